Source: an optimization exercise on an open RTL-to-GDS flow (aim: small area). Production flows keep margins and buffers that such runs may drop. In this exercise RTL edits were held to simulation tests only and were not proved equivalent to the original. Order is by start time. A run may have started before the one above it ended, and the first run may already hold edits. The series may have gaps, and a smaller design here may also do less where the tests do not look. No activity file was given, so power comes from the tool's default toggle rates.

===== run.sh =====
#!/bin/bash
# synth_recipe.tcl (not shown) runs the flow's synth.tcl, then flattens the netlist and writes it again
# the make line also repeats each setting of config.mk as NAME=value (left out here)
make -C /OpenROAD-flow-scripts/flow DESIGN_CONFIG=/design/flow/config.mk WORK_HOME=/design/flow/orfs CLKGATE_MAP_FILE= SYNTH_SCRIPT=/design/flow/synth_recipe.tcl finish

===== config.mk =====
export PLATFORM = sky130hd
export DESIGN_NAME = gm
export DESIGN_NICKNAME = gm
export VERILOG_FILES = /design/flow/design.v
export SDC_FILE = /design/flow/constraint.sdc
export NUM_CORES = 4
export LEC_CHECK = 0
export CAP_MARGIN = 20
export CORE_MARGIN = 2
export CORE_UTILIZATION = 40
export SLEW_MARGIN = 20

===== constraint.sdc =====
create_clock -name core_clock -period 25.0 [get_ports {clk_1mhz}]
set_input_delay 5.0000 -clock core_clock [delete_from_list [all_inputs] [get_ports {clk_1mhz}]]
set_output_delay 5.0000 -clock core_clock [all_outputs]
set_load 0.01 [all_outputs]

===== design.v =====
module rand_gen #(
    parameter [8:0] SEED = 9'd0  
)(
    input wire clk_1mhz, input wire rst,
    output reg [8:0] rand_num
);
reg [15:0] lfsr;
always @(posedge clk_1mhz or posedge rst) begin
    if (rst) begin
        lfsr <= {7'd0, SEED};
        rand_num <= 9'd0;
    end else begin
        lfsr <= {lfsr[14:0], lfsr[15] ^ lfsr[13] ^ lfsr[12] ^ lfsr[10]};
        rand_num <= lfsr[8:0];  
    end
end
endmodule
module key_button_input(
    input wire clk_1mhz, input wire rst,
    input wire[10:0] key_button_in,
    output reg button_pressed,
    output reg[3:0] button_value
);
always @(posedge clk_1mhz or posedge rst) begin
    if (rst) begin
        button_pressed <= 1'b0;
        button_value <= 4'd0;
    end else begin
        case (key_button_in)
            11'b000_0000_0001: begin button_pressed <= 1'b1; button_value <= 4'd1; end
            11'b000_0000_0010: begin button_pressed <= 1'b1; button_value <= 4'd2; end
            11'b000_0000_0100: begin button_pressed <= 1'b1; button_value <= 4'd3; end
            11'b000_0000_1000: begin button_pressed <= 1'b1; button_value <= 4'd4; end
            11'b000_0001_0000: begin button_pressed <= 1'b1; button_value <= 4'd5; end
            11'b000_0010_0000: begin button_pressed <= 1'b1; button_value <= 4'd6; end
            11'b000_0100_0000: begin button_pressed <= 1'b1; button_value <= 4'd7; end
            11'b000_1000_0000: begin button_pressed <= 1'b1; button_value <= 4'd8; end
            11'b001_0000_0000: begin button_pressed <= 1'b1; button_value <= 4'd9; end
            11'b010_0000_0000: begin button_pressed <= 1'b1; button_value <= 4'd10; end
            11'b100_0000_0000: begin button_pressed <= 1'b1; button_value <= 4'd11; end
            default: begin button_pressed <= 1'b0; button_value <= 4'd0; end
        endcase
    end
end
endmodule
module leds_output(
    input wire [3:0] mole_pos1,  
    input wire [3:0] mole_pos2,  
    output reg [7:0] leds  
);
always @(*) begin
    leds = 8'b00000000;
    leds = (mole_pos1 != 4'b0000) ? (leds | (8'b1 << (mole_pos1 - 1))) : leds;
    leds = (mole_pos2 != 4'b0000) ? (leds | (8'b1 << (mole_pos2 - 1))) : leds;
end
endmodule
module peizo_output (
    input wire clk_1MHz, input wire rst,
    input wire [3:0] mode,
    output reg piezo_out
);
wire [11:0] freq;
reg  [11:0] cnt;
assign freq = (mode == 4'b0001) ? 12'd19 :  
              (mode == 4'b0010) ? 12'd17 :  
              (mode == 4'b0011) ? 12'd15 :  
              (mode == 4'b0100) ? 12'd14 :  
              (mode == 4'b0101) ? 12'd13 :  
              (mode == 4'b0110) ? 12'd11 :  
              (mode == 4'b0111) ? 12'd10 :  
              (mode == 4'b1000) ? 12'd9  :  
                                    12'd0;   
always @(posedge clk_1MHz or posedge rst) begin
    if (rst) begin
        cnt <= 12'd0;
        piezo_out <= 1'b0;
    end 
    else if (freq > 0) begin
        cnt <= cnt + 12'd1;
        if (cnt >= freq) begin 
            piezo_out <= ~piezo_out;
            cnt <= 12'd0;
        end
    end 
    else begin
        cnt <= 12'd0;
        piezo_out <= 1'b0;
    end
end
endmodule
module seg_output(
    input  wire       clk_1mhz,
    input  wire       rst,
    input  wire [1:0] lives,      
    output reg  [7:0] seg_out    
);
    wire [3:0] lives_ext = {2'b00, lives};
    function [7:0] encode_7seg(input [3:0] digit);
        begin
            case (digit)
                4'd0: encode_7seg = 8'b00111111;
                4'd1: encode_7seg = 8'b00000110;
                4'd2: encode_7seg = 8'b01011011;
                4'd3: encode_7seg = 8'b01001111;
                4'd4: encode_7seg = 8'b01100110;
                4'd5: encode_7seg = 8'b01101101;
                4'd6: encode_7seg = 8'b01111101;
                4'd7: encode_7seg = 8'b00000111;
                4'd8: encode_7seg = 8'b01111111;
                4'd9: encode_7seg = 8'b01101111;
                default: encode_7seg = 8'b00000000;  
            endcase
        end
    endfunction
    always @(posedge clk_1mhz or posedge rst) begin
        if (rst) begin
            seg_out <= 8'b00000000;  
        end else begin
            seg_out <= encode_7seg(lives_ext[3:0]);  
        end
    end
endmodule
module seg_arr_output(
    input  wire       clk_1mhz,
    input  wire       rst,
    input  wire [6:0] base_score, 
    input  wire [9:0] score,      
    output reg  [7:0] seg_out,    
    output reg  [7:0] array_out   
);
    localparam integer REFRESH_DIV = 10;  
    localparam COMMON_ANODE = 1;            
    reg [9:0] refresh_cnt;  
    reg [2:0] scan_idx;     
    always @(posedge clk_1mhz or posedge rst) begin
        if (rst) begin
            refresh_cnt <= 10'd0;
            scan_idx    <= 3'd0;
        end else if (refresh_cnt == REFRESH_DIV - 1) begin
            refresh_cnt <= 10'd0;
            scan_idx    <= scan_idx + 3'd1;
        end else begin
            refresh_cnt <= refresh_cnt + 10'd1;
        end
    end
    wire [13:0] score_clamped = (score > 14'd9999) ? 14'd9999 : score;
    wire [3:0] thousands = score_clamped / 14'd1000;
    wire [3:0] hundreds  = (score_clamped / 14'd100) % 10;
    wire [3:0] tens      = (score_clamped / 14'd10) % 10;
    wire [3:0] ones      = score_clamped % 14'd10;
    wire blank_thousands = (thousands == 4'd0);
    wire blank_hundreds  = blank_thousands && (hundreds == 4'd0);
    wire blank_tens      = blank_hundreds && (tens == 4'd0);
    wire [3:0] bs_tens = (base_score / 7'd10) % 10;
    wire [3:0] bs_ones = base_score % 7'd10;
    wire bs_blank_tens = (bs_tens == 4'd0);
    reg [3:0] digit_val;
    reg       digit_blank;
    always @(*) begin
        digit_blank = 1'b0;
        case (scan_idx)
            3'd7: begin digit_val = 4'h0;    digit_blank = 1'b1; end
            3'd6: begin digit_val = 4'h0;    digit_blank = 1'b1; end
            3'd5: begin digit_val = bs_tens; digit_blank = bs_blank_tens; end
            3'd4: begin digit_val = bs_ones; digit_blank = 1'b0; end 
            3'd3: begin digit_val = thousands; digit_blank = blank_thousands; end  
            3'd2: begin digit_val = hundreds;  digit_blank = blank_hundreds;  end  
            3'd1: begin digit_val = tens;      digit_blank = blank_tens;      end  
            3'd0: digit_val = ones;                                            
            default: begin digit_val = 4'h0; digit_blank = 1'b1; end
        endcase
    end
    function [7:0] encode_digit;
        input [3:0] d;
        begin
            case (d)
                4'd0: encode_digit = 8'b11111100;  
                4'd1: encode_digit = 8'b01100000;  
                4'd2: encode_digit = 8'b11011010;  
                4'd3: encode_digit = 8'b11110010;  
                4'd4: encode_digit = 8'b01100110;  
                4'd5: encode_digit = 8'b10110110;  
                4'd6: encode_digit = 8'b10111110;  
                4'd7: encode_digit = 8'b11100000;  
                4'd8: encode_digit = 8'b11111110;  
                4'd9: encode_digit = 8'b11110110;  
                default: encode_digit = 8'b00000000;  
            endcase
        end
    endfunction
    wire [7:0] seg_raw = encode_digit(digit_val);
    always @(*) begin
        seg_out = digit_blank ? 8'b00000000 : seg_raw;
        if (COMMON_ANODE) begin
            array_out = ~(8'b0000_0001 << scan_idx);  
        end else begin
            array_out = (8'b0000_0001 << scan_idx);   
        end
    end
endmodule
module servo_output (
    input  wire       clk_1mhz,
    input  wire       rst,
    input  wire       enable,       
    input  wire [6:0] timer,        
    output reg        servo_out
);
    localparam integer FRAME_CYCLES       = 200;     
    localparam integer MIN_PULSE_CYCLES   = 7;       
    localparam integer MAX_PULSE_CYCLES   = 23;      
    localparam integer CENTER_PULSE_CYCLES= (MIN_PULSE_CYCLES + MAX_PULSE_CYCLES)/2;  
    localparam integer TIMER_MAX          = 60;      
    reg [14:0] frame_cnt;  
    wire frame_last = (frame_cnt == FRAME_CYCLES - 1);
    always @(posedge clk_1mhz or posedge rst) begin
        if (rst) begin
            frame_cnt <= 15'd0;
        end else if (frame_last) begin
            frame_cnt <= 15'd0;
        end else begin
            frame_cnt <= frame_cnt + 15'd1;
        end
    end
    wire [6:0] timer_clamped = (timer > TIMER_MAX[6:0]) ? TIMER_MAX[6:0] : timer;
    localparam integer RANGE = (MAX_PULSE_CYCLES - MIN_PULSE_CYCLES);  
    wire [21:0] scaled = RANGE * timer_clamped;  
    wire [12:0] mapped_pulse = MIN_PULSE_CYCLES + (scaled / TIMER_MAX);  
    reg [12:0] active_pulse;
    always @(*) begin
        if (!enable) begin
            active_pulse = CENTER_PULSE_CYCLES;
        end else begin
            active_pulse = mapped_pulse;
        end
    end
    always @(posedge clk_1mhz or posedge rst) begin
        if (rst) begin
            servo_out <= 1'b0;  
        end else begin
            servo_out <= (frame_cnt < active_pulse);
        end
    end
endmodule
module rgb_led_output (
    input  wire        clk,
    input  wire        rst,
    input  wire [2:0]  state,
    input  wire        timer_running,
    input  wire [6:0]  timer,
    output reg [3:0]  led_red,
    output reg [3:0]  led_green,
    output reg [3:0]  led_blue
);
    always @(posedge clk or posedge rst) begin
        if (rst) begin
            led_red   <= 4'b0000;
            led_green <= 4'b0000;
            led_blue  <= 4'b0000;
        end else begin
            case (state)
                3'b001: begin 
                    if (timer_running) begin
                        if (timer > 7'd0) begin  
                            led_red   <= 4'b1111;
                            led_green <= 4'b1111;
                            led_blue  <= 4'b0000;
                        end else begin  
                            led_red   <= 4'b0000;
                            led_green <= 4'b1111;
                            led_blue  <= 4'b0000;
                        end
                    end else begin
                        led_red   <= 4'b0000;
                        led_green <= 4'b0000;
                        led_blue  <= 4'b0000;
                    end
                end
                3'b011: begin  
                    led_red   <= 4'b1111;
                    led_green <= 4'b0000;
                    led_blue  <= 4'b0000;
                end
                3'b101: begin  
                    led_red   <= 4'b0000;
                    led_green <= 4'b1111;
                    led_blue  <= 4'b0000;
                end
                default: begin  
                    led_red   <= 4'b0000;
                    led_green <= 4'b0000;
                    led_blue  <= 4'b0000;
                end
            endcase
        end
    end
endmodule
module text_lcd_output (
    input  wire        clk_1mhz,
    input  wire        rst,
    input  wire [2:0]  gsm_state,
    input  wire [1:0]  gsm_stage,
    input  wire [9:0]  gsm_high_score,
    input  wire        gsm_high_score_updated,
    output reg         lcd_rs,
    output reg         lcd_rw,
    output wire        lcd_en,
    output reg [7:0]   lcd_data
);
reg [3:0] state;
parameter delay = 4'd0, 
    function_set = 4'd1, 
    entry_mode = 4'd2,
    disp_onoff = 4'd3,
    line1 = 4'd4,
    line2 = 4'd5,
    delay_t = 4'd6,
    clear_disp = 4'd7,
    idle = 4'd8;
reg update_req;
reg [2:0] prev_gsm_state;
reg prev_high_score_updated;
wire [9:0] high_score_clamped = (gsm_high_score > 10'd999) ? 10'd999 : gsm_high_score;
wire [3:0] hs_hundreds = (high_score_clamped / 10'd100) % 10;
wire [3:0] hs_tens     = (high_score_clamped / 10'd10) % 10;
wire [3:0] hs_ones     = high_score_clamped % 10;
always @(posedge clk_1mhz or posedge rst) begin
    if (rst) begin
        update_req <= 1'b1;
        prev_gsm_state <= 3'b000;
    end
    else begin
        if (gsm_state != prev_gsm_state) begin
            update_req <= 1'b1;
            prev_gsm_state <= gsm_state;
        end
        if (gsm_high_score_updated != prev_high_score_updated) begin
            update_req <= 1'b1;
            prev_high_score_updated <= gsm_high_score_updated;
        end
        else if (state == clear_disp) update_req <= 1'b0;
    end
end
reg clk_100hz;
reg [19:0] cnt_100hz, cnt;
wire lcd_tick = (cnt_100hz >= 20'd49) && !clk_100hz;
wire [19:0] cnt_inc = cnt + 20'd1;
always @(posedge clk_1mhz or posedge rst) begin
    if (rst) begin
        cnt_100hz <= 20'd0;
        clk_100hz <= 1'b0;
    end else begin
        if (cnt_100hz < 20'd49) begin
            cnt_100hz <= cnt_100hz + 20'd1;
        end else begin
            cnt_100hz <= 20'd0;
            clk_100hz <= ~clk_100hz;
        end
    end
end
always @(posedge clk_1mhz or posedge rst) begin
    if (rst) begin
        state <= delay;
        cnt <= 20'd0;
    end
    else if (lcd_tick) begin
        cnt <= cnt_inc;
        case (state)
            delay:          begin if (cnt_inc >= 70) begin state <= function_set; cnt <= 20'd0; end end
            function_set:   begin if (cnt_inc >= 30) begin state <= disp_onoff; cnt <= 20'd0; end end
            disp_onoff:     begin if (cnt_inc >= 30) begin state <= entry_mode; cnt <= 20'd0; end end
            entry_mode:     begin if (cnt_inc >= 30) begin state <= idle; cnt <= 20'd0; end end
            idle:           begin if (update_req) begin state <= clear_disp; cnt <= 20'd0; end end
            line1:          begin if (cnt_inc >= 20) begin state <= line2; cnt <= 20'd0; end end
            line2:          begin if (cnt_inc >= 20) begin state <= idle; cnt <= 20'd0; end end
            delay_t:        begin if (cnt_inc >= 2) begin state <= clear_disp; cnt <= 20'd0; end end
            clear_disp:     begin if (cnt_inc >= 2) begin state <= line1; cnt <= 20'd0; end end
            default:        begin state <= delay; cnt <= 20'd0; end
        endcase
    end
end
always @(posedge clk_1mhz or posedge rst) begin
    if (rst) begin
        lcd_rs   <= 1'b1;
        lcd_rw   <= 1'b1;
        lcd_data <= 8'b00000000;
    end
    else if (lcd_tick) begin
        case (state)
            function_set: begin
                lcd_rs   <= 1'b0; lcd_rw   <= 1'b0; lcd_data <= 8'b00111100;
            end
            disp_onoff: begin 
                lcd_rs   <= 1'b0; lcd_rw   <= 1'b0; lcd_data <= 8'b00001100;
            end
            entry_mode: begin
                lcd_rs   <= 1'b0; lcd_rw   <= 1'b0; lcd_data <= 8'b00000110;
            end
            line1: begin
                lcd_rw <= 1'b0;
                if (gsm_state == 3'b001) begin
                    case (cnt)
                        0: begin
                            lcd_rs   <= 1'b0; lcd_data <= 8'b10000000;  
                        end
                        1: begin
                            lcd_rs   <= 1'b1; lcd_data <= 8'b01010010;  
                        end
                        2: begin
                            lcd_rs   <= 1'b1; lcd_data <= 8'b01000101;  
                        end
                        3: begin
                            lcd_rs   <= 1'b1; lcd_data <= 8'b01000001;  
                        end
                        4: begin
                            lcd_rs   <= 1'b1; lcd_data <= 8'b01000100;  
                        end
                        5: begin
                            lcd_rs   <= 1'b1; lcd_data <= 8'b01011001;  
                        end
                        default : begin
                            lcd_rs <= 1'b1; lcd_data <= 8'b00100000;  
                        end
                    endcase
                end
                else if (gsm_state == 3'b010) begin
                    case (cnt)
                        0: begin
                            lcd_rs   <= 1'b0; lcd_data <= 8'b10000000;  
                        end
                        1: begin
                            lcd_rs   <= 1'b1; lcd_data <= 8'b01010000;  
                        end
                        2: begin
                            lcd_rs   <= 1'b1; lcd_data <= 8'b01001100;  
                        end
                        3: begin
                            lcd_rs   <= 1'b1; lcd_data <= 8'b01000001;  
                        end
                        4: begin
                            lcd_rs   <= 1'b1; lcd_data <= 8'b01011001;  
                        end
                        5: begin
                            lcd_rs   <= 1'b1; lcd_data <= 8'b01001001;  
                        end
                        6: begin
                            lcd_rs   <= 1'b1; lcd_data <= 8'b01001110;  
                        end
                        7: begin
                            lcd_rs   <= 1'b1; lcd_data <= 8'b01000111;  
                        end
                        default : begin
                            lcd_rs <= 1'b1; lcd_data <= 8'b00100000;  
                        end
                    endcase
                end
                else if (gsm_state == 3'b011) begin
                    case (cnt)
                        0: begin
                            lcd_rs   <= 1'b0; lcd_data <= 8'b10000000;  
                        end
                        1: begin
                            lcd_rs   <= 1'b1; lcd_data <= 8'b01000111;  
                        end
                        2: begin
                            lcd_rs   <= 1'b1; lcd_data <= 8'b01000001;  
                        end
                        3: begin
                            lcd_rs   <= 1'b1; lcd_data <= 8'b01001101;  
                        end
                        4: begin
                            lcd_rs   <= 1'b1; lcd_data <= 8'b01000101;  
                        end
                        5: begin
                            lcd_rs   <= 1'b1; lcd_data <= 8'b00100000;  
                        end
                        6: begin
                            lcd_rs   <= 1'b1; lcd_data <= 8'b01001111;  
                        end
                        7: begin
                            lcd_rs   <= 1'b1; lcd_data <= 8'b01010110;  
                        end
                        8: begin
                            lcd_rs   <= 1'b1; lcd_data <= 8'b01000101;  
                        end
                        9: begin
                            lcd_rs   <= 1'b1; lcd_data <= 8'b01010010;  
                        end
                        default : begin
                            lcd_rs <= 1'b1; lcd_data <= 8'b00100000;  
                        end
                    endcase
                end
                else if (gsm_state == 3'b100) begin
                    case (cnt)
                        0: begin
                            lcd_rs   <= 1'b0; lcd_data <= 8'b10000000;  
                        end
                        1: begin
                            lcd_rs   <= 1'b1; lcd_data <= 8'b01010011;  
                        end
                        2: begin
                            lcd_rs   <= 1'b1; lcd_data <= 8'b01010100;  
                        end
                        3: begin
                            lcd_rs   <= 1'b1; lcd_data <= 8'b01000001;  
                        end
                        4: begin
                            lcd_rs   <= 1'b1; lcd_data <= 8'b01000111;  
                        end
                        5: begin
                            lcd_rs   <= 1'b1; lcd_data <= 8'b01000101;  
                        end
                        6: begin
                            lcd_rs   <= 1'b1; lcd_data <= 8'b00100000;  
                        end
                        7: begin
                            lcd_rs   <= 1'b1; lcd_data <= 8'b01000011;  
                        end
                        8: begin
                            lcd_rs   <= 1'b1; lcd_data <= 8'b01001100;  
                        end
                        9: begin
                            lcd_rs   <= 1'b1; lcd_data <= 8'b01000101;  
                        end
                        10: begin
                            lcd_rs   <= 1'b1; lcd_data <= 8'b01000001;  
                        end
                        default : begin
                            lcd_rs <= 1'b1; lcd_data <= 8'b00100000;  
                        end
                    endcase
                end
                else if (gsm_state == 3'b101) begin
                    case (cnt)
                        0: begin
                            lcd_rs   <= 1'b0; lcd_data <= 8'b10000000;  
                        end
                        1: begin
                            lcd_rs   <= 1'b1; lcd_data <= 8'b01000111;  
                        end
                        2: begin
                            lcd_rs   <= 1'b1; lcd_data <= 8'b01000001;  
                        end
                        3: begin
                            lcd_rs   <= 1'b1; lcd_data <= 8'b01001101;  
                        end
                        4: begin
                            lcd_rs   <= 1'b1; lcd_data <= 8'b01000101;  
                        end
                        5: begin
                            lcd_rs   <= 1'b1; lcd_data <= 8'b00100000;  
                        end
                        6: begin
                            lcd_rs   <= 1'b1; lcd_data <= 8'b01000011;  
                        end
                        7: begin
                            lcd_rs   <= 1'b1; lcd_data <= 8'b01001100;  
                        end
                        8: begin
                            lcd_rs   <= 1'b1; lcd_data <= 8'b01000101;  
                        end
                        9: begin
                            lcd_rs   <= 1'b1; lcd_data <= 8'b01000001;  
                        end
                        10: begin
                            lcd_rs   <= 1'b1; lcd_data <= 8'b01010010;  
                        end
                        default : begin
                            lcd_rs <= 1'b1; lcd_data <= 8'b00100000;  
                        end
                    endcase
                end
                else begin
                    case (cnt)
                        0: begin
                            lcd_rs   <= 1'b0; lcd_data <= 8'b10000000;  
                        end
                        default : begin
                            lcd_rs <= 1'b1; lcd_data <= 8'b00100000;  
                        end
                    endcase
                end 
            end
            line2: begin
                if (gsm_state == 3'b001 || gsm_state == 3'b010) begin
                    case(cnt)
                        0: begin
                            lcd_rs   <= 1'b0; lcd_data <= 8'b11000000;  
                        end
                        1: begin
                            lcd_rs   <= 1'b1; lcd_data <= 8'b01010011;  
                        end
                        2: begin
                            lcd_rs   <= 1'b1; lcd_data <= 8'b01010100;  
                        end
                        3: begin
                            lcd_rs   <= 1'b1; lcd_data <= 8'b01000001;  
                        end
                        4: begin
                            lcd_rs   <= 1'b1; lcd_data <= 8'b01000111;  
                        end
                        5: begin
                            lcd_rs   <= 1'b1; lcd_data <= 8'b01000101;  
                        end
                        6: begin
                            lcd_rs   <= 1'b1; lcd_data <= 8'b00111010;  
                        end
                        7: begin
                            lcd_rs   <= 1'b1; lcd_data <= 8'b00100000;  
                        end
                        8: begin
                            lcd_rs   <= 1'b1; lcd_data <= {6'b001100, gsm_stage};  
                        end
                        default : begin
                            lcd_rs <= 1'b1; lcd_data <= 8'b00100000;  
                        end
                    endcase
                end
                else if (gsm_state == 3'b011 || gsm_state == 3'b101) begin
                    case (cnt)
                        0: begin
                            lcd_rs   <= 1'b0;
                            lcd_data <= 8'b11000000;  
                        end
                        1: begin
                            lcd_rs   <= 1'b1;
                            lcd_data <= 8'b01000010;  
                        end
                        2: begin
                            lcd_rs   <= 1'b1;
                            lcd_data <= 8'b01000101;  
                        end
                        3: begin
                            lcd_rs   <= 1'b1;
                            lcd_data <= 8'b01010011;  
                        end
                        4: begin
                            lcd_rs   <= 1'b1;
                            lcd_data <= 8'b01010100;  
                        end
                        5: begin
                            lcd_rs   <= 1'b1;
                            lcd_data <= 8'b00111010;  
                        end
                        6: begin
                            lcd_rs   <= 1'b1;
                            lcd_data <= 8'b00100000;  
                        end
                        8: begin
                            lcd_rs   <= 1'b1;
                            if (hs_hundreds != 4'd0) begin
                                lcd_data <= {4'b0011, hs_hundreds};  
                            end else begin
                                lcd_data <= 8'b00100000;  
                            end
                        end
                        9: begin
                            lcd_rs   <= 1'b1;
                            if (hs_hundreds != 4'd0 || hs_tens != 4'd0) begin
                                lcd_data <= {4'b0011, hs_tens};      
                            end else begin
                                lcd_data <= 8'b00100000;  
                            end
                        end
                        10: begin
                            lcd_rs   <= 1'b1;
                            lcd_data <= {4'b0011, hs_ones};      
                        end
                        11: begin
                            lcd_rs   <= 1'b1;
                            if (gsm_high_score_updated) begin
                                lcd_data <= 8'b00101010;  
                            end else begin
                                lcd_data <= 8'b00100000;  
                            end
                        end
                        default : begin
                            lcd_rs <= 1'b1;
                            lcd_data <= 8'b00100000;  
                        end
                    endcase
                end
                else begin
                    case (cnt)
                        0: begin
                            lcd_rs   <= 1'b0;
                            lcd_data <= 8'b11000000;  
                        end
                        default : begin
                            lcd_rs <= 1'b1;
                            lcd_data <= 8'b00100000;  
                        end
                    endcase
                end
            end
            delay_t: begin
                lcd_rs   <= 1'b0;
                lcd_rw   <= 1'b0;
                lcd_data <= 8'b00000010;             
            end
            clear_disp: begin
                lcd_rs   <= 1'b0;
                lcd_rw   <= 1'b0;
                lcd_data <= 8'b00000001;  
            end
            default: begin
                lcd_rs   <= 1'b1;
                lcd_rw   <= 1'b1;
                lcd_data <= 8'b00000000;
            end
        endcase
    end
end
assign lcd_en = (state == idle) ? 1'b0 : clk_100hz;
endmodule
module gsm(
    input wire clk_1mhz, input wire rst,
    input wire [3:0] flag,  
    input wire trig,  
    output reg done,  
    output reg sec_posedge,  
    output reg timer_running,  
    output reg [6:0] timer,  
    output reg [2:0] state,  
    output reg [1:0] stage,  
    output reg [1:0] lives,  
    output reg [9:0] score,  
    output reg [6:0] base_score,  
    output reg [9:0] high_score,  
    output reg high_score_updated  
);
localparam integer BASE_DURATION = 10'd10;  
localparam integer BASE_SCORE = 7'd30; 
localparam integer PLAY_DURATION = 7'd60; 
localparam integer READY_DURATION = 7'd4; 
reg [1:0] sync_trig;
reg [9:0] clk_cnt, mille_cnt;
always @(posedge clk_1mhz) begin
    if (rst || state == 3'b000) begin
        done <= 1'b0;
        sec_posedge <= 1'b0;
        timer_running <= 1'b0;
        timer <= READY_DURATION;
        state <= 3'b001;  
        stage <= 2'd1;  
        lives <= 2'd3;  
        base_score <= BASE_SCORE;  
        score <= 10'd0;  
        high_score <= 10'd0;  
        high_score_updated <= 1'b0;  
        sync_trig <= 2'b00;
        clk_cnt <= 10'd0;
        mille_cnt <= 10'd0;
    end
    else begin
        done <= 1'b0;
        sec_posedge <= 1'b0;
        sync_trig <= {sync_trig[0], trig};
        if (sync_trig[0] & ~sync_trig[1]) begin
            case (flag)
                4'b0001: begin 
                    score <= score + 10'd1; 
                    if (base_score > 0) begin
                        base_score <= base_score - 7'd1;
                    end
                end  
                4'b0010: begin if (lives > 0) lives <= lives - 2'd1; end  
                4'b0100: begin timer_running <= 1'b0; end  
                4'b0101: begin timer_running <= 1'b1; end  
                4'b1000: begin   
                    state <= 3'b001; 
                    timer <= READY_DURATION;
                    timer_running <= 1'b0; 
                    lives <= 2'd3;  
                    base_score <= BASE_SCORE;  
                    high_score_updated <= 1'b0;
                end
                4'b1010: begin 
                    state <= 3'b010;  
                    timer <= PLAY_DURATION;
                    timer_running <= 1'b1;
                    high_score_updated <= 1'b0;
                end
                4'b1100: begin
                    state <= 3'b100;
                    stage <= stage + 2'd1;
                    timer_running <= 1'b0;
                    high_score_updated <= 1'b0;
                end
                4'b1101: begin 
                    state <= 3'b011;
                    timer_running <= 1'b0;
                    if (score > high_score) begin
                        high_score <= score;  
                        high_score_updated <= 1'b1;
                    end
                end
                4'b1110: begin 
                    state <= 3'b101;
                    timer_running <= 1'b0;
                    if (score > high_score) begin
                        high_score <= score;  
                        high_score_updated <= 1'b1;
                    end
                end
                4'b1111: begin 
                    state <= 3'b001;  
                    timer <= READY_DURATION;
                    timer_running <= 1'b0;
                    stage <= 2'd1;  
                    lives <= 2'd3;  
                    score <= 10'd0;  
                    base_score <= BASE_SCORE;  
                    high_score_updated <= 1'b0;
                end
            endcase
            done <= 1'b1;
        end
        if (timer_running) begin
            if (clk_cnt < BASE_DURATION - 1) begin
                clk_cnt <= clk_cnt + 10'd1;
            end else begin
                clk_cnt <= 10'd0;
                if (mille_cnt < 10'd999) begin
                    mille_cnt <= mille_cnt + 10'd1;
                end else begin
                    mille_cnt <= 10'd0;
                    if (timer > 0) begin
                        timer <= timer - 7'd1;
                        sec_posedge <= 1'b1;
                    end else begin
                        timer_running <= 1'b0; 
                    end
                end
            end
        end else begin
            clk_cnt <= 10'd0;
            mille_cnt <= 10'd0;
        end
    end
end
endmodule
module igm #(
    parameter [8:0] SEED = 9'd0  
)(
    input wire clk_1mhz,
    input wire rst,
    input wire enable,
    input wire [1:0] gsm_stage,
    output reg [3:0] mole_pos  
);
localparam integer BASE_DURATION = 10'd10;  
wire [9:0] mole_dur;
wire [8:0] inter_limit;
assign mole_dur = (gsm_stage == 2'b01) ? 10'd1000 :  
                  (gsm_stage == 2'b10) ? 10'd750  :  
                  (gsm_stage == 2'b11) ? 10'd500  :  
                                         10'd1000;  
assign inter_limit = (gsm_stage == 2'b01) ? 9'd500 :  
                     (gsm_stage == 2'b10) ? 9'd250 :  
                     (gsm_stage == 2'b11) ? 9'd200 :  
                                            9'd500;  
reg [9:0] clk_cnt, mille_cnt;
wire [8:0] rand_val;  
reg [1:0] mole_state;  
reg [8:0] mole_interval;  
rand_gen #(.SEED(SEED)) rg_inst(
    .clk_1mhz(clk_1mhz),
    .rst(rst),
    .rand_num(rand_val)
);
always @(posedge clk_1mhz or posedge rst) begin
    if (rst) begin
        clk_cnt <= 10'd0;
        mille_cnt <= 10'd0;
        mole_pos <= 4'b0000;
        mole_state <= 2'b00;
        mole_interval <= 9'd0;
    end else if (!enable) begin
        clk_cnt <= 10'd0;
        mille_cnt <= 10'd0;
        mole_pos <= 4'b0000;
        mole_state <= 2'b00;
        mole_interval <= 9'd0;
    end else begin
        if (mole_state == 2'b01) begin  
            if (clk_cnt < BASE_DURATION - 1) begin
                clk_cnt <= clk_cnt + 10'd1;
            end else begin
                clk_cnt <= 10'd0;
                if (mille_cnt < mole_dur - 1) begin
                    mille_cnt <= mille_cnt + 10'd1;
                end else begin
                    clk_cnt <= 10'd0;
                    mille_cnt <= 10'd0;
                    mole_interval <= (rand_val % inter_limit) + 9'd1;  
                    mole_pos <= 4'b0000;  
                    mole_state <= 2'b10;  
                end
            end
        end else if (mole_state == 2'b10) begin  
            if (clk_cnt < BASE_DURATION - 1) begin
                clk_cnt <= clk_cnt + 10'd1;
            end else begin
                clk_cnt <= 10'd0;
                if (mille_cnt < mole_interval - 1) begin
                    mille_cnt <= mille_cnt + 10'd1;
                end else begin
                    clk_cnt <= 10'd0;
                    mille_cnt <= 10'd0;
                    mole_pos <= (rand_val % 8) + 4'b0001;  
                    mole_state <= 2'b01;  
                end
            end
        end else begin  
            clk_cnt <= 10'd0;
            mille_cnt <= 10'd0;
            mole_interval <= (rand_val % inter_limit) + 9'd1;  
            mole_pos <= (rand_val % 8) + 4'b0001;  
            mole_state <= 2'b01;  
        end
    end
end
endmodule
module sndm(
    input wire clk_1mhz,
    input wire rst,
    input wire [2:0] snd_mode,  
    input wire trig,  
    output reg playing,
    output wire piezo_out  
);
wire [3:0] buzzer_mode;
peizo_output peizo_inst(
    .clk_1MHz(clk_1mhz),
    .rst(rst),
    .mode(buzzer_mode),
    .piezo_out(piezo_out)
);
localparam integer BASE_CYCLES = 18'd2000;  
wire [3:0] snd_table [0:6];  
reg [2:0] snd_mode_latched;
assign snd_table[0] = (snd_mode_latched == 3'b001) ? 4'b0010 :  
                      (snd_mode_latched == 3'b010) ? 4'b1000 :  
                      (snd_mode_latched == 3'b011) ? 4'b0001 :  
                      (snd_mode_latched == 3'b100) ? 4'b0011 :  
                      (snd_mode_latched == 3'b101) ? 4'b0001 :  
                      (snd_mode_latched == 3'b110) ? 4'b1000 :  
                      (snd_mode_latched == 3'b111) ? 4'b0111 :  
                                                  4'b1111;  
assign snd_table[1] = (snd_mode_latched == 3'b011) ? 4'b0101 :  
                      (snd_mode_latched == 3'b100) ? 4'b0000 :  
                      (snd_mode_latched == 3'b101) ? 4'b0011 :  
                      (snd_mode_latched == 3'b110) ? 4'b0101 :  
                      (snd_mode_latched == 3'b111) ? 4'b0011 :  
                                                  4'b1111;  
assign snd_table[2] = (snd_mode_latched == 3'b100) ? 4'b0011 :  
                      (snd_mode_latched == 3'b101) ? 4'b0101 :  
                      (snd_mode_latched == 3'b110) ? 4'b0011 :  
                      (snd_mode_latched == 3'b111) ? 4'b0101 :  
                                                  4'b1111;  
assign snd_table[3] = (snd_mode_latched == 3'b101) ? 4'b1000 :  
                      (snd_mode_latched == 3'b110) ? 4'b0001 :  
                      (snd_mode_latched == 3'b111) ? 4'b0000 :  
                                                  4'b1111;  
assign snd_table[4] = (snd_mode_latched == 3'b111) ? 4'b0010 :  
                                                  4'b1111;  
assign snd_table[5] = (snd_mode_latched == 3'b111) ? 4'b0100 :  
                                                  4'b1111;  
assign snd_table[6] = (snd_mode_latched == 3'b111) ? 4'b1000 :  
                                                  4'b1111;  
reg [17:0] clk_cnt;  
reg [2:0] snd_idx;   
reg prev_trig;       
assign buzzer_mode = (playing && (snd_table[snd_idx] != 4'b1111)) ? snd_table[snd_idx] : 4'b0000;
always @(posedge clk_1mhz or posedge rst) begin
    if (rst) begin
        clk_cnt <= 18'd0;
        snd_idx <= 3'd0;
        playing <= 1'b0;
        prev_trig <= 1'b0;
        snd_mode_latched <= 3'd0;
    end else begin
        prev_trig <= trig;
        if (trig && !prev_trig) begin
            playing <= 1'b1;
            snd_idx <= 3'd0;
            clk_cnt <= 18'd0;
            snd_mode_latched <= snd_mode;  
        end else if (playing) begin
            if (clk_cnt < BASE_CYCLES - 1) begin
                clk_cnt <= clk_cnt + 18'd1;
            end else begin
                clk_cnt <= 18'd0;
                if ((snd_idx < 3'd6) && (snd_table[snd_idx + 3'd1] != 4'b1111)) begin
                    snd_idx <= snd_idx + 3'd1;
                end else begin
                    playing <= 1'b0;
                    snd_idx <= 3'd0;
                end
            end
        end else begin
            clk_cnt <= 18'd0;
            snd_idx <= 3'd0;
        end
    end
end
endmodule
module gm(
    input wire clk_1mhz, input wire rst,
    input wire [10:0] btn_in,  
    output wire piezo_out,  
    output wire [7:0] led_out,  
    output wire [7:0] seg_out,  
    output wire [7:0] seg_arr_out,  
    output wire [7:0] seg_sel_out,  
    output wire servo_out,  
    output wire [3:0] led_red_out,
    output wire [3:0] led_green_out,
    output wire [3:0] led_blue_out,
    output wire [7:0] lcd_data,
    output wire lcd_rs,
    output wire lcd_rw,
    output wire lcd_en
);
reg gsm_trig;
reg[3:0] gsm_flag;
wire gsm_done;
wire gsm_sec_posedge;
wire gsm_timer_running;
wire [6:0] gsm_timer;
wire [2:0] gsm_state;
wire [1:0] gsm_stage;
wire [1:0] gsm_lives;
wire [9:0] gsm_score;
wire [6:0] gsm_base_score;
wire [9:0] gsm_high_score;
wire gsm_high_score_updated;
gsm gsm_inst(
    .clk_1mhz(clk_1mhz),
    .rst(rst),
    .flag(gsm_flag),
    .trig(gsm_trig),
    .done(gsm_done),
    .sec_posedge(gsm_sec_posedge),
    .timer_running(gsm_timer_running),
    .timer(gsm_timer),
    .state(gsm_state),
    .stage(gsm_stage),
    .lives(gsm_lives),
    .score(gsm_score),
    .base_score(gsm_base_score),
    .high_score(gsm_high_score),
    .high_score_updated(gsm_high_score_updated)
);
wire [3:0] igm_mole_pos1;
wire [3:0] igm_mole_pos2;
wire igm_enable;
assign igm_enable = ((gsm_state == 3'b010) && gsm_timer_running);  
igm #(.SEED(9'd123)) igm_inst1(
    .clk_1mhz(clk_1mhz),
    .rst(rst),
    .enable(igm_enable),  
    .gsm_stage(gsm_stage),
    .mole_pos(igm_mole_pos1)
);
igm #(.SEED(9'd456)) igm_inst2(
    .clk_1mhz(clk_1mhz),
    .rst(rst),
    .enable(igm_enable),  
    .gsm_stage(gsm_stage),
    .mole_pos(igm_mole_pos2)
);
wire snd_playing;
reg snd_trig;
reg [2:0] snd_mode;
sndm sndm_inst(
    .clk_1mhz(clk_1mhz),
    .rst(rst),
    .snd_mode(snd_mode),
    .trig(snd_trig),
    .playing(snd_playing),
    .piezo_out(piezo_out)
);
wire btn_pressed;
wire [3:0] btn_value;
key_button_input kbi_inst(
    .clk_1mhz(clk_1mhz),
    .rst(rst),
    .key_button_in(btn_in),
    .button_pressed(btn_pressed),
    .button_value(btn_value)
);
leds_output leds_inst(
    .mole_pos1(igm_mole_pos1),
    .mole_pos2(igm_mole_pos2),
    .leds(led_out)
);
seg_output seg_single_inst(
    .clk_1mhz(clk_1mhz),
    .rst(rst),
    .lives(gsm_lives),
    .seg_out(seg_out)
);
seg_arr_output seg_inst(
    .clk_1mhz(clk_1mhz),
    .rst(rst),
    .base_score(gsm_base_score),  
    .score(gsm_score),
    .seg_out(seg_arr_out),
    .array_out(seg_sel_out)
);
servo_output servo_inst(
    .clk_1mhz(clk_1mhz),
    .rst(rst),
    .enable(igm_enable),  
    .timer(gsm_timer),
    .servo_out(servo_out)
);
rgb_led_output rgb_led_inst(
    .clk(clk_1mhz),
    .rst(rst),
    .state(gsm_state),
    .timer_running(gsm_timer_running),
    .timer(gsm_timer),
    .led_red(led_red_out),
    .led_green(led_green_out),
    .led_blue(led_blue_out)
);
text_lcd_output lcd_inst(
    .clk_1mhz(clk_1mhz),
    .rst(rst),
    .gsm_state(gsm_state),
    .gsm_stage(gsm_stage),
    .gsm_high_score(gsm_high_score),
    .gsm_high_score_updated(gsm_high_score_updated),
    .lcd_rs(lcd_rs),
    .lcd_rw(lcd_rw),
    .lcd_en(lcd_en),
    .lcd_data(lcd_data)
);
reg [1:0] snd_sync, btn_sync, gsm_timer_sync, gsm_sec_sync;
reg ready_btn_clicked, state_sound_played;
always @(posedge clk_1mhz or posedge rst) begin
    if (rst) begin
        gsm_trig <= 1'b0;
        gsm_flag <= 4'd0;
        snd_trig <= 1'b0;
        snd_mode <= 3'd0;
        snd_sync <= 2'd0;
        btn_sync <= 2'd0;
        gsm_timer_sync <= 2'd0;
        gsm_sec_sync <= 2'd0;
        ready_btn_clicked <= 1'b0;
        state_sound_played <= 1'b0;
    end else begin
        gsm_timer_sync <= {gsm_timer_sync[0], gsm_timer_running};
        snd_sync <= {snd_sync[0], snd_playing};
        btn_sync <= {btn_sync[0], btn_pressed};
        gsm_sec_sync <= {gsm_sec_sync[0], gsm_sec_posedge};
        if (gsm_state == 3'b001) begin
            gsm_trig <= 1'b0;
            snd_trig <= 1'b0;
            if ((btn_sync == 2'b01) && (btn_value == 4'd10)) begin  
                gsm_flag <= 4'b0101;  
                gsm_trig <= 1'b1;
                ready_btn_clicked <= 1'b1;
            end 
            if (ready_btn_clicked) begin
                if (gsm_sec_sync == 2'b01 && !snd_playing) begin  
                    if (gsm_timer == 7'd0) begin
                        snd_mode <= 3'b010;  
                        snd_trig <= 1'b1;
                    end else begin
                        snd_mode <= 3'b001;  
                        snd_trig <= 1'b1;
                    end
                end
                if (gsm_timer_sync == 2'b10) begin  
                    gsm_flag <= 4'b1010;  
                    gsm_trig <= 1'b1;
                end
            end
        end
        else if (gsm_state == 3'b010) begin
            gsm_trig <= 1'b0;
            snd_trig <= 1'b0;
            ready_btn_clicked <= 1'b0;
            state_sound_played <= 1'b0;
            if (gsm_lives != 2'd0) begin
                if (btn_sync == 2'b01) begin  
                    if ((btn_value >= 4'd1) && (btn_value <= 4'd8)) begin
                        if ((igm_mole_pos1 == btn_value) || (igm_mole_pos2 == btn_value)) begin  
                            gsm_flag <= 4'b0001;  
                            gsm_trig <= 1'b1;
                            snd_mode <= 3'b011;  
                            snd_trig <= 1'b1;
                        end else begin  
                            gsm_flag <= 4'b0010;  
                            gsm_trig <= 1'b1;
                            snd_mode <= 3'b100;  
                            snd_trig <= 1'b1;
                        end
                    end
                end
                if (gsm_timer_sync == 2'b10) begin  
                    if (gsm_base_score > 7'd0) begin
                        gsm_flag <= 4'b1101;  
                    end else if (gsm_stage < 2'd3) begin
                        gsm_flag <= 4'b1100;  
                    end else begin
                        gsm_flag <= 4'b1110;  
                    end
                    gsm_trig <= 1'b1;
                end
            end else begin
                if (!gsm_done) begin
                    if (gsm_base_score > 7'd0) begin
                        gsm_flag <= 4'b1101;  
                    end else if (gsm_stage < 2'd3) begin
                        gsm_flag <= 4'b1100;  
                    end else begin
                        gsm_flag <= 4'b1110;  
                    end
                    gsm_trig <= 1'b1;
                end
            end
        end
        else if (gsm_state == 3'b011) begin
            gsm_trig <= 1'b0;
            snd_trig <= 1'b0;
            if (!snd_playing && !state_sound_played) begin
                snd_mode <= 3'b110;  
                snd_trig <= 1'b1;
                state_sound_played <= 1'b1;  
            end
            if (btn_sync == 2'b01 && (btn_value == 4'd10)) begin  
                gsm_flag <= 4'b1111;  
                gsm_trig <= 1'b1;
            end
        end
        else if (gsm_state == 3'b100) begin
            gsm_trig <= 1'b0;
            snd_trig <= 1'b0;
            if (!snd_playing) begin
                if (snd_mode != 3'b101) begin
                    snd_mode <= 3'b101;  
                    snd_trig <= 1'b1;
                end else begin
                    gsm_flag <= 4'b1000;  
                    gsm_trig <= 1'b1;
                end
            end
        end
        else if (gsm_state == 3'b101) begin
            gsm_trig <= 1'b0;
            snd_trig <= 1'b0;
            if (!snd_playing && !state_sound_played) begin
                snd_mode <= 3'b111;  
                snd_trig <= 1'b1;
                state_sound_played <= 1'b1;  
            end
            if (btn_sync == 2'b01 && (btn_value == 4'd10)) begin  
                gsm_flag <= 4'b1111;  
                gsm_trig <= 1'b1;
            end
        end
    end
end
endmodule

==> results list, run 1 <==
* Portion of the post-synthesis area used by sequential elements: 29.8%
* Number of gates resized after CTS: 0
- IR analysis of the VDD net gives a maximum drop of around 0.00006 V.
- The analysis attributes to cell leakage a power of 12.7 nW.
* Clock Latency Late Sink: 0.55 ns
- The final-report hold violation count is 0.
* Growth of design area from synthesis to finish: 9.95%
* Initial Utilization: 40.4%
- Crit path required time: 20.00 ns
- Area enclosed by the die boundary: about 0.070 mm²
- Number of DRC violations after detailed routing: 0
- FF+latch count, synth: 336
* Arrival time at the worst endpoint: 8.64 ns
* R2R setup slack: between 15 and 20 ns
* Antenna violations before repair: 1
- Slew HR: 32.7%
- Register area: 0.00809 mm²
- Distinct cells, synth: 127
- R2r worst-path depth: 28
* Avg Vias per Cell: 5.66
* Crit Path Class: register to output pin
- Period minus WS final: 13.64 ns
- Power per cell area: 47.0 mW/mm²
- For this run, asynchronously set or reset flops after synthesis account for around 80%.
* Cell Rows: 95
- Upper clock frequency limit: 73.3 MHz
- Layout cell share with drive strength beyond 1: 6.63%
- At the pin with the least slew margin, the transition time is roughly 1 ns.
- Status: complete, no violations
* Element type at the critical path start: register
- HPWL Detailed: 48.5 mm
* Number of optimization iterations in the first detailed-route pass: 5
- Clock sinks: between 300 and 400
- Yosys top cell by area: sky130_fd_sc_hd__dfrtp_1
- Fin crit share: 54.5%
- The critical path ends at seg_arr_out[7].
- By area the synthesized netlist is led by sky130_fd_sc_hd__dfrtp_1 (23%), sky130_fd_sc_hd__ha_1 (8.5%), sky130_fd_sc_hd__nor2_1 (5.1%).
- Vias in the first global route: 22600
* Post-synthesis cell area: ~0.027 mm²
- Global routing finished with a remaining overflow of 0.
* Total global-route track usage: 19.0%
- The critical path starts at gsm_inst.score[8]$_SDFFE_PP0P_.
* X dimension of the die: ~260 µm
- The most used flip-flop cell after synthesis is sky130_fd_sc_hd__dfrtp_1.
- In this run the deepest clock path goes through 3 buffers.
- Root buffer selected by CTS: sky130_fd_sc_hd__clkbuf_16
- STA classifies the critical path endpoint as an output pin.
- Buffers placed on the I/O ports in this run total 63.
* Total number of vias: around 24000
- Post-CTS setup-driven buffer insertion count: 0
- The top cell type by area accounts for 23.5% of the synthesized area.
- In the post-route analysis, the smallest setup slack over all paths is 11.36 ns.
- TritonCTS created 38 clock buffers.
* Total Negative Setup Slacks: 0 ns
- Number of warnings issued by yosys: 15
* Final layout net count: 3577
* Synthesized netlist cell count: 3379
* HP Class: register to register
- Routed length per instance: 15.7 µm
- Largest net degree at the start of global routing: 140
* Die H: 265 µm
* Filler cells: 6714
- Starting DRT DRC Count: ~1900
- Along the worst path, the maximum fanout reaches 24.
- Clock Skew: 0.0173 ns
- TritonCTS built the clock tree.
- Final core utilization: 44.5%
- Max-cap check violation count: 0
* Total count of max-transition violations in the final report: 0
- The routed design has 67.3 mm of wire.
* Top Ports: 70
- Most common library cells after synthesis: sky130_fd_sc_hd__nor2_1 (370), sky130_fd_sc_hd__nand2_1 (284), sky130_fd_sc_hd__o21ai_0 (258)
- The first global-routing pass estimated 114 mm of wire.
- Final count of negative-setup-slack endpoints: 0
- Clock-pin slew was measured on the worst setup and hold paths at about 0.060 ns.
- The worst register-to-register path begins at gsm_inst.high_score[6]$_SDFFE_PP0P_.
- In the final layout, the multi-input gates occupy roughly 0.018 mm².
- Counting flops with a built-in enable in the synthesized netlist gives 1.
* Antenna-violating nets left: 0
- Yosys instantiated no cell more often than sky130_fd_sc_hd__nor2_1.
- Endpoint of the lowest-slack register-to-register path: lcd_inst.lcd_data[1]$_DFFE_PP0P_
- RSZ-0062 raised after global routing: no
- Post-Place Cells: 4212
- The tightest hold path in the finished design has a slack of roughly 0.35 ns.
- Syn_area_per_cell: 8.05 µm²
- In this run, post-CTS hold repair placed 0 buffers.
- Routability-driven placement finished with a final weighted congestion of 0.922.
* Core area: 0.0673 mm²
- Final Non-Filler Cells: 4283
- Timing analysis after detailed placement gives a worst setup slack of 11.98 ns.
- The H-tree was split into 2 levels.
final cells by class:
class / count / area share (%)
Timing Repair Buffer: 90 / 2.79
Sequential cell: 336 / 27.1
Antenna cell: 1 / 0.00837
Clock inverter: 19 / 0.975
Tap cell: 873 / 3.65
Inverter: 156 / 2.00
Clock buffer: 50 / 3.60
Multi-Input combinational cell: 2758 / 59.9
registers in the layout, indices dropped and copies added, names as in the netlist, 9 cells and up:
name,cells
lcd_inst.cnt,20
lcd_inst.cnt_100hz,20
sndm_inst.clk_cnt,18
servo_inst.frame_cnt,15
igm_inst1.rg_inst.lfsr,13
igm_inst2.rg_inst.lfsr,12
sndm_inst.peizo_inst.cnt,12
gsm_inst.clk_cnt,10
gsm_inst.high_score,10
gsm_inst.mille_cnt,10
gsm_inst.score,10
igm_inst1.clk_cnt,10
igm_inst1.mille_cnt,10
igm_inst2.clk_cnt,10
igm_inst2.mille_cnt,10
seg_inst.refresh_cnt,10
igm_inst1.mole_interval,9
igm_inst2.mole_interval,9
metal layers:
metal,vias up,GRT usage (%),share of wire (%)
met3,90,2.13,4.3
met1,11400,27.8,49
met2,573,29.9,44
met4,0,4.96,1.9
li1,12200,-,-
met5,-,0,0
where the power goes:
group | switching [mW] | leakage (nW) | total (mW) | internal (mW)
Clock | 0.232 | 0.662 | 0.609 | 0.377
Sequential | 0.0209 | 4.06 | 0.578 | 0.557
Combinational | 0.145 | 7.94 | 0.220 | 0.0751
worst min path at each step:
stage	slack [ns]	depth (start not counted)	end	start
after floorplan	0.32	0	gsm_sec_sync[0]$_DFF_PP0_	gsm_inst.sec_posedge$_SDFF_PP0_
after global placement	0.33	0	gsm_sec_sync[0]$_DFF_PP0_	gsm_inst.sec_posedge$_SDFF_PP0_
after detailed placement	0.33	0	gsm_sec_sync[0]$_DFF_PP0_	gsm_inst.sec_posedge$_SDFF_PP0_
after CTS	0.34	0	gsm_sec_sync[0]$_DFF_PP0_	gsm_inst.sec_posedge$_SDFF_PP0_
after global routing	0.35	0	gsm_sec_sync[0]$_DFF_PP0_	gsm_inst.sec_posedge$_SDFF_PP0_
final	0.35	0	igm_inst1.rg_inst.lfsr[15]$_DFF_PP0_	igm_inst1.rg_inst.lfsr[14]$_DFF_PP0_
worst max-delay path, stage by stage, from the launching register on:
cell,delay [ns]
sky130_fd_sc_hd__dfxtp_1,0.86
sky130_fd_sc_hd__nor2_2,0.13
sky130_fd_sc_hd__inv_2,0.16
sky130_fd_sc_hd__ha_1,0.26
sky130_fd_sc_hd__and2b_1,0.30
sky130_fd_sc_hd__a21bo_2,0.24
sky130_fd_sc_hd__nand2_4,0.13
sky130_fd_sc_hd__clkinv_1,0.26
sky130_fd_sc_hd__a311oi_2,0.15
sky130_fd_sc_hd__a22o_2,0.34
sky130_fd_sc_hd__nor2_1,0.66
sky130_fd_sc_hd__inv_1,0.39
sky130_fd_sc_hd__o21ai_0,0.38
sky130_fd_sc_hd__nand3b_1,0.12
sky130_fd_sc_hd__o211ai_1,0.28
sky130_fd_sc_hd__a22oi_1,0.23
sky130_fd_sc_hd__inv_1,0.14
sky130_fd_sc_hd__ha_1,0.19
sky130_fd_sc_hd__o21ai_0,0.11
sky130_fd_sc_hd__nor4_2,0.36
sky130_fd_sc_hd__a21oi_2,0.19
sky130_fd_sc_hd__mux2_4,0.36
sky130_fd_sc_hd__a211o_1,0.33
sky130_fd_sc_hd__a211o_1,0.29
sky130_fd_sc_hd__and3_1,0.26
sky130_fd_sc_hd__nor3b_4,0.25
sky130_fd_sc_hd__o21bai_1,0.14
sky130_fd_sc_hd__clkdlybuf4s50_1,0.56
cell families after synthesis:
family / Yosys count / synth area share, %
AO/OA/AOI/OAI: 968 / 23.9
XOR/XNOR: 191 / 6.20
adder cells (fa/ha/maj): 195 / 8.88
buffers and inverters: 338 / 5.15
flip-flops: 336 / 29.8
multiplexers: 68 / 2.66
other: 2 / 0.0276
AND/OR/NAND/NOR: 1281 / 23.4
stage by stage:
stage | cell area (µm²) | power (mW)
global route | 29900 | 1.48
global placement | 28500 | 0.803
detailed placement | 28500 | 0.801
CTS | 29900 | 1.42
floorplan | 27400 | 0.741
finish | 29900 | 1.41
layout by cell type (no fill, tap or decap), types with 78 or more instances in the layout:
cell type and count:
sky130_fd_sc_hd__a21oi_1 211, sky130_fd_sc_hd__nor3_1 94, sky130_fd_sc_hd__nor2_1 370, sky130_fd_sc_hd__nand2b_1 78
sky130_fd_sc_hd__o21ai_0 258, sky130_fd_sc_hd__nand3_1 101, sky130_fd_sc_hd__nand2_1 284, sky130_fd_sc_hd__xnor2_1 110
sky130_fd_sc_hd__xor2_1 79, sky130_fd_sc_hd__inv_1 138, sky130_fd_sc_hd__ha_1 184, sky130_fd_sc_hd__dfrtp_1 255
==> run 2, diff against run 1 <==
==> design.v (replaced) <==
module gm(
    input wire clk_1mhz, input wire rst,
    input wire [10:0] btn_in,
    output wire piezo_out,
    output wire [7:0] led_out,
    output wire [7:0] seg_out,
    output wire [7:0] seg_arr_out,
    output wire [7:0] seg_sel_out,
    output wire servo_out,
    output wire [3:0] led_red_out,
    output wire [3:0] led_green_out,
    output wire [3:0] led_blue_out,
    output wire [7:0] lcd_data,
    output wire lcd_rs,
    output wire lcd_rw,
    output wire lcd_en
);
reg [3:0] bv;
reg [1:0] btn_sync;
always @(posedge clk_1mhz or posedge rst) begin
    if (rst) begin
        bv <= 4'hf;
        btn_sync <= 2'b00;
    end else begin
        case (btn_in)
            11'b000_0000_0001: bv <= 4'd0;
            11'b000_0000_0010: bv <= 4'd1;
            11'b000_0000_0100: bv <= 4'd2;
            11'b000_0000_1000: bv <= 4'd3;
            11'b000_0001_0000: bv <= 4'd4;
            11'b000_0010_0000: bv <= 4'd5;
            11'b000_0100_0000: bv <= 4'd6;
            11'b000_1000_0000: bv <= 4'd7;
            11'b001_0000_0000: bv <= 4'd8;
            11'b010_0000_0000: bv <= 4'd9;
            11'b100_0000_0000: bv <= 4'd10;
            default:           bv <= 4'hf;
        endcase
        btn_sync <= {btn_sync[0], ~&bv};
    end
end
wire btn_edge  = (btn_sync == 2'b01);
wire start_btn = btn_edge && (bv == 4'd9);
wire mole_btn  = btn_edge && !bv[3];
reg        done, sec_posedge, running;
reg [5:0]  timer;
reg [2:0]  state;
reg [1:0]  stage;
reg [1:0]  lives;
reg        sc3;             
reg [3:0]  sc2, sc1, sc0;   
reg [1:0]  bs1;             
reg [3:0]  bs0;             
reg        hs3;
reg [3:0]  hs2, hs1, hs0;   
reg        hsu;
reg [1:0]  sync_trig;
reg [3:0]  g_clk;
reg [9:0]  g_ms;
reg        st_chg;          
wire en = (state == 3'd2) && running;
reg        act;
reg [3:0]  pre;
reg [15:0] lfsr1, lfsr2;
reg        show1, show2;
reg [2:0]  pos1, pos2;
reg [9:0]  dc1, dc2;
wire [8:0] r1 = lfsr1[9:1];
wire [8:0] r2 = lfsr2[9:1];
wire hit = (show1 && (pos1 == bv[2:0])) || (show2 && (pos2 == bv[2:0]));
reg        gsm_trig;
reg [3:0]  gsm_flag;
reg        snd_trig;
reg [2:0]  snd_mode;
reg [1:0]  tsync;
reg        ssync;
reg        rbc, ssp;
reg        playing;
wire bs_nz = (bs1 != 2'd0) || (bs0 != 4'd0);
wire [3:0] end_flag = bs_nz ? 4'b1101 : (stage != 2'd3) ? 4'b1100 : 4'b1110;
always @(posedge clk_1mhz or posedge rst) begin
    if (rst) begin
        gsm_trig <= 1'b0;
        gsm_flag <= 4'd0;
        snd_trig <= 1'b0;
        snd_mode <= 3'd0;
        tsync <= 2'd0;
        ssync <= 1'b0;
        rbc <= 1'b0;
        ssp <= 1'b0;
    end else begin
        tsync <= {tsync[0], running};
        ssync <= sec_posedge;
        case (state)
        3'd1: begin
            gsm_trig <= 1'b0;
            snd_trig <= 1'b0;
            if (start_btn) begin
                gsm_flag <= 4'b0101;
                gsm_trig <= 1'b1;
                rbc <= 1'b1;
            end
            if (rbc) begin
                if (ssync && !playing) begin
                    snd_mode <= (timer == 6'd0) ? 3'b010 : 3'b001;
                    snd_trig <= 1'b1;
                end
                if (tsync == 2'b10) begin
                    gsm_flag <= 4'b1010;
                    gsm_trig <= 1'b1;
                end
            end
        end
        3'd2: begin
            gsm_trig <= 1'b0;
            snd_trig <= 1'b0;
            rbc <= 1'b0;
            ssp <= 1'b0;
            if (lives != 2'd0) begin
                if (mole_btn) begin
                    gsm_flag <= hit ? 4'b0001 : 4'b0010;
                    snd_mode <= hit ? 3'b011 : 3'b100;
                    gsm_trig <= 1'b1;
                    snd_trig <= 1'b1;
                end
                if (tsync == 2'b10) begin
                    gsm_flag <= end_flag;
                    gsm_trig <= 1'b1;
                end
            end else if (!done) begin
                gsm_flag <= end_flag;
                gsm_trig <= 1'b1;
            end
        end
        3'd3, 3'd5: begin
            gsm_trig <= 1'b0;
            snd_trig <= 1'b0;
            if (!playing && !ssp) begin
                snd_mode <= {2'b11, ~state[1]};
                snd_trig <= 1'b1;
                ssp <= 1'b1;
            end
            if (start_btn) begin
                gsm_flag <= 4'b1111;
                gsm_trig <= 1'b1;
            end
        end
        3'd4: begin
            gsm_trig <= 1'b0;
            snd_trig <= 1'b0;
            if (!playing) begin
                if (snd_mode != 3'b101) begin
                    snd_mode <= 3'b101;
                    snd_trig <= 1'b1;
                end else begin
                    gsm_flag <= 4'b1000;
                    gsm_trig <= 1'b1;
                end
            end
        end
        default: ;
        endcase
    end
end
wire trig_edge = sync_trig[0] & ~sync_trig[1];
wire sc_wrap = sc3 && (sc2 == 4'd0) && (sc1 == 4'd2) && (sc0 == 4'd3);
wire score_gt = {sc3, sc2, sc1, sc0} > {hs3, hs2, hs1, hs0};
reg [2:0] state_n;
always @(*) begin
    state_n = state;
    if (trig_edge) begin
        case (gsm_flag)
            4'b1000, 4'b1111: state_n = 3'd1;
            4'b1010: state_n = 3'd2;
            4'b1100: state_n = 3'd4;
            4'b1101: state_n = 3'd3;
            4'b1110: state_n = 3'd5;
            default: ;
        endcase
    end
end
always @(posedge clk_1mhz) begin
    if (rst) begin
        done <= 1'b0;
        sec_posedge <= 1'b0;
        running <= 1'b0;
        timer <= 6'd4;
        state <= 3'd1;
        stage <= 2'd1;
        lives <= 2'd3;
        bs1 <= 2'd3; bs0 <= 4'd0;
        sc3 <= 1'b0; sc2 <= 4'd0; sc1 <= 4'd0; sc0 <= 4'd0;
        hs3 <= 1'b0; hs2 <= 4'd0; hs1 <= 4'd0; hs0 <= 4'd0;
        hsu <= 1'b0;
        sync_trig <= 2'b00;
        g_clk <= 4'd0;
        g_ms <= 10'd0;
        st_chg <= 1'b0;
    end else begin
        done <= trig_edge;
        sec_posedge <= 1'b0;
        sync_trig <= {sync_trig[0], gsm_trig};
        state <= state_n;
        st_chg <= (state_n != state);
        if (trig_edge) begin
            case (gsm_flag)
                4'b0001: begin
                    if (sc_wrap) begin
                        sc3 <= 1'b0; sc2 <= 4'd0; sc1 <= 4'd0; sc0 <= 4'd0;
                    end else if (sc0 != 4'd9) begin
                        sc0 <= sc0 + 4'd1;
                    end else begin
                        sc0 <= 4'd0;
                        if (sc1 != 4'd9) begin
                            sc1 <= sc1 + 4'd1;
                        end else begin
                            sc1 <= 4'd0;
                            if (sc2 != 4'd9) begin
                                sc2 <= sc2 + 4'd1;
                            end else begin
                                sc2 <= 4'd0;
                                sc3 <= 1'b1;
                            end
                        end
                    end
                    if (bs_nz) begin
                        if (bs0 != 4'd0) begin
                            bs0 <= bs0 - 4'd1;
                        end else begin
                            bs0 <= 4'd9;
                            bs1 <= bs1 - 2'd1;
                        end
                    end
                end
                4'b0010: begin if (lives != 2'd0) lives <= lives - 2'd1; end
                4'b0101: begin running <= 1'b1; end
                4'b1000: begin
                    timer <= 6'd4;
                    running <= 1'b0;
                    lives <= 2'd3;
                    bs1 <= 2'd3; bs0 <= 4'd0;
                    hsu <= 1'b0;
                end
                4'b1010: begin
                    timer <= 6'd60;
                    running <= 1'b1;
                    hsu <= 1'b0;
                end
                4'b1100: begin
                    stage <= stage + 2'd1;
                    running <= 1'b0;
                    hsu <= 1'b0;
                end
                4'b1101, 4'b1110: begin
                    running <= 1'b0;
                    if (score_gt) begin
                        hs3 <= sc3; hs2 <= sc2; hs1 <= sc1; hs0 <= sc0;
                        hsu <= 1'b1;
                    end
                end
                4'b1111: begin
                    timer <= 6'd4;
                    running <= 1'b0;
                    stage <= 2'd1;
                    lives <= 2'd3;
                    sc3 <= 1'b0; sc2 <= 4'd0; sc1 <= 4'd0; sc0 <= 4'd0;
                    bs1 <= 2'd3; bs0 <= 4'd0;
                    hsu <= 1'b0;
                end
                default: ;
            endcase
        end
        if (running) begin
            if (g_clk != 4'd9) begin
                g_clk <= g_clk + 4'd1;
            end else begin
                g_clk <= 4'd0;
                if (g_ms != 10'd999) begin
                    g_ms <= g_ms + 10'd1;
                end else begin
                    g_ms <= 10'd0;
                    if (timer != 6'd0) begin
                        timer <= timer - 6'd1;
                        sec_posedge <= 1'b1;
                    end else begin
                        running <= 1'b0;
                    end
                end
            end
        end else begin
            g_clk <= 4'd0;
            g_ms <= 10'd0;
        end
    end
end
always @(posedge clk_1mhz or posedge rst) begin
    if (rst) begin
        lfsr1 <= 16'd123;
        lfsr2 <= 16'd456;
    end else begin
        lfsr1 <= {lfsr1[14:0], lfsr1[15] ^ lfsr1[13] ^ lfsr1[12] ^ lfsr1[10]};
        lfsr2 <= {lfsr2[14:0], lfsr2[15] ^ lfsr2[13] ^ lfsr2[12] ^ lfsr2[10]};
    end
end
wire [9:0] dur_m1 = (stage == 2'd2) ? 10'd749 : (stage == 2'd3) ? 10'd499 : 10'd999;
function hide_end(input [9:0] d, input [1:0] stg);
    begin
        case (stg)
            2'd2: hide_end = (d == 10'd0) || (d == 10'd250) || (d == 10'd500);
            2'd3: hide_end = (d == 10'd0) || (d == 10'd200) || (d == 10'd400);
            default: hide_end = (d == 10'd0) || (d == 10'd500);
        endcase
    end
endfunction
wire ms_tick = (pre == 4'd9);
always @(posedge clk_1mhz) begin
    if (!en) begin
        act <= 1'b0;
        pre <= 4'd0;
        show1 <= 1'b0;
        show2 <= 1'b0;
    end else if (!act) begin
        act <= 1'b1;
        pre <= 4'd0;
        show1 <= 1'b1; pos1 <= r1[2:0]; dc1 <= dur_m1;
        show2 <= 1'b1; pos2 <= r2[2:0]; dc2 <= dur_m1;
    end else begin
        pre <= ms_tick ? 4'd0 : pre + 4'd1;
        if (ms_tick) begin
            if (show1) begin
                if (dc1 == 10'd0) begin show1 <= 1'b0; dc1 <= {1'b0, r1}; end
                else dc1 <= dc1 - 10'd1;
            end else begin
                if (hide_end(dc1, stage)) begin show1 <= 1'b1; pos1 <= r1[2:0]; dc1 <= dur_m1; end
                else dc1 <= dc1 - 10'd1;
            end
            if (show2) begin
                if (dc2 == 10'd0) begin show2 <= 1'b0; dc2 <= {1'b0, r2}; end
                else dc2 <= dc2 - 10'd1;
            end else begin
                if (hide_end(dc2, stage)) begin show2 <= 1'b1; pos2 <= r2[2:0]; dc2 <= dur_m1; end
                else dc2 <= dc2 - 10'd1;
            end
        end
    end
end
assign led_out = ({8{show1}} & (8'd1 << pos1)) | ({8{show2}} & (8'd1 << pos2));
reg        ptrig;
reg [2:0]  sidx;
reg [10:0] scnt;
reg [2:0]  lmode;
wire snd_start = snd_trig && !ptrig;
reg [3:0] note;
reg       last;
always @(*) begin
    note = 4'd0;
    case (lmode)
        3'd1: note = 4'd2;
        3'd2: note = 4'd8;
        3'd3: case (sidx) 3'd0: note = 4'd1; default: note = 4'd5; endcase
        3'd4: case (sidx) 3'd1: note = 4'd0; default: note = 4'd3; endcase
        3'd5: case (sidx) 3'd0: note = 4'd1; 3'd1: note = 4'd3; 3'd2: note = 4'd5; default: note = 4'd8; endcase
        3'd6: case (sidx) 3'd0: note = 4'd8; 3'd1: note = 4'd5; 3'd2: note = 4'd3; default: note = 4'd1; endcase
        3'd7: case (sidx) 3'd0: note = 4'd7; 3'd1: note = 4'd3; 3'd2: note = 4'd5; 3'd3: note = 4'd0;
                          3'd4: note = 4'd2; 3'd5: note = 4'd4; default: note = 4'd8; endcase
        default: note = 4'd0;
    endcase
    case (lmode)
        3'd3: last = (sidx == 3'd1);
        3'd4: last = (sidx == 3'd2);
        3'd5, 3'd6: last = (sidx == 3'd3);
        3'd7: last = (sidx == 3'd6);
        default: last = 1'b1;
    endcase
end
always @(posedge clk_1mhz or posedge rst) begin
    if (rst) begin
        playing <= 1'b0;
        ptrig <= 1'b0;
    end else begin
        ptrig <= snd_trig;
        if (snd_start) playing <= 1'b1;
        else if (playing && scnt == 11'd1999 && last) playing <= 1'b0;
    end
end
always @(posedge clk_1mhz) begin
    if (snd_start) begin
        sidx <= 3'd0;
        scnt <= 11'd0;
        lmode <= snd_mode;
    end else begin
        scnt <= (scnt == 11'd1999) ? 11'd0 : scnt + 11'd1;
        if (scnt == 11'd1999) sidx <= sidx + 3'd1;
    end
end
wire [3:0] bmode = playing ? note : 4'd0;
reg [4:0] freq;
always @(*) begin
    case (bmode)
        4'd1: freq = 5'd19;
        4'd2: freq = 5'd17;
        4'd3: freq = 5'd15;
        4'd4: freq = 5'd14;
        4'd5: freq = 5'd13;
        4'd6: freq = 5'd11;
        4'd7: freq = 5'd10;
        4'd8: freq = 5'd9;
        default: freq = 5'd0;
    endcase
end
reg [4:0] pcnt;
reg       pz;
always @(posedge clk_1mhz) begin
    if (freq != 5'd0) begin
        pcnt <= pcnt + 5'd1;
        if (pcnt >= freq) begin
            pz <= ~pz;
            pcnt <= 5'd0;
        end
    end else begin
        pcnt <= 5'd0;
        pz <= 1'b0;
    end
end
assign piezo_out = pz;
reg [3:0] fr, ft;
reg       fh;
reg [2:0] scan;
always @(posedge clk_1mhz or posedge rst) begin
    if (rst) begin
        fr <= 4'd0; ft <= 4'd0; fh <= 1'b0; scan <= 3'd0;
    end else if (fr == 4'd9) begin
        fr <= 4'd0;
        scan <= scan + 3'd1;
        if (ft == 4'd9) begin
            ft <= 4'd0;
            fh <= ~fh;
        end else begin
            ft <= ft + 4'd1;
        end
    end else begin
        fr <= fr + 4'd1;
    end
end
reg [1:0] lives_d;
reg       seg_v;
always @(posedge clk_1mhz or posedge rst) begin
    if (rst) seg_v <= 1'b0;
    else seg_v <= 1'b1;
end
always @(posedge clk_1mhz) lives_d <= lives;
reg [7:0] seg1;
always @(*) begin
    case (lives_d)
        2'd0: seg1 = 8'b00111111;
        2'd1: seg1 = 8'b00000110;
        2'd2: seg1 = 8'b01011011;
        default: seg1 = 8'b01001111;
    endcase
end
assign seg_out = seg_v ? seg1 : 8'd0;
reg [3:0] dval;
reg       dblank;
always @(*) begin
    dval = 4'd0;
    dblank = 1'b0;
    case (scan)
        3'd5: begin dval = {2'b00, bs1}; dblank = (bs1 == 2'd0); end
        3'd4: begin dval = bs0; end
        3'd3: begin dval = {3'b000, sc3}; dblank = !sc3; end
        3'd2: begin dval = sc2; dblank = !sc3 && (sc2 == 4'd0); end
        3'd1: begin dval = sc1; dblank = !sc3 && (sc2 == 4'd0) && (sc1 == 4'd0); end
        3'd0: begin dval = sc0; end
        default: begin dblank = 1'b1; end
    endcase
end
reg [7:0] segd;
always @(*) begin
    case (dval)
        4'd0: segd = 8'b11111100;
        4'd1: segd = 8'b01100000;
        4'd2: segd = 8'b11011010;
        4'd3: segd = 8'b11110010;
        4'd4: segd = 8'b01100110;
        4'd5: segd = 8'b10110110;
        4'd6: segd = 8'b10111110;
        4'd7: segd = 8'b11100000;
        4'd8: segd = 8'b11111110;
        4'd9: segd = 8'b11110110;
        default: segd = 8'b00000000;
    endcase
end
assign seg_arr_out = dblank ? 8'd0 : segd;
assign seg_sel_out = ~(8'd1 << scan);
reg [4:0] pulse;
always @(*) begin
    if (!en) pulse = 5'd15;
    else if (timer >= 6'd60) pulse = 5'd23;
    else if (timer >= 6'd57) pulse = 5'd22;
    else if (timer >= 6'd53) pulse = 5'd21;
    else if (timer >= 6'd49) pulse = 5'd20;
    else if (timer >= 6'd45) pulse = 5'd19;
    else if (timer >= 6'd42) pulse = 5'd18;
    else if (timer >= 6'd38) pulse = 5'd17;
    else if (timer >= 6'd34) pulse = 5'd16;
    else if (timer >= 6'd30) pulse = 5'd15;
    else if (timer >= 6'd27) pulse = 5'd14;
    else if (timer >= 6'd23) pulse = 5'd13;
    else if (timer >= 6'd19) pulse = 5'd12;
    else if (timer >= 6'd15) pulse = 5'd11;
    else if (timer >= 6'd12) pulse = 5'd10;
    else if (timer >= 6'd8)  pulse = 5'd9;
    else if (timer >= 6'd4)  pulse = 5'd8;
    else pulse = 5'd7;
end
wire [4:0] frame5 = (ft[1] ? 5'd20 : ft[0] ? 5'd10 : 5'd0) + {1'b0, fr};
wire servo_d = !fh && (ft < 4'd3) && (frame5 < pulse);
reg servo_q;
always @(posedge clk_1mhz or posedge rst) begin
    if (rst) servo_q <= 1'b0;
    else servo_q <= servo_d;
end
assign servo_out = servo_q;
reg red_q, green_q;
always @(posedge clk_1mhz or posedge rst) begin
    if (rst) begin
        red_q <= 1'b0;
        green_q <= 1'b0;
    end else begin
        red_q <= ((state == 3'd1) && running && (timer != 6'd0)) || (state == 3'd3);
        green_q <= ((state == 3'd1) && running) || (state == 3'd5);
    end
end
assign led_red_out = {4{red_q}};
assign led_green_out = {4{green_q}};
assign led_blue_out = 4'b0000;
localparam L_DELAY = 3'd0, L_FS = 3'd1, L_DO = 3'd2, L_EM = 3'd3,
           L_IDLE = 3'd4, L_CLR = 3'd5, L_L1 = 3'd6, L_L2 = 3'd7;
reg [2:0] lst;
reg [6:0] lcnt;
reg       update_req, prev_hsu;
reg       rs_q, rw_q;
reg [7:0] data_q;
wire lcd_tick = (ft == 4'd4) && (fr == 4'd9);
wire clk_100hz = (ft >= 4'd5);
always @(posedge clk_1mhz or posedge rst) begin
    if (rst) begin
        update_req <= 1'b1;
        prev_hsu <= 1'b0;
    end else begin
        if (st_chg) update_req <= 1'b1;
        if (hsu != prev_hsu) begin
            update_req <= 1'b1;
            prev_hsu <= hsu;
        end else if (lst == L_CLR) update_req <= 1'b0;
    end
end
wire [6:0] lcnt_inc = lcnt + 7'd1;
always @(posedge clk_1mhz or posedge rst) begin
    if (rst) begin
        lst <= L_DELAY;
        lcnt <= 7'd0;
    end else if (lcd_tick) begin
        lcnt <= lcnt_inc;
        case (lst)
            L_DELAY: if (lcnt == 7'd69) begin lst <= L_FS; lcnt <= 7'd0; end
            L_FS:    if (lcnt == 7'd29) begin lst <= L_DO; lcnt <= 7'd0; end
            L_DO:    if (lcnt == 7'd29) begin lst <= L_EM; lcnt <= 7'd0; end
            L_EM:    if (lcnt == 7'd29) begin lst <= L_IDLE; lcnt <= 7'd0; end
            L_IDLE:  if (update_req) begin lst <= L_CLR; lcnt <= 7'd0; end
            L_CLR:   if (lcnt == 7'd1) begin lst <= L_L1; lcnt <= 7'd0; end
            L_L1:    if (lcnt == 7'd19) begin lst <= L_L2; lcnt <= 7'd0; end
            default: if (lcnt == 7'd19) begin lst <= L_IDLE; lcnt <= 7'd0; end
        endcase
    end
end
wire [3:0] hd2 = hs3 ? 4'd9 : hs2;
wire [3:0] hd1 = hs3 ? 4'd9 : hs1;
wire [3:0] hd0 = hs3 ? 4'd9 : hs0;
wire [4:0] ci = lcnt[4:0];
reg [7:0] ch1, ch2;
always @(*) begin
    ch1 = 8'h20;
    case (state)
        3'd1: case (ci) 5'd1: ch1 = "R"; 5'd2: ch1 = "E"; 5'd3: ch1 = "A"; 5'd4: ch1 = "D"; 5'd5: ch1 = "Y"; default: ; endcase
        3'd2: case (ci) 5'd1: ch1 = "P"; 5'd2: ch1 = "L"; 5'd3: ch1 = "A"; 5'd4: ch1 = "Y"; 5'd5: ch1 = "I";
                        5'd6: ch1 = "N"; 5'd7: ch1 = "G"; default: ; endcase
        3'd3: case (ci) 5'd1: ch1 = "G"; 5'd2: ch1 = "A"; 5'd3: ch1 = "M"; 5'd4: ch1 = "E";
                        5'd6: ch1 = "O"; 5'd7: ch1 = "V"; 5'd8: ch1 = "E"; 5'd9: ch1 = "R"; default: ; endcase
        3'd4: case (ci) 5'd1: ch1 = "S"; 5'd2: ch1 = "T"; 5'd3: ch1 = "A"; 5'd4: ch1 = "G"; 5'd5: ch1 = "E";
                        5'd7: ch1 = "C"; 5'd8: ch1 = "L"; 5'd9: ch1 = "E"; 5'd10: ch1 = "A"; default: ; endcase
        3'd5: case (ci) 5'd1: ch1 = "G"; 5'd2: ch1 = "A"; 5'd3: ch1 = "M"; 5'd4: ch1 = "E";
                        5'd6: ch1 = "C"; 5'd7: ch1 = "L"; 5'd8: ch1 = "E"; 5'd9: ch1 = "A"; 5'd10: ch1 = "R"; default: ; endcase
        default: ;
    endcase
    ch2 = 8'h20;
    case (state)
        3'd1, 3'd2: case (ci) 5'd1: ch2 = "S"; 5'd2: ch2 = "T"; 5'd3: ch2 = "A"; 5'd4: ch2 = "G"; 5'd5: ch2 = "E";
                              5'd6: ch2 = ":"; 5'd8: ch2 = {6'b001100, stage}; default: ; endcase
        3'd3, 3'd5: case (ci) 5'd1: ch2 = "B"; 5'd2: ch2 = "E"; 5'd3: ch2 = "S"; 5'd4: ch2 = "T"; 5'd5: ch2 = ":";
                              5'd8: if (hd2 != 4'd0) ch2 = {4'b0011, hd2};
                              5'd9: if (hd2 != 4'd0 || hd1 != 4'd0) ch2 = {4'b0011, hd1};
                              5'd10: ch2 = {4'b0011, hd0};
                              5'd11: if (hsu) ch2 = "*";
                              default: ; endcase
        default: ;
    endcase
end
always @(posedge clk_1mhz or posedge rst) begin
    if (rst) begin
        rs_q <= 1'b1;
        rw_q <= 1'b1;
        data_q <= 8'd0;
    end else if (lcd_tick) begin
        case (lst)
            L_FS:  begin rs_q <= 1'b0; rw_q <= 1'b0; data_q <= 8'b00111100; end
            L_DO:  begin rs_q <= 1'b0; rw_q <= 1'b0; data_q <= 8'b00001100; end
            L_EM:  begin rs_q <= 1'b0; rw_q <= 1'b0; data_q <= 8'b00000110; end
            L_CLR: begin rs_q <= 1'b0; rw_q <= 1'b0; data_q <= 8'b00000001; end
            L_L1:  begin
                rw_q <= 1'b0;
                if (lcnt == 7'd0) begin rs_q <= 1'b0; data_q <= 8'h80; end
                else begin rs_q <= 1'b1; data_q <= ch1; end
            end
            L_L2:  begin
                if (lcnt == 7'd0) begin rs_q <= 1'b0; data_q <= 8'hc0; end
                else begin rs_q <= 1'b1; data_q <= ch2; end
            end
            default: begin rs_q <= 1'b1; rw_q <= 1'b1; data_q <= 8'd0; end
        endcase
    end
end
assign lcd_rs = rs_q;
assign lcd_rw = rw_q;
assign lcd_data = data_q;
assign lcd_en = (lst == L_IDLE) ? 1'b0 : clk_100hz;
endmodule
--- a/config.mk
+++ b/config.mk
@@ -7,5 +7,6 @@
 export LEC_CHECK = 0
+export ABC_AREA = 1
 export CAP_MARGIN = 20
 export CORE_MARGIN = 2
-export CORE_UTILIZATION = 40
+export CORE_UTILIZATION = 60
 export SLEW_MARGIN = 20
==> run 2 against run 1 <==
  * Still clean
  * Non-clock buffer count shrank 24
  * Global-route usage grew 8.2 points
  * Sequential cell count down 120
  * Clock skew shrank 0.0075 ns
  * Sequential power is 34% lower
  * Count of clock-buffer cells in the layout is 17 lower
  * Synthesized area is 51% lower
  * Synthesized cell count shrank 48%
  * Register-to-register slack better by 6.1 ns
  * Sequential share of layout area is 7.1 points higher
  * Final cell count fell by 50%
  * Critical path depth decreased by 14
  * Largest power group is now registers
==> results list, run 2 <==
* Slew HR: between 40% and 50%
- The most common cell in the synthesized netlist is sky130_fd_sc_hd__nand2_1.
* Number of gates resized after CTS: 0
* Clk pin slew, worst setup/hold paths: 0.06 ns
* Area enclosed by the die boundary: between 0.02 and 0.025 mm²
- Max-cap violations in this run came to 0.
- The critical path goes through inv_1 > ha_1 > nand2_1 > o22ai_1 > nor2_1 > nand3b_1 > inv_1 > ha_1 > inv_1 > nor2_1 > nor2_1 > nor2_1 > clkdlybuf4s50_1.
* Power per cell area: roughly 56 mW/mm²
- Routed length per instance: 15.0 µm
* Number of warnings issued by yosys: 1
* Final weighted congestion in routability-driven placement: just under 1
- Synthesized netlist cell count: 1772
* Core area: 0.0218 mm²
- The netlist uses 65 different library cells.
- Final Non-Filler Cells: 2128
- TritonCTS built the clock tree.
- The average instance in the mapped netlist occupies ~7.5 µm².
- Summing all placed instances gives a cell area of 0.0141 mm².
* Maximum count of clock buffers along a single path: 3
- Highest-count cells in the layout ignoring fill and taps: sky130_fd_sc_hd__nand2_1 (341), sky130_fd_sc_hd__inv_1 (236), sky130_fd_sc_hd__nor2_1 (192)
* Layout cell share with drive strength beyond 1: 6.82%
- HPWL Detailed: 23.9 mm
- After clock tree synthesis, the flow added hold-fix buffers numbering 0.
- Counting flops and latches in the post-synthesis netlist gives 216.
- The pre-antenna-repair detailed-routing pass consisted of 7 iterations.
- X dimension of the die: around 150 µm
- Arrival time at the worst endpoint: approximately 3.1 ns
* Total global-route track usage: 27.2%
- The initial antenna violation count came to 1.
- Total number of vias: 11900
- First-pass GRT wire length: ~54 mm
* Delay of the slowest cell on the worst path: around 0.53 ns
- The via count of the first global-routing pass was 11200.
- After detailed routing, the number of vias per cell comes to 5.59.
* Number of DRC violations after detailed routing: 0
- Post-CTS setup-driven buffer insertion count: 0
- Period minus WS final: between 8 and 9 ns
- Portion of the post-synthesis area used by sequential elements: 38.4%
* Library cell appearing most often on the critical path: sky130_fd_sc_hd__nor2_1
- By count the netlist is led by sky130_fd_sc_hd__nand2_1 (341), sky130_fd_sc_hd__inv_1 (237), sky130_fd_sc_hd__nor2_1 (192).
- The flow ran to the end and the layout has no timing, DRC or antenna violations.
* Worst-path fanout max: 4
* Fin crit share: 32.5%
- The analysis attributes to cell leakage a power of 6.84 nW.
- The mapped netlist covers 0.0133 mm².
- For the final routed database, the setup TNS stands at 0 ns.
* Most used DFF post-synth: sky130_fd_sc_hd__dfxtp_1
- # port buffers: 63
- The worst setup path is captured at an output pin.
- Entering global routing, the biggest net connects 72 pins.
* Top Ports: 70
- The worst-case IR drop observed on VDD is 0.0000576 V.
- Final layout net count: 1927
- For the worst-skew pair, the clock arrives at the later sink with an insertion delay of ~0.52 ns.
- In this run the number of H-tree levels came out at 1.
- Of all cell types, the one taking the most synthesized area is sky130_fd_sc_hd__dfxtp_1.
- Final count of negative-setup-slack endpoints: 0
- Crit Path Class: register to output pin
- Die H: ~150 µm
- Max stage delay cell, worst path: sky130_fd_sc_hd__clkdlybuf4s50_1
* Post-synth ARST share: 42.6%
- By area the synthesized netlist is led by sky130_fd_sc_hd__dfxtp_1 (14%), sky130_fd_sc_hd__dfrtp_1 (14%), sky130_fd_sc_hd__nand2_1 (9.6%).
- Total Power: about 0.83 mW
* Filler cells: 1842
* Final routed wirelength across all metal layers: around 32 mm
- In this run, the number of DRC markers left after iteration 0 of detailed routing was 906.
- After synthesis, the largest area contributor takes up around 14% of total cell area.
- Upper clock frequency limit: 123 MHz
- For the worst setup path, the data required time is 20.00 ns.
- Growth of design area from synthesis to finish: 12.4%
* Fin area: 0.0149 mm²
- Transition time of the tightest slew-check pin: 0.871 ns
* Overflow left after global routing: 0
* Final Hold Violating Endpoints: 0
- STA classifies the critical path startpoint as a register.
* Root buffer selected by CTS: sky130_fd_sc_hd__clkbuf_16
* Largest registers: lfsr1 (16), lfsr2 (16), scnt (11)
- CTS Buf Count: 24
- RSZ-0062 raised after global routing: no
- Cell Rows: 54
* Number of flops mapped to enable cells by yosys: 29
- Initial Utilization: 61.0%
* HP Class: register to register
- The total count of max-transition violations in the final report was 0.
- Clock sinks: 216
- Post-Place Cells: 2084
- The repair_antennas step left the layout with diodes totalling 0.
* Antenna-violating nets left: 0
- Across the routed clock network, the largest skew measured is 0.00976 ns.
- Most common library cell in the layout ignoring fill and taps: sky130_fd_sc_hd__nand2_1
[run 2: cell count changes after synthesis, sizes merged, moves of 96 or more]
cell and change:
a21oi -105, dfrtp -180, inv +112, clkbuf -121, nor2 -167, o21ai -147
ha -101, xnor2 -96
[run 2: final cells by class]
class	count	area, µm²	area share [%]
sequential	216	5100	34.2
multi-input combinational	1262	6990	46.8
timing repair buffer	66	653	4.38
clock buffer	33	676	4.53
inverter	260	981	6.58
tap	280	350	2.35
clock inverter	11	171	1.15
[run 2: path summary, 6_finish.rpt]
path	from	end	slack [ns]	cells past startpoint
setup / recovery	scan[0]$_DFFE_PP0N_	seg_arr_out[4]	16.87	13
hold / removal	sec_posedge$_SDFF_PP0_	ssync$_DFF_PP0_	0.34	0
setup reg to reg	sidx[1]$_SDFFE_PP0N_	pz$_SDFFE_PP0P_	21.71	19
hold reg to reg	sec_posedge$_SDFF_PP0_	ssync$_DFF_PP0_	0.34	0
max in group asynchronous	rst	lfsr1[10]$_DFF_PP0_	18.58	4
min in group asynchronous	rst	scan[2]$_DFFE_PP0N_	5.14	3
[run 2: worst max-delay path, delay by kind of cell, from the launching register on]
family	cells	cell delay, ns
and+or+nand+nor	6	0.66
DFF	1	0.40
buffers and inverters	4	0.83
adders and majority gates	2	0.54
AOI/OAI and AO/OA	1	0.17
[run 2: per-stage QoR]
stage / setup slack, ns / util, % / hold WS (ns)
2_1_floorplan: 16.21 / - / 0.316
3_3_place_gp: 17.50 / 64.7 / 0.320
3_5_place_dp: 17.41 / 64.7 / 0.335
4_1_cts: 16.85 / 68.6 / 0.339
5_1_grt: 16.62 / 68.6 / 0.342
6_report: 16.87 / 68.6 / 0.341
[run 2: cells by family after synthesis]
group | Yosys count | synth area share [%]
AO/OA/AOI/OAI | 331 | 14.5
XOR/XNOR | 54 | 3.56
adder cells (fa/ha/maj) | 84 | 7.98
buffers and inverters | 299 | 9.11
flip-flops | 216 | 38.4
other | 2 | 0.0566
AND/OR/NAND/NOR | 786 | 26.5
[run 2: metal layers]
metal / part of all wire [%] / GRT usage [%] / vias to the layer above
met2: 45 / 44.4 / 394
met5: 0 / 0 / -
met1: 46 / 38.9 / 5467
met4: 1.9 / 6.39 / 0
li1: - / - / 5992
met3: 6.4 / 3.50 / 40
[run 2: report_power, final]
group	internal, mW	switching, mW	total (mW)
clock network	0.232	0.145	0.377
registers	0.369	0.0131	0.382
logic	0.0275	0.0481	0.0756
total	0.628	0.206	0.835
==> run 3, diff against run 2 <==
==> design.v (replaced) <==
module timebase(
    input  wire       clk_1mhz,
    input  wire       rst,
    output reg  [3:0] fr,
    output reg  [3:0] ft,
    output reg        fh,
    output reg  [2:0] scan
);
always @(posedge clk_1mhz or posedge rst) begin
    if (rst) begin
        fr <= 4'd0; ft <= 4'd0; fh <= 1'b0; scan <= 3'd0;
    end else if (fr == 4'd9) begin
        fr <= 4'd0;
        scan <= scan + 3'd1;
        if (ft == 4'd9) begin
            ft <= 4'd0;
            fh <= ~fh;
        end else begin
            ft <= ft + 4'd1;
        end
    end else begin
        fr <= fr + 4'd1;
    end
end
endmodule
module key_button_input(
    input  wire       clk_1mhz,
    input  wire       rst,
    input  wire [10:0] key_button_in,
    output wire       start_btn,    
    output wire       mole_btn,     
    output wire [2:0] mole_idx      
);
reg [3:0] bv;
reg [1:0] btn_sync;
always @(posedge clk_1mhz or posedge rst) begin
    if (rst) begin
        bv <= 4'hf;
        btn_sync <= 2'b00;
    end else begin
        case (key_button_in)
            11'b000_0000_0001: bv <= 4'd0;
            11'b000_0000_0010: bv <= 4'd1;
            11'b000_0000_0100: bv <= 4'd2;
            11'b000_0000_1000: bv <= 4'd3;
            11'b000_0001_0000: bv <= 4'd4;
            11'b000_0010_0000: bv <= 4'd5;
            11'b000_0100_0000: bv <= 4'd6;
            11'b000_1000_0000: bv <= 4'd7;
            11'b001_0000_0000: bv <= 4'd8;
            11'b010_0000_0000: bv <= 4'd9;
            11'b100_0000_0000: bv <= 4'd10;
            default:           bv <= 4'hf;
        endcase
        btn_sync <= {btn_sync[0], ~&bv};
    end
end
wire btn_edge = (btn_sync == 2'b01);
assign start_btn = btn_edge && (bv == 4'd9);
assign mole_btn  = btn_edge && !bv[3];
assign mole_idx  = bv[2:0];
endmodule
module peizo_output(
    input  wire       clk_1MHz,
    input  wire [3:0] mode,
    output reg        piezo_out
);
reg [4:0] freq;
always @(*) begin
    case (mode)
        4'd1: freq = 5'd19;
        4'd2: freq = 5'd17;
        4'd3: freq = 5'd15;
        4'd4: freq = 5'd14;
        4'd5: freq = 5'd13;
        4'd6: freq = 5'd11;
        4'd7: freq = 5'd10;
        4'd8: freq = 5'd9;
        default: freq = 5'd0;
    endcase
end
reg [4:0] cnt;
always @(posedge clk_1MHz) begin
    if (freq != 5'd0) begin
        cnt <= cnt + 5'd1;
        if (cnt >= freq) begin
            piezo_out <= ~piezo_out;
            cnt <= 5'd0;
        end
    end else begin
        cnt <= 5'd0;
        piezo_out <= 1'b0;
    end
end
endmodule
module seg_output(
    input  wire       clk_1mhz,
    input  wire       rst,
    input  wire [1:0] lives,
    output wire [7:0] seg_out
);
reg [1:0] lives_d;
reg       v;
always @(posedge clk_1mhz or posedge rst) begin
    if (rst) v <= 1'b0;
    else v <= 1'b1;
end
always @(posedge clk_1mhz) lives_d <= lives;
reg [7:0] seg;
always @(*) begin
    case (lives_d)
        2'd0: seg = 8'b00111111;
        2'd1: seg = 8'b00000110;
        2'd2: seg = 8'b01011011;
        default: seg = 8'b01001111;
    endcase
end
assign seg_out = v ? seg : 8'd0;
endmodule
module seg_arr_output(
    input  wire [2:0] scan,
    input  wire [1:0] bs1,
    input  wire [3:0] bs0,
    input  wire       sc3,
    input  wire [3:0] sc2, sc1, sc0,
    output wire [7:0] seg_out,
    output wire [7:0] array_out
);
reg [3:0] dval;
reg       dblank;
always @(*) begin
    dval = 4'd0;
    dblank = 1'b0;
    case (scan)
        3'd5: begin dval = {2'b00, bs1}; dblank = (bs1 == 2'd0); end
        3'd4: begin dval = bs0; end
        3'd3: begin dval = {3'b000, sc3}; dblank = !sc3; end
        3'd2: begin dval = sc2; dblank = !sc3 && (sc2 == 4'd0); end
        3'd1: begin dval = sc1; dblank = !sc3 && (sc2 == 4'd0) && (sc1 == 4'd0); end
        3'd0: begin dval = sc0; end
        default: begin dblank = 1'b1; end
    endcase
end
reg [7:0] segd;
always @(*) begin
    case (dval)
        4'd0: segd = 8'b11111100;
        4'd1: segd = 8'b01100000;
        4'd2: segd = 8'b11011010;
        4'd3: segd = 8'b11110010;
        4'd4: segd = 8'b01100110;
        4'd5: segd = 8'b10110110;
        4'd6: segd = 8'b10111110;
        4'd7: segd = 8'b11100000;
        4'd8: segd = 8'b11111110;
        4'd9: segd = 8'b11110110;
        default: segd = 8'b00000000;
    endcase
end
assign seg_out = dblank ? 8'd0 : segd;
assign array_out = ~(8'd1 << scan);
endmodule
module servo_output(
    input  wire       clk_1mhz,
    input  wire       rst,
    input  wire       enable,
    input  wire [2:0] tA,
    input  wire [3:0] tB,
    input  wire [3:0] fr,
    input  wire [3:0] ft,
    input  wire       fh,
    output reg        servo_out
);
wire [4:0] q = enable ? {tA, tB[3:2]} : 5'd8;
wire [5:0] lim = 6'd7 + {1'b0, q};
wire [5:0] frame = (ft[1] ? 6'd20 : ft[0] ? 6'd10 : 6'd0) + {2'b00, fr};
always @(posedge clk_1mhz or posedge rst) begin
    if (rst) servo_out <= 1'b0;
    else servo_out <= !fh && (ft < 4'd3) && (frame < lim);
end
endmodule
module rgb_led_output(
    input  wire       clk,
    input  wire       rst,
    input  wire [2:0] state,
    input  wire       timer_running,
    input  wire       timer_nz,
    output wire [3:0] led_red,
    output wire [3:0] led_green,
    output wire [3:0] led_blue
);
reg red, green;
always @(posedge clk or posedge rst) begin
    if (rst) begin
        red <= 1'b0;
        green <= 1'b0;
    end else begin
        red <= ((state == 3'd1) && timer_running && timer_nz) || (state == 3'd3);
        green <= ((state == 3'd1) && timer_running) || (state == 3'd5);
    end
end
assign led_red = {4{red}};
assign led_green = {4{green}};
assign led_blue = 4'b0000;
endmodule
module text_lcd_output(
    input  wire       clk_1mhz,
    input  wire       rst,
    input  wire       lcd_tick,
    input  wire       clk_100hz,
    input  wire [2:0] gsm_state,
    input  wire       gsm_state_changed,
    input  wire [1:0] gsm_stage,
    input  wire       hs3,
    input  wire [3:0] hs2, hs1, hs0,
    input  wire       hsu,
    output reg        lcd_rs,
    output reg        lcd_rw,
    output wire       lcd_en,
    output reg  [7:0] lcd_data
);
localparam L_DELAY = 3'd0, L_FS = 3'd1, L_DO = 3'd2, L_EM = 3'd3,
           L_IDLE = 3'd4, L_CLR = 3'd5, L_L1 = 3'd6, L_L2 = 3'd7;
reg [2:0] lst;
reg [6:0] lcnt;
reg       update_req, prev_hsu;
always @(posedge clk_1mhz or posedge rst) begin
    if (rst) begin
        update_req <= 1'b1;
        prev_hsu <= 1'b0;
    end else begin
        if (gsm_state_changed) update_req <= 1'b1;
        if (hsu != prev_hsu) begin
            update_req <= 1'b1;
            prev_hsu <= hsu;
        end else if (lst == L_CLR) update_req <= 1'b0;
    end
end
wire [6:0] lcnt_inc = lcnt + 7'd1;
always @(posedge clk_1mhz or posedge rst) begin
    if (rst) begin
        lst <= L_DELAY;
        lcnt <= 7'd0;
    end else if (lcd_tick) begin
        lcnt <= lcnt_inc;
        case (lst)
            L_DELAY: if (lcnt == 7'd69) begin lst <= L_FS; lcnt <= 7'd0; end
            L_FS:    if (lcnt == 7'd29) begin lst <= L_DO; lcnt <= 7'd0; end
            L_DO:    if (lcnt == 7'd29) begin lst <= L_EM; lcnt <= 7'd0; end
            L_EM:    if (lcnt == 7'd29) begin lst <= L_IDLE; lcnt <= 7'd0; end
            L_IDLE:  if (update_req) begin lst <= L_CLR; lcnt <= 7'd0; end
            L_CLR:   if (lcnt == 7'd1) begin lst <= L_L1; lcnt <= 7'd0; end
            L_L1:    if (lcnt == 7'd19) begin lst <= L_L2; lcnt <= 7'd0; end
            default: if (lcnt == 7'd19) begin lst <= L_IDLE; lcnt <= 7'd0; end
        endcase
    end
end
wire [3:0] hd2 = hs3 ? 4'd9 : hs2;
wire [3:0] hd1 = hs3 ? 4'd9 : hs1;
wire [3:0] hd0 = hs3 ? 4'd9 : hs0;
wire [4:0] ci = lcnt[4:0];
reg [7:0] ch1, ch2;
always @(*) begin
    ch1 = 8'h20;
    case (gsm_state)
        3'd1: case (ci) 5'd1: ch1 = "R"; 5'd2: ch1 = "E"; 5'd3: ch1 = "A"; 5'd4: ch1 = "D"; 5'd5: ch1 = "Y"; default: ; endcase
        3'd2: case (ci) 5'd1: ch1 = "P"; 5'd2: ch1 = "L"; 5'd3: ch1 = "A"; 5'd4: ch1 = "Y"; 5'd5: ch1 = "I";
                        5'd6: ch1 = "N"; 5'd7: ch1 = "G"; default: ; endcase
        3'd3: case (ci) 5'd1: ch1 = "G"; 5'd2: ch1 = "A"; 5'd3: ch1 = "M"; 5'd4: ch1 = "E";
                        5'd6: ch1 = "O"; 5'd7: ch1 = "V"; 5'd8: ch1 = "E"; 5'd9: ch1 = "R"; default: ; endcase
        3'd4: case (ci) 5'd1: ch1 = "S"; 5'd2: ch1 = "T"; 5'd3: ch1 = "A"; 5'd4: ch1 = "G"; 5'd5: ch1 = "E";
                        5'd7: ch1 = "C"; 5'd8: ch1 = "L"; 5'd9: ch1 = "E"; 5'd10: ch1 = "A"; default: ; endcase
        3'd5: case (ci) 5'd1: ch1 = "G"; 5'd2: ch1 = "A"; 5'd3: ch1 = "M"; 5'd4: ch1 = "E";
                        5'd6: ch1 = "C"; 5'd7: ch1 = "L"; 5'd8: ch1 = "E"; 5'd9: ch1 = "A"; 5'd10: ch1 = "R"; default: ; endcase
        default: ;
    endcase
    ch2 = 8'h20;
    case (gsm_state)
        3'd1, 3'd2: case (ci) 5'd1: ch2 = "S"; 5'd2: ch2 = "T"; 5'd3: ch2 = "A"; 5'd4: ch2 = "G"; 5'd5: ch2 = "E";
                              5'd6: ch2 = ":"; 5'd8: ch2 = {6'b001100, gsm_stage}; default: ; endcase
        3'd3, 3'd5: case (ci) 5'd1: ch2 = "B"; 5'd2: ch2 = "E"; 5'd3: ch2 = "S"; 5'd4: ch2 = "T"; 5'd5: ch2 = ":";
                              5'd8: if (hd2 != 4'd0) ch2 = {4'b0011, hd2};
                              5'd9: if (hd2 != 4'd0 || hd1 != 4'd0) ch2 = {4'b0011, hd1};
                              5'd10: ch2 = {4'b0011, hd0};
                              5'd11: if (hsu) ch2 = "*";
                              default: ; endcase
        default: ;
    endcase
end
always @(posedge clk_1mhz or posedge rst) begin
    if (rst) begin
        lcd_rs <= 1'b1;
        lcd_rw <= 1'b1;
        lcd_data <= 8'd0;
    end else if (lcd_tick) begin
        case (lst)
            L_FS:  begin lcd_rs <= 1'b0; lcd_rw <= 1'b0; lcd_data <= 8'b00111100; end
            L_DO:  begin lcd_rs <= 1'b0; lcd_rw <= 1'b0; lcd_data <= 8'b00001100; end
            L_EM:  begin lcd_rs <= 1'b0; lcd_rw <= 1'b0; lcd_data <= 8'b00000110; end
            L_CLR: begin lcd_rs <= 1'b0; lcd_rw <= 1'b0; lcd_data <= 8'b00000001; end
            L_L1:  begin
                lcd_rw <= 1'b0;
                if (lcnt == 7'd0) begin lcd_rs <= 1'b0; lcd_data <= 8'h80; end
                else begin lcd_rs <= 1'b1; lcd_data <= ch1; end
            end
            L_L2:  begin
                if (lcnt == 7'd0) begin lcd_rs <= 1'b0; lcd_data <= 8'hc0; end
                else begin lcd_rs <= 1'b1; lcd_data <= ch2; end
            end
            default: begin lcd_rs <= 1'b1; lcd_rw <= 1'b1; lcd_data <= 8'd0; end
        endcase
    end
end
assign lcd_en = (lst == L_IDLE) ? 1'b0 : clk_100hz;
endmodule
module gsm(
    input  wire       clk_1mhz,
    input  wire       rst,
    input  wire [3:0] flag,
    input  wire       trig,
    output reg        done,
    output reg        sec_posedge,
    output reg        running,
    output reg  [2:0] tA,
    output reg  [3:0] tB,
    output reg  [2:0] state,
    output reg  [1:0] stage,
    output reg  [1:0] lives,
    output reg        sc3,
    output reg  [3:0] sc2, sc1, sc0,
    output reg  [1:0] bs1,
    output reg  [3:0] bs0,
    output reg        hs3,
    output reg  [3:0] hs2, hs1, hs0,
    output reg        hsu,
    output reg        st_chg
);
localparam [13:0] G_LAST = 14'd8629;
reg [13:0] g;
reg [1:0] sync_trig;
wire trig_edge = sync_trig[0] & ~sync_trig[1];
wire bs_nz = (bs1 != 2'd0) || (bs0 != 4'd0);
wire sc_wrap = sc3 && (sc2 == 4'd0) && (sc1 == 4'd2) && (sc0 == 4'd3);
wire score_gt = {sc3, sc2, sc1, sc0} > {hs3, hs2, hs1, hs0};
wire timer_nz = (tA != 3'd0) || (tB != 4'd0);
reg [2:0] state_n;
always @(*) begin
    state_n = state;
    if (trig_edge) begin
        case (flag)
            4'b1000, 4'b1111: state_n = 3'd1;
            4'b1010: state_n = 3'd2;
            4'b1100: state_n = 3'd4;
            4'b1101: state_n = 3'd3;
            4'b1110: state_n = 3'd5;
            default: ;
        endcase
    end
end
always @(posedge clk_1mhz) begin
    if (rst) begin
        done <= 1'b0;
        sec_posedge <= 1'b0;
        running <= 1'b0;
        tA <= 3'd0; tB <= 4'd4;
        state <= 3'd1;
        stage <= 2'd1;
        lives <= 2'd3;
        bs1 <= 2'd3; bs0 <= 4'd0;
        sc3 <= 1'b0; sc2 <= 4'd0; sc1 <= 4'd0; sc0 <= 4'd0;
        hs3 <= 1'b0; hs2 <= 4'd0; hs1 <= 4'd0; hs0 <= 4'd0;
        hsu <= 1'b0;
        sync_trig <= 2'b00;
        g <= 14'd0;
        st_chg <= 1'b0;
    end else begin
        done <= trig_edge;
        sec_posedge <= 1'b0;
        sync_trig <= {sync_trig[0], trig};
        state <= state_n;
        st_chg <= (state_n != state);
        if (trig_edge) begin
            case (flag)
                4'b0001: begin
                    if (sc_wrap) begin
                        sc3 <= 1'b0; sc2 <= 4'd0; sc1 <= 4'd0; sc0 <= 4'd0;
                    end else if (sc0 != 4'd9) begin
                        sc0 <= sc0 + 4'd1;
                    end else begin
                        sc0 <= 4'd0;
                        if (sc1 != 4'd9) begin
                            sc1 <= sc1 + 4'd1;
                        end else begin
                            sc1 <= 4'd0;
                            if (sc2 != 4'd9) begin
                                sc2 <= sc2 + 4'd1;
                            end else begin
                                sc2 <= 4'd0;
                                sc3 <= 1'b1;
                            end
                        end
                    end
                    if (bs_nz) begin
                        if (bs0 != 4'd0) begin
                            bs0 <= bs0 - 4'd1;
                        end else begin
                            bs0 <= 4'd9;
                            bs1 <= bs1 - 2'd1;
                        end
                    end
                end
                4'b0010: begin if (lives != 2'd0) lives <= lives - 2'd1; end
                4'b0101: begin running <= 1'b1; end
                4'b1000: begin
                    tA <= 3'd0; tB <= 4'd4;
                    running <= 1'b0;
                    lives <= 2'd3;
                    bs1 <= 2'd3; bs0 <= 4'd0;
                    hsu <= 1'b0;
                end
                4'b1010: begin
                    tA <= 3'd4; tB <= 4'd0;
                    running <= 1'b1;
                    hsu <= 1'b0;
                end
                4'b1100: begin
                    stage <= stage + 2'd1;
                    running <= 1'b0;
                    hsu <= 1'b0;
                end
                4'b1101, 4'b1110: begin
                    running <= 1'b0;
                    if (score_gt) begin
                        hs3 <= sc3; hs2 <= sc2; hs1 <= sc1; hs0 <= sc0;
                        hsu <= 1'b1;
                    end
                end
                4'b1111: begin
                    tA <= 3'd0; tB <= 4'd4;
                    running <= 1'b0;
                    stage <= 2'd1;
                    lives <= 2'd3;
                    sc3 <= 1'b0; sc2 <= 4'd0; sc1 <= 4'd0; sc0 <= 4'd0;
                    bs1 <= 2'd3; bs0 <= 4'd0;
                    hsu <= 1'b0;
                end
                default: ;
            endcase
        end
        if (running) begin
            if (g != G_LAST) begin
                g <= {g[12:0], ~(g[13] ^ g[12] ^ g[11] ^ g[1])};
            end else begin
                g <= 14'd0;
                if (timer_nz) begin
                    if (tB == 4'd0) begin
                        tB <= 4'd14;
                        tA <= tA - 3'd1;
                    end else begin
                        tB <= tB - 4'd1;
                        tA <= tA;
                    end
                    sec_posedge <= 1'b1;
                end else begin
                    running <= 1'b0;
                end
            end
        end else begin
            g <= 14'd0;
        end
    end
end
endmodule
module igm(
    input  wire       clk_1mhz,
    input  wire       rst,
    input  wire       enable,
    input  wire [1:0] gsm_stage,
    input  wire [2:0] btn_idx,
    output wire       hit,         
    output wire [7:0] leds
);
reg [15:0] lfsr1, lfsr2;
always @(posedge clk_1mhz or posedge rst) begin
    if (rst) begin
        lfsr1 <= 16'd123;
        lfsr2 <= 16'd456;
    end else begin
        lfsr1 <= {lfsr1[14:0], lfsr1[15] ^ lfsr1[13] ^ lfsr1[12] ^ lfsr1[10]};
        lfsr2 <= {lfsr2[14:0], lfsr2[15] ^ lfsr2[13] ^ lfsr2[12] ^ lfsr2[10]};
    end
end
wire [8:0] r1 = lfsr1[9:1];
wire [8:0] r2 = lfsr2[9:1];
reg        act;
reg [3:0]  pre;      
reg        show1, show2;
reg [2:0]  pos1, pos2;
reg [9:0]  dc1, dc2;
wire [9:0] dur_m1 = (gsm_stage == 2'd2) ? 10'd749 : (gsm_stage == 2'd3) ? 10'd499 : 10'd999;
function hide_end(input [9:0] d, input [1:0] stg);
    begin
        case (stg)
            2'd2: hide_end = (d == 10'd0) || (d == 10'd250) || (d == 10'd500);
            2'd3: hide_end = (d == 10'd0) || (d == 10'd200) || (d == 10'd400);
            default: hide_end = (d == 10'd0) || (d == 10'd500);
        endcase
    end
endfunction
wire ms_tick = (pre == 4'd9);
always @(posedge clk_1mhz) begin
    if (!enable) begin
        act <= 1'b0;
        pre <= 4'd0;
        show1 <= 1'b0;
        show2 <= 1'b0;
    end else if (!act) begin
        act <= 1'b1;
        pre <= 4'd0;
        show1 <= 1'b1; pos1 <= r1[2:0]; dc1 <= dur_m1;
        show2 <= 1'b1; pos2 <= r2[2:0]; dc2 <= dur_m1;
    end else begin
        pre <= ms_tick ? 4'd0 : {pre[2:0], ~(pre[3] ^ pre[2])};
        if (ms_tick) begin
            if (show1) begin
                if (dc1 == 10'd0) begin show1 <= 1'b0; dc1 <= {1'b0, r1}; end
                else dc1 <= dc1 - 10'd1;
            end else begin
                if (hide_end(dc1, gsm_stage)) begin show1 <= 1'b1; pos1 <= r1[2:0]; dc1 <= dur_m1; end
                else dc1 <= dc1 - 10'd1;
            end
            if (show2) begin
                if (dc2 == 10'd0) begin show2 <= 1'b0; dc2 <= {1'b0, r2}; end
                else dc2 <= dc2 - 10'd1;
            end else begin
                if (hide_end(dc2, gsm_stage)) begin show2 <= 1'b1; pos2 <= r2[2:0]; dc2 <= dur_m1; end
                else dc2 <= dc2 - 10'd1;
            end
        end
    end
end
assign hit = (show1 && (pos1 == btn_idx)) || (show2 && (pos2 == btn_idx));
assign leds = ({8{show1}} & (8'd1 << pos1)) | ({8{show2}} & (8'd1 << pos2));
endmodule
module sndm(
    input  wire       clk_1mhz,
    input  wire       rst,
    input  wire [2:0] snd_mode,
    input  wire       trig,
    output reg        playing,
    output wire       piezo_out
);
localparam [10:0] S_LAST = 11'd1491;
reg        ptrig;
reg [2:0]  sidx;
reg [10:0] scnt;
reg [2:0]  lmode;
wire start = trig && !ptrig;
wire note_end = (scnt == S_LAST);
reg [3:0] note;
reg       last;
always @(*) begin
    note = 4'd0;
    case (lmode)
        3'd1: note = 4'd2;
        3'd2: note = 4'd8;
        3'd3: case (sidx) 3'd0: note = 4'd1; default: note = 4'd5; endcase
        3'd4: case (sidx) 3'd1: note = 4'd0; default: note = 4'd3; endcase
        3'd5: case (sidx) 3'd0: note = 4'd1; 3'd1: note = 4'd3; 3'd2: note = 4'd5; default: note = 4'd8; endcase
        3'd6: case (sidx) 3'd0: note = 4'd8; 3'd1: note = 4'd5; 3'd2: note = 4'd3; default: note = 4'd1; endcase
        3'd7: case (sidx) 3'd0: note = 4'd7; 3'd1: note = 4'd3; 3'd2: note = 4'd5; 3'd3: note = 4'd0;
                          3'd4: note = 4'd2; 3'd5: note = 4'd4; default: note = 4'd8; endcase
        default: note = 4'd0;
    endcase
    case (lmode)
        3'd3: last = (sidx == 3'd1);
        3'd4: last = (sidx == 3'd2);
        3'd5, 3'd6: last = (sidx == 3'd3);
        3'd7: last = (sidx == 3'd6);
        default: last = 1'b1;
    endcase
end
always @(posedge clk_1mhz or posedge rst) begin
    if (rst) begin
        playing <= 1'b0;
        ptrig <= 1'b0;
    end else begin
        ptrig <= trig;
        if (start) playing <= 1'b1;
        else if (note_end && last) playing <= 1'b0;
    end
end
always @(posedge clk_1mhz) begin
    if (start) begin
        sidx <= 3'd0;
        scnt <= 11'd0;
        lmode <= snd_mode;
    end else begin
        scnt <= note_end ? 11'd0 : {scnt[9:0], ~(scnt[10] ^ scnt[8])};
        if (note_end) sidx <= sidx + 3'd1;
    end
end
peizo_output peizo_inst(
    .clk_1MHz(clk_1mhz),
    .mode(playing ? note : 4'd0),
    .piezo_out(piezo_out)
);
endmodule
module gm(
    input wire clk_1mhz, input wire rst,
    input wire [10:0] btn_in,
    output wire piezo_out,
    output wire [7:0] led_out,
    output wire [7:0] seg_out,
    output wire [7:0] seg_arr_out,
    output wire [7:0] seg_sel_out,
    output wire servo_out,
    output wire [3:0] led_red_out,
    output wire [3:0] led_green_out,
    output wire [3:0] led_blue_out,
    output wire [7:0] lcd_data,
    output wire lcd_rs,
    output wire lcd_rw,
    output wire lcd_en
);
reg        gsm_trig;
reg [3:0]  gsm_flag;
reg        snd_trig;
reg [2:0]  snd_mode;
wire       gsm_done, gsm_sec_posedge, gsm_running, gsm_hsu, gsm_st_chg;
wire [2:0] tA;
wire [3:0] tB;
wire [2:0] gsm_state;
wire [1:0] gsm_stage, gsm_lives;
wire       sc3, hs3;
wire [3:0] sc2, sc1, sc0, hs2, hs1, hs0, bs0;
wire [1:0] bs1;
gsm gsm_inst(
    .clk_1mhz(clk_1mhz), .rst(rst),
    .flag(gsm_flag), .trig(gsm_trig),
    .done(gsm_done), .sec_posedge(gsm_sec_posedge), .running(gsm_running),
    .tA(tA), .tB(tB), .state(gsm_state), .stage(gsm_stage), .lives(gsm_lives),
    .sc3(sc3), .sc2(sc2), .sc1(sc1), .sc0(sc0), .bs1(bs1), .bs0(bs0),
    .hs3(hs3), .hs2(hs2), .hs1(hs1), .hs0(hs0), .hsu(gsm_hsu), .st_chg(gsm_st_chg)
);
wire timer_nz = (tA != 3'd0) || (tB != 4'd0);
wire start_btn, mole_btn;
wire [2:0] mole_idx;
key_button_input kbi_inst(
    .clk_1mhz(clk_1mhz), .rst(rst), .key_button_in(btn_in),
    .start_btn(start_btn), .mole_btn(mole_btn), .mole_idx(mole_idx)
);
wire igm_enable = (gsm_state == 3'd2) && gsm_running;
wire hit;
igm igm_inst(
    .clk_1mhz(clk_1mhz), .rst(rst), .enable(igm_enable), .gsm_stage(gsm_stage),
    .btn_idx(mole_idx), .hit(hit), .leds(led_out)
);
wire snd_playing;
sndm sndm_inst(
    .clk_1mhz(clk_1mhz), .rst(rst), .snd_mode(snd_mode), .trig(snd_trig),
    .playing(snd_playing), .piezo_out(piezo_out)
);
wire [3:0] fr, ft;
wire       fh;
wire [2:0] scan;
timebase tb_inst(.clk_1mhz(clk_1mhz), .rst(rst), .fr(fr), .ft(ft), .fh(fh), .scan(scan));
seg_output seg_single_inst(.clk_1mhz(clk_1mhz), .rst(rst), .lives(gsm_lives), .seg_out(seg_out));
seg_arr_output seg_inst(
    .scan(scan), .bs1(bs1), .bs0(bs0), .sc3(sc3), .sc2(sc2), .sc1(sc1), .sc0(sc0),
    .seg_out(seg_arr_out), .array_out(seg_sel_out)
);
servo_output servo_inst(
    .clk_1mhz(clk_1mhz), .rst(rst), .enable(igm_enable), .tA(tA), .tB(tB),
    .fr(fr), .ft(ft), .fh(fh), .servo_out(servo_out)
);
rgb_led_output rgb_led_inst(
    .clk(clk_1mhz), .rst(rst), .state(gsm_state), .timer_running(gsm_running),
    .timer_nz(timer_nz), .led_red(led_red_out), .led_green(led_green_out), .led_blue(led_blue_out)
);
text_lcd_output lcd_inst(
    .clk_1mhz(clk_1mhz), .rst(rst),
    .lcd_tick((ft == 4'd4) && (fr == 4'd9)), .clk_100hz(ft >= 4'd5),
    .gsm_state(gsm_state), .gsm_state_changed(gsm_st_chg), .gsm_stage(gsm_stage),
    .hs3(hs3), .hs2(hs2), .hs1(hs1), .hs0(hs0), .hsu(gsm_hsu),
    .lcd_rs(lcd_rs), .lcd_rw(lcd_rw), .lcd_en(lcd_en), .lcd_data(lcd_data)
);
reg [1:0] tsync;
reg       ssync;
reg       rbc, ssp;
wire bs_nz = (bs1 != 2'd0) || (bs0 != 4'd0);
wire [3:0] end_flag = bs_nz ? 4'b1101 : (gsm_stage != 2'd3) ? 4'b1100 : 4'b1110;
always @(posedge clk_1mhz or posedge rst) begin
    if (rst) begin
        gsm_trig <= 1'b0;
        gsm_flag <= 4'd0;
        snd_trig <= 1'b0;
        snd_mode <= 3'd0;
        tsync <= 2'd0;
        ssync <= 1'b0;
        rbc <= 1'b0;
        ssp <= 1'b0;
    end else begin
        tsync <= {tsync[0], gsm_running};
        ssync <= gsm_sec_posedge;
        case (gsm_state)
        3'd1: begin
            gsm_trig <= 1'b0;
            snd_trig <= 1'b0;
            if (start_btn) begin
                gsm_flag <= 4'b0101;
                gsm_trig <= 1'b1;
                rbc <= 1'b1;
            end
            if (rbc) begin
                if (ssync && !snd_playing) begin
                    snd_mode <= timer_nz ? 3'b001 : 3'b010;
                    snd_trig <= 1'b1;
                end
                if (tsync == 2'b10) begin
                    gsm_flag <= 4'b1010;
                    gsm_trig <= 1'b1;
                end
            end
        end
        3'd2: begin
            gsm_trig <= 1'b0;
            snd_trig <= 1'b0;
            rbc <= 1'b0;
            ssp <= 1'b0;
            if (gsm_lives != 2'd0) begin
                if (mole_btn) begin
                    gsm_flag <= hit ? 4'b0001 : 4'b0010;
                    snd_mode <= hit ? 3'b011 : 3'b100;
                    gsm_trig <= 1'b1;
                    snd_trig <= 1'b1;
                end
                if (tsync == 2'b10) begin
                    gsm_flag <= end_flag;
                    gsm_trig <= 1'b1;
                end
            end else if (!gsm_done) begin
                gsm_flag <= end_flag;
                gsm_trig <= 1'b1;
            end
        end
        3'd3, 3'd5: begin
            gsm_trig <= 1'b0;
            snd_trig <= 1'b0;
            if (!snd_playing && !ssp) begin
                snd_mode <= {2'b11, ~gsm_state[1]};
                snd_trig <= 1'b1;
                ssp <= 1'b1;
            end
            if (start_btn) begin
                gsm_flag <= 4'b1111;
                gsm_trig <= 1'b1;
            end
        end
        3'd4: begin
            gsm_trig <= 1'b0;
            snd_trig <= 1'b0;
            if (!snd_playing) begin
                if (snd_mode != 3'b101) begin
                    snd_mode <= 3'b101;
                    snd_trig <= 1'b1;
                end else begin
                    gsm_flag <= 4'b1000;
                    gsm_trig <= 1'b1;
                end
            end
        end
        default: ;
        endcase
    end
end
endmodule
--- a/config.mk
+++ b/config.mk
@@ -10,3 +10,4 @@
 export CORE_MARGIN = 2
-export CORE_UTILIZATION = 60
+export CORE_UTILIZATION = 70
+export CTS_BUF_LIST = sky130_fd_sc_hd__clkbuf_4
 export SLEW_MARGIN = 20
==> run 3 against run 2 <==
  * Register-to-register slack better by 0.06 ns
  * Die area decreased by 14%
  * Total power down 9.6%
  * Combinational power fell by 12%
  * Fmax fell by 4.6%
  * Critical path type unchanged
  * Sequential power about the same
  * Clock power decreased by 18%
  * First-iteration DRC count up 6.8%
==> results list, run 3 <==
- After clock tree synthesis, the repair step resized 0 gates.
* Number of flops mapped to enable cells by yosys: 29
- The H-tree was split into 2 levels.
- Largest net degree at the start of global routing: 64
- Synthesis produced approximately 1800 cells.
* RSZ-0062 raised after global routing: no
- Synth top area share: between 10% and 20%
* Number of DRC violations after detailed routing: 0
* Portion of the post-synthesis area used by sequential elements: 38.7%
* CTS tree: yes
* Cell Rows: 50
- Crit Path Class: register to output pin
* Number of optimization iterations in the first detailed-route pass: 6
* Yosys top cell by area: sky130_fd_sc_hd__dfxtp_1
* Clk pin slew, worst setup/hold paths: 0.06 ns
* CTS Buf Count: 55
- STA classifies the critical path endpoint as an output pin.
- The worst-case IR drop observed on VDD is between 0.00004 and 0.00005 V.
- After detailed routing, the number of vias per cell comes to 5.70.
- Final core utilization: 78.8%
* Total global-route track usage: approximately a third
* Largest registers: igm_inst.lfsr1 (16), igm_inst.lfsr2 (16), gsm_inst.g (14)
- Final weighted congestion in routability-driven placement: roughly 0.96
* Clock sinks: 217
* Antenna violations before repair: 2
- The die covers between 0.02 and 0.025 mm².
- Counting flops and latches in the post-synthesis netlist gives 217.
- Most common library cell in the layout ignoring fill and taps: sky130_fd_sc_hd__nand2_1
- Starting DRT DRC Count: between 900 and 1000
- Total Negative Setup Slacks: 0 ns
- Layout cell share with drive strength beyond 1: 10.9%
- Most common library cells after synthesis: sky130_fd_sc_hd__nand2_1 (349), sky130_fd_sc_hd__inv_1 (227), sky130_fd_sc_hd__nor2_1 (203)
- Die H: 142 µm
* Post-CTS setup-driven buffer insertion count: 0
* Status: complete, no violations
- Max-cap violations in this run came to 0.
- Worst-path fanout max: 4
- HP Class: register to register
* Final routed wirelength across all metal layers: ~32 mm
- STA puts the critical path data arrival time at about 3.5 ns.
- Slew HR: 49.5%
* Overflow left after global routing: 0
* Placed instance area: ~0.014 mm²
- The first global-routing pass estimated 53.2 mm of wire.
* HPWL Detailed: 23.7 mm
* Power per cell area: 51.4 mW/mm²
- Each instance of the synthesized netlist takes up on average 7.43 µm².
- The final-report hold violation count was 0.
- Root buffer selected by CTS: sky130_fd_sc_hd__clkbuf_4
- sky130_fd_sc_hd__nand2_1 is the most common cell in the netlist.
* Antenna-violating nets left: 0
* Vias in the first global route: 11300
- Most used DFF post-synth: sky130_fd_sc_hd__dfxtp_1
- STA classifies the critical path startpoint as a register.
- For the pin with the worst max-slew slack, the measured transition is 0.758 ns.
- Upper clock frequency limit: 117 MHz
- CTS Hold Bufs: 0
- Total count of max-transition violations in the final report: 0
* Fin area: 0.0147 mm²
- On the final layout, the worst clock skew is ~0.024 ns.
* Routed length per instance: 14.8 µm
- Final count of negative-setup-slack endpoints: 0
* Period minus WS final: 8.52 ns
- Leading cell types by total area after synthesis: sky130_fd_sc_hd__dfxtp_1 (15%), sky130_fd_sc_hd__dfrtp_1 (14%), sky130_fd_sc_hd__nand2_1 (9.9%)
- In the final design database the tool counted 1968 nets.
- In this run the tool buffered the top-level ports with 63 buffer cells.
- Highest-count cells in the layout ignoring fill and taps: sky130_fd_sc_hd__nand2_1 (349), sky130_fd_sc_hd__inv_1 (227), sky130_fd_sc_hd__nor2_1 (203)
- The Yosys step of the flow raised 12 warnings.
- Fin crit share: 34.1%
- Clock Latency Late Sink: 0.68 ns
- Initial Utilization: 71.0%
- Of all flip-flops after synthesis, the portion carrying an async set or reset was 42.4%.
- During I/O placement, the number of pins put on the boundary was 70.
- Distinct cells, synth: 62
- Total number of vias: ~12000
* Maximum count of clock buffers along a single path: 3
- The die is between 100 and 150 µm wide.
- Summing every instance area after synthesis gives 0.0132 mm².
* Core area: ~0.019 mm²
- Summed over all cells, the static leakage comes to roughly 6.9 nW.
- Growth of design area from synthesis to finish: 11.1%
- Crit path required time: 20.00 ns
==> run 3: cells by family after synthesis <==
| logic type | Yosys count | share of synthesized area (%) |
|---|---|---|
| adder cells (fa/ha/maj) | 85 | 8.09 |
| flip-flops | 217 | 38.7 |
| other | 2 | 0.0567 |
| AND/OR/NAND/NOR | 848 | 28.8 |
| XOR/XNOR | 45 | 2.98 |
| AO/OA/AOI/OAI | 274 | 11.9 |
| multiplexers | 1 | 0.0851 |
| buffers and inverters | 309 | 9.43 |
==> run 3: through the flow <==
step | power, mW | instances | hold slack (ns) | setup slack [ns]
4_1_cts | 0.760 | 2149 | 0.325 | 16.47
5_1_grt | 0.791 | 2150 | 0.331 | 16.23
3_5_place_dp | 0.455 | 2047 | 0.337 | 17.20
6_report | 0.755 | 2151 | 0.339 | 16.48
3_3_place_gp | 0.451 | 2047 | 0.325 | 17.35
2_1_floorplan | 0.437 | 1786 | 0.316 | 16.19
==> run 3: path summary, 6_finish.rpt <==
kind	start	end	slack [ns]	cells after the start
worst max-delay path	tb_inst.scan[0]$_DFFE_PP0N_	seg_arr_out[2]	16.48	11
worst min register to register	gsm_inst.sec_posedge$_SDFF_PP0_	ssync$_DFF_PP0_	0.34	0
worst max register to register	sndm_inst.sidx[1]$_SDFFE_PP0P_	sndm_inst.peizo_inst.cnt[0]$_SDFF_PP0_	21.77	22
min in group asynchronous	rst	tb_inst.ft[3]$_DFFE_PP0N_	4.98	3
max in group asynchronous	rst	igm_inst.lfsr2[11]$_DFF_PP0_	18.81	4
worst min-delay path	gsm_inst.sec_posedge$_SDFF_PP0_	ssync$_DFF_PP0_	0.34	0
==> run 3: cell type report <==
cell class              count  area, µm²
clock buffers              81        608
multi-input cells        1260       6890
clock inverters            21        114
repair buffers             67        661
fillers                  1420       3950
inverters                 269       1010
diodes                      2       5.00
flip-flops and latches    217       5120
well taps                 234        293
==> run 3: worst max-delay path, cell delays in order (launching register included) <==
cell and delay (ns):
sky130_fd_sc_hd__dfrtp_1 0.40, sky130_fd_sc_hd__ha_1 0.23, sky130_fd_sc_hd__ha_1 0.21, sky130_fd_sc_hd__nand2_1 0.08, sky130_fd_sc_hd__o211ai_1 0.10, sky130_fd_sc_hd__nor3_1 0.48, sky130_fd_sc_hd__inv_1 0.17, sky130_fd_sc_hd__ha_1 0.24
sky130_fd_sc_hd__nand2_1 0.09, sky130_fd_sc_hd__o21ai_0 0.10, sky130_fd_sc_hd__a21oi_1 0.18, sky130_fd_sc_hd__clkdlybuf4s50_1 0.58
==> run 3: where the power goes <==
| part | internal, mW | switching, mW | leakage (nW) |
|---|---|---|---|
| combinational | 0.0252 | 0.0410 | 4.22 |
| sequential | 0.370 | 0.0108 | 2.22 |
| clock | 0.160 | 0.148 | 0.428 |
| total | 0.555 | 0.200 | 6.87 |
==> run 3: layer usage <==
layer / GRT usage, % / routed length, µm
met4: 10.5 / 775
met5: 0 / 0
met2: 51.1 / 14500
met3: 6.04 / 2470
met1: 44.2 / 14200
==> run 4, diff against run 3 <==
==> flow/run.sh (new file) <==
#!/bin/bash
# Own layout flow: the standard ORFS flow, with
#  - the standard synthesis script, only ABC's mapping script swapped (flow/abc_map.script)
#  - port buffers of the smallest buffer cell
#  - clock tree without dummy loads
# Every tool's output goes to a log in this folder (and ORFS's own logs under orfs/logs).
set -euo pipefail
W=$(pwd)
F=$W/flow

# synthesis: synth_recipe.tcl unchanged, with abc's -script argument replaced
cat > $W/own_synth.tcl <<EOT
proc abc {args} {
  set i [lsearch -exact \$args -script]
  if {\$i >= 0} { lset args [expr {\$i + 1}] {$F/abc_map.script} }
  yosys abc {*}\$args
}
source {$W/synth_recipe.tcl}
EOT

# extra settings on top of the standard flow's config.mk
cp $W/config.mk $W/own_config.mk
cat $F/extra.mk >> $W/own_config.mk

sed -e "s#SYNTH_SCRIPT=[^ ]*synth_recipe.tcl#SYNTH_SCRIPT=$W/own_synth.tcl#" \
    -e "s#DESIGN_CONFIG=[^ ]*config.mk#DESIGN_CONFIG=$W/own_config.mk#" \
    $W/standard.sh > $W/own_standard.sh
grep -q own_synth.tcl $W/own_standard.sh
grep -q own_config.mk $W/own_standard.sh

bash $W/own_standard.sh > $W/own_flow.log 2>&1
==> flow/abc_map.script (new file) <==
strash
&get -n
&deepsyn -T 60
&put
dch -f
map -a
topo
==> flow/extra.mk (new file) <==
export BUFFER_PORTS_ARGS = -buffer_cell sky130_fd_sc_hd__buf_1
export CTS_ARGS = -sink_clustering_enable -repair_clock_nets -dont_use_dummy_load -buf_list sky130_fd_sc_hd__clkbuf_4
==> standard.sh (new file) <==
#!/bin/bash
# synth_recipe.tcl (not shown) runs the flow's synth.tcl, then flattens the netlist and writes it again
# the make line also repeats each setting of config.mk as NAME=value (left out here)
make -C /OpenROAD-flow-scripts/flow DESIGN_CONFIG=/design/flow/config.mk WORK_HOME=/design/flow/orfs CLKGATE_MAP_FILE= SYNTH_SCRIPT=/design/flow/synth_recipe.tcl "${@:-finish}"
--- a/config.mk
+++ b/config.mk
@@ -11,3 +11,2 @@
 export CORE_UTILIZATION = 70
-export CTS_BUF_LIST = sky130_fd_sc_hd__clkbuf_4
 export SLEW_MARGIN = 20
removed: run.sh
==> run 4 against run 3 <==
  * Still clean
  * Largest cell class unchanged
  * Worst setup slack better by 0.17 ns
  * First-iteration DRC count decreased by 6.2%
  * Register-to-register slack worse by 1.2 ns
  * Design area is 14% lower
  * Via count is 14% lower
  * Synthesized cell count fell by 19%
  * Combinational power down 7.3%
  * Worst hold slack worse by 0.0077 ns
  * Sequential share of layout area rose by 5.9 points
  * Total power fell by 11%
  * Non-clock buffer count fell by 3
==> results list, run 4 <==
* Status: complete, no violations
- Synthesis handed over a netlist of 1451 instances.
- Summed over its instances, the top area cell type makes up 16.4% of the synthesized netlist area.
* Cells along the critical path: clkinv_1 > ha_1 > nand2_1 > nor2_1 > nor4_1 > clkinv_1 > ha_1 > nand2_1 > nand2_1 > a21oi_1 > buf_1
- For the worst setup path, the data required time is 20.00 ns.
* Number of gates resized after CTS: 0
- Number of DRC violations after detailed routing: 0
* Power per cell area: between 50 and 60 mW/mm²
- Transition time of the tightest slew-check pin: about 0.93 ns
- Counting both buffers and inverters, the worst setup path holds a total of 3.
- Layout cell share with drive strength beyond 1: under 10%
- Initial Utilization: 71.3%
- Final worst setup slack: ~17 ns
* Final Hold Violating Endpoints: 0
* Clock Skew: 0.0758 ns
- Crit Path Class: register to output pin
- From bottom edge to top edge, the die measures around 130 µm.
- Top Family by Delay on Critical Path: simple AND/OR/NAND/NOR gates
- CP Capture Type: output pin
- Avg Vias per Cell: 5.93
* FF+latch count, synth: 217
- Summed over all cells, the static leakage comes to a little over 5 nW.
- The routed layout has 10600 vias.
* Max stage delay cell, worst path: sky130_fd_sc_hd__nor4_1
* Final count of negative-setup-slack endpoints: 0
- Final routed wirelength across all metal layers: 27.6 mm
- Register area: 0.00512 mm²
- Leading cell types by total area after synthesis: sky130_fd_sc_hd__dfxtp_1 (16%), sky130_fd_sc_hd__dfrtp_1 (16%), sky130_fd_sc_hd__ha_1 (9.0%)
- Worst IR Drop VDD: 0.0000520 V
- The total count of max-transition violations in the final report is 0.
- Total global-route track usage: 31.2%
- Post-synth ARST share: 42.4%
- The library cell used most frequently in the layout, excluding fill and tap cells, is sky130_fd_sc_hd__clkinv_1.
- A synthesized cell averages 8.09 µm².
- Vias in the first global route: 9892
- The count of buffers added on input and output ports is 63.
- By instance count, the cell type seen most on the critical path is sky130_fd_sc_hd__nand2_1.
- The final critical path takes up 33.4% of the cycle.
- The tightest min-delay check is of the register to register type.
* Clk pin slew, worst setup/hold paths: 0.06 ns
* Number of flops mapped to enable cells by yosys: 29
- After layout, the minimum clock period comes to between 8 and 9 ns.
* RSZ-0062 raised after global routing: no
* Slew HR: between 30% and 40%
* Clock Latency Late Sink: 0.67 ns
* Growth of design area from synthesis to finish: 7.15%
* Number of optimization iterations in the first detailed-route pass: 7
- Largest registers: igm_inst.lfsr1 (16), igm_inst.lfsr2 (16), gsm_inst.g (14)
- The largest total area in the synthesized netlist belongs to sky130_fd_sc_hd__dfxtp_1.
- CTS tree: yes
- Clock sinks: between 200 and 250
* Portion of the post-synthesis area used by sequential elements: between 40% and 50%
* HPWL Detailed: a little over 20 mm
- Root buffer selected by CTS: sky130_fd_sc_hd__clkbuf_4
* First-pass GRT wire length: 45.9 mm
- The number of setup buffers added after CTS is 0.
- Across the run, the number of max-cap violations was 0.
- Counting instances in the post-synthesis netlist gives the leading cell types as sky130_fd_sc_hd__clkinv_1 (249), sky130_fd_sc_hd__nor2_1 (213), sky130_fd_sc_hd__nand2_1 (171).
- X dimension of the die: between 100 and 150 µm
* Final weighted congestion in routability-driven placement: 1.01
* Worst-path fanout max: 5
* Maximum count of clock buffers along a single path: 3
* Number of warnings issued by yosys: 12
- CTS Buf Count: 56
- Cell Rows: 47
- Element type at the critical path start: register
* Final hold slack: about 0.33 ns
- The number of hold buffers added after CTS was 0.
* Routed length per instance: 15.5 µm
- Area enclosed by the die boundary: 0.0178 mm²
* Distinct cells, synth: 51
- The clock tree synthesis step divided the H-tree into 2 levels.
- In the layout the commonest cells are sky130_fd_sc_hd__clkinv_1 (248), sky130_fd_sc_hd__nor2_1 (213), sky130_fd_sc_hd__nand2_1 (171).
- Multi-input logic area: 0.00558 mm²
- Antenna-violating nets left: 0
* Arrival time at the worst endpoint: 3.36 ns
- Filler cells: 1239
* Core area: around 0.016 mm²
- Yosys instantiated no cell more often than sky130_fd_sc_hd__clkinv_1.
* Total Negative Setup Slacks: 0 ns
- In this run the cell area of the synthesized design comes to approximately 0.012 mm².
- On the worst path, the slowest cell contributes a delay of 0.74 ns.
* Largest net degree at the start of global routing: 67
* Overflow left after global routing: 0
- For this run, the top clock speed supported by timing is 120 MHz.
- Across all register-to-register paths, the minimum setup slack is 20.59 ns.
* Top Ports: 70
* Final layout net count: 1659
* Antenna violations before repair: 2
* Most used DFF post-synth: sky130_fd_sc_hd__dfxtp_1
- Starting DRT DRC Count: 908
- OpenSTA, run right after detailed placement, puts the worst setup slack at 17.33 ns.
==> run 4: worst paths after layout <==
check / start / cells after the start / to
min reg2reg: igm_inst.lfsr1[4]$_DFF_PP1_ / 0 / igm_inst.lfsr1[5]$_DFF_PP1_
max in group asynchronous: rst / 3 / lcd_inst.lcd_data[1]$_DFFE_PP0P_
max reg2reg: gsm_inst.state[1]$_SDFF_PP0_ / 9 / igm_inst.dc2[0]$_SDFFCE_PN1P_
max: tb_inst.scan[0]$_DFFE_PP0N_ / 11 / seg_arr_out[1]
min: igm_inst.lfsr1[4]$_DFF_PP1_ / 0 / igm_inst.lfsr1[5]$_DFF_PP1_
min in group asynchronous: rst / 2 / tb_inst.scan[0]$_DFFE_PP0N_
==> run 4: layout make-up <==
class / count / share of cell area [%]
well taps: 220 / 2.19
flip-flops and latches: 217 / 40.7
repair buffers: 64 / 1.94
clock buffers: 56 / 3.34
inverters: 249 / 7.45
multi-input cells: 973 / 44.4
diodes: 1 / 0.0199
==> run 4: per-layer routing <==
| layer | share of wire [%] | global-route usage, % | wire (µm) | vias to the layer above |
|---|---|---|---|---|
| met4 | 2.2 | 11.0 | 610 | 2 |
| li1 | - | - | - | 5195 |
| met2 | 46 | 49.9 | 12600 | 388 |
| met1 | 45 | 43.1 | 12500 | 4899 |
| met5 | 0.047 | 0 | 13 | - |
| met3 | 6.7 | 5.78 | 1850 | 67 |
==> run 4: metrics by stage <==
step                power (mW)  instance area, µm²  std cells  utilization (%)
finish                   0.670               12600       1780             76.4
global route             0.705               12600       1780             76.4
CTS                      0.676               12600       1779             76.4
detailed placement       0.453               12200       1723             73.8
global placement         0.451               12200       1723             73.8
floorplan                0.438               11800       1456                -
==> run 4: kinds of logic (layout without fill, tap and decap cells) <==
group / after synthesis / after routing / synth area share [%]
buf+inv: 266 / 369 / 9.02
simple gates: 539 / 539 / 19.5
fa+ha+maj: 85 / 85 / 9.12
xor+xnor: 24 / 24 / 1.79
other cells: 2 / 8 / 0.0640
compound gates: 318 / 318 / 17.0
flops: 217 / 217 / 43.6
==> run 4: report_power, final <==
group,internal [mW],switching [mW]
Combinational,0.0220,0.0394
Sequential,0.373,0.0127
Clock,0.101,0.122
==> run 5, diff against run 4 <==
--- a/design.v
+++ b/design.v
@@ -217,5 +217,5 @@
     output reg        lcd_rs,
-    output reg        lcd_rw,
+    output wire       lcd_rw,
     output wire       lcd_en,
-    output reg  [7:0] lcd_data
+    output wire [7:0] lcd_data
 );
@@ -250,3 +250,3 @@
             L_EM:    if (lcnt == 7'd29) begin lst <= L_IDLE; lcnt <= 7'd0; end
-            L_IDLE:  if (update_req) begin lst <= L_CLR; lcnt <= 7'd0; end
+            L_IDLE:  if (update_req) begin lst <= L_CLR; lcnt <= 7'd0; end else lcnt <= 7'd1;
             L_CLR:   if (lcnt == 7'd1) begin lst <= L_L1; lcnt <= 7'd0; end
@@ -289,2 +289,3 @@
 end
+reg [6:0] data_q;
 always @(posedge clk_1mhz or posedge rst) begin
@@ -292,20 +293,18 @@
         lcd_rs <= 1'b1;
-        lcd_rw <= 1'b1;
-        lcd_data <= 8'd0;
+        data_q <= 7'd0;
     end else if (lcd_tick) begin
         case (lst)
-            L_FS:  begin lcd_rs <= 1'b0; lcd_rw <= 1'b0; lcd_data <= 8'b00111100; end
-            L_DO:  begin lcd_rs <= 1'b0; lcd_rw <= 1'b0; lcd_data <= 8'b00001100; end
-            L_EM:  begin lcd_rs <= 1'b0; lcd_rw <= 1'b0; lcd_data <= 8'b00000110; end
-            L_CLR: begin lcd_rs <= 1'b0; lcd_rw <= 1'b0; lcd_data <= 8'b00000001; end
+            L_FS:  begin lcd_rs <= 1'b0; data_q <= 7'b0111100; end
+            L_DO:  begin lcd_rs <= 1'b0; data_q <= 7'b0001100; end
+            L_EM:  begin lcd_rs <= 1'b0; data_q <= 7'b0000110; end
+            L_CLR: begin lcd_rs <= 1'b0; data_q <= 7'b0000001; end
             L_L1:  begin
-                lcd_rw <= 1'b0;
-                if (lcnt == 7'd0) begin lcd_rs <= 1'b0; lcd_data <= 8'h80; end
-                else begin lcd_rs <= 1'b1; lcd_data <= ch1; end
+                if (lcnt == 7'd0) begin lcd_rs <= 1'b0; data_q <= 7'h00; end
+                else begin lcd_rs <= 1'b1; data_q <= ch1[6:0]; end
             end
             L_L2:  begin
-                if (lcnt == 7'd0) begin lcd_rs <= 1'b0; lcd_data <= 8'hc0; end
-                else begin lcd_rs <= 1'b1; lcd_data <= ch2; end
+                if (lcnt == 7'd0) begin lcd_rs <= 1'b0; data_q <= 7'h40; end
+                else begin lcd_rs <= 1'b1; data_q <= ch2[6:0]; end
             end
-            default: begin lcd_rs <= 1'b1; lcd_rw <= 1'b1; lcd_data <= 8'd0; end
+            default: begin lcd_rs <= 1'b1; data_q <= 7'd0; end
         endcase
@@ -313,2 +312,5 @@
 end
+assign lcd_data = {~lcd_rs & (data_q[5:0] == 6'd0), data_q};
+assign lcd_rw = (lst == L_DELAY) || ((lst == L_IDLE) && lcnt[0]) ||
+                (((lst == L_FS) || (lst == L_CLR)) && (lcnt == 7'd0));
 assign lcd_en = (lst == L_IDLE) ? 1'b0 : clk_100hz;
@@ -341,2 +343,3 @@
 wire trig_edge = sync_trig[0] & ~sync_trig[1];
+wire g_last = (g == G_LAST);
 wire bs_nz = (bs1 != 2'd0) || (bs0 != 4'd0);
@@ -361,4 +364,2 @@
     if (rst) begin
-        done <= 1'b0;
-        sec_posedge <= 1'b0;
         running <= 1'b0;
@@ -373,10 +374,5 @@
         sync_trig <= 2'b00;
-        g <= 14'd0;
-        st_chg <= 1'b0;
     end else begin
-        done <= trig_edge;
-        sec_posedge <= 1'b0;
         sync_trig <= {sync_trig[0], trig};
         state <= state_n;
-        st_chg <= (state_n != state);
         if (trig_edge) begin
@@ -449,22 +445,14 @@
         end
-        if (running) begin
-            if (g != G_LAST) begin
-                g <= {g[12:0], ~(g[13] ^ g[12] ^ g[11] ^ g[1])};
-            end else begin
-                g <= 14'd0;
-                if (timer_nz) begin
-                    if (tB == 4'd0) begin
-                        tB <= 4'd14;
-                        tA <= tA - 3'd1;
-                    end else begin
-                        tB <= tB - 4'd1;
-                        tA <= tA;
-                    end
-                    sec_posedge <= 1'b1;
+        if (running && g_last) begin
+            if (timer_nz) begin
+                if (tB == 4'd0) begin
+                    tB <= 4'd14;
+                    tA <= tA - 3'd1;
                 end else begin
-                    running <= 1'b0;
+                    tB <= tB - 4'd1;
+                    tA <= tA;
                 end
+            end else begin
+                running <= 1'b0;
             end
-        end else begin
-            g <= 14'd0;
         end
@@ -472,2 +460,9 @@
 end
+always @(posedge clk_1mhz) begin
+    done <= trig_edge;
+    st_chg <= (state_n != state);
+    sec_posedge <= running && g_last && timer_nz;
+    if (running && !g_last) g <= {g[12:0], ~(g[13] ^ g[12] ^ g[11] ^ g[1])};
+    else g <= 14'd0;
+end
 endmodule
@@ -494,3 +489,2 @@
 wire [8:0] r2 = lfsr2[9:1];
-reg        act;
 reg [3:0]  pre;      
@@ -512,8 +506,6 @@
     if (!enable) begin
-        act <= 1'b0;
-        pre <= 4'd0;
+        pre <= 4'd15;
         show1 <= 1'b0;
         show2 <= 1'b0;
-    end else if (!act) begin
-        act <= 1'b1;
+    end else if (pre == 4'd15) begin
         pre <= 4'd0;
==> flow/abc_map.script (replaced) <==
strash
&get -n
&deepsyn -T 60
&put
dch -f
amap
topo
==> flow/extra.mk (replaced) <==
export BUFFER_PORTS_ARGS = -buffer_cell sky130_fd_sc_hd__buf_1
export CTS_ARGS = -sink_clustering_enable -repair_clock_nets -dont_use_dummy_load -buf_list "sky130_fd_sc_hd__clkbuf_8" -sink_clustering_size 18 -sink_clustering_max_diameter 120
--- a/config.mk
+++ b/config.mk
@@ -10,3 +10,3 @@
 export CORE_MARGIN = 2
-export CORE_UTILIZATION = 70
+export CORE_UTILIZATION = 80
 export SLEW_MARGIN = 20
==> run 5 against run 4 <==
  * Worst hold slack better by 0.011 ns
  * Via count rose by 3.8%
  * Design area decreased by 3.6%
  * Register-to-register slack got worse by 0.45 ns
  * Sequential power is 2% lower
  * Critical path type unchanged
==> results list, run 5 <==
- Arrival time at the worst endpoint: ~3.6 ns
- Layout cell share with drive strength beyond 1: 2.43%
* Distinct cells, synth: 60
* Growth of design area from synthesis to finish: 5.05%
* Maximum count of clock buffers along a single path: 3
* CP Capture Type: output pin
- Register area: 0.00504 mm²
- TritonCTS built the clock tree.
- # port buffers: 63
- The routed layout has 11000 vias.
- Max-cap violations in this run came to 0.
- Endpoint of the lowest-slack register-to-register path: servo_inst.servo_out$_DFF_PP0_
* HP Class: register to register
- Setup violations remaining at the end of the flow were counted as 0.
- Measured against its own limit, the worst slew margin works out to 30.9%.
- Final weighted congestion in routability-driven placement: 1.01
* Total global-route track usage: 39.7%
- Final layout net count: 1539
- Core area: between 0.01 and 0.015 mm²
- By count the netlist is led by sky130_fd_sc_hd__clkinv_1 (212), sky130_fd_sc_hd__nor2_1 (208), sky130_fd_sc_hd__nand2_1 (118).
- For the worst setup path, the data required time is 20.00 ns.
* Crit Path Class: register to output pin
- End point of the worst hold path: ssync$_DFF_PP0_
* Overflow left after global routing: 0
* Total Negative Setup Slacks: 0 ns
- TritonCTS created 15 clock buffers.
* Period minus WS final: around 8.6 ns
- Critical Path Start: tb_inst.scan[0]$_DFFE_PP0P_
- Number of DRC violations after detailed routing: 0
* Root buffer selected by CTS: sky130_fd_sc_hd__clkbuf_8
* Final core utilization: 86.7%
- Post-synthesis cell area: 0.0115 mm²
- Clock-pin slew was measured on the worst setup and hold paths at between 0.1 and 0.15 ns.
- The clock drives 214 sinks.
- First-pass GRT wire length: 48.8 mm
* Antenna-violating nets left: 0
- For this design the static power due to leakage is between 4 and 5 nW.
* Synth top area share: 16.5%
- The startpoint identified for the worst register-to-register timing path is gsm_inst.state[1]$_SDFF_PP0_.
- Yosys top cell by area: sky130_fd_sc_hd__dfxtp_1
- In the synthesized netlist, the number of instances is 1370.
* Clock Latency Late Sink: about 0.51 ns
- Filler cells: about 760
- Largest registers: igm_inst.lfsr1 (16), igm_inst.lfsr2 (16), gsm_inst.g (14)
- Power spread over the standard cell area amounts to 48.4 mW/mm².
- The worst setup path is launched from a register.
- Leading cell types by total area after synthesis: sky130_fd_sc_hd__dfxtp_1 (16%), sky130_fd_sc_hd__dfrtp_1 (16%), sky130_fd_sc_hd__ha_1 (9.2%)
- The final-report hold violation count is 0.
- Summing all non-filler instances in the final layout gives an area of 0.0121 mm².
* Dominant cell by count in the synthesized netlist: sky130_fd_sc_hd__clkinv_1
- Final hold slack: 0.342 ns
* Total count of max-transition violations in the final report: 0
- Largest net degree at the start of global routing: 58
- In the final routed layout, each cell accounts on average for ~19 µm.
- Leaving out fill and tap cells, the most frequent cell in the layout is sky130_fd_sc_hd__clkinv_1.
- Avg Vias per Cell: between 6 and 7
- Between clock sinks in the finished design, the worst skew comes to 0.0224 ns.
- Counting flops with a built-in enable in the synthesized netlist gives 29.
* Starting DRT DRC Count: 1403
- In this run the most critical hold path is launched from gsm_inst.sec_posedge$_DFF_P_.
* FF+latch count, synth: about 210
* Worst hold path cell count: 0
- Status: complete, no violations
- Area enclosed by the die boundary: 0.0154 mm²
- After synthesis, the mean cell area works out to ~8.4 µm².
- Final routed wirelength across all metal layers: 30.2 mm
- Number of optimization iterations in the first detailed-route pass: 9
- After clock tree synthesis, the flow added hold-fix buffers numbering 0.
- The multi-input combinational cells in the finished layout cover a total of 0.00560 mm².
- R2R setup slack: 20.14 ns
- Number of gates resized after CTS: 0
- Derived from the worst setup path, the maximum achievable clock frequency is roughly 120 MHz.
- Among all flip-flop cells after synthesis, the most frequent one is sky130_fd_sc_hd__dfxtp_1.
- CTS built an H-tree with a depth of 1.
* RSZ-0062 raised after global routing: no
- Buffers added to address setup during post-CTS repair amount to 0.
- After detailed placement, the total cell area comes to 0.0119 mm².
* Top Ports: 70
- The worst-case IR drop observed on VDD is 0.0000519 V.
- 0 antenna diodes ended up in the layout.
- The floorplan has 43 rows.
- Worst-path fanout max: 7
* HPWL Detailed: approximately 23 mm
- Number of warnings issued by yosys: 12
* Post-synth ARST share: 42.1%
- For the worst flop-to-flop path, the logic depth is 18.
* Antenna violations before repair: 0
* Transition time of the tightest slew-check pin: 1.03 ns
- Once the floorplan was initialized, standard cells occupied roughly 83% of the core.
- Fin crit share: between 30% and 40%
- Vias in the first global route: slightly above 10000
* X dimension of the die: 124 µm
- Highest-count cells in the layout ignoring fill and taps: sky130_fd_sc_hd__clkinv_1 (211), sky130_fd_sc_hd__nor2_1 (207), sky130_fd_sc_hd__nand2_1 (118)
* Die H: 124 µm
- Portion of the post-synthesis area used by sequential elements: between 40% and 50%
-- run 5: cell types whose count changed in the layout (fill, tap and decap cells not counted), sizes merged, moves of 11 or more --
| cell | delta |
|---|---|
| nand2 | -53 |
| clkbuf | -41 |
| clkinv | -37 |
| a21oi | -32 |
| nand3 | -27 |
| o22ai | +26 |
| nor2b | +23 |
| o21a | +16 |
| xor2 | -16 |
| or2 | +12 |
| a31oi | +11 |
-- run 5: critical path, stage by stage, from the launching register on --
cell,delay (ns)
sky130_fd_sc_hd__dfrtp_1,0.43
sky130_fd_sc_hd__clkinv_1,0.14
sky130_fd_sc_hd__ha_1,0.25
sky130_fd_sc_hd__nand2_1,0.14
sky130_fd_sc_hd__clkinv_1,0.14
sky130_fd_sc_hd__a221oi_1,0.86
sky130_fd_sc_hd__clkinv_1,0.32
sky130_fd_sc_hd__a211oi_1,0.44
sky130_fd_sc_hd__o21a_1,0.21
sky130_fd_sc_hd__buf_1,0.16
-- run 5: per-stage QoR --
stage / instances / power, mW / setup WS, ns
global route: 1618 / 0.606 / 16.27
detailed placement: 1603 / 0.432 / 17.16
CTS: 1618 / 0.585 / 16.57
finish: 1618 / 0.587 / 16.42
floorplan: 1375 / 0.419 / 16.41
global placement: 1603 / 0.428 / 17.44
-- run 5: worst max-delay path by stage --
stage,to,slack [ns],cells after the start
2_1_floorplan,gsm_inst.tA[0]$_SDFFE_PP0P_,16.41,11
3_3_place_gp,seg_arr_out[7],17.44,9
3_5_place_dp,seg_arr_out[2],17.16,9
4_1_cts,seg_arr_out[2],16.57,9
5_1_grt,seg_arr_out[7],16.27,9
6_report,seg_arr_out[2],16.42,9
-- run 5: kinds of logic (layout without fill, tap and decap cells) --
logic type	Yosys count	in the layout	share of synthesized area (%)
simple gates	488	488	18.7
fa+ha+maj	86	86	9.39
other cells	2	7	0.0651
buf+inv	229	292	7.97
compound gates	351	351	20.2
flops	214	214	43.7
-- run 5: power by group --
group | internal, mW | switching (mW) | total, mW
clock network | 0.0546 | 0.105 | 0.160
registers | 0.365 | 0.0124 | 0.378
logic | 0.0197 | 0.0305 | 0.0502
-- run 5: layout make-up --
class	count	share of cell area, %
multi-input cells	932	46.2
flip-flops and latches	214	41.6
inverters	212	6.58
repair buffers	65	2.07
well taps	180	1.86
clock buffers	15	1.70
-- run 5: routing by layer --
metal	up-vias	part of all wire, %	global-route usage (%)	routed length [µm]
li1	4955	-	-	-
met1	5073	39	52.1	11600
met2	748	47	65.9	14200
met3	179	9.4	6.14	2840
met4	0	4.9	16.8	1490
met5	-	0	0	0
==> run 6, diff against run 5 <==
==> flow/extra.mk (replaced) <==
export BUFFER_PORTS_ARGS = -buffer_cell sky130_fd_sc_hd__buf_1
export CTS_ARGS = -sink_clustering_enable -repair_clock_nets -dont_use_dummy_load -buf_list "sky130_fd_sc_hd__clkbuf_8" -sink_clustering_size 16 -sink_clustering_max_diameter 120
==> run 6 against run 5 <==
  * Still clean
  * Via count is 0.77% higher
  * Die area stayed put
  * First-iteration DRC count is 4.1% lower
  * Final cell count is 0.12% higher
  * Core utilization is 0.20 points higher
  * Worst hold slack worse by 0.0076 ns
  * Wire length is 1.0% higher
  * Critical endpoint unchanged
  * Largest cell class unchanged
==> results list, run 6 <==
- Status: complete, no violations
- Synthesized netlist cell count: around 1400
- # port buffers: 63
* FF+latch count, synth: 214
- STA classifies the critical path endpoint as an output pin.
- Total global-route track usage: 40.2%
- Growth of design area from synthesis to finish: 5.29%
- Post-CTS repair changed the size of 0 cells.
- After detailed routing, the number of vias per cell comes to 6.81.
* Most common library cell in the layout ignoring fill and taps: sky130_fd_sc_hd__clkinv_1
- Transition time of the tightest slew-check pin: 1.02 ns
* Dominant cell by count in the synthesized netlist: sky130_fd_sc_hd__clkinv_1
- Final routed wirelength across all metal layers: 30.5 mm
- Headroom to the max-slew limit came out at 31.7%.
- Of all cell types, the one taking the most synthesized area is sky130_fd_sc_hd__dfxtp_1.
* Final Non-Filler Cells: approximately 1600
- In the routed design, unresolved DRC markers number 0.
* Layout cell share with drive strength beyond 1: 2.57%
- The first detailed-routing pass took 7 iterations.
- Row generation in the floorplan step produced 43 rows.
- Filler cells: between 700 and 800
- Worst-path fanout max: 7
- The initial antenna violation count was 0.
- Among the stages of the critical path, the cell type that occurs most often is sky130_fd_sc_hd__clkinv_1.
* Total count of max-transition violations in the final report: 0
- In the final timing run, aggregate negative setup slack is 0 ns.
- Routability-driven placement finished with a final weighted congestion of 1.01.
- Placed instance area: around 0.012 mm²
- Max-cap check violation count: 0
- TritonCTS created 17 clock buffers.
- Registers take 0.00504 mm².
- TritonCTS built the clock tree.
- Largest registers: igm_inst.lfsr1 (16), igm_inst.lfsr2 (16), gsm_inst.g (14)
* Starting DRT DRC Count: 1346
* Final count of negative-setup-slack endpoints: 0
* Vias in the first global route: between 10000 and 15000
- The mapped netlist covers 0.0115 mm².
- For this run, the number of Yosys warnings is 12.
- Clock sinks: ~210
- For the worst setup path, the data arrival time is 3.53 ns.
- X dimension of the die: 124 µm
- Post-CTS timing repair inserted 0 buffers for setup.
* Element type at the critical path start: register
- Final Hold Violating Endpoints: 0
- After clock tree synthesis, the clock-pin slew on the worst setup and hold paths is 0.10 ns.
- Period minus WS final: roughly 8.5 ns
- Worst IR Drop VDD: 0.0000439 V
* Clock Skew: ~0.047 ns
* HP Class: register to register
- Syn_area_per_cell: 8.43 µm²
- The synthesized design contains 29 enable-type register cells.
* Leading cell types by total area after synthesis: sky130_fd_sc_hd__dfxtp_1 (16%), sky130_fd_sc_hd__dfrtp_1 (16%), sky130_fd_sc_hd__ha_1 (9.2%)
- Max stage delay cell, worst path: sky130_fd_sc_hd__a221oi_1
- Measured along the y axis, the die boundary spans 124 µm.
* Initial Utilization: 82.5%
- Final layout net count: 1541
- Antenna-violating nets left: 0
- Post-synth ARST share: 42.1%
- At the worst endpoint, the required time is about 20 ns.
- Total number of vias: 11000
- Distinct cells, synth: 60
* Portion of the post-synthesis area used by sequential elements: 43.7%
- Synth top area share: 16.5%
* Root buffer selected by CTS: sky130_fd_sc_hd__clkbuf_8
- Fin crit share: 34.1%
* HPWL Detailed: 22.7 mm
- The floorplan step defined a core boundary enclosing 0.0140 mm².
* Delay of the slowest cell on the worst path: a little over 0.8 ns
* Most used DFF post-synth: sky130_fd_sc_hd__dfxtp_1
* Final worst setup slack: around 16 ns
- CTS Hold Bufs: 0
- Highest-count cells in the layout ignoring fill and taps: sky130_fd_sc_hd__clkinv_1 (211), sky130_fd_sc_hd__nor2_1 (207), sky130_fd_sc_hd__nand2_1 (118)
- Setup repair after global routing left no endpoint under its margin.
- Overflow left after global routing: 0
- Counting instances in the post-synthesis netlist gives the leading cell types as sky130_fd_sc_hd__clkinv_1 (212), sky130_fd_sc_hd__nor2_1 (208), sky130_fd_sc_hd__nand2_1 (118).
- Summing all non-filler instances in the final layout gives an area of 0.0122 mm².
* Max H-tree Level: 1
- The die covers 0.0154 mm².
- Largest net degree at the start of global routing: 58
* Post-Place Cells: roughly 1600
* Number of diodes added for antenna fixing: 0
- Crit Path Class: register to output pin
- Routed length per instance: 18.8 µm
* Upper clock frequency limit: 117 MHz
- 70 I/O pins were placed.
* Power per cell area: 49.0 mW/mm²
- The multi-input combinational cells in the finished layout cover a total of between 0.005 and 0.006 mm².
- Broken down by cell family, the worst path's largest delay share belongs to compound AO/OA/AOI/OAI gates.
- Sum of buffers and inverters on the critical path: 4
- OpenSTA, run right after detailed placement, puts the worst setup slack at 17.16 ns.
- Clock latency on the worst-skew pair, taken at its later pin, is between 0.5 and 0.6 ns.
- Cells along the critical path: clkinv_1 > ha_1 > nand2_1 > clkinv_1 > a221oi_1 > clkinv_1 > a211oi_1 > o21a_1 > buf_1
- Standby leakage power: 4.66 nW
- First-pass GRT wire length: a little under 50 mm
- The clock passes through at most 3 buffers.
run 6: cell counts after synthesis:
No cell type changed its count.
run 6: worst paths after layout:
path,depth (start not counted),slack [ns],start,to
setup / recovery,9,16.47,tb_inst.scan[0]$_DFFE_PP0P_,seg_arr_out[2]
hold / removal,0,0.33,igm_inst.lfsr1[4]$_DFF_PP1_,igm_inst.lfsr1[5]$_DFF_PP1_
setup reg to reg,18,20.09,gsm_inst.state[1]$_SDFF_PP0_,servo_inst.servo_out$_DFF_PP0_
hold reg to reg,0,0.33,igm_inst.lfsr1[4]$_DFF_PP1_,igm_inst.lfsr1[5]$_DFF_PP1_
max in group asynchronous,3,19.24,rst,lcd_inst.data_q[1]$_DFFE_PP0P_
min in group asynchronous,2,4.63,rst,igm_inst.lfsr1[13]$_DFF_PP0_
run 6: layout make-up:
type	count	area share (%)
clock buffer	17	1.93
timing repair buffer	65	2.07
inverter	212	6.57
sequential	214	41.5
tap	180	1.85
multi-input combinational	932	46.1
run 6: power by group:
| part | leakage (nW) | internal, mW | total [mW] | switching, mW |
|---|---|---|---|---|
| sequential | 2.21 | 0.365 | 0.376 | 0.0111 |
| clock | 0.122 | 0.0615 | 0.169 | 0.108 |
| combinational | 2.33 | 0.0197 | 0.0500 | 0.0304 |
run 6: logic make-up after synthesis:
group,synth area share (%)
other,0.0651
flip-flops,43.7
AO/OA/AOI/OAI,20.2
adder cells (fa/ha/maj),9.39
buffers and inverters,7.97
AND/OR/NAND/NOR,18.7
run 6: routing by layer:
layer	up-vias	wire length (µm)	track usage [%]
met5	-	0	0
met4	0	1510	17.6
met3	202	3150	8.10
met2	843	14300	66.4
met1	5027	11600	51.6
li1	4967	-	-
run 6: stage by stage:
step	hold slack [ns]	power [mW]	utilization (%)
floorplan	0.316	0.419	-
global placement	0.316	0.428	85.2
detailed placement	0.320	0.432	85.2
CTS	0.331	0.594	86.9
global route	0.336	0.616	86.9
finish	0.335	0.595	86.9
==> run 7, diff against run 6 <==
--- a/design.v
+++ b/design.v
@@ -8,2 +8,34 @@
 );
+function [15:0] f_inc(input [15:0] x);
+    integer i;
+    reg c;
+    begin
+        c = 1'b1;
+        for (i = 0; i < 16; i = i + 1) begin
+            f_inc[i] = x[i] ^ c;
+            c = c & x[i];
+        end
+    end
+endfunction
+function [15:0] f_dec(input [15:0] x);
+    integer i;
+    reg b;
+    begin
+        b = 1'b1;
+        for (i = 0; i < 16; i = i + 1) begin
+            f_dec[i] = x[i] ^ b;
+            b = b & ~x[i];
+        end
+    end
+endfunction
+function f_lt(input [15:0] a, input [15:0] b);    
+    integer i;
+    reg lt;
+    begin
+        lt = 1'b0;
+        for (i = 0; i < 16; i = i + 1)
+            lt = (~a[i] & b[i]) | (~(a[i] ^ b[i]) & lt);
+        f_lt = lt;
+    end
+endfunction
 always @(posedge clk_1mhz or posedge rst) begin
@@ -13,3 +45,3 @@
         fr <= 4'd0;
-        scan <= scan + 3'd1;
+        scan <= f_inc(scan);
         if (ft == 4'd9) begin
@@ -18,6 +50,6 @@
         end else begin
-            ft <= ft + 4'd1;
+            ft <= f_inc(ft);
         end
     end else begin
-        fr <= fr + 4'd1;
+        fr <= f_inc(fr);
     end
@@ -67,2 +99,34 @@
 );
+function [15:0] f_inc(input [15:0] x);
+    integer i;
+    reg c;
+    begin
+        c = 1'b1;
+        for (i = 0; i < 16; i = i + 1) begin
+            f_inc[i] = x[i] ^ c;
+            c = c & x[i];
+        end
+    end
+endfunction
+function [15:0] f_dec(input [15:0] x);
+    integer i;
+    reg b;
+    begin
+        b = 1'b1;
+        for (i = 0; i < 16; i = i + 1) begin
+            f_dec[i] = x[i] ^ b;
+            b = b & ~x[i];
+        end
+    end
+endfunction
+function f_lt(input [15:0] a, input [15:0] b);    
+    integer i;
+    reg lt;
+    begin
+        lt = 1'b0;
+        for (i = 0; i < 16; i = i + 1)
+            lt = (~a[i] & b[i]) | (~(a[i] ^ b[i]) & lt);
+        f_lt = lt;
+    end
+endfunction
 reg [4:0] freq;
@@ -84,4 +148,4 @@
     if (freq != 5'd0) begin
-        cnt <= cnt + 5'd1;
-        if (cnt >= freq) begin
+        cnt <= f_inc(cnt);
+        if (!f_lt(cnt, freq)) begin
             piezo_out <= ~piezo_out;
@@ -173,8 +237,30 @@
 );
+function [5:0] f_add(input [5:0] a, input [5:0] b);
+    integer i;
+    reg c;
+    begin
+        c = 1'b0;
+        for (i = 0; i < 6; i = i + 1) begin
+            f_add[i] = a[i] ^ b[i] ^ c;
+            c = (a[i] & b[i]) | (c & (a[i] ^ b[i]));
+        end
+    end
+endfunction
+function f_lt(input [5:0] a, input [5:0] b);    
+    integer i;
+    reg lt;
+    begin
+        lt = 1'b0;
+        for (i = 0; i < 6; i = i + 1)
+            lt = (~a[i] & b[i]) | (~(a[i] ^ b[i]) & lt);
+        f_lt = lt;
+    end
+endfunction
 wire [4:0] q = enable ? {tA, tB[3:2]} : 5'd8;
-wire [5:0] lim = 6'd7 + {1'b0, q};
-wire [5:0] frame = (ft[1] ? 6'd20 : ft[0] ? 6'd10 : 6'd0) + {2'b00, fr};
+wire [5:0] lim = f_add(6'd7, {1'b0, q});
+wire [5:0] frame = f_add(ft[1] ? 6'd20 : ft[0] ? 6'd10 : 6'd0, {2'b00, fr});
+wire ft_lt3 = !ft[3] && !ft[2] && !(ft[1] && ft[0]);
 always @(posedge clk_1mhz or posedge rst) begin
     if (rst) servo_out <= 1'b0;
-    else servo_out <= !fh && (ft < 4'd3) && (frame < lim);
+    else servo_out <= !fh && ft_lt3 && f_lt(frame, lim);
 end
@@ -221,2 +307,34 @@
 );
+function [15:0] f_inc(input [15:0] x);
+    integer i;
+    reg c;
+    begin
+        c = 1'b1;
+        for (i = 0; i < 16; i = i + 1) begin
+            f_inc[i] = x[i] ^ c;
+            c = c & x[i];
+        end
+    end
+endfunction
+function [15:0] f_dec(input [15:0] x);
+    integer i;
+    reg b;
+    begin
+        b = 1'b1;
+        for (i = 0; i < 16; i = i + 1) begin
+            f_dec[i] = x[i] ^ b;
+            b = b & ~x[i];
+        end
+    end
+endfunction
+function f_lt(input [15:0] a, input [15:0] b);    
+    integer i;
+    reg lt;
+    begin
+        lt = 1'b0;
+        for (i = 0; i < 16; i = i + 1)
+            lt = (~a[i] & b[i]) | (~(a[i] ^ b[i]) & lt);
+        f_lt = lt;
+    end
+endfunction
 localparam L_DELAY = 3'd0, L_FS = 3'd1, L_DO = 3'd2, L_EM = 3'd3,
@@ -238,3 +356,3 @@
 end
-wire [6:0] lcnt_inc = lcnt + 7'd1;
+wire [6:0] lcnt_inc = f_inc(lcnt);
 always @(posedge clk_1mhz or posedge rst) begin
@@ -339,2 +457,34 @@
 );
+function [15:0] f_inc(input [15:0] x);
+    integer i;
+    reg c;
+    begin
+        c = 1'b1;
+        for (i = 0; i < 16; i = i + 1) begin
+            f_inc[i] = x[i] ^ c;
+            c = c & x[i];
+        end
+    end
+endfunction
+function [15:0] f_dec(input [15:0] x);
+    integer i;
+    reg b;
+    begin
+        b = 1'b1;
+        for (i = 0; i < 16; i = i + 1) begin
+            f_dec[i] = x[i] ^ b;
+            b = b & ~x[i];
+        end
+    end
+endfunction
+function f_lt(input [15:0] a, input [15:0] b);    
+    integer i;
+    reg lt;
+    begin
+        lt = 1'b0;
+        for (i = 0; i < 16; i = i + 1)
+            lt = (~a[i] & b[i]) | (~(a[i] ^ b[i]) & lt);
+        f_lt = lt;
+    end
+endfunction
 localparam [13:0] G_LAST = 14'd8629;
@@ -346,3 +496,3 @@
 wire sc_wrap = sc3 && (sc2 == 4'd0) && (sc1 == 4'd2) && (sc0 == 4'd3);
-wire score_gt = {sc3, sc2, sc1, sc0} > {hs3, hs2, hs1, hs0};
+wire score_gt = f_lt({hs3, hs2, hs1, hs0}, {sc3, sc2, sc1, sc0});
 wire timer_nz = (tA != 3'd0) || (tB != 4'd0);
@@ -383,3 +533,3 @@
                     end else if (sc0 != 4'd9) begin
-                        sc0 <= sc0 + 4'd1;
+                        sc0 <= f_inc(sc0);
                     end else begin
@@ -387,3 +537,3 @@
                         if (sc1 != 4'd9) begin
-                            sc1 <= sc1 + 4'd1;
+                            sc1 <= f_inc(sc1);
                         end else begin
@@ -391,3 +541,3 @@
                             if (sc2 != 4'd9) begin
-                                sc2 <= sc2 + 4'd1;
+                                sc2 <= f_inc(sc2);
                             end else begin
@@ -400,6 +550,6 @@
                         if (bs0 != 4'd0) begin
-                            bs0 <= bs0 - 4'd1;
+                            bs0 <= f_dec(bs0);
                         end else begin
                             bs0 <= 4'd9;
-                            bs1 <= bs1 - 2'd1;
+                            bs1 <= f_dec(bs1);
                         end
@@ -407,3 +557,3 @@
                 end
-                4'b0010: begin if (lives != 2'd0) lives <= lives - 2'd1; end
+                4'b0010: begin if (lives != 2'd0) lives <= f_dec(lives); end
                 4'b0101: begin running <= 1'b1; end
@@ -422,3 +572,3 @@
                 4'b1100: begin
-                    stage <= stage + 2'd1;
+                    stage <= f_inc(stage);
                     running <= 1'b0;
@@ -449,5 +599,5 @@
                     tB <= 4'd14;
-                    tA <= tA - 3'd1;
+                    tA <= f_dec(tA);
                 end else begin
-                    tB <= tB - 4'd1;
+                    tB <= f_dec(tB);
                     tA <= tA;
@@ -477,2 +627,34 @@
 );
+function [15:0] f_inc(input [15:0] x);
+    integer i;
+    reg c;
+    begin
+        c = 1'b1;
+        for (i = 0; i < 16; i = i + 1) begin
+            f_inc[i] = x[i] ^ c;
+            c = c & x[i];
+        end
+    end
+endfunction
+function [15:0] f_dec(input [15:0] x);
+    integer i;
+    reg b;
+    begin
+        b = 1'b1;
+        for (i = 0; i < 16; i = i + 1) begin
+            f_dec[i] = x[i] ^ b;
+            b = b & ~x[i];
+        end
+    end
+endfunction
+function f_lt(input [15:0] a, input [15:0] b);    
+    integer i;
+    reg lt;
+    begin
+        lt = 1'b0;
+        for (i = 0; i < 16; i = i + 1)
+            lt = (~a[i] & b[i]) | (~(a[i] ^ b[i]) & lt);
+        f_lt = lt;
+    end
+endfunction
 reg [15:0] lfsr1, lfsr2;
@@ -518,6 +700,6 @@
                 if (dc1 == 10'd0) begin show1 <= 1'b0; dc1 <= {1'b0, r1}; end
-                else dc1 <= dc1 - 10'd1;
+                else dc1 <= f_dec(dc1);
             end else begin
                 if (hide_end(dc1, gsm_stage)) begin show1 <= 1'b1; pos1 <= r1[2:0]; dc1 <= dur_m1; end
-                else dc1 <= dc1 - 10'd1;
+                else dc1 <= f_dec(dc1);
             end
@@ -525,6 +707,6 @@
                 if (dc2 == 10'd0) begin show2 <= 1'b0; dc2 <= {1'b0, r2}; end
-                else dc2 <= dc2 - 10'd1;
+                else dc2 <= f_dec(dc2);
             end else begin
                 if (hide_end(dc2, gsm_stage)) begin show2 <= 1'b1; pos2 <= r2[2:0]; dc2 <= dur_m1; end
-                else dc2 <= dc2 - 10'd1;
+                else dc2 <= f_dec(dc2);
             end
@@ -544,2 +726,34 @@
 );
+function [15:0] f_inc(input [15:0] x);
+    integer i;
+    reg c;
+    begin
+        c = 1'b1;
+        for (i = 0; i < 16; i = i + 1) begin
+            f_inc[i] = x[i] ^ c;
+            c = c & x[i];
+        end
+    end
+endfunction
+function [15:0] f_dec(input [15:0] x);
+    integer i;
+    reg b;
+    begin
+        b = 1'b1;
+        for (i = 0; i < 16; i = i + 1) begin
+            f_dec[i] = x[i] ^ b;
+            b = b & ~x[i];
+        end
+    end
+endfunction
+function f_lt(input [15:0] a, input [15:0] b);    
+    integer i;
+    reg lt;
+    begin
+        lt = 1'b0;
+        for (i = 0; i < 16; i = i + 1)
+            lt = (~a[i] & b[i]) | (~(a[i] ^ b[i]) & lt);
+        f_lt = lt;
+    end
+endfunction
 localparam [10:0] S_LAST = 11'd1491;
@@ -591,3 +805,3 @@
         scnt <= note_end ? 11'd0 : {scnt[9:0], ~(scnt[10] ^ scnt[8])};
-        if (note_end) sidx <= sidx + 3'd1;
+        if (note_end) sidx <= f_inc(sidx);
     end
@@ -674,3 +888,3 @@
     .clk_1mhz(clk_1mhz), .rst(rst),
-    .lcd_tick((ft == 4'd4) && (fr == 4'd9)), .clk_100hz(ft >= 4'd5),
+    .lcd_tick((ft == 4'd4) && (fr == 4'd9)), .clk_100hz(ft[3] || (ft[2] && (ft[1] || ft[0]))),
     .gsm_state(gsm_state), .gsm_state_changed(gsm_st_chg), .gsm_stage(gsm_stage),
--- a/flow/run.sh
+++ b/flow/run.sh
@@ -5,2 +5,3 @@
 #  - clock tree without dummy loads
+#  - no adder-cell mapping before ABC (extra.mk: ADDER_MAP_FILE empty)
 # Every tool's output goes to a log in this folder (and ORFS's own logs under orfs/logs).
==> flow/abc_map.script (replaced) <==
strash
&get -n
&deepsyn -T 150
&put
dch -f
amap
topo
==> flow/extra.mk (replaced) <==
export BUFFER_PORTS_ARGS = -buffer_cell sky130_fd_sc_hd__buf_1
export CTS_ARGS = -sink_clustering_enable -repair_clock_nets -dont_use_dummy_load -buf_list "sky130_fd_sc_hd__clkbuf_8" -sink_clustering_size 12 -sink_clustering_max_diameter 100
export ADDER_MAP_FILE =
==> run 7 against run 6 <==
  * Via count is 9.1% lower
  * Sequential power is 2% lower
  * Worst setup slack better by 0.19 ns
  * Still clean
  * Critical path type unchanged
  * Register-to-register slack better by 0.57 ns
  * Sequential share of layout area is 5.2 points higher
  * Fmax is 2.2% higher
  * Sequential cell count stayed put
  * Wire length is 3.7% lower
  * Die area is 12% lower
==> results list, run 7 <==
- Buffers inserted to repair hold after CTS numbered 0.
* Syn_area_per_cell: 8.30 µm²
- Global routing used 7.32% of the available met3 tracks.
* Final layout net count: 1311
- The die is 116 µm wide.
- In this run the power spent charging and discharging nets is 0.139 mW.
- CTS Buf Count: 21
- After detailed routing, the number of remaining DRC violations is 0.
- Parity-gate share of the synthesized area counting xor and xnor cells: 0.0865%
- Core area: 0.0125 mm²
* Layer with the highest usage after global routing: met2
- Top Ports: 70
- Clk pin slew, worst setup/hold paths: 0.08 ns
- Counting instances in the post-synthesis netlist gives the leading cell types as sky130_fd_sc_hd__nor2_1 (228), sky130_fd_sc_hd__clkinv_1 (179), sky130_fd_sc_hd__nand2_1 (99).
* Synthesized netlist cell count: 1219
- Sequential elements use approximately half of the synthesized area.
* Total count of max-transition violations in the final report: 0
- Post-CTS setup-driven buffer insertion count: 0
- Yosys top cell by area: sky130_fd_sc_hd__dfxtp_1
- Starting DRT DRC Count: 1420
- The via count of the first global-routing pass was 9513.
- The longest clock path from root to sink contains 3 buffers.
* Number of warnings issued by yosys: 12
- Growth of design area from synthesis to finish: 6.80%
- Synthesized-area fraction occupied by and/or/nand/nor cells: 20.4%
- The worst register-to-register path ends at lcd_inst.data_q[3]$_DFFE_PP0P_.
- Together, buffers and inverters on the worst path number 3.
- After detailed routing, the number of vias per cell comes to approximately 7.
- Worst IR Drop VDD: 0.0000559 V
- For this run, global-route usage on met2 was measured as 74.1%.
* Number of flops mapped to enable cells by yosys: 29
* Launch instance of the worst register-to-register path: lcd_inst.lcnt[0]$_DFFE_PP0P_
- Walking the worst path, the cells encountered are clkinv_1 > nand3_1 > o22ai_1 > a311oi_1 > nand2_1 > nand2_1 > o21ai_0 > a21o_1 > a21oi_1 > clkinv_1 > nor2_1 > buf_1.
- The die covers about 0.014 mm².
- After detailed placement, the total cell area comes to around 0.011 mm².
* Post-synthesis cell area: ~0.01 mm²
- Most common library cell in the layout ignoring fill and taps: sky130_fd_sc_hd__nor2_1
- After layout, the worst path uses 33.4% of the clock period.
- The floorplan step set the die height to roughly 120 µm.
- Initial Utilization: 81.2%
- Dividing the detail-routed wire length by the instance count gives about 20 µm.
- The run finished with no timing, DRC or antenna violations.
- Headroom to the max-slew limit came out at roughly 47%.
- The most common cell in the synthesized netlist is sky130_fd_sc_hd__nor2_1.
* Crit Path Class: register to output pin
- Cell internal power was estimated by the tool at 0.446 mW.
- Number of diodes added for antenna fixing: 0
- For the pin with the worst max-slew slack, the measured transition is 0.783 ns.
- At the worst endpoint, the required time is 20.00 ns.
- Synth top area share: 18.8%
* # port buffers: 63
* HP Class: register to register
- The first global-routing pass estimated 46.5 mm of wire.
- After legalization and detailed placement, the total HPWL measured roughly 20 mm.
- RSZ-0062 raised after global routing: no
- Summing the areas of all compound-gate instances in the mapped netlist gives about 22% of the synthesized area.
- Share of total power in the clock network: 32.1%
- CTS placed an instance of sky130_fd_sc_hd__clkbuf_8 at the clock tree root.
- Overflow left after global routing: 0
- Combinational family with the most area after synthesis: compound AO/OA/AOI/OAI gates
* CP Capture Type: output pin
* Share of total power in combinational logic: 5.0%
* Final Hold Violating Endpoints: 0
- Largest registers: igm_inst.lfsr1 (16), igm_inst.lfsr2 (16), gsm_inst.g (14)
- Leading cell types by total area after synthesis: sky130_fd_sc_hd__dfxtp_1 (19%), sky130_fd_sc_hd__dfrtp_1 (18%), sky130_fd_sc_hd__edfxtp_1 (8.6%)
- Total Negative Setup Slacks: 0 ns
- Max stage delay cell, worst path: sky130_fd_sc_hd__dfrtp_1
* Upper clock frequency limit: 120 MHz
- Arrival time at the worst endpoint: 3.34 ns
- CTS tree: yes
* Standby leakage power: just under 4 nW
- Of the cells placed in the final design, the portion with a size suffix greater than 1 is under 10%.
* Max H-tree Level: 1
- Summing all non-filler instances in the final layout gives an area of 0.0108 mm².
- Following the worst setup path forward leads to its endpoint at seg_arr_out[4].
- Count of cell instances traversed by the critical path: 12
* Met1 track demand over resource in global routing: between 50% and 60%
* Total number of vias: roughly 10000
- The first detailed-routing pass took 8 iterations.
- For the worst-skew pair, the clock arrives at the later sink with an insertion delay of 0.52 ns.
- Most used DFF post-synth: sky130_fd_sc_hd__dfxtp_1
* Distinct cells, synth: 54
- Total global-route track usage: 43.5%
- Entering global routing, the biggest net connects 79 pins.
- For the finished layout, the period the worst path requires is roughly 8.3 ns.
* Final routed wirelength across all metal layers: 29.4 mm
* Clock Skew: ~0.021 ns
* FF+latch count, synth: 214
- Setup slack on the worst reg-to-reg path comes out at 20.66 ns.
* Element type at the critical path start: register
- Of the total power, the share spent switching nets is a little under a quarter.
- For the worst flop-to-flop path, the logic depth is 17.
- Final count of negative-setup-slack endpoints: 0
- After synthesis, the share of cell area in mux cells is 0%.
* Adder-Cell Fraction of Synth Area: 0%
* Critical Path Start: tb_inst.scan[2]$_DFFE_PP0N_
- Top Family by Delay on Critical Path: compound AO/OA/AOI/OAI gates
- In the synthesized netlist the async set-or-reset flop fraction comes to 42.1%.
- For this design, the sink count on the clock tree is between 200 and 250.
- The share of total power dissipated in sequential elements is 63.0%.
- Delay of the slowest cell on the worst path: 0.55 ns
- Cell Rows: between 40 and 50
- Gates resized during post-CTS repair numbered 0.
- Final weighted congestion in routability-driven placement: 1.00
- Highest-count cells in the layout ignoring fill and taps: sky130_fd_sc_hd__nor2_1 (228), sky130_fd_sc_hd__clkinv_1 (178), sky130_fd_sc_hd__nand2_1 (99)
* Antenna violations before repair: 0
* Worst-path fanout max: 11
- Antenna-violating nets left: 0
- Power per cell area: between 50 and 60 mW/mm²
- The tool flagged a number of max-cap violations equal to 0.
==> run 7: per-stage QoR <==
step	hold slack, ns	instances	total power, mW	setup slack, ns	utilization, %
4_1_cts	0.333	1467	0.581	16.80	86.6
5_1_grt	0.335	1468	0.599	16.43	86.7
6_report	0.333	1468	0.585	16.66	86.7
2_1_floorplan	0.316	1224	0.395	16.00	-
3_5_place_dp	0.326	1446	0.403	17.34	84.3
3_3_place_gp	0.319	1446	0.401	17.45	84.3
==> run 7: worst register-to-register path: stages (launching register included) <==
cell	delay, ns
sky130_fd_sc_hd__dfrtp_1	0.67
sky130_fd_sc_hd__clkinv_1	0.50
sky130_fd_sc_hd__nor2_1	0.56
sky130_fd_sc_hd__nor2_1	0.16
sky130_fd_sc_hd__clkinv_1	0.10
sky130_fd_sc_hd__a21oi_1	0.08
sky130_fd_sc_hd__o21ai_0	0.09
sky130_fd_sc_hd__or2_0	0.19
sky130_fd_sc_hd__or3_1	0.17
sky130_fd_sc_hd__nand4_1	0.18
sky130_fd_sc_hd__clkinv_1	0.08
sky130_fd_sc_hd__a21oi_1	0.09
sky130_fd_sc_hd__o221ai_1	0.47
sky130_fd_sc_hd__nor2_1	0.11
sky130_fd_sc_hd__o21a_1	0.13
sky130_fd_sc_hd__nor4_1	0.22
sky130_fd_sc_hd__nor3_1	0.11
sky130_fd_sc_hd__o32a_1	0.32
==> run 7: layer usage <==
| layer | vias to the layer above | share of wire (%) | wire, µm |
|---|---|---|---|
| met2 | 794 | 47 | 13900 |
| met3 | 208 | 11 | 3220 |
| met5 | - | 0 | 0 |
| met1 | 4595 | 36 | 10600 |
| met4 | 0 | 6.0 | 1760 |
| li1 | 4438 | - | - |
==> run 7: kinds of logic after synthesis <==
| group | after synthesis |
|---|---|
| AND/OR/NAND/NOR | 472 |
| AO/OA/AOI/OAI | 334 |
| flip-flops | 214 |
| buffers and inverters | 196 |
| other | 2 |
| XOR/XNOR | 1 |
==> run 7: how the worst min path moves through the flow <==
stage / startpoint / to / slack [ns] / cells after the start
floorplan: gsm_inst.sec_posedge$_DFF_P_ / ssync$_DFF_PP0_ / 0.32 / 0
global placement: gsm_inst.sec_posedge$_DFF_P_ / ssync$_DFF_PP0_ / 0.32 / 0
detailed placement: gsm_inst.sec_posedge$_DFF_P_ / ssync$_DFF_PP0_ / 0.33 / 0
CTS: gsm_inst.sec_posedge$_DFF_P_ / ssync$_DFF_PP0_ / 0.33 / 0
global route: gsm_inst.sec_posedge$_DFF_P_ / ssync$_DFF_PP0_ / 0.34 / 0
finish: gsm_inst.sec_posedge$_DFF_P_ / ssync$_DFF_PP0_ / 0.33 / 0
==> run 7: area by class of cell <==
| cell class | instances | area, µm² |
|---|---|---|
| inverter | 179 | 674 |
| multi-input combinational | 814 | 4300 |
| fill | 661 | 1650 |
| clock buffer | 21 | 289 |
| timing repair buffer | 68 | 287 |
| tap | 172 | 215 |
| sequential | 214 | 5040 |
==> run 7: power groups by stage <==
stage | clock [mW] | sequential, mW | combinational [mW]
after floorplan | 0 | 0.373 | 0.0217
after global placement | 0 | 0.374 | 0.0265
after detailed placement | 0 | 0.375 | 0.0279
after CTS | 0.185 | 0.368 | 0.0285
after global routing | 0.197 | 0.369 | 0.0329
final | 0.187 | 0.368 | 0.0291
==> run 8, diff against run 7 <==
==> flow/extra.mk (replaced) <==
export BUFFER_PORTS_ARGS = -buffer_cell sky130_fd_sc_hd__buf_1
export CTS_ARGS = -sink_clustering_enable -repair_clock_nets -dont_use_dummy_load -buf_list "sky130_fd_sc_hd__clkbuf_16" -sink_clustering_size 24 -sink_clustering_max_diameter 100
export ADDER_MAP_FILE =
==> run 8 against run 7 <==
  * Sequential share of layout area is essentially flat
  * Clock power increased by 4%
  * Largest cell class unchanged
  * Sequential cell count is the same
  * Register-to-register slack got worse by 0.04 ns
  * Die area is the same
  * Clock skew decreased by 0.0043 ns
  * Via count shrank 1.3%
  * Sequential power hardly changed
==> results list, run 8 <==
- The flow ran to the end and the layout has no timing, DRC or antenna violations.
* Worst IR Drop VDD: 0.0000789 V
* Most common library cells after synthesis: sky130_fd_sc_hd__nor2_1 (228), sky130_fd_sc_hd__clkinv_1 (179), sky130_fd_sc_hd__nand2_1 (99)
* Leading cell types by total area after synthesis: sky130_fd_sc_hd__dfxtp_1 (19%), sky130_fd_sc_hd__dfrtp_1 (18%), sky130_fd_sc_hd__edfxtp_1 (8.6%)
* Standby leakage power: 3.90 nW
- Post-CTS setup-driven buffer insertion count: 0
- Transition time of the tightest slew-check pin: 0.788 ns
- Dominant cell by count in the synthesized netlist: sky130_fd_sc_hd__nor2_1
* CTS tree: yes
* Synth top area share: 18.8%
* Routed length per instance: between 15 and 20 µm
* Die H: 116 µm
- For the worst-skew pair, the clock arrives at the later sink with an insertion delay of 0.47 ns.
- Crit path required time: 20.00 ns
- Starting DRT DRC Count: 1491
* Crit Path Class: register to output pin
- Antenna violations before repair: 0
- Leaving out fill and tap cells, the most frequent cells in the layout are sky130_fd_sc_hd__nor2_1 (228), sky130_fd_sc_hd__clkinv_1 (178), sky130_fd_sc_hd__nand2_1 (99).
* Yosys top cell by area: sky130_fd_sc_hd__dfxtp_1
* Total Negative Setup Slacks: 0 ns
* Max-cap check violation count: 0
- RSZ-0062 raised after global routing: no
- Global routing used 8.20% of the available met3 tracks.
- Final weighted congestion in routability-driven placement: 1.00
- Max H-tree Level: 1
- After legalization and detailed placement, the total HPWL measured 19.6 mm.
- First-pass GRT wire length: 46.0 mm
* Total count of max-transition violations in the final report: 0
* Final hold slack: roughly 0.34 ns
* Synthesized netlist cell count: 1219
- The via count of the first global-routing pass is 9438.
- Element type at the critical path start: register
- Dividing the detail-routed via count by the number of cells gives 6.79.
- Clock sinks: 214
- Clock Skew: 0.0172 ns
- In this run the cell area of the synthesized design comes to 0.0101 mm².
- The die covers 0.0136 mm².
- Maximum count of clock buffers along a single path: 3
- Period minus WS final: 8.26 ns
* Number of flops mapped to enable cells by yosys: 29
* Layout cell share with drive strength beyond 1: 2.64%
* Power per cell area: 54.6 mW/mm²
* Final layout net count: 1302
- Overflow left after global routing: 0
- After synthesis, the share of flip-flops with an asynchronous set or reset is between 40% and 50%.
* Met2 routing resource usage after global routing: between 70% and 80%
- Final Non-Filler Cells: 1459
- The path class of the tightest hold or removal check is register to register.
* Most used DFF post-synth: sky130_fd_sc_hd__dfxtp_1
* Total global-route track usage: between 40% and 50%
- Summing all placed instances gives a cell area of 0.0105 mm².
- Placement-stage worst setup slack: 17.34 ns
- The finished cells cover 0.0108 mm².
- Entering global routing, the biggest net connects 79 pins.
- Final Hold Violating Endpoints: 0
- After detailed placement, the design holds a cell count of between 1000 and 1500.
- Syn_area_per_cell: 8.30 µm²
- # port buffers: 63
* CTS Buf Count: 12
- Most common library cell in the layout ignoring fill and taps: sky130_fd_sc_hd__nor2_1
- CTS Hold Bufs: 0
- After layout, the worst setup slack is 16.74 ns.
- The number of different library cells used by synthesis comes to 54.
- Once the floorplan was initialized, standard cells occupied 81.2% of the core.
- Wires add up to 28.8 mm.
* Number of DRC violations after detailed routing: 0
- The detail route stage leaves a number of antenna-violating nets equal to 0.
* Cell Rows: 41
- Of all nets on the critical path, the largest fanout is 11.
- Number of optimization iterations in the first detailed-route pass: 7
- Fin crit share: 33.0%
- Root buffer selected by CTS: sky130_fd_sc_hd__clkbuf_16
- Top Ports: 70
- Number of warnings issued by yosys: 12
* X dimension of the die: 116 µm
- Arrival time at the worst endpoint: 3.26 ns
- The global routing stage identified its most utilized layer as met2.
* Core area: 0.0125 mm²
* Met1 track demand over resource in global routing: a little over half
- Setup violations remaining at the end of the flow were counted as 0.
- Clk pin slew, worst setup/hold paths: 0.10 ns
- The worst pin sits at a relative slew slack of 47.5%.
* Portion of the post-synthesis area used by sequential elements: 49.8%
- FF+latch count, synth: 214
* Number of gates resized after CTS: 0
- For this block, the via count after detailed routing is 9907.
* Upper clock frequency limit: 121 MHz
- Largest registers: igm_inst.lfsr1 (16), igm_inst.lfsr2 (16), gsm_inst.g (14)
* Number of diodes added for antenna fixing: 0
* CP Capture Type: output pin
- Growth of design area from synthesis to finish: 6.91%
run 8: cell types whose count changed in the layout (fill, tap and decap cells not counted), sizes merged:
cell,previous run,this run
clkbuf,21,12
run 8: final timing paths:
path | endpoint | depth (start not counted) | slack [ns] | from
max in group asynchronous | igm_inst.lfsr2[7]$_DFF_PP1_ | 4 | 19.25 | rst
hold / removal | ssync$_DFF_PP0_ | 0 | 0.34 | gsm_inst.sec_posedge$_DFF_P_
min in group asynchronous | snd_mode[2]$_DFFE_PP0P_ | 2 | 4.66 | rst
setup reg to reg | gsm_inst.sc2[3]$_SDFFE_PP0P_ | 21 | 20.62 | gsm_inst.sync_trig[0]$_SDFF_PP0_
setup / recovery | seg_arr_out[4] | 12 | 16.74 | tb_inst.scan[2]$_DFFE_PP0N_
hold reg to reg | ssync$_DFF_PP0_ | 0 | 0.34 | gsm_inst.sec_posedge$_DFF_P_
run 8: kinds of logic (layout without fill, tap and decap cells):
kind of cell,after synthesis,after routing,synth area share (%)
XOR/XNOR,1,1,0.0865
other,2,7,0.0742
AND/OR/NAND/NOR,472,472,20.4
flip-flops,214,214,49.8
AO/OA/AOI/OAI,334,334,21.8
buffers and inverters,196,259,7.86
run 8: layout make-up:
| class | count | area, µm² |
|---|---|---|
| fill | 658 | 1640 |
| clock buffer | 12 | 300 |
| sequential | 214 | 5040 |
| inverter | 179 | 674 |
| tap | 172 | 215 |
| timing repair buffer | 68 | 287 |
| multi-input combinational | 814 | 4300 |
run 8: routing by layer:
layer  vias to the layer above  share of wire (%)
li1                       4423                  -
met1                      4480                 36
met2                       781                 47
met3                       223                 10
met4                         0                6.1
met5                         -                  0
run 8: worst max-delay path, cell delays in order, from the launching register on:
cell and delay [ns]:
sky130_fd_sc_hd__dfrtp_1 0.55, sky130_fd_sc_hd__clkinv_1 0.29, sky130_fd_sc_hd__nand3_1 0.23, sky130_fd_sc_hd__o22ai_1 0.10, sky130_fd_sc_hd__a311oi_1 0.45, sky130_fd_sc_hd__nand2_1 0.14, sky130_fd_sc_hd__nand2_1 0.11, sky130_fd_sc_hd__o21ai_0 0.15
sky130_fd_sc_hd__a21o_1 0.22, sky130_fd_sc_hd__a21oi_1 0.17, sky130_fd_sc_hd__clkinv_1 0.11, sky130_fd_sc_hd__nor2_1 0.12, sky130_fd_sc_hd__buf_1 0.16
run 8: per-stage QoR:
stage / utilization, % / total power, mW
after floorplan: - / 0.395
after global placement: 84.3 / 0.401
after detailed placement: 84.3 / 0.403
after CTS: 86.7 / 0.588
after global routing: 86.8 / 0.608
final: 86.8 / 0.591
run 8: power breakdown:
part	leakage [nW]	internal (mW)	switching, mW
combinational	1.62	0.0105	0.0187
sequential	2.14	0.361	0.00756
clock	0.148	0.0865	0.108
total	3.90	0.458	0.134
==> run 9, diff against run 8 <==
==> flow/abc_map.script (replaced) <==
strash
&get -n
&deepsyn -T 300
&put
dch -f
amap
topo
==> flow/extra.mk (replaced) <==
export BUFFER_PORTS_ARGS = -buffer_cell sky130_fd_sc_hd__buf_1
export CTS_ARGS = -sink_clustering_enable -repair_clock_nets -dont_use_dummy_load -buf_list "sky130_fd_sc_hd__clkbuf_8" -sink_clustering_size 12 -sink_clustering_max_diameter 100
export ADDER_MAP_FILE =
==> run 9 against run 8 <==
  * Core utilization is 1.2 points higher
  * Clock skew is 0.036 ns higher
  * Count of clock-buffer cells in the layout is 9 higher
  * Register-to-register slack worse by 0.13 ns
  * Worst setup slack worse by 0.28 ns
  * Critical path depth is 2 higher
  * Fmax is 3.3% lower
  * Design area is 1.1% lower
  * Highest routed layer unchanged
  * Critical path type unchanged
  * Still clean on timing, DRC and antenna
==> results list, run 9 <==
* FF+latch count, synth: 214
- Post-CTS setup-driven buffer insertion count: 0
- Vias in the first global route: 9149
- Entering global routing, the biggest net connects 70 pins.
- In this run the most critical hold path is launched from gsm_inst.sec_posedge$_DFF_P_.
- STA classifies the critical path endpoint as an output pin.
- Summed over its instances, the top area cell type makes up 18.9% of the synthesized netlist area.
- For the final routed database, the setup TNS stands at 0 ns.
* Post-synthesis cell area: 0.0100 mm²
* Delay of the slowest cell on the worst path: 0.49 ns
- Growth of design area from synthesis to finish: 6.52%
- Counting flops with an async set or reset pin after synthesis yields a share of 42.1%.
- After synthesis, the cell types taking the most area are sky130_fd_sc_hd__dfxtp_1 (19%), sky130_fd_sc_hd__dfrtp_1 (18%), sky130_fd_sc_hd__edfxtp_1 (8.7%).
- After synthesis, the largest family of logic cells by area is compound AO/OA/AOI/OAI gates.
- Power Internal: 0.456 mW
* RSZ-0062 raised after global routing: no
- In this run the critical register-to-register path is captured at gsm_inst.hs2[1]$_SDFFE_PP0P_.
- Once detail routing completed, the nets flagged for antenna violations numbered 0.
- # port buffers: 63
* Upper clock frequency limit: 117 MHz
* Placed instance area: 0.0104 mm²
- Of all nets on the critical path, the largest fanout is 8.
* Synthesized netlist cell count: between 1000 and 1500
- For this run, the detailed router's first-pass iteration total came to 6.
- In the routed design, unresolved DRC markers number 0.
- Of the total power, registers draw 62.5%.
- Arrival time at the worst endpoint: 3.54 ns
- Using the TritonRoute via totals, the vias-per-cell ratio works out to approximately 6.7.
* Area enclosed by the die boundary: roughly 0.013 mm²
* CTS Buf Count: 21
- End point of the worst hold path: ssync$_DFF_PP0_
- For this design the total switching power over the nets is approximately 0.15 mW.
* Dominant cell by count in the synthesized netlist: sky130_fd_sc_hd__nor2_1
* Fraction of the mapped netlist area in compound gates: 21.5%
* X dimension of the die: 116 µm
* Antenna violations before repair: 0
* Period minus WS final: roughly 8.5 ns
* Slew HR: 41.3%
- Final Hold Violating Endpoints: 0
- Largest registers: igm_inst.lfsr1 (16), igm_inst.lfsr2 (16), gsm_inst.g (14)
- Register area: just over 0.005 mm²
- Status: complete, no violations
- Max stage delay cell, worst path: sky130_fd_sc_hd__dfrtp_1
- The core region is 0.0122 mm².
- Crit Path Class: register to output pin
- Initial Utilization: 82.6%
- Overflow left after global routing: 0
- STA classifies the critical path startpoint as a register.
- Total number of vias: 9711
- Parity-gate share of the synthesized area counting xor and xnor cells: 0.0872%
- By count the netlist is led by sky130_fd_sc_hd__nor2_1 (216), sky130_fd_sc_hd__clkinv_1 (177), sky130_fd_sc_hd__nand2_1 (99).
- Along the worst hold path, the cell count comes to 0.
- Portion of the post-synthesis area used by sequential elements: 50.2%
* Highest-count cells in the layout ignoring fill and taps: sky130_fd_sc_hd__nor2_1 (216), sky130_fd_sc_hd__clkinv_1 (176), sky130_fd_sc_hd__nand2_1 (99)
- Total Power: 0.605 mW
- R2r worst-path depth: 16
- Each instance of the synthesized netlist takes up on average 8.35 µm².
- At the later pin of the worst-skew pair, clock insertion delay measures approximately 0.55 ns.
- For this run, the post-layout net count is 1294.
- Fin crit share: 34.2%
- The clock passes through at most 3 buffers.
- Buffers inserted to repair hold after CTS numbered 0.
* Standby leakage power: ~3.9 nW
* Root buffer selected by CTS: sky130_fd_sc_hd__clkbuf_8
- Synthesized-area fraction occupied by and/or/nand/nor cells: 20.3%
- Launch instance of the worst register-to-register path: gsm_inst.sync_trig[0]$_SDFF_PP0_
* Top Family by Delay on Critical Path: simple AND/OR/NAND/NOR gates
- Layout cell share with drive strength beyond 1: 3.21%
- Clock Skew: 0.0529 ns
- HP Class: register to register
- Summing the areas of all fa, ha and maj instances in the mapped netlist gives 0% of the synthesized area.
* Power per cell area: 56.5 mW/mm²
* Most used DFF post-synth: sky130_fd_sc_hd__dfxtp_1
* Final routed wirelength across all metal layers: 26.8 mm
- Cells along the critical path: clkinv_1 > nand3_1 > o22ai_1 > nor2_1 > clkinv_1 > nor2_1 > clkinv_1 > nor2_1 > a21oi_1 > or2_0 > o32ai_1 > nor2b_1 > a21oi_1 > buf_1
- Final count of negative-setup-slack endpoints: 0
- After clock tree synthesis, the repair step resized 0 gates.
- Final weighted congestion in routability-driven placement: 1.04
- Counting the fill cells in the layout gives around 650.
- Number of warnings issued by yosys: 12
* First-pass GRT wire length: 43.6 mm
- Combinational cells account for 6.9% of the total power.
- Cell Rows: 40
* Distinct cells, synth: 50
- Clk pin slew, worst setup/hold paths: 0.08 ns
* Worst IR Drop VDD: approximately 0.00005 V
- For the pin with the worst max-slew slack, the measured transition is 0.859 ns.
- Routed length per instance: 18.5 µm
- Max H-tree Level: 1
- In the final layout, the multi-input gates occupy 0.00424 mm².
- Sum of buffers and inverters on the critical path: 4
- The total count of max-transition violations in the final report was 0.
* Share of total power in the clock network: 30.6%
- Starting DRT DRC Count: 1426
* Die H: 116 µm
* Number of diodes added for antenna fixing: 0
- Max-cap check violation count: 0
* Top Ports: 70
* Total global-route track usage: roughly two fifths
- HPWL Detailed: 18.9 mm
- In this run, synthesis inferred 29 flip-flops with an integrated enable.
- R2R setup slack: 20.49 ns
- Multiplexer share of the synthesized area: 0%
- TritonCTS built the clock tree.
* Crit path required time: around 20 ns
- Fin area: 0.0107 mm²
- Switching Fraction: between 20 and 25%
- The library cell used most frequently in the layout, excluding fill and tap cells, is sky130_fd_sc_hd__nor2_1.
- Counting every sink on the clock net gives 214.
* Yosys top cell by area: sky130_fd_sc_hd__dfxtp_1
-- run 9: cell types whose count changed in the layout (fill, tap and decap cells not counted), moves of 5 or more --
cell,delta
sky130_fd_sc_hd__clkbuf_8,+21
sky130_fd_sc_hd__o22ai_1,-17
sky130_fd_sc_hd__clkbuf_16,-12
sky130_fd_sc_hd__nor2_1,-12
sky130_fd_sc_hd__nand3_1,+8
sky130_fd_sc_hd__o221ai_1,+8
sky130_fd_sc_hd__o21ai_0,+7
sky130_fd_sc_hd__o41ai_1,+5
-- run 9: worst max path at each step --
| stage | start | slack (ns) | cells after the start | endpoint |
|---|---|---|---|---|
| finish | tb_inst.scan[2]$_DFFE_PP0N_ | 16.46 | 14 | seg_arr_out[6] |
| CTS | tb_inst.scan[2]$_DFFE_PP0N_ | 16.55 | 14 | seg_arr_out[6] |
| global route | tb_inst.scan[2]$_DFFE_PP0N_ | 16.16 | 14 | seg_arr_out[6] |
| floorplan | rst | 16.73 | 4 | gsm_inst.tA[0]$_SDFFE_PP0P_ |
| detailed placement | tb_inst.scan[2]$_DFFE_PP0N_ | 17.16 | 14 | seg_arr_out[6] |
| global placement | tb_inst.scan[2]$_DFFE_PP0N_ | 17.30 | 14 | seg_arr_out[6] |
-- run 9: stage by stage --
step / utilization [%] / setup WS, ns / instances / hold slack (ns)
after global placement: 85.6 / 17.30 / 1426 / 0.317
after detailed placement: 85.6 / 17.16 / 1426 / 0.329
final: 88.0 / 16.46 / 1447 / 0.349
after global routing: 88.0 / 16.16 / 1447 / 0.359
after floorplan: - / 16.73 / 1209 / 0.316
after CTS: 88.0 / 16.55 / 1447 / 0.345
-- run 9: cell type report --
type / count / share of cell area [%]
Sequential cell: 214 / 47.1
Multi-Input combinational cell: 801 / 39.6
Inverter: 177 / 6.23
Timing Repair Buffer: 66 / 2.42
Tap cell: 168 / 1.96
Clock buffer: 21 / 2.70
-- run 9: metal layers --
metal / up-vias / wire length [µm] / share of wire (%) / track usage (%)
met4: 0 / 1410 / 5.2 / 19.4
li1: 4420 / - / - / -
met3: 168 / 2620 / 9.8 / 7.95
met2: 696 / 12800 / 48 / 69.5
met5: - / 0 / 0 / 0
met1: 4427 / 10000 / 37 / 50.6
-- run 9: cell families after synthesis --
group                     count (synthesis)
xor gates and xnor gates                  1
buffers and inverters                   194
other                                     2
and+or+nand+nor                         466
AOI/OAI and AO/OA                       327
DFF                                     214
-- run 9: power by group through the flow --
stage	clock network (mW)	logic, mW	registers [mW]
3_3_place_gp	0	0.0374	0.383
4_1_cts	0.183	0.0411	0.377
2_1_floorplan	0	0.0312	0.381
5_1_grt	0.195	0.0473	0.380
6_report	0.185	0.0416	0.378
3_5_place_dp	0	0.0398	0.384
==> run 10, diff against run 9 <==
--- a/design.v
+++ b/design.v
@@ -283,4 +283,4 @@
     end else begin
-        red <= ((state == 3'd1) && timer_running && timer_nz) || (state == 3'd3);
-        green <= ((state == 3'd1) && timer_running) || (state == 3'd5);
+        red <= ((state == 3'd0) && timer_running && timer_nz) || (state == 3'd2);
+        green <= ((state == 3'd0) && timer_running) || (state == 3'd3);
     end
@@ -383,6 +383,6 @@
     case (gsm_state)
-        3'd1: case (ci) 5'd1: ch1 = "R"; 5'd2: ch1 = "E"; 5'd3: ch1 = "A"; 5'd4: ch1 = "D"; 5'd5: ch1 = "Y"; default: ; endcase
-        3'd2: case (ci) 5'd1: ch1 = "P"; 5'd2: ch1 = "L"; 5'd3: ch1 = "A"; 5'd4: ch1 = "Y"; 5'd5: ch1 = "I";
+        3'd0: case (ci) 5'd1: ch1 = "R"; 5'd2: ch1 = "E"; 5'd3: ch1 = "A"; 5'd4: ch1 = "D"; 5'd5: ch1 = "Y"; default: ; endcase
+        3'd1: case (ci) 5'd1: ch1 = "P"; 5'd2: ch1 = "L"; 5'd3: ch1 = "A"; 5'd4: ch1 = "Y"; 5'd5: ch1 = "I";
                         5'd6: ch1 = "N"; 5'd7: ch1 = "G"; default: ; endcase
-        3'd3: case (ci) 5'd1: ch1 = "G"; 5'd2: ch1 = "A"; 5'd3: ch1 = "M"; 5'd4: ch1 = "E";
+        3'd2: case (ci) 5'd1: ch1 = "G"; 5'd2: ch1 = "A"; 5'd3: ch1 = "M"; 5'd4: ch1 = "E";
                         5'd6: ch1 = "O"; 5'd7: ch1 = "V"; 5'd8: ch1 = "E"; 5'd9: ch1 = "R"; default: ; endcase
@@ -390,3 +390,3 @@
                         5'd7: ch1 = "C"; 5'd8: ch1 = "L"; 5'd9: ch1 = "E"; 5'd10: ch1 = "A"; default: ; endcase
-        3'd5: case (ci) 5'd1: ch1 = "G"; 5'd2: ch1 = "A"; 5'd3: ch1 = "M"; 5'd4: ch1 = "E";
+        3'd3: case (ci) 5'd1: ch1 = "G"; 5'd2: ch1 = "A"; 5'd3: ch1 = "M"; 5'd4: ch1 = "E";
                         5'd6: ch1 = "C"; 5'd7: ch1 = "L"; 5'd8: ch1 = "E"; 5'd9: ch1 = "A"; 5'd10: ch1 = "R"; default: ; endcase
@@ -396,5 +396,5 @@
     case (gsm_state)
-        3'd1, 3'd2: case (ci) 5'd1: ch2 = "S"; 5'd2: ch2 = "T"; 5'd3: ch2 = "A"; 5'd4: ch2 = "G"; 5'd5: ch2 = "E";
+        3'd0, 3'd1: case (ci) 5'd1: ch2 = "S"; 5'd2: ch2 = "T"; 5'd3: ch2 = "A"; 5'd4: ch2 = "G"; 5'd5: ch2 = "E";
                               5'd6: ch2 = ":"; 5'd8: ch2 = {6'b001100, gsm_stage}; default: ; endcase
-        3'd3, 3'd5: case (ci) 5'd1: ch2 = "B"; 5'd2: ch2 = "E"; 5'd3: ch2 = "S"; 5'd4: ch2 = "T"; 5'd5: ch2 = ":";
+        3'd2, 3'd3: case (ci) 5'd1: ch2 = "B"; 5'd2: ch2 = "E"; 5'd3: ch2 = "S"; 5'd4: ch2 = "T"; 5'd5: ch2 = ":";
                               5'd8: if (hd2 != 4'd0) ch2 = {4'b0011, hd2};
@@ -503,7 +503,7 @@
         case (flag)
-            4'b1000, 4'b1111: state_n = 3'd1;
-            4'b1010: state_n = 3'd2;
+            4'b1000, 4'b1111: state_n = 3'd0;
+            4'b1010: state_n = 3'd1;
             4'b1100: state_n = 3'd4;
-            4'b1101: state_n = 3'd3;
-            4'b1110: state_n = 3'd5;
+            4'b1101: state_n = 3'd2;
+            4'b1110: state_n = 3'd3;
             default: ;
@@ -516,3 +516,3 @@
         tA <= 3'd0; tB <= 4'd4;
-        state <= 3'd1;
+        state <= 3'd0;
         stage <= 2'd1;
@@ -858,3 +858,3 @@
 );
-wire igm_enable = (gsm_state == 3'd2) && gsm_running;
+wire igm_enable = (gsm_state == 3'd1) && gsm_running;
 wire hit;
@@ -912,3 +912,3 @@
         case (gsm_state)
-        3'd1: begin
+        3'd0: begin
             gsm_trig <= 1'b0;
@@ -931,3 +931,3 @@
         end
-        3'd2: begin
+        3'd1: begin
             gsm_trig <= 1'b0;
@@ -952,3 +952,3 @@
         end
-        3'd3, 3'd5: begin
+        3'd2, 3'd3: begin
             gsm_trig <= 1'b0;
@@ -956,3 +956,3 @@
             if (!snd_playing && !ssp) begin
-                snd_mode <= {2'b11, ~gsm_state[1]};
+                snd_mode <= (gsm_state == 3'd2) ? 3'b110 : 3'b111;
                 snd_trig <= 1'b1;
==> run 10 against run 9 <==
  * Still clean
  * Total power rose by 6.9%
  * Wire length fell by 3.4%
  * Synthesized area rose by 0.32%
  * Clock skew fell by 0.017 ns
  * Critical endpoint is now seg_arr_out[4]
  * Largest power group unchanged
==> results list, run 10 <==
* Largest net degree at the start of global routing: 50
- Sorting the synthesized cells by area gives the leading types as sky130_fd_sc_hd__dfxtp_1 (19%), sky130_fd_sc_hd__dfrtp_1 (18%), sky130_fd_sc_hd__edfxtp_1 (8.6%).
- Number of gates resized after CTS: 0
* Power per cell area: 60.2 mW/mm²
* Root buffer selected by CTS: sky130_fd_sc_hd__clkbuf_8
* Initial Utilization: 80.9%
* Filler cells: 703
- Number of diodes added for antenna fixing: 0
* Distinct cells, synth: 54
- Cell Rows: 41
* Top Ports: 70
- Compared with the post-synthesis result, the final layout area differs by 6.48%.
- The via count of the first global-routing pass was 9019.
- CP Capture Type: output pin
- Cells fill 86.1% of the core in the end.
- The tool flagged a number of max-cap violations equal to 0.
* Crit Path Class: register to output pin
- The library cell used most frequently in the layout, excluding fill and tap cells, is sky130_fd_sc_hd__nor2_1.
* Overflow left after global routing: 0
- The floorplan step set the die width to around 120 µm.
- Launch instance of the worst register-to-register path: lcd_inst.lcnt[2]$_DFFE_PP0P_
* Number of flops mapped to enable cells by yosys: 29
* Placed instance area: ~0.010 mm²
* Avg Vias per Cell: 6.52
- The largest registers in the layout are igm_inst.lfsr1 (16), igm_inst.lfsr2 (16), gsm_inst.g (14).
- The critical path starts at tb_inst.scan[2]$_DFFE_PP0N_.
- Antenna violations before repair: 0
* Total global-route track usage: 38.8%
* Clock sinks: 214
- For this run, design rule violations remaining after detail routing come to 0.
- Final worst setup slack: 16.98 ns
* Maximum count of clock buffers along a single path: 3
- For the pin with the worst max-slew slack, the measured transition is 0.793 ns.
* # port buffers: 63
* Worst IR Drop VDD: 0.0000622 V
- Placement-stage worst setup slack: 17.59 ns
- Yosys top cell by area: sky130_fd_sc_hd__dfxtp_1
- Final Hold Violating Endpoints: 0
* Total count of max-transition violations in the final report: 0
- Syn_area_per_cell: 8.28 µm²
- Highest-count cells in the layout ignoring fill and taps: sky130_fd_sc_hd__nor2_1 (225), sky130_fd_sc_hd__clkinv_1 (169), sky130_fd_sc_hd__nand2_1 (121)
- After detailed routing, the average wire length per cell comes to ~18 µm.
- HP Class: register to register
- Core area: 0.0125 mm²
- The worst path needs 8.02 ns of the cycle, external delays included.
- At the end of the flow, the number of nets in the layout was ~1300.
* Synth top area share: approximately a fifth
- The number of clock buffers added by TritonCTS is 21.
- Starting DRT DRC Count: 1164
- Final weighted congestion in routability-driven placement: ~1.0
- Clock Skew: approximately 0.035 ns
- Fin area: 0.0107 mm²
- Status: complete, no violations
- Max H-tree Level: 1
- Fin crit share: 32.1%
- Across all register-to-register paths, the minimum setup slack is 20.50 ns.
- Portion of the post-synthesis area used by sequential elements: 50.0%
- The worst setup path is launched from a register.
* Area enclosed by the die boundary: 0.0135 mm²
- In this run the static leakage power is 3.98 nW.
- FF+latch count, synth: 214
- The floorplan step set the die height to approximately 120 µm.
* Number of optimization iterations in the first detailed-route pass: 6
* Upper clock frequency limit: 125 MHz
- The detail route stage leaves a number of antenna-violating nets equal to 0.
* Layout cell share with drive strength beyond 1: around 3.1%
* Post-synthesis cell area: 0.0101 mm²
* Most common library cells after synthesis: sky130_fd_sc_hd__nor2_1 (225), sky130_fd_sc_hd__clkinv_1 (170), sky130_fd_sc_hd__nand2_1 (121)
- In this run the most critical hold path is launched from igm_inst.lfsr1[14]$_DFF_PP0_.
* CTS tree: yes
- By instance count, the leading cell after synthesis is sky130_fd_sc_hd__nor2_1.
- The final layout contains routed wiring with a total length of 25.9 mm.
* Number of warnings issued by yosys: 12
* RSZ-0062 raised after global routing: no
- STA puts the critical path data arrival time at 3.02 ns.
- First-pass GRT wire length: 41.7 mm
- Clk pin slew, worst setup/hold paths: about 0.070 ns
* Post-CTS setup-driven buffer insertion count: 0
* Synthesized netlist cell count: between 1000 and 1500
- Buffers inserted to repair hold after CTS numbered 0.
* Clock Latency Late Sink: 0.53 ns
* Final count of negative-setup-slack endpoints: 0
- Slew HR: ~47%
- After legalization and detailed placement, the total HPWL measured 18.9 mm.
* Post-synth ARST share: a little over two fifths
- Total Negative Setup Slacks: 0 ns
- Total number of vias: 9540
* Crit path required time: approximately 20 ns
* Worst-path fanout max: 10
* Most used DFF post-synth: sky130_fd_sc_hd__dfxtp_1
run 10: path summary, 6_finish.rpt:
kind | endpoint | cells past startpoint
min in group asynchronous | gsm_flag[2]$_DFFE_PP0P_ | 2
max | seg_arr_out[4] | 10
max in group asynchronous | tb_inst.scan[1]$_DFFE_PP0N_ | 3
max reg2reg | lcd_inst.data_q[3]$_DFFE_PP0P_ | 20
min | igm_inst.lfsr1[15]$_DFF_PP0_ | 0
min reg2reg | igm_inst.lfsr1[15]$_DFF_PP0_ | 0
run 10: report_power, final:
part	switching, mW	total, mW	leakage (nW)	internal (mW)
logic	0.0473	0.0693	1.68	0.0220
clock network	0.110	0.185	0.151	0.0751
registers	0.0179	0.392	2.15	0.375
run 10: cell families after synthesis:
logic type | count (synthesis) | share of synthesized area (%)
DFF | 214 | 50.0
other | 2 | 0.0745
AOI/OAI and AO/OA | 306 | 20.1
xor gates and xnor gates | 1 | 0.0869
and+or+nand+nor | 508 | 22.2
buffers and inverters | 187 | 7.56
run 10: final cells by class:
type                    instances  area (µm²)  area share [%]
flip-flops and latches        214        5040            47.0
multi-input cells             822        4290            40.0
clock buffers                  21         289            2.69
well taps                     172         215            2.00
inverters                     170         641            5.97
repair buffers                 65         251            2.34
run 10: through the flow:
stage / hold slack [ns] / cells / power (mW)
floorplan: 0.316 / 1223 / 0.451
finish: 0.351 / 1464 / 0.646
CTS: 0.352 / 1464 / 0.645
detailed placement: 0.330 / 1443 / 0.465
global placement: 0.316 / 1443 / 0.460
global route: 0.352 / 1464 / 0.672
run 10: routing by layer:
metal	wire length [µm]	vias to the layer above	part of all wire [%]	track usage, %
met1	10200	4414	39	50.8
met2	12500	604	48	65.2
li1	-	4400	-	-
met4	1000	0	3.9	16.3
met3	2250	122	8.7	5.76
met5	0	-	0	0
run 10: worst max-delay path: stages, from the launching register on:
cell	delay [ns]
sky130_fd_sc_hd__dfrtp_1	0.53
sky130_fd_sc_hd__clkinv_1	0.29
sky130_fd_sc_hd__nand3_1	0.25
sky130_fd_sc_hd__o22ai_1	0.10
sky130_fd_sc_hd__nor2_1	0.30
sky130_fd_sc_hd__a21oi_1	0.14
sky130_fd_sc_hd__or2_0	0.28
sky130_fd_sc_hd__a21oi_1	0.19
sky130_fd_sc_hd__nand2_1	0.11
sky130_fd_sc_hd__nor2_1	0.14
sky130_fd_sc_hd__buf_1	0.19

-- afterwards: timing with drivers on the ports --
No port has a modelled driver above. Below, the same layouts with a new extraction and two added sets of constraints.
Step 1 assumes that a clkbuf_16 drives the clock port and a buf_2 every other input.
Step 2 times the ports against the registers' clock, not the clock port: input delays grow and output delays shrink by t, the midpoint of the rising clock arrivals with the driver on.
Three values: ideal ports, drivers, drivers and shift; two values: the first two.
run | t (ns) | setup slack, ns | hold WS [ns]
run 1 | 0.595 | 11.363 / 11.309 / 11.903 | 0.347 / 0.347 / 0.347
run 2 | 0.563 | 16.867 / 16.818 / 17.381 | 0.341 / 0.341 / 0.341
run 3 | 0.715 | 16.475 / 16.432 / 17.147 | 0.339 / 0.339 / 0.339
run 4 | 0.675 | 16.643 / 16.603 / 17.278 | 0.331 / 0.331 / 0.331
run 5 | 0.539 | 16.417 / 16.375 / 16.914 | 0.342 / 0.342 / 0.342
run 6 | 0.536 | 16.474 / 16.434 / 16.969 | 0.335 / 0.335 / 0.335
run 7 | 0.550 | 16.659 / 16.621 / 17.171 | 0.333 / 0.333 / 0.333
run 8 | 0.500 | 16.740 / 16.697 / 17.197 | 0.342 / 0.342 / 0.342
run 9 | 0.558 | 16.461 / 16.423 / 16.981 | 0.349 / 0.349 / 0.349
run 10 | 0.553 | 16.978 / 16.939 / 17.492 | 0.351 / 0.351 / 0.351
After both steps every run listed still meets setup and hold.
